What follows belongs to an exercise in optimizing a design on an open flow for small area and a short achievable clock period; a production flow would make more cautious choices. Where RTL was checked, it was by simulation tests only, not by an equivalence proof against the original. Runs are listed by start time; runs that overlapped did not see each other's results, and the first one shown may already differ from the original design. Not every run is shown, and edits may drop behaviour that the tests do not exercise. No functional check of the RTL was part of runs 2 to 5, 8, 13 and 17. Power figures rest on the tool's default switching activity, not on a simulated workload.

$ cat run.sh
#!/bin/bash
# synth_recipe.tcl (not shown) runs the flow's synth.tcl, then flattens the netlist and writes it again
# the make line also repeats each setting of config.mk as NAME=value (left out here)
make -C /OpenROAD-flow-scripts/flow DESIGN_CONFIG=/design/flow/config.mk WORK_HOME=/design/flow/orfs CLKGATE_MAP_FILE= SYNTH_SCRIPT=/design/flow/synth_recipe.tcl finish
$ cat config.mk
export PLATFORM = sky130hd
export DESIGN_NAME = CPU
export DESIGN_NICKNAME = CPU
export VERILOG_FILES = /design/flow/design.v
export SDC_FILE = /design/flow/constraint.sdc
export NUM_CORES = 4
export LEC_CHECK = 0
export CAP_MARGIN = 20
export CORE_MARGIN = 2
export CORE_UTILIZATION = 40
export SLEW_MARGIN = 20
$ cat constraint.sdc
create_clock -name core_clock -period 27.0 [get_ports {clk}]
set_input_delay 5.4000 -clock core_clock [delete_from_list [all_inputs] [get_ports {clk}]]
set_output_delay 5.4000 -clock core_clock [all_outputs]
set_load 0.01 [all_outputs]
$ cat design.v
module Fetch(
    input clk,
    input reset,
    input [15:0] imem_data,
    output reg [15:0] instruction
);
    always @(posedge clk or posedge reset) begin
        if (reset) begin
            instruction <= 16'b0;
        end else begin
            instruction <= imem_data;
        end
    end
endmodule
module Decode(
    input [15:0] instruction,
    output reg [3:0] opcode,
    output reg [3:0] src_addr1,
    output reg [3:0] src_addr2,
    output reg [3:0] dest_addr,
    output reg [11:0] operand
);
    always @(*) begin
        opcode = instruction[15:12];
        src_addr1 = instruction[11:8];
        src_addr2 = instruction[7:4];
        dest_addr = instruction[3:0];
        operand = instruction[11:0];
    end
endmodule
module ALU(
    input [15:0] A,
    input [15:0] B,
    input [3:0] opcode,
    output reg [15:0] result,
    output reg N,
    output reg Z
);
    always @(*) begin
        N = 1'b0;
        Z = 1'b0;
        case(opcode)
            4'b0001: result = A + B;           
            4'b0010: result = A - B;           
            4'b0100: result = A * B;           
            4'b0101: result = (B == 16'b0) ? 16'hFFFF : A / B;   
            4'b0110: begin                     
                result = A - B;
                N = result[15];
                Z = (result == 0) ? 1 : 0;
            end
            default: result = 16'b0;
        endcase
    end
endmodule
module Execute(
    input [3:0] opcode,
    input [11:0] operand,
    input [15:0] read_data1,
    input [15:0] read_data2,
    output reg [15:0] result,
    output reg N,
    output reg Z
);
    wire [15:0] alu_result;
    wire alu_N, alu_Z;
    ALU alu(
        .A(read_data1),
        .B(read_data2),
        .opcode(opcode),
        .result(alu_result),
        .N(alu_N),
        .Z(alu_Z)
    );
    always @(*) begin
        N = 1'b0;
        Z = 1'b0;
        case(opcode)
            4'b0000: result = {4'b0, operand};  
            4'b0111: result = {4'b0, operand};  
            default: begin
                result = alu_result;
                N = alu_N;
                Z = alu_Z;
            end
        endcase
    end
endmodule
module RegisterFile(
    input clk,
    input reset,
    input write_enable,
    input [3:0] read_addr1,
    input [3:0] read_addr2,
    input [3:0] write_addr,
    input [15:0] write_data,
    output reg [15:0] read_data1,
    output reg [15:0] read_data2
);
    reg [15:0] registers [0:12];   
    integer i;
    always @(posedge clk or posedge reset) begin
        if (reset) begin
            for (i = 0; i < 13; i = i + 1) begin
                registers[i] <= 16'b0;
            end
        end else if (write_enable && write_addr < 4'd13) begin
            registers[write_addr] <= write_data;
        end
    end
    always @(*) begin
        read_data1 = (read_addr1 < 4'd13) ? registers[read_addr1] : 16'b0;
        read_data2 = (read_addr2 < 4'd13) ? registers[read_addr2] : 16'b0;
    end
endmodule
module CPU(
    input clk,
    input reset,
    output [15:0] imem_addr,
    input [15:0] imem_data,
    output rf_we,
    output [3:0] rf_waddr,
    output [15:0] rf_wdata,
    output flag_n,
    output flag_z
);
    reg [15:0] pc;
    wire [15:0] instruction;
    wire [3:0] opcode;
    wire [3:0] read_addr1, read_addr2, write_addr;
    wire [11:0] operand;
    wire [15:0] read_data1, read_data2;
    wire [15:0] result;
    wire N, Z;
    reg write_enable;
    reg [15:0] instruction_reg;
    reg [3:0] opcode_reg;
    reg [3:0] read_addr1_reg, read_addr2_reg, write_addr_reg;
    reg [11:0] operand_reg;
    reg [15:0] read_data1_reg, read_data2_reg;
    reg [15:0] result_reg;
    reg [3:0] write_addr_wb;
    reg N_reg, Z_reg;
    assign imem_addr = pc;
    assign rf_we = write_enable;
    assign rf_waddr = write_addr_wb;
    assign rf_wdata = result_reg;
    assign flag_n = N_reg;
    assign flag_z = Z_reg;
    Fetch fetch(.clk(clk), .reset(reset), .imem_data(imem_data), .instruction(instruction));
    Decode decode(.instruction(instruction_reg), .opcode(opcode), .src_addr1(read_addr1), .src_addr2(read_addr2), .dest_addr(write_addr), .operand(operand));
    Execute execute(.opcode(opcode_reg), .operand(operand_reg), .read_data1(read_data1_reg), .read_data2(read_data2_reg), .result(result), .N(N), .Z(Z));
    RegisterFile rf(.clk(clk), .reset(reset), .write_enable(write_enable), .read_addr1(read_addr1), .read_addr2(read_addr2), .write_addr(write_addr_wb), .write_data(result_reg), .read_data1(read_data1), .read_data2(read_data2));
    always @(posedge clk or posedge reset) begin
        if (reset) begin
            instruction_reg <= 16'b0;
        end else begin
            instruction_reg <= instruction;
        end
    end
    always @(posedge clk or posedge reset) begin
        if (reset) begin
            opcode_reg <= 4'b0;
            read_addr1_reg <= 4'b0;
            read_addr2_reg <= 4'b0;
            write_addr_reg <= 4'b0;
            operand_reg <= 12'b0;
            read_data1_reg <= 16'b0;
            read_data2_reg <= 16'b0;
        end else begin
            opcode_reg <= opcode;
            read_addr1_reg <= read_addr1;
            read_addr2_reg <= read_addr2;
            write_addr_reg <= write_addr;
            operand_reg <= operand;
            read_data1_reg <= read_data1;
            read_data2_reg <= read_data2;
        end
    end
    always @(posedge clk or posedge reset) begin
        if (reset) begin
            result_reg <= 16'b0;
            write_addr_wb <= 4'b0;
            N_reg <= 0;
            Z_reg <= 0;
        end else begin
            result_reg <= result;
            write_addr_wb <= write_addr_reg;
            if (opcode_reg == 4'b0110) begin   
                N_reg <= N;
                Z_reg <= Z;
            end
        end
    end
    always @(posedge clk or posedge reset) begin
        if (reset) begin
            pc <= 16'b0;
            write_enable <= 0;
        end else begin
            case(opcode_reg)
                4'b0000: begin   
                    write_enable <= 1;
                    pc <= pc + 1;
                end
                4'b0011: begin   
                    write_enable <= 1;
                    pc <= pc + 1;
                end
                4'b0111: begin   
                    pc <= result;
                    write_enable <= 0;
                end
                default: begin   
                    write_enable <= 1;
                    pc <= pc + 1;
                end
            endcase
        end
    end
endmodule
==> qor.yml, run 1 <==
syn_to_final_growth_pct: 13.83
arrival_ns: 26.20
maxSlewHeadroom_pct: 14.34
path_class: "register to register"
dr.pass1.iters: 9
multi_input_area_mm2: 0.01738
cts_tree: "done"
grt_remaining_overflow: 0
ff2ff_setup_slack_ns: 1.26
place_hpwl_um: 64520
synth_seq_area_share_pct: 31.27
grt_pass1_wl_um: 141500
synth_cell_types: 87
grt.busiest_layer: "met2"
cts_hold_buf: 0
num_rows: 93
clock_latency_ns: 0.58
antenna_found_initial: 3
post-route-min-period_ns: 25.74
cp-end-kind: "register"
fin_util_pct: 46.12
syn_avg_cell_area_um2: 9.603
required_ns: 27.46
crit_top_cell: "ha_1"
rr_startpoint: "read_data2_reg[11]$_DFF_PP0_"
met3_usage_pct: 4.747
globalRouteMet2Util_pct: 44.58
fillers: 6124
run_status: "no timing/DRC/antenna violations"
min-delay-start: "fetch.instruction[5]$_DFF_PP0_"
maxSlewViolCount: 0
cts_root_buffer: "clkbuf_16"
num_vias: 23010
finalCritPeriodShare_pct: 95.32
layout-drive-gt1-share_pct: 19.70
regToRegEndpoint: "result_reg[0]$_DFF_PP0_"
worst_pin_slew_ns: 1.284
grtUsageTotal_pct: 27.22
drt-total-wl_um: 92780
die_y_um: 259.8
grt.met1_usage_pct: 34.52
die_width_um: 259.8
hold_class: "register to register"
startpoint: "read_data2_reg[11]$_DFF_PP0_"
dp_slack_ns: -0.5606
async_reset_ff_share_pct: 100.0
max_stage_delay_ns: 0.54
ios: 57
maxCapViolCount: 0
hold_viol: 0
rr_worst_depth: 118
grt_pass1_vias: 23370
fmax_ghz: 0.03885
portBuffers: 56
finalSetupViolations: 0
setup_tns_ns: 0
worst_slack_ns: 1.263
finalNonFillerCells: 3669
synth_ff_type: "dfrtp_1"
drtIter0Drc: 2558
grt_start_max_net_pins: 117
skew_ns: 0.01125
largest-register: "rf.registers"
avgViaCountPerCell: 6.271
crit_slowest_cell: "or4_1"
clk_pin_slew_ns: 0.07
syn_inst: 2725
dieArea_mm2: 0.06748
register_area_mm2: 0.008185
synth-edff-count: 0
htreeDepth: 1
placed_cells: 3594
whs_endpoint: "instruction_reg[5]$_DFF_PP0_"
ant_nets: 0
ys_warn_count: 7
synthesis.nets: 3044
holdPathStages: 0
cts.sinks: 327
largest_reg_flops: 208
core_mm2: 0.06458
finalWeightedCongestion: 0.9417
syn_area_mm2: 0.02617
nNetsFinal: 3107
numCtsBuffers: 31
cts_buffer_depth: 3
synth.ff_latch_count: 327
cp_max_fo: 16
start_kind: "register"
initial_core_util_pct: 40.52
drc: 0
routedWlPerCell_um: 25.29
-- worst max-delay path by stage --
stage | end | depth (start not counted)
floorplan | result_reg[0]$_DFF_PP0_ | 117
global placement | result_reg[0]$_DFF_PP0_ | 116
detailed placement | result_reg[0]$_DFF_PP0_ | 117
CTS | result_reg[0]$_DFF_PP0_ | 120
global route | result_reg[0]$_DFF_PP0_ | 114
finish | result_reg[0]$_DFF_PP0_ | 118
-- cells in the final DEF (no fill, tap or decap), drive strengths merged, types with 12 or more instances in the layout --
master,count
and2,41
o211ai,19
ha,219
xnor2,82
xor2,50
a31oi,17
inv,172
or3,20
dfrtp,327
nand2b,25
o21a,40
o31ai,12
a22o,35
nand3,67
nor2,188
a221oi,77
a211oi,15
clkdlybuf4s50,56
a21oi,128
nand2,207
a222oi,31
a22oi,70
nor3,73
a21o,35
and3,13
nor2b,23
o21ai,86
fa,82
clkbuf,43
a21boi,12
buf,110
or2,14
nand4,15
mux2i,12
mux2,242
-- per-layer routing --
layer,vias to the layer above,wire [um],share of wire [%]
met5,-,0,0
met4,0,5317,5.7
met3,353,7813,8.4
met2,1186,42610,46
met1,11390,37040,40
li1,10080,-,-
-- synth_stat cells, types with 7 or more instances --
cell,count,area share [%]
nand2b_1,25,0.60
nand2_1,207,3.0
or2_2,13,0.31
o21a_1,40,1.1
nor2_1,188,2.7
a211oi_1,14,0.40
a22oi_1,70,2.0
a221oi_1,74,2.5
a21oi_1,126,2.4
nor4_1,9,0.22
o211ai_1,19,0.55
or3_1,19,0.45
inv_1,171,2.5
mux2i_1,12,0.46
nand4_1,15,0.36
nand3_1,66,1.3
xnor2_1,82,2.7
nor3_1,69,1.3
and3_1,13,0.31
nor3b_1,11,0.32
nand3b_1,8,0.23
clkbuf_1,130,1.9
o21ai_0,83,1.6
a21o_1,35,1.0
o22ai_1,10,0.24
o211a_1,7,0.27
a22o_1,35,1.2
a31oi_1,15,0.36
xor2_1,50,1.7
a21boi_0,11,0.32
ha_1,219,10
o221ai_1,11,0.37
mux2_2,242,10
o21bai_1,9,0.26
a222oi_1,31,1.2
fa_1,82,6.3
and2_1,40,0.96
dfrtp_1,327,31
o31ai_1,11,0.32
nor2b_1,23,0.55
-- what timing repair did --
item / in CTS / in global routing
pin swaps: 1 / 15
buffers inserted: 0 / 13
gates cloned: 0 / 1
resized for setup: 14 / 87
setup endpoints to repair: 1 / 2
-- per-stage QoR --
stage | area (um2) | hold WS [ns]
finish | 29790 | 0.3457
global route | 29780 | 0.3524
CTS | 29320 | 0.3468
detailed placement | 28180 | 0.3347
global placement | 28170 | 0.3332
floorplan | 26170 | 0.3312
-- layout make-up --
class	instances	share of cell area, %
multi-input combinational	2090	58.35
sequential	327	27.48
timing repair buffer	166	4.721
tap	855	3.592
clock buffer	43	3.024
inverter	172	2.193
clock inverter	14	0.6217
antenna	2	0.01680
-- logic make-up (layout without fill, tap and decap cells) --
| group | Yosys count | in the layout | synth area share, % |
|---|---|---|---|
| other cells | 0 | 2 | 0 |
| xor+xnor | 132 | 132 | 4.418 |
| mux | 254 | 254 | 10.87 |
| fa+ha+maj | 301 | 301 | 16.74 |
| compound gates | 669 | 669 | 18.66 |
| flops | 327 | 327 | 31.27 |
| buf+inv | 308 | 395 | 4.480 |
| simple gates | 734 | 734 | 13.56 |
-- critical path, delay by kind of cell, from the launching register on --
family | cells | cell delay, ns
AO/OA/AOI/OAI | 54 | 10.43
AND/OR/NAND/NOR | 33 | 6.59
adder cells (fa/ha/maj) | 15 | 4.83
buffers and inverters | 12 | 1.91
multiplexers | 4 | 1.39
flip-flops | 1 | 0.45
Power of run 1 is left out: the tool's default activity adds up to more than one toggle a clock period on the data nets, which glitch-free logic cannot reach.
==> run 2, diff against run 1 <==
==> design.v (replaced) <==
module Fetch(
    input clk,
    input reset,
    input [15:0] imem_data,
    output reg [15:0] instruction
);
    always @(posedge clk or posedge reset) begin
        if (reset) instruction <= 16'b0;
        else       instruction <= imem_data;
    end
endmodule
module Stage #(parameter QW = 4) (
    input clk,
    input reset,
    input [15:0] x_in,
    input [3:0] d_in,
    input is_div_in, is_jmp_in, is_cmp_in,
    input [15:0] ra_in,                         
    input [QW-1:0] q_in,                        
    output reg [15:0] x,
    output reg [3:0] d,
    output reg is_div, is_jmp, is_cmp,
    output reg [15:0] ra,
    output reg [QW-1:0] q
);
    always @(posedge clk or posedge reset) begin
        if (reset) begin
            x <= 16'b0;
            d <= 4'b0;
            is_div <= 1'b0;
            is_jmp <= 1'b0;
            is_cmp <= 1'b0;
        end else begin
            x <= x_in;
            d <= d_in;
            is_div <= is_div_in;
            is_jmp <= is_jmp_in;
            is_cmp <= is_cmp_in;
        end
    end
    always @(posedge clk) begin
        ra <= ra_in;
        q <= q_in;
    end
endmodule
module ALU(
    input [15:0] A,
    input [15:0] B,
    input [3:0] opcode,
    input [11:0] imm,
    output reg [15:0] X
);
    wire sub = opcode[1];                       
    wire [15:0] sum = A + (B ^ {16{sub}}) + {15'b0, sub};
    wire [15:0] prod = A * B;
    always @(*) begin
        case (opcode)
            4'd0, 4'd7: X = {4'b0, imm};
            4'd1, 4'd2, 4'd6: X = sum;
            4'd4: X = prod;
            4'd5: X = B;
            default: X = 16'b0;
        endcase
    end
endmodule
module DivRows #(parameter HI = 15, parameter LO = 8) (
    input [(HI == 15) ? 0 : 14 - HI:0] rin,     
    input [HI:LO] a,
    input [15:0] b,
    output [HI:LO] q,
    output [15-LO:0] rout
);
    genvar k;
    generate
        for (k = HI; k >= LO; k = k - 1) begin : row
            localparam W = 16 - k;
            wire [W-1:0] t;
            wire [W:0] d;
            wire bz;
            wire [W-1:0] r;
            if (W == 1) begin : first
                assign t = a[k];
            end else if (k == HI) begin : first
                assign t = {rin[W-2:0], a[k]};
            end else begin : next
                assign t = {row[k+1].r[W-2:0], a[k]};
            end
            if (W == 16) begin : nohi
                assign bz = 1'b1;
            end else begin : hi
                assign bz = ~|b[15:W];
            end
            assign d = {1'b0, t} - {1'b0, b[W-1:0]};
            assign q[k] = bz & ~d[W];
            assign r = q[k] ? d[W-1:0] : t;
        end
    endgenerate
    assign rout = row[LO].r;
endmodule
module Execute #(parameter L2 = 4) (
    input is_div,
    input [15:0] x,
    input [15:0] ra,
    input [15:L2] qhi,
    output [15:0] result
);
    wire [L2-1:0] qlo;
    DivRows #(.HI(L2-1), .LO(0)) rows(.rin(ra[15:L2]), .a(ra[L2-1:0]), .b(x), .q(qlo), .rout());
    assign result = is_div ? {qhi, qlo} : x;
endmodule
module RegisterFile(
    input clk,
    input reset,
    input write_enable,
    input [3:0] read_addr1,
    input [3:0] read_addr2,
    input [3:0] write_addr,
    input [15:0] write_data,
    output [15:0] read_data1,
    output [15:0] read_data2
);
    reg [15:0] registers [0:12];
    reg [12:0] valid;
    wire [12:0] wsel;
    genvar i;
    generate
        for (i = 0; i < 13; i = i + 1) begin : g_reg
            assign wsel[i] = write_enable && (write_addr == i);
            always @(posedge clk)
                if (wsel[i]) registers[i] <= write_data;
        end
    endgenerate
    always @(posedge clk or posedge reset) begin
        if (reset) valid <= 13'b0;
        else       valid <= valid | wsel;
    end
    RegRead rd1(.sel(read_addr1), .valid(valid),
                .r0(registers[0]), .r1(registers[1]), .r2(registers[2]), .r3(registers[3]),
                .r4(registers[4]), .r5(registers[5]), .r6(registers[6]), .r7(registers[7]),
                .r8(registers[8]), .r9(registers[9]), .r10(registers[10]), .r11(registers[11]),
                .r12(registers[12]), .data(read_data1));
    RegRead rd2(.sel(read_addr2), .valid(valid),
                .r0(registers[0]), .r1(registers[1]), .r2(registers[2]), .r3(registers[3]),
                .r4(registers[4]), .r5(registers[5]), .r6(registers[6]), .r7(registers[7]),
                .r8(registers[8]), .r9(registers[9]), .r10(registers[10]), .r11(registers[11]),
                .r12(registers[12]), .data(read_data2));
endmodule
module RegRead(
    input [3:0] sel,
    input [12:0] valid,
    input [15:0] r0, r1, r2, r3, r4, r5, r6, r7, r8, r9, r10, r11, r12,
    output [15:0] data
);
    wire [12:0] s;
    genvar i;
    generate
        for (i = 0; i < 13; i = i + 1) begin : g_sel
            assign s[i] = valid[i] && (sel == i);
        end
    endgenerate
    assign data = ({16{s[0]}}  & r0)  | ({16{s[1]}}  & r1)  | ({16{s[2]}}  & r2)  |
                  ({16{s[3]}}  & r3)  | ({16{s[4]}}  & r4)  | ({16{s[5]}}  & r5)  |
                  ({16{s[6]}}  & r6)  | ({16{s[7]}}  & r7)  | ({16{s[8]}}  & r8)  |
                  ({16{s[9]}}  & r9)  | ({16{s[10]}} & r10) | ({16{s[11]}} & r11) |
                  ({16{s[12]}} & r12);
endmodule
module CPU(
    input clk,
    input reset,
    output [15:0] imem_addr,
    input [15:0] imem_data,
    output rf_we,
    output [3:0] rf_waddr,
    output [15:0] rf_wdata,
    output flag_n,
    output flag_z
);
    localparam L1 = 9;                  
    localparam L2 = 4;                  
    reg [15:0] pc;
    wire [15:0] ir;
    wire [15:0] A, B, X;
    wire [15:L1] q1;
    wire [15-L1:0] rem1;
    wire [L1-1:L2] q2;
    wire [15-L2:0] rem2;
    wire [15:0] x_d, x_e, ra_d, ra_e, result;
    wire [3:0] d_d, d_e;
    wire is_div_d, is_jmp_d, is_cmp_d, is_div_e, is_jmp_e, is_cmp_e;
    wire [15:L1] q_d;
    wire [15:L2] q_e;
    reg [15:0] result_reg;
    reg [3:0] write_addr_wb;
    reg write_enable;
    reg N_reg, Z_reg;
    assign imem_addr = pc;
    assign rf_we = write_enable;
    assign rf_waddr = write_addr_wb;
    assign rf_wdata = result_reg;
    assign flag_n = N_reg;
    assign flag_z = Z_reg;
    Fetch fetch(.clk(clk), .reset(reset), .imem_data(imem_data), .instruction(ir));
    RegisterFile rf(.clk(clk), .reset(reset), .write_enable(~is_jmp_e),
                    .read_addr1(ir[11:8]), .read_addr2(ir[7:4]),
                    .write_addr(d_e), .write_data(result),
                    .read_data1(A), .read_data2(B));
    ALU alu(.A(A), .B(B), .opcode(ir[15:12]), .imm(ir[11:0]), .X(X));
    DivRows #(.HI(15), .LO(L1)) div1(.rin(1'b0), .a(A[15:L1]), .b(B), .q(q1), .rout(rem1));
    Stage #(.QW(16-L1)) sd(.clk(clk), .reset(reset), .x_in(X), .d_in(ir[3:0]),
        .is_div_in(ir[15:12] == 4'd5), .is_jmp_in(ir[15:12] == 4'd7), .is_cmp_in(ir[15:12] == 4'd6),
        .ra_in({rem1, A[L1-1:0]}), .q_in(q1),
        .x(x_d), .d(d_d), .is_div(is_div_d), .is_jmp(is_jmp_d), .is_cmp(is_cmp_d),
        .ra(ra_d), .q(q_d));
    DivRows #(.HI(L1-1), .LO(L2)) div2(.rin(ra_d[15:L1]), .a(ra_d[L1-1:L2]), .b(x_d), .q(q2), .rout(rem2));
    Stage #(.QW(16-L2)) se(.clk(clk), .reset(reset), .x_in(x_d), .d_in(d_d),
        .is_div_in(is_div_d), .is_jmp_in(is_jmp_d), .is_cmp_in(is_cmp_d),
        .ra_in({rem2, ra_d[L2-1:0]}), .q_in({q_d, q2}),
        .x(x_e), .d(d_e), .is_div(is_div_e), .is_jmp(is_jmp_e), .is_cmp(is_cmp_e),
        .ra(ra_e), .q(q_e));
    Execute #(.L2(L2)) execute(.is_div(is_div_e), .x(x_e), .ra(ra_e), .qhi(q_e), .result(result));
    always @(posedge clk or posedge reset) begin
        if (reset) begin
            result_reg <= 16'b0;
            write_addr_wb <= 4'b0;
            write_enable <= 1'b0;
            N_reg <= 1'b0;
            Z_reg <= 1'b0;
            pc <= 16'b0;
        end else begin
            result_reg <= result;
            write_addr_wb <= d_e;
            write_enable <= ~is_jmp_e;
            if (is_cmp_e) begin
                N_reg <= x_e[15];
                Z_reg <= x_e == 16'b0;
            end
            pc <= is_jmp_e ? x_e : pc + 16'd1;
        end
    end
endmodule
==> qor.yml, run 2 <==
routedWlPerCell_um: 24.69
num_rows: 94
synth_ff_type: "edfxtp_1"
dieArea_mm2: 0.06800
final_common_cell: "nand3_1"
hold_class: "register to register"
grt.busiest_layer: "met2"
synth.area.top_cells: "edfxtp_1 24%, dfrtp_1 11%, ha_1 9.7%"
grt_remaining_overflow: 0
ios: 57
layout-drive-gt1-share_pct: 12.65
largest-register: "rf.registers"
ant_nets: 0
grtUsageTotal_pct: 26.42
cts_root_buffer: "clkbuf_16"
arrival_ns: 14.16
synth.ff_latch_count: 373
synth.most_common_cell: "nand3_1"
finalWeightedCongestion: 0.9157
die_width_um: 260.8
dr.pass1.iters: 8
met3_usage_pct: 4.720
drtIter0Drc: 2680
setup_tns_ns: 0
maxSlewHeadroom_pct: 35.81
post-route-min-period_ns: 13.71
crit_slowest_cell: "fa_1"
portBuffers: 56
path_class: "register to register"
crit_top_cell: "o21ai_0"
drc: 0
syn_inst: 2682
worst_pin_slew_ns: 0.9576
finalSetupViolations: 0
fillers: 6055
place_hpwl_um: 61990
finalCritPeriodShare_pct: 50.78
cts_buffer_depth: 3
synth-edff-count: 208
initial_core_util_pct: 40.26
htreeDepth: 2
synth_top_area_cell: "edfxtp_1"
synth_commonest_cells: "266 x nand3_1, 251 x inv_1, 208 x edfxtp_1, 205 x ha_1, 198 x nor2_1"
syn_to_final_growth_pct: 13.05
rsz0062_at_grt: "no"
cp_max_fo: 16
synthesis.nets: 3000
synth_top_area_share_pct: 23.68
globalRouteMet2Util_pct: 42.21
grt_pass1_vias: 21780
cts_setup_buffers: 0
core_mm2: 0.06551
cp-end-kind: "register"
ys_warn_count: 8
cts.sinks: 373
skew_ns: 0.03007
avgViaCountPerCell: 6.002
cts_tree: "done"
async_reset_ff_share_pct: 30.56
synth_cell_types: 93
fmax_ghz: 0.07294
diodes: 0
required_ns: 27.45
drt-total-wl_um: 90230
syn_area_mm2: 0.02637
final_cell_mix: "266 x nand3_1, 250 x inv_1, 208 x edfxtp_1"
synth_seq_area_share_pct: 38.37
die_y_um: 260.8
cts_hold_buf: 0
hold_viol: 0
multi_input_area_mm2: 0.01492
maxCapViolCount: 0
num_vias: 21940
grt.met1_usage_pct: 34.15
register_area_mm2: 0.01012
nNetsFinal: 3077
clk_pin_slew_ns: 0.06
maxSlewViolCount: 0
clock_latency_ns: 0.59
grt_pass1_wl_um: 134200
antenna_found_initial: 1
largest_reg_flops: 208
cts_resized: 0
numCtsBuffers: 43
start_kind: "register"
run_status: "no timing/DRC/antenna violations"
grt_start_max_net_pins: 83
syn_avg_cell_area_um2: 9.833
max_stage_delay_ns: 0.51
## run 2: cell count changes in the layout (fill, tap and decap cells not counted), moves of 48 or more
cell	previous run	this run
dfxtp_1	0	51
dfrtp_1	325	114
edfxtp_1	0	208
o21ai_0	73	121
nand4_1	15	69
mux2_2	242	65
nand2_1	205	140
a221oi_1	74	6
a22oi_1	70	20
inv_1	170	250
nand3_1	65	266
## run 2: kinds of logic (layout without fill, tap and decap cells)
group                      Yosys count  after routing  synth area share (%)
DFF                                373            373                 38.37
buffers and inverters              377            486                 5.760
adders and majority gates          300            300                 16.94
and+or+nand+nor                    960            960                 19.30
xor gates and xnor gates           138            138                 4.635
AOI/OAI and AO/OA                  451            451                 11.48
muxes                               83             83                 3.520
## run 2: path summary, 6_finish.rpt
check / endpoint / start / cells after the start / slack (ns)
worst max register to register: se.ra[8]$_DFF_P_ / sd.x[1]$_DFF_PP0_ / 57 / 13.29
worst min-delay path: se.q[7]$_DFF_P_ / sd.q[2]$_DFF_P_ / 0 / 0.33
worst max-delay path: se.ra[8]$_DFF_P_ / sd.x[1]$_DFF_PP0_ / 57 / 13.29
min in group asynchronous: pc[12]$_DFF_PP0_ / reset / 2 / 5.18
max in group asynchronous: result_reg[15]$_DFF_PP0_ / reset / 3 / 20.67
worst min register to register: se.q[7]$_DFF_P_ / sd.q[2]$_DFF_P_ / 0 / 0.33
## run 2: stage by stage
stage          instances  setup slack (ns)  hold slack, ns  area [um2]  utilization [%]
2_1_floorplan       2682             15.56          0.3096       26370                -
3_5_place_dp        3577             13.43          0.3121       28360            43.30
6_report            3655             13.29          0.3268       29810            45.51
3_3_place_gp        3577             13.76          0.3102       28350            43.28
5_1_grt             3655             11.83          0.3357       29810            45.51
4_1_cts             3654             13.32          0.3273       29790            45.48
## run 2: metal layers
| layer | vias up | wire, um |
|---|---|---|
| met4 | 0 | 5011 |
| li1 | 9729 | - |
| met5 | - | 0 |
| met2 | 1307 | 41070 |
| met3 | 285 | 8276 |
| met1 | 10620 | 35870 |
## run 2: critical path: cells and delay by family (launching register included)
family                   cells  cell delay [ns]
buffers and inverters        5             1.26
adder cells (fa/ha/maj)      5             1.88
AND/OR/NAND/NOR              7             1.42
AO/OA/AOI/OAI               38             7.90
multiplexers                 2             0.77
flip-flops                   1             0.39
## run 2: cell type report
type | count | area share (%)
Inverter | 257 | 3.290
Clock inverter | 22 | 0.8981
Multi-Input combinational cell | 1932 | 50.04
Clock buffer | 55 | 3.899
Timing Repair Buffer | 152 | 4.310
Tap cell | 864 | 3.626
Sequential cell | 373 | 33.94
Power of run 2 is not shown: the default activity estimate is doubtful for this run.
==> run 3, diff against run 2 <==
--- a/design.v
+++ b/design.v
@@ -17,11 +17,13 @@
     input is_div_in, is_jmp_in, is_cmp_in,
     input [15:0] ra_in,                         
     input [QW-1:0] q_in,                        
+    input [15:0] b3_in,                         
     output reg [15:0] x,
     output reg [3:0] d,
     output reg is_div, is_jmp, is_cmp,
     output reg [15:0] ra,
-    output reg [QW-1:0] q
+    output reg [QW-1:0] q,
+    output reg [15:0] b3
 );
     always @(posedge clk or posedge reset) begin
         if (reset) begin
@@ -41,6 +43,7 @@
     always @(posedge clk) begin
         ra <= ra_in;
         q <= q_in;
+        b3 <= b3_in;
     end
 endmodule
 module ALU(
@@ -63,50 +66,69 @@
         endcase
     end
 endmodule
-module DivRows #(parameter HI = 15, parameter LO = 8) (
-    input [(HI == 15) ? 0 : 14 - HI:0] rin,     
-    input [HI:LO] a,
+module DivStep2 #(parameter L = 15) (
+    input [(L >= 15) ? 0 : 14 - L:0] rin,       
+    input a,
     input [15:0] b,
-    output [HI:LO] q,
-    output [15-LO:0] rout
-);
-    genvar k;
-    generate
-        for (k = HI; k >= LO; k = k - 1) begin : row
-            localparam W = 16 - k;
-            wire [W-1:0] t;
-            wire [W:0] d;
-            wire bz;
-            wire [W-1:0] r;
-            if (W == 1) begin : first
-                assign t = a[k];
-            end else if (k == HI) begin : first
-                assign t = {rin[W-2:0], a[k]};
-            end else begin : next
-                assign t = {row[k+1].r[W-2:0], a[k]};
-            end
-            if (W == 16) begin : nohi
-                assign bz = 1'b1;
-            end else begin : hi
-                assign bz = ~|b[15:W];
-            end
-            assign d = {1'b0, t} - {1'b0, b[W-1:0]};
-            assign q[k] = bz & ~d[W];
-            assign r = q[k] ? d[W-1:0] : t;
-        end
-    endgenerate
-    assign rout = row[LO].r;
-endmodule
-module Execute #(parameter L2 = 4) (
+    output q,
+    output [15-L:0] rout
+);
+    localparam W = 16 - L;
+    wire [W-1:0] t;
+    generate if (L >= 15) begin : f
+        assign t = a;
+    end else begin : n
+        assign t = {rin, a};
+    end endgenerate
+    wire [W:0] d1 = {1'b0, t} - {1'b0, b[W-1:0]};
+    wire fit1 = (b <= 16'hFFFF >> L);           
+    assign q = fit1 & ~d1[W];
+    assign rout = q ? d1[W-1:0] : t;
+endmodule
+module DivStep4 #(parameter L = 14) (
+    input [(L >= 14) ? 0 : 13 - L:0] rin,       
+    input [1:0] a,
+    input [15:0] b,
+    input [15:0] b3,
+    output [1:0] q,
+    output [15-L:0] rout
+);
+    localparam W = 16 - L;
+    localparam [16:0] TOP = (17'h1 << W) - 17'h1;    
+    wire [W-1:0] t;
+    generate if (L >= 14) begin : f
+        assign t = a;
+    end else begin : n
+        assign t = {rin, a};
+    end endgenerate
+    wire [15:0] b2 = {b[14:0], 1'b0};
+    wire [W:0] d1 = {1'b0, t} - {1'b0, b[W-1:0]};
+    wire [W:0] d2 = {1'b0, t} - {1'b0, b2[W-1:0]};
+    wire [W:0] d3 = {1'b0, t} - {1'b0, b3[W-1:0]};
+    wire fit1 = ({1'b0, b} <= TOP);
+    wire fit2 = ({1'b0, b} <= TOP / 2);
+    wire fit3 = ({1'b0, b} <= TOP / 3);
+    wire c1 = fit1 & ~d1[W];
+    wire c2 = fit2 & ~d2[W];
+    wire c3 = fit3 & ~d3[W];
+    assign q = {c2, c1 & ~c2 | c3};
+    assign rout = c3 ? d3[W-1:0] : c2 ? d2[W-1:0] : c1 ? d1[W-1:0] : t;
+endmodule
+module Execute(
     input is_div,
     input [15:0] x,
     input [15:0] ra,
-    input [15:L2] qhi,
+    input [15:0] b3,
+    input [15:4] qhi,
     output [15:0] result
 );
-    wire [L2-1:0] qlo;
-    DivRows #(.HI(L2-1), .LO(0)) rows(.rin(ra[15:L2]), .a(ra[L2-1:0]), .b(x), .q(qlo), .rout());
-    assign result = is_div ? {qhi, qlo} : x;
+    wire [13:0] s3_0_r;
+    wire [1:0] s3_0_q;
+    DivStep4 #(.L(2)) s3_0(.rin(ra[15:4]), .a(ra[3:2]), .b(x), .b3(b3), .q(s3_0_q), .rout(s3_0_r));
+    wire [15:0] s3_1_r;
+    wire [1:0] s3_1_q;
+    DivStep4 #(.L(0)) s3_1(.rin(s3_0_r), .a(ra[1:0]), .b(x), .b3(b3), .q(s3_1_q), .rout(s3_1_r));
+    assign result = is_div ? {qhi, s3_0_q, s3_1_q} : x;
 endmodule
 module RegisterFile(
     input clk,
@@ -175,20 +197,16 @@
     output flag_n,
     output flag_z
 );
-    localparam L1 = 9;                  
-    localparam L2 = 4;                  
     reg [15:0] pc;
     wire [15:0] ir;
     wire [15:0] A, B, X;
-    wire [15:L1] q1;
-    wire [15-L1:0] rem1;
-    wire [L1-1:L2] q2;
-    wire [15-L2:0] rem2;
+    wire [15:0] b3 = B + {B[14:0], 1'b0};      
     wire [15:0] x_d, x_e, ra_d, ra_e, result;
     wire [3:0] d_d, d_e;
     wire is_div_d, is_jmp_d, is_cmp_d, is_div_e, is_jmp_e, is_cmp_e;
-    wire [15:L1] q_d;
-    wire [15:L2] q_e;
+    wire [5:0] q_d;
+    wire [11:0] q_e;
+    wire [15:0] b3_d, b3_e;
     reg [15:0] result_reg;
     reg [3:0] write_addr_wb;
     reg write_enable;
@@ -205,19 +223,35 @@
                     .write_addr(d_e), .write_data(result),
                     .read_data1(A), .read_data2(B));
     ALU alu(.A(A), .B(B), .opcode(ir[15:12]), .imm(ir[11:0]), .X(X));
-    DivRows #(.HI(15), .LO(L1)) div1(.rin(1'b0), .a(A[15:L1]), .b(B), .q(q1), .rout(rem1));
-    Stage #(.QW(16-L1)) sd(.clk(clk), .reset(reset), .x_in(X), .d_in(ir[3:0]),
+    wire [1:0] s1_0_r;
+    wire [1:0] s1_0_q;
+    DivStep4 #(.L(14)) s1_0(.rin(1'b0), .a(A[15:14]), .b(B), .b3(b3), .q(s1_0_q), .rout(s1_0_r));
+    wire [3:0] s1_1_r;
+    wire [1:0] s1_1_q;
+    DivStep4 #(.L(12)) s1_1(.rin(s1_0_r), .a(A[13:12]), .b(B), .b3(b3), .q(s1_1_q), .rout(s1_1_r));
+    wire [5:0] s1_2_r;
+    wire [1:0] s1_2_q;
+    DivStep4 #(.L(10)) s1_2(.rin(s1_1_r), .a(A[11:10]), .b(B), .b3(b3), .q(s1_2_q), .rout(s1_2_r));
+    Stage #(.QW(6)) sd(.clk(clk), .reset(reset), .x_in(X), .d_in(ir[3:0]),
         .is_div_in(ir[15:12] == 4'd5), .is_jmp_in(ir[15:12] == 4'd7), .is_cmp_in(ir[15:12] == 4'd6),
-        .ra_in({rem1, A[L1-1:0]}), .q_in(q1),
+        .ra_in({s1_2_r, A[9:0]}), .q_in({s1_0_q, s1_1_q, s1_2_q}), .b3_in(b3),
         .x(x_d), .d(d_d), .is_div(is_div_d), .is_jmp(is_jmp_d), .is_cmp(is_cmp_d),
-        .ra(ra_d), .q(q_d));
-    DivRows #(.HI(L1-1), .LO(L2)) div2(.rin(ra_d[15:L1]), .a(ra_d[L1-1:L2]), .b(x_d), .q(q2), .rout(rem2));
-    Stage #(.QW(16-L2)) se(.clk(clk), .reset(reset), .x_in(x_d), .d_in(d_d),
+        .ra(ra_d), .q(q_d), .b3(b3_d));
+    wire [7:0] s2_0_r;
+    wire [1:0] s2_0_q;
+    DivStep4 #(.L(8)) s2_0(.rin(ra_d[15:10]), .a(ra_d[9:8]), .b(x_d), .b3(b3_d), .q(s2_0_q), .rout(s2_0_r));
+    wire [9:0] s2_1_r;
+    wire [1:0] s2_1_q;
+    DivStep4 #(.L(6)) s2_1(.rin(s2_0_r), .a(ra_d[7:6]), .b(x_d), .b3(b3_d), .q(s2_1_q), .rout(s2_1_r));
+    wire [11:0] s2_2_r;
+    wire [1:0] s2_2_q;
+    DivStep4 #(.L(4)) s2_2(.rin(s2_1_r), .a(ra_d[5:4]), .b(x_d), .b3(b3_d), .q(s2_2_q), .rout(s2_2_r));
+    Stage #(.QW(12)) se(.clk(clk), .reset(reset), .x_in(x_d), .d_in(d_d),
         .is_div_in(is_div_d), .is_jmp_in(is_jmp_d), .is_cmp_in(is_cmp_d),
-        .ra_in({rem2, ra_d[L2-1:0]}), .q_in({q_d, q2}),
+        .ra_in({s2_2_r, ra_d[3:0]}), .q_in({q_d, s2_0_q, s2_1_q, s2_2_q}), .b3_in(b3_d),
         .x(x_e), .d(d_e), .is_div(is_div_e), .is_jmp(is_jmp_e), .is_cmp(is_cmp_e),
-        .ra(ra_e), .q(q_e));
-    Execute #(.L2(L2)) execute(.is_div(is_div_e), .x(x_e), .ra(ra_e), .qhi(q_e), .result(result));
+        .ra(ra_e), .q(q_e), .b3(b3_e));
+    Execute execute(.is_div(is_div_e), .x(x_e), .ra(ra_e), .b3(b3_e), .qhi(q_e), .result(result));
     always @(posedge clk or posedge reset) begin
         if (reset) begin
             result_reg <= 16'b0;
==> qor.yml, run 3 <==
numCtsBuffers: 43
finalSetupViolations: 0
cts_hold_buf: 0
num_vias: 24560
htreeDepth: 2
ys_warn_count: 8
diodes: 0
place_hpwl_um: 73310
synth-edff-count: 208
synth_cell_types: 87
cp_max_fo: 16
die_y_um: 275.9
cp-end-kind: "register"
cts_resized: 0
crit_slowest_cell: "nand4bb_1"
clock_latency_ns: 0.58
cts_buffer_depth: 3
grt_pass1_vias: 23790
maxCapViolCount: 0
cts.sinks: 404
worst_slack_ns: 17.73
initial_core_util_pct: 40.46
drtIter0Drc: 2685
largest-register: "rf.registers"
max_stage_delay_ns: 0.81
dieArea_mm2: 0.07611
rsz0062_at_grt: "no"
ios: 57
run_status: "no timing/DRC/antenna violations"
fillers: 6984
finalCritPeriodShare_pct: 34.34
arrival_ns: 9.72
drt-total-wl_um: 99360
final_cell_mix: "308 x inv_1, 301 x ha_1, 275 x nand2_1"
nNetsFinal: 3562
dr.pass1.iters: 8
clk_pin_slew_ns: 0.06
grt.busiest_layer: "met2"
maxSlewHeadroom_pct: 29.01
path_class: "register to register"
dp_slack_ns: 17.95
avgViaCountPerCell: 5.941
rr_startpoint: "fetch.instruction[6]$_DFF_PP0_"
drc: 0
cts_setup_buffers: 0
rr_worst_depth: 29
placed_cell_area_mm2: 0.03143
grtUsageTotal_pct: 25.85
whs_ns: 0.3215
synth_top_area_share_pct: 21.12
async_reset_ff_share_pct: 28.22
cts_tree: "done"
startpoint: "fetch.instruction[6]$_DFF_PP0_"
hold_viol: 0
met3_usage_pct: 5.063
start_kind: "register"
antenna_found_initial: 2
grt_start_max_net_pins: 74
skew_ns: 0.02388
grt_pass1_wl_um: 147400
portBuffers: 56
maxSlewViolCount: 0
synth.ff_latch_count: 404
stdcell_area_mm2: 0.03292
endpoint: "sd.ra[10]$_DFF_P_"
ff2ff_setup_slack_ns: 17.73
fmax_ghz: 0.1078
syn_area_mm2: 0.02957
synth_commonest_cells: "309 x inv_1, 301 x ha_1, 275 x nand2_1, 208 x edfxtp_1, 198 x nor2_1"
finalWeightedCongestion: 0.9685
syn_to_final_growth_pct: 11.34
regToRegEndpoint: "sd.ra[10]$_DFF_P_"
core_mm2: 0.07308
worst_pin_slew_ns: 1.065
synthesis.nets: 3506
syn_inst: 3085
synth_seq_area_share_pct: 36.33
num_rows: 99
final_common_cell: "inv_1"
routedWlPerCell_um: 24.04
hold_class: "register to register"
synth.most_common_cell: "inv_1"
grt_remaining_overflow: 0
globalRouteMet2Util_pct: 41.47
ant_nets: 0
synth.area.top_cells: "edfxtp_1 21%, ha_1 13%, dfrtp_1 9.6%"
required_ns: 27.45
grt.met1_usage_pct: 34.47
largest_reg_flops: 208
synth_ff_type: "edfxtp_1"
syn_avg_cell_area_um2: 9.584
post-route-min-period_ns: 9.273
synth_top_area_cell: "edfxtp_1"
setup_tns_ns: 0
cts_root_buffer: "clkbuf_16"
die_width_um: 275.9
layout-drive-gt1-share_pct: 6.646
## run 3: how the worst min path moves through the flow
| stage | endpoint | cells after the start | startpoint |
|---|---|---|---|
| floorplan | se.b3[12]$_DFF_P_ | 0 | sd.b3[12]$_DFF_P_ |
| global placement | se.b3[12]$_DFF_P_ | 0 | sd.b3[12]$_DFF_P_ |
| detailed placement | se.ra[2]$_DFF_P_ | 0 | sd.ra[2]$_DFF_P_ |
| CTS | se.ra[2]$_DFF_P_ | 0 | sd.ra[2]$_DFF_P_ |
| global route | se.ra[2]$_DFF_P_ | 0 | sd.ra[2]$_DFF_P_ |
| finish | se.ra[0]$_DFF_P_ | 0 | sd.ra[0]$_DFF_P_ |
## run 3: stage by stage
stage	util, %	instances
after CTS	45.03	4134
after detailed placement	43.01	4055
after global placement	43.00	4055
after global routing	45.05	4134
after floorplan	-	3085
final	45.05	4134
## run 3: worst max-delay path, delay by kind of cell (launching register included)
family / cells / cell delay (ns)
AND/OR/NAND/NOR: 8 / 2.88
multiplexers: 5 / 1.43
adder cells (fa/ha/maj): 3 / 0.91
AO/OA/AOI/OAI: 10 / 2.55
buffers and inverters: 3 / 0.64
flip-flops: 1 / 0.73
## run 3: cell type report
type                       count  area [um2]  area share (%)
clock buffer                  53        1227           3.728
clock inverter                26       252.7          0.7677
inverter                     310        1169           3.550
multi-input combinational   2261       17280           52.50
sequential                   404       10740           32.63
tap                          959        1200           3.645
timing repair buffer         121        1049           3.185
## run 3: cells by family after synthesis
family          count (synthesis)  share of synthesized area [%]
simple gates                  927                          15.72
mux                            26                         0.9267
fa+ha+maj                     403                          19.64
xor+xnor                      184                          5.497
buf+inv                       420                          5.489
compound gates                721                          16.40
flops                         404                          36.33
## run 3: routing by layer
metal	wire, um	vias to the layer above	part of all wire, %
li1	-	11190	-
met1	40790	11890	41
met2	45240	1256	46
met3	9461	224	9.5
met4	3862	2	3.9
met5	13	-	0.013
Power of run 3 is not shown: the default activity estimate is doubtful for this run.
==> run 4, diff against run 3 <==
--- a/design.v
+++ b/design.v
@@ -119,23 +119,26 @@
     input [15:0] x,
     input [15:0] ra,
     input [15:0] b3,
-    input [15:4] qhi,
+    input [15:5] qhi,
     output [15:0] result
 );
-    wire [13:0] s3_0_r;
-    wire [1:0] s3_0_q;
-    DivStep4 #(.L(2)) s3_0(.rin(ra[15:4]), .a(ra[3:2]), .b(x), .b3(b3), .q(s3_0_q), .rout(s3_0_r));
-    wire [15:0] s3_1_r;
+    wire [11:0] s3_0_r;
+    wire s3_0_q;
+    DivStep2 #(.L(4)) s3_0(.rin(ra[15:5]), .a(ra[4]), .b(x), .q(s3_0_q), .rout(s3_0_r));
+    wire [13:0] s3_1_r;
     wire [1:0] s3_1_q;
-    DivStep4 #(.L(0)) s3_1(.rin(s3_0_r), .a(ra[1:0]), .b(x), .b3(b3), .q(s3_1_q), .rout(s3_1_r));
-    assign result = is_div ? {qhi, s3_0_q, s3_1_q} : x;
+    DivStep4 #(.L(2)) s3_1(.rin(s3_0_r), .a(ra[3:2]), .b(x), .b3(b3), .q(s3_1_q), .rout(s3_1_r));
+    wire [15:0] s3_2_r;
+    wire [1:0] s3_2_q;
+    DivStep4 #(.L(0)) s3_2(.rin(s3_1_r), .a(ra[1:0]), .b(x), .b3(b3), .q(s3_2_q), .rout(s3_2_r));
+    assign result = is_div ? {qhi, s3_0_q, s3_1_q, s3_2_q} : x;
 endmodule
 module RegisterFile(
     input clk,
     input reset,
     input write_enable,
-    input [3:0] read_addr1,
-    input [3:0] read_addr2,
+    input [3:0] next_read_addr1,
+    input [3:0] next_read_addr2,
     input [3:0] write_addr,
     input [15:0] write_data,
     output [15:0] read_data1,
@@ -143,7 +146,9 @@
 );
     reg [15:0] registers [0:12];
     reg [12:0] valid;
+    reg [12:0] sel1, sel2;
     wire [12:0] wsel;
+    wire [12:0] valid_next = valid | wsel;
     genvar i;
     generate
         for (i = 0; i < 13; i = i + 1) begin : g_reg
@@ -153,33 +158,39 @@
         end
     endgenerate
     always @(posedge clk or posedge reset) begin
-        if (reset) valid <= 13'b0;
-        else       valid <= valid | wsel;
-    end
-    RegRead rd1(.sel(read_addr1), .valid(valid),
+        if (reset) begin
+            valid <= 13'b0;
+            sel1 <= 13'b0;
+            sel2 <= 13'b0;
+        end else begin
+            valid <= valid_next;
+            sel1 <= Decode13(next_read_addr1) & valid_next;
+            sel2 <= Decode13(next_read_addr2) & valid_next;
+        end
+    end
+    function [12:0] Decode13(input [3:0] a);
+        integer k;
+        begin
+            for (k = 0; k < 13; k = k + 1)
+                Decode13[k] = (a == k);
+        end
+    endfunction
+    RegRead rd1(.s(sel1),
                 .r0(registers[0]), .r1(registers[1]), .r2(registers[2]), .r3(registers[3]),
                 .r4(registers[4]), .r5(registers[5]), .r6(registers[6]), .r7(registers[7]),
                 .r8(registers[8]), .r9(registers[9]), .r10(registers[10]), .r11(registers[11]),
                 .r12(registers[12]), .data(read_data1));
-    RegRead rd2(.sel(read_addr2), .valid(valid),
+    RegRead rd2(.s(sel2),
                 .r0(registers[0]), .r1(registers[1]), .r2(registers[2]), .r3(registers[3]),
                 .r4(registers[4]), .r5(registers[5]), .r6(registers[6]), .r7(registers[7]),
                 .r8(registers[8]), .r9(registers[9]), .r10(registers[10]), .r11(registers[11]),
                 .r12(registers[12]), .data(read_data2));
 endmodule
 module RegRead(
-    input [3:0] sel,
-    input [12:0] valid,
+    input [12:0] s,
     input [15:0] r0, r1, r2, r3, r4, r5, r6, r7, r8, r9, r10, r11, r12,
     output [15:0] data
 );
-    wire [12:0] s;
-    genvar i;
-    generate
-        for (i = 0; i < 13; i = i + 1) begin : g_sel
-            assign s[i] = valid[i] && (sel == i);
-        end
-    endgenerate
     assign data = ({16{s[0]}}  & r0)  | ({16{s[1]}}  & r1)  | ({16{s[2]}}  & r2)  |
                   ({16{s[3]}}  & r3)  | ({16{s[4]}}  & r4)  | ({16{s[5]}}  & r5)  |
                   ({16{s[6]}}  & r6)  | ({16{s[7]}}  & r7)  | ({16{s[8]}}  & r8)  |
@@ -205,7 +216,7 @@
     wire [3:0] d_d, d_e;
     wire is_div_d, is_jmp_d, is_cmp_d, is_div_e, is_jmp_e, is_cmp_e;
     wire [5:0] q_d;
-    wire [11:0] q_e;
+    wire [10:0] q_e;
     wire [15:0] b3_d, b3_e;
     reg [15:0] result_reg;
     reg [3:0] write_addr_wb;
@@ -219,7 +230,7 @@
     assign flag_z = Z_reg;
     Fetch fetch(.clk(clk), .reset(reset), .imem_data(imem_data), .instruction(ir));
     RegisterFile rf(.clk(clk), .reset(reset), .write_enable(~is_jmp_e),
-                    .read_addr1(ir[11:8]), .read_addr2(ir[7:4]),
+                    .next_read_addr1(imem_data[11:8]), .next_read_addr2(imem_data[7:4]),
                     .write_addr(d_e), .write_data(result),
                     .read_data1(A), .read_data2(B));
     ALU alu(.A(A), .B(B), .opcode(ir[15:12]), .imm(ir[11:0]), .X(X));
@@ -243,12 +254,12 @@
     wire [9:0] s2_1_r;
     wire [1:0] s2_1_q;
     DivStep4 #(.L(6)) s2_1(.rin(s2_0_r), .a(ra_d[7:6]), .b(x_d), .b3(b3_d), .q(s2_1_q), .rout(s2_1_r));
-    wire [11:0] s2_2_r;
-    wire [1:0] s2_2_q;
-    DivStep4 #(.L(4)) s2_2(.rin(s2_1_r), .a(ra_d[5:4]), .b(x_d), .b3(b3_d), .q(s2_2_q), .rout(s2_2_r));
-    Stage #(.QW(12)) se(.clk(clk), .reset(reset), .x_in(x_d), .d_in(d_d),
+    wire [10:0] s2_2_r;
+    wire s2_2_q;
+    DivStep2 #(.L(5)) s2_2(.rin(s2_1_r), .a(ra_d[5]), .b(x_d), .q(s2_2_q), .rout(s2_2_r));
+    Stage #(.QW(11)) se(.clk(clk), .reset(reset), .x_in(x_d), .d_in(d_d),
         .is_div_in(is_div_d), .is_jmp_in(is_jmp_d), .is_cmp_in(is_cmp_d),
-        .ra_in({s2_2_r, ra_d[3:0]}), .q_in({q_d, s2_0_q, s2_1_q, s2_2_q}), .b3_in(b3_d),
+        .ra_in({s2_2_r, ra_d[4:0]}), .q_in({q_d, s2_0_q, s2_1_q, s2_2_q}), .b3_in(b3_d),
         .x(x_e), .d(d_e), .is_div(is_div_e), .is_jmp(is_jmp_e), .is_cmp(is_cmp_e),
         .ra(ra_e), .q(q_e), .b3(b3_e));
     Execute execute(.is_div(is_div_e), .x(x_e), .ra(ra_e), .b3(b3_e), .qhi(q_e), .result(result));
==> qor.yml, run 4 <==
syn_inst: 2882
fmax_ghz: 0.1107
finalCritPeriodShare_pct: 33.47
cp_max_fo: 24
drt-total-wl_um: 97890
synth_compound_gate_area_share_pct: 17.94
run_status: "no timing/DRC/antenna violations"
synth.ff_latch_count: 429
max_stage_delay_ns: 0.90
finalSetupViolations: 0
ios: 57
diodes: 0
portBuffers: 56
multi_input_area_mm2: 0.01628
path_class: "register to register"
min-delay-start: "sd.b3[11]$_DFF_P_"
numCtsBuffers: 45
maxSlewViolCount: 0
cts_hold_buf: 0
worst_pin_slew_ns: 1.175
syn_area_mm2: 0.02902
post-route-min-period_ns: 9.037
core_mm2: 0.07161
nNetsFinal: 3360
num_rows: 98
htreeDepth: 2
syn_to_final_growth_pct: 11.77
synth_adder_area_share_pct: 19.43
place_hpwl_um: 71090
hold_viol: 0
startpoint: "se.x[1]$_DFF_PP0_"
grt_pass1_wl_um: 147000
maxCapViolCount: 0
cts_root_buffer: "clkbuf_16"
dieArea_mm2: 0.07473
cts_resized: 0
rsz0062_at_grt: "no"
grt_pass1_vias: 23890
synthesis.nets: 3290
yosys.area_share.simple_pct: 11.82
finalWeightedCongestion: 0.9621
required_ns: 27.23
skew_ns: 0.02704
arrival_ns: 9.27
synth_seq_area_share_pct: 39.18
async_reset_ff_share_pct: 32.63
crit_slowest_cell: "o311ai_2"
cp-end-kind: "register"
start_kind: "register"
antenna_found_initial: 5
synth_commonest_cells: "289 x ha_1, 289 x inv_1, 208 x edfxtp_1, 187 x nand2_1, 187 x nor2_1"
ant_nets: 0
maxSlewHeadroom_pct: 21.66
die_width_um: 273.4
regToRegEndpoint: "rf.registers[4][0]$_DFFE_PP_"
dp_slack_ns: 18.13
synth-edff-count: 208
clk_pin_slew_ns: 0.06
initial_core_util_pct: 40.53
rr_worst_depth: 30
cts.sinks: 429
synth.area.top_cells: "edfxtp_1 22%, ha_1 12%, dfrtp_1 12%"
fillers: 6700
ff2ff_setup_slack_ns: 17.96
drc: 0
hold_class: "register to register"
synth_top_area_cell: "edfxtp_1"
grt_start_max_net_pins: 72
muxShareOfSynthArea_pct: 1.022
grt_remaining_overflow: 0
dr.pass1.iters: 9
num_vias: 23570
register_area_mm2: 0.01137
final_cell_mix: "289 x ha_1, 288 x inv_1, 208 x edfxtp_1"
synth_xor_area_share_pct: 5.600
final_common_cell: "ha_1"
synth_ff_type: "edfxtp_1"
cts_tree: "done"
largest-register: "rf.registers"
synth_top_area_share_pct: 21.52
synth_cell_types: 92
rr_startpoint: "se.x[1]$_DFF_PP0_"
setup_tns_ns: 0
die_y_um: 273.4
drtIter0Drc: 3064
cts_buffer_depth: 3
clock_latency_ns: 0.59
syn_avg_cell_area_um2: 10.07
ys_warn_count: 8
cts_setup_buffers: 0
routedWlPerCell_um: 24.86
endpoint: "rf.registers[4][0]$_DFFE_PP_"
largest_reg_flops: 208
layout-drive-gt1-share_pct: 6.660
grtUsageTotal_pct: 26.07
synth_top_family_by_area: "adder cells"
avgViaCountPerCell: 5.986
worst_slack_ns: 17.96
run 4: cell count changes in the layout (fill, tap and decap cells not counted), sizes merged, moves of 20 or more:
| cell | delta |
|---|---|
| a2111oi | -32 |
| a222oi | +20 |
| a22oi | +111 |
| and3 | -100 |
| dfrtp | +26 |
| nand2 | -88 |
| nand3 | +30 |
| o22ai | -64 |
run 4: worst max-delay path, delay by kind of cell, from the launching register on:
family / cells / cell delay, ns
and+or+nand+nor: 7 / 1.31
muxes: 2 / 0.65
AOI/OAI and AO/OA: 16 / 4.25
DFF: 1 / 0.60
adders and majority gates: 3 / 1.30
buffers and inverters: 2 / 0.56
run 4: layout make-up:
class | count | area share, %
clock inverters | 23 | 0.5940
well taps | 950 | 3.664
multi-input cells | 2069 | 50.20
repair buffers | 110 | 2.989
flip-flops and latches | 429 | 35.05
clock buffers | 60 | 4.031
inverters | 297 | 3.468
run 4: worst min path at each step:
stage / endpoint / cells past startpoint / slack (ns)
2_1_floorplan: se.b3[10]$_DFF_P_ / 0 / 0.31
3_3_place_gp: se.q[6]$_DFF_P_ / 0 / 0.31
3_5_place_dp: se.b3[11]$_DFF_P_ / 0 / 0.31
4_1_cts: se.b3[11]$_DFF_P_ / 0 / 0.33
5_1_grt: se.b3[11]$_DFF_P_ / 0 / 0.33
6_report: se.b3[11]$_DFF_P_ / 0 / 0.33
run 4: metal layers:
layer | routed length [um] | track usage (%) | vias up
met1 | 41060 | 35.59 | 11450
met2 | 42890 | 40.31 | 1278
met3 | 9224 | 4.912 | 285
met4 | 4705 | 11.42 | 2
met5 | 8 | 0 | -
li1 | - | - | 10560
run 4: logic make-up (layout without fill, tap and decap cells):
logic type,count (synthesis),count (layout)
AO/OA/AOI/OAI,750,750
AND/OR/NAND/NOR,717,717
flip-flops,429,429
adder cells (fa/ha/maj),390,390
buffers and inverters,384,490
XOR/XNOR,184,184
multiplexers,28,28
run 4: per-stage QoR:
stage | std cells | instance area, um2 | utilization (%) | hold WS (ns)
floorplan | 2882 | 29020 | - | 0.3096
global placement | 3854 | 30900 | 43.15 | 0.3142
detailed placement | 3855 | 30930 | 43.19 | 0.3136
CTS | 3938 | 32430 | 45.28 | 0.3298
global route | 3938 | 32440 | 45.30 | 0.3346
finish | 3938 | 32440 | 45.30 | 0.3287
Power of run 4 is not shown: the default activity estimate is doubtful for this run.
==> run 5, diff against run 4 <==
--- a/config.mk
+++ b/config.mk
@@ -7,5 +7,6 @@
 export LEC_CHECK = 0
 export CAP_MARGIN = 20
 export CORE_MARGIN = 2
-export CORE_UTILIZATION = 40
+export CORE_UTILIZATION = 60
+export CTS_BUF_LIST = sky130_fd_sc_hd__clkbuf_4 sky130_fd_sc_hd__clkbuf_8
 export SLEW_MARGIN = 20
==> qor.yml, run 5 <==
die_width_um: 223.9
setup_tns_ns: 0
synth_top_area_share_pct: 21.52
synth-edff-count: 208
synth_ff_type: "edfxtp_1"
syn_to_final_growth_pct: 10.69
core_mm2: 0.04775
crit_top_cell: "o21ai_0"
route.met2.wl_um: 40510
async_reset_ff_share_pct: 32.63
syn_inst: 2882
required_ns: 27.48
die_y_um: 223.9
largest_reg_flops: 208
cts.sinks: 429
drc: 0
arrival_ns: 9.19
fillers: 3734
worst-path-buf-inv: 2
ys_warn_count: 8
max_stage_delay_ns: 0.81
synthesis.nets: 3290
m1WireLength_um: 38650
clk_pin_slew_ns: 0.06
cp-end-kind: "register"
critical_path.top_delay_family: "compound AO/OA/AOI/OAI gates"
maxSlewHeadroom_pct: 17.96
synth.ff_latch_count: 429
final_common_cell: "ha_1"
synth_top_area_cell: "edfxtp_1"
path_class: "register to register"
placed_cells: 3529
final_cell_mix: "289 x ha_1, 288 x inv_1, 208 x edfxtp_1"
startpoint: "sd.x[1]$_DFF_PP0_"
avgViaCountPerCell: 6.650
place_hpwl_um: 70200
clock_latency_ns: 0.70
finalWeightedCongestion: 0.9915
cts_resized: 0
htreeDepth: 3
rr_startpoint: "sd.x[1]$_DFF_PP0_"
cp_max_fo: 14
crit_slowest_cell: "a41oi_1"
maxSlewViolCount: 0
drt-total-wl_um: 97120
cts_hold_buf: 0
initial_core_util_pct: 60.78
drtIter0Drc: 3274
synth.area.top_cells: "edfxtp_1 22%, ha_1 12%, dfrtp_1 12%"
ant_nets: 0
finalNonFillerCells: 3664
grt_remaining_overflow: 0
syn_avg_cell_area_um2: 10.07
cts_setup_buffers: 0
num_vias: 24370
numCtsBuffers: 72
skew_ns: 0.05860
hold_class: "register to register"
ios: 57
cts_tree: "done"
wl_met3_um: 12270
fmax_ghz: 0.1149
dr.pass1.iters: 7
layout-drive-gt1-share_pct: 8.634
antenna_found_initial: 5
grt_start_max_net_pins: 85
synth_commonest_cells: "289 x ha_1, 289 x inv_1, 208 x edfxtp_1, 187 x nand2_1, 187 x nor2_1"
rsz0062_at_grt: "no"
start_kind: "register"
grtUsageTotal_pct: 38.82
dieArea_mm2: 0.05014
largest-register: "rf.registers"
syn_area_mm2: 0.02902
portBuffers: 56
top_layer: "met5"
worst_pin_slew_ns: 1.226
hold_viol: 0
num_rows: 80
maxCapViolCount: 0
grt_pass1_vias: 24200
nNetsFinal: 3396
min-delay-start: "sd.b3[14]$_DFF_P_"
cts_root_buffer: "clkbuf_8"
finalSetupViolations: 0
finalCritPeriodShare_pct: 32.24
synth_cell_types: 92
whs_ns: 0.3100
synth_seq_area_share_pct: 39.18
cts_buffer_depth: 3
routedWlPerCell_um: 26.51
run_status: "no timing/DRC/antenna violations"
grt_pass1_wl_um: 144600
post-route-min-period_ns: 8.705
## run 5: worst register-to-register path, delay by kind of cell, from the launching register on
kind / cells / cell delay (ns)
buf+inv: 2 / 0.77
compound gates: 21 / 5.03
simple gates: 2 / 0.22
flops: 1 / 0.46
mux: 2 / 0.89
fa+ha+maj: 3 / 1.18
## run 5: cell families after synthesis
| kind of cell | Yosys count | synth area share (%) |
|---|---|---|
| compound gates | 750 | 17.94 |
| buf+inv | 384 | 5.010 |
| simple gates | 717 | 11.82 |
| mux | 28 | 1.022 |
| flops | 429 | 39.18 |
| fa+ha+maj | 390 | 19.43 |
| xor+xnor | 184 | 5.600 |
## run 5: worst paths after layout
check                                       to  slack, ns  cells past startpoint
hold reg to reg              se.b3[14]$_DFF_P_       0.31                      0
setup / recovery             se.ra[15]$_DFF_P_      18.29                     30
min in group asynchronous      pc[9]$_DFF_PP0_       5.26                      2
hold / removal               se.b3[14]$_DFF_P_       0.31                      0
setup reg to reg             se.ra[15]$_DFF_P_      18.29                     30
max in group asynchronous  se.is_jmp$_DFF_PP0_      20.38                      3
## run 5: stage by stage
stage          instance area (um2)  utilization, %  worst slack (ns)
3_3_place_gp                 30560           64.00             18.26
6_report                     32120           67.28             18.29
2_1_floorplan                29020               -             17.85
4_1_cts                      32100           67.24             18.39
5_1_grt                      32120           67.27             17.48
3_5_place_dp                 30560           64.01             18.43
## run 5: area by class of cell
cell class / instances / area, um2 / share of cell area (%)
Sequential cell: 429 / 11370 / 35.40
Multi-Input combinational cell: 2069 / 16280 / 50.67
Tap cell: 615 / 769.5 / 2.395
Clock inverter: 25 / 242.7 / 0.7556
Timing Repair Buffer: 119 / 1033 / 3.217
Clock buffer: 107 / 1297 / 4.039
Inverter: 297 / 1125 / 3.501
Antenna cell: 3 / 7.507 / 0.02337
## run 5: metal layers
layer	vias up	global-route usage (%)
li1	10630	-
met4	2	19.63
met2	1670	56.63
met5	-	0
met3	391	10.78
met1	11670	53.18
Power of run 5 is not shown: the default activity estimate is doubtful for this run.
==> run 6, diff against run 5 <==
--- a/design.v
+++ b/design.v
@@ -55,7 +55,8 @@
 );
     wire sub = opcode[1];                       
     wire [15:0] sum = A + (B ^ {16{sub}}) + {15'b0, sub};
-    wire [15:0] prod = A * B;
+    wire [15:0] prod;
+    MulLo16 mul(.a(A), .b(B), .p(prod));
     always @(*) begin
         case (opcode)
             4'd0, 4'd7: X = {4'b0, imm};
@@ -114,6 +115,357 @@
     assign q = {c2, c1 & ~c2 | c3};
     assign rout = c3 ? d3[W-1:0] : c2 ? d2[W-1:0] : c1 ? d1[W-1:0] : t;
 endmodule
+module MulLo16(input [15:0] a, input [15:0] b, output [15:0] p);
+    wire pp0_0 = a[0] & b[0];
+    wire pp0_1 = a[1] & b[0];
+    wire pp1_0 = a[0] & b[1];
+    wire pp0_2 = a[2] & b[0];
+    wire pp1_1 = a[1] & b[1];
+    wire pp2_0 = a[0] & b[2];
+    wire pp0_3 = a[3] & b[0];
+    wire pp1_2 = a[2] & b[1];
+    wire pp2_1 = a[1] & b[2];
+    wire pp3_0 = a[0] & b[3];
+    wire pp0_4 = a[4] & b[0];
+    wire pp1_3 = a[3] & b[1];
+    wire pp2_2 = a[2] & b[2];
+    wire pp3_1 = a[1] & b[3];
+    wire pp4_0 = a[0] & b[4];
+    wire pp0_5 = a[5] & b[0];
+    wire pp1_4 = a[4] & b[1];
+    wire pp2_3 = a[3] & b[2];
+    wire pp3_2 = a[2] & b[3];
+    wire pp4_1 = a[1] & b[4];
+    wire pp5_0 = a[0] & b[5];
+    wire pp0_6 = a[6] & b[0];
+    wire pp1_5 = a[5] & b[1];
+    wire pp2_4 = a[4] & b[2];
+    wire pp3_3 = a[3] & b[3];
+    wire pp4_2 = a[2] & b[4];
+    wire pp5_1 = a[1] & b[5];
+    wire pp6_0 = a[0] & b[6];
+    wire pp0_7 = a[7] & b[0];
+    wire pp1_6 = a[6] & b[1];
+    wire pp2_5 = a[5] & b[2];
+    wire pp3_4 = a[4] & b[3];
+    wire pp4_3 = a[3] & b[4];
+    wire pp5_2 = a[2] & b[5];
+    wire pp6_1 = a[1] & b[6];
+    wire pp7_0 = a[0] & b[7];
+    wire pp0_8 = a[8] & b[0];
+    wire pp1_7 = a[7] & b[1];
+    wire pp2_6 = a[6] & b[2];
+    wire pp3_5 = a[5] & b[3];
+    wire pp4_4 = a[4] & b[4];
+    wire pp5_3 = a[3] & b[5];
+    wire pp6_2 = a[2] & b[6];
+    wire pp7_1 = a[1] & b[7];
+    wire pp8_0 = a[0] & b[8];
+    wire pp0_9 = a[9] & b[0];
+    wire pp1_8 = a[8] & b[1];
+    wire pp2_7 = a[7] & b[2];
+    wire pp3_6 = a[6] & b[3];
+    wire pp4_5 = a[5] & b[4];
+    wire pp5_4 = a[4] & b[5];
+    wire pp6_3 = a[3] & b[6];
+    wire pp7_2 = a[2] & b[7];
+    wire pp8_1 = a[1] & b[8];
+    wire pp9_0 = a[0] & b[9];
+    wire pp0_10 = a[10] & b[0];
+    wire pp1_9 = a[9] & b[1];
+    wire pp2_8 = a[8] & b[2];
+    wire pp3_7 = a[7] & b[3];
+    wire pp4_6 = a[6] & b[4];
+    wire pp5_5 = a[5] & b[5];
+    wire pp6_4 = a[4] & b[6];
+    wire pp7_3 = a[3] & b[7];
+    wire pp8_2 = a[2] & b[8];
+    wire pp9_1 = a[1] & b[9];
+    wire pp10_0 = a[0] & b[10];
+    wire pp0_11 = a[11] & b[0];
+    wire pp1_10 = a[10] & b[1];
+    wire pp2_9 = a[9] & b[2];
+    wire pp3_8 = a[8] & b[3];
+    wire pp4_7 = a[7] & b[4];
+    wire pp5_6 = a[6] & b[5];
+    wire pp6_5 = a[5] & b[6];
+    wire pp7_4 = a[4] & b[7];
+    wire pp8_3 = a[3] & b[8];
+    wire pp9_2 = a[2] & b[9];
+    wire pp10_1 = a[1] & b[10];
+    wire pp11_0 = a[0] & b[11];
+    wire pp0_12 = a[12] & b[0];
+    wire pp1_11 = a[11] & b[1];
+    wire pp2_10 = a[10] & b[2];
+    wire pp3_9 = a[9] & b[3];
+    wire pp4_8 = a[8] & b[4];
+    wire pp5_7 = a[7] & b[5];
+    wire pp6_6 = a[6] & b[6];
+    wire pp7_5 = a[5] & b[7];
+    wire pp8_4 = a[4] & b[8];
+    wire pp9_3 = a[3] & b[9];
+    wire pp10_2 = a[2] & b[10];
+    wire pp11_1 = a[1] & b[11];
+    wire pp12_0 = a[0] & b[12];
+    wire pp0_13 = a[13] & b[0];
+    wire pp1_12 = a[12] & b[1];
+    wire pp2_11 = a[11] & b[2];
+    wire pp3_10 = a[10] & b[3];
+    wire pp4_9 = a[9] & b[4];
+    wire pp5_8 = a[8] & b[5];
+    wire pp6_7 = a[7] & b[6];
+    wire pp7_6 = a[6] & b[7];
+    wire pp8_5 = a[5] & b[8];
+    wire pp9_4 = a[4] & b[9];
+    wire pp10_3 = a[3] & b[10];
+    wire pp11_2 = a[2] & b[11];
+    wire pp12_1 = a[1] & b[12];
+    wire pp13_0 = a[0] & b[13];
+    wire pp0_14 = a[14] & b[0];
+    wire pp1_13 = a[13] & b[1];
+    wire pp2_12 = a[12] & b[2];
+    wire pp3_11 = a[11] & b[3];
+    wire pp4_10 = a[10] & b[4];
+    wire pp5_9 = a[9] & b[5];
+    wire pp6_8 = a[8] & b[6];
+    wire pp7_7 = a[7] & b[7];
+    wire pp8_6 = a[6] & b[8];
+    wire pp9_5 = a[5] & b[9];
+    wire pp10_4 = a[4] & b[10];
+    wire pp11_3 = a[3] & b[11];
+    wire pp12_2 = a[2] & b[12];
+    wire pp13_1 = a[1] & b[13];
+    wire pp14_0 = a[0] & b[14];
+    wire pp0_15 = a[15] & b[0];
+    wire pp1_14 = a[14] & b[1];
+    wire pp2_13 = a[13] & b[2];
+    wire pp3_12 = a[12] & b[3];
+    wire pp4_11 = a[11] & b[4];
+    wire pp5_10 = a[10] & b[5];
+    wire pp6_9 = a[9] & b[6];
+    wire pp7_8 = a[8] & b[7];
+    wire pp8_7 = a[7] & b[8];
+    wire pp9_6 = a[6] & b[9];
+    wire pp10_5 = a[5] & b[10];
+    wire pp11_4 = a[4] & b[11];
+    wire pp12_3 = a[3] & b[12];
+    wire pp13_2 = a[2] & b[13];
+    wire pp14_1 = a[1] & b[14];
+    wire pp15_0 = a[0] & b[15];
+    wire n1, n2;
+    assign {n2, n1} = pp0_13 + pp1_12;
+    wire n3, n4;
+    assign {n4, n3} = pp0_14 + pp1_13 + pp2_12;
+    wire n5, n6;
+    assign {n6, n5} = pp3_11 + pp4_10;
+    wire n7, n8;
+    assign {n8, n7} = pp0_15 + pp1_14 + pp2_13;
+    wire n9, n10;
+    assign {n10, n9} = pp3_12 + pp4_11 + pp5_10;
+    wire n11, n12;
+    assign {n12, n11} = pp6_9 + pp7_8;
+    wire n13, n14;
+    assign {n14, n13} = pp0_9 + pp1_8;
+    wire n15, n16;
+    assign {n16, n15} = pp0_10 + pp1_9 + pp2_8;
+    wire n17, n18;
+    assign {n18, n17} = pp3_7 + pp4_6;
+    wire n19, n20;
+    assign {n20, n19} = pp0_11 + pp1_10 + pp2_9;
+    wire n21, n22;
+    assign {n22, n21} = pp3_8 + pp4_7 + pp5_6;
+    wire n23, n24;
+    assign {n24, n23} = pp6_5 + pp7_4;
+    wire n25, n26;
+    assign {n26, n25} = pp0_12 + pp1_11 + pp2_10;
+    wire n27, n28;
+    assign {n28, n27} = pp3_9 + pp4_8 + pp5_7;
+    wire n29, n30;
+    assign {n30, n29} = pp6_6 + pp7_5 + pp8_4;
+    wire n31, n32;
+    assign {n32, n31} = pp9_3 + pp10_2;
+    wire n33, n34;
+    assign {n34, n33} = pp2_11 + pp3_10 + pp4_9;
+    wire n35, n36;
+    assign {n36, n35} = pp5_8 + pp6_7 + pp7_6;
+    wire n37, n38;
+    assign {n38, n37} = pp8_5 + pp9_4 + pp10_3;
+    wire n39, n40;
+    assign {n40, n39} = pp11_2 + pp12_1 + pp13_0;
+    wire n41, n42;
+    assign {n42, n41} = pp5_9 + pp6_8 + pp7_7;
+    wire n43, n44;
+    assign {n44, n43} = pp8_6 + pp9_5 + pp10_4;
+    wire n45, n46;
+    assign {n46, n45} = pp11_3 + pp12_2 + pp13_1;
+    wire n47, n48;
+    assign {n48, n47} = pp14_0 + n2 + n3;
+    wire n49, n50;
+    assign {n50, n49} = pp8_7 + pp9_6 + pp10_5;
+    wire n51, n52;
+    assign {n52, n51} = pp11_4 + pp12_3 + pp13_2;
+    wire n53, n54;
+    assign {n54, n53} = pp14_1 + pp15_0 + n4;
+    wire n55, n56;
+    assign {n56, n55} = n6 + n7 + n9;
+    wire n57, n58;
+    assign {n58, n57} = pp0_6 + pp1_5;
+    wire n59, n60;
+    assign {n60, n59} = pp0_7 + pp1_6 + pp2_5;
+    wire n61, n62;
+    assign {n62, n61} = pp3_4 + pp4_3;
+    wire n63, n64;
+    assign {n64, n63} = pp0_8 + pp1_7 + pp2_6;
+    wire n65, n66;
+    assign {n66, n65} = pp3_5 + pp4_4 + pp5_3;
+    wire n67, n68;
+    assign {n68, n67} = pp6_2 + pp7_1;
+    wire n69, n70;
+    assign {n70, n69} = pp2_7 + pp3_6 + pp4_5;
+    wire n71, n72;
+    assign {n72, n71} = pp5_4 + pp6_3 + pp7_2;
+    wire n73, n74;
+    assign {n74, n73} = pp8_1 + pp9_0 + n13;
+    wire n75, n76;
+    assign {n76, n75} = pp5_5 + pp6_4 + pp7_3;
+    wire n77, n78;
+    assign {n78, n77} = pp8_2 + pp9_1 + pp10_0;
+    wire n79, n80;
+    assign {n80, n79} = n14 + n15 + n17;
+    wire n81, n82;
+    assign {n82, n81} = pp8_3 + pp9_2 + pp10_1;
+    wire n83, n84;
+    assign {n84, n83} = pp11_0 + n16 + n18;
+    wire n85, n86;
+    assign {n86, n85} = n19 + n21 + n23;
+    wire n87, n88;
+    assign {n88, n87} = pp11_1 + pp12_0 + n20;
+    wire n89, n90;
+    assign {n90, n89} = n22 + n24 + n25;
+    wire n91, n92;
+    assign {n92, n91} = n27 + n29 + n31;
+    wire n93, n94;
+    assign {n94, n93} = n1 + n26 + n28;
+    wire n95, n96;
+    assign {n96, n95} = n30 + n32 + n33;
+    wire n97, n98;
+    assign {n98, n97} = n35 + n37 + n39;
+    wire n99, n100;
+    assign {n100, n99} = n5 + n34 + n36;
+    wire n101, n102;
+    assign {n102, n101} = n38 + n40 + n41;
+    wire n103, n104;
+    assign {n104, n103} = n43 + n45 + n47;
+    wire n105, n106;
+    assign {n106, n105} = n11 + n42 + n44;
+    wire n107, n108;
+    assign {n108, n107} = n46 + n48 + n49;
+    wire n109, n110;
+    assign {n110, n109} = n51 + n53 + n55;
+    wire n111, n112;
+    assign {n112, n111} = pp0_4 + pp1_3;
+    wire n113, n114;
+    assign {n114, n113} = pp0_5 + pp1_4 + pp2_3;
+    wire n115, n116;
+    assign {n116, n115} = pp3_2 + pp4_1;
+    wire n117, n118;
+    assign {n118, n117} = pp2_4 + pp3_3 + pp4_2;
+    wire n119, n120;
+    assign {n120, n119} = pp5_1 + pp6_0 + n57;
+    wire n121, n122;
+    assign {n122, n121} = pp5_2 + pp6_1 + pp7_0;
+    wire n123, n124;
+    assign {n124, n123} = n58 + n59 + n61;
+    wire n125, n126;
+    assign {n126, n125} = pp8_0 + n60 + n62;
+    wire n127, n128;
+    assign {n128, n127} = n63 + n65 + n67;
+    wire n129, n130;
+    assign {n130, n129} = n64 + n66 + n68;
+    wire n131, n132;
+    assign {n132, n131} = n69 + n71 + n73;
+    wire n133, n134;
+    assign {n134, n133} = n70 + n72 + n74;
+    wire n135, n136;
+    assign {n136, n135} = n75 + n77 + n79;
+    wire n137, n138;
+    assign {n138, n137} = n76 + n78 + n80;
+    wire n139, n140;
+    assign {n140, n139} = n81 + n83 + n85;
+    wire n141, n142;
+    assign {n142, n141} = n82 + n84 + n86;
+    wire n143, n144;
+    assign {n144, n143} = n87 + n89 + n91;
+    wire n145, n146;
+    assign {n146, n145} = n88 + n90 + n92;
+    wire n147, n148;
+    assign {n148, n147} = n93 + n95 + n97;
+    wire n149, n150;
+    assign {n150, n149} = n94 + n96 + n98;
+    wire n151, n152;
+    assign {n152, n151} = n99 + n101 + n103;
+    wire n153, n154;
+    assign {n154, n153} = n100 + n102 + n104;
+    wire n155, n156;
+    assign {n156, n155} = n105 + n107 + n109;
+    wire n157, n158;
+    assign {n158, n157} = pp0_3 + pp1_2;
+    wire n159, n160;
+    assign {n160, n159} = pp2_2 + pp3_1 + pp4_0;
+    wire n161, n162;
+    assign {n162, n161} = pp5_0 + n112 + n113;
+    wire n163, n164;
+    assign {n164, n163} = n114 + n116 + n117;
+    wire n165, n166;
+    assign {n166, n165} = n118 + n120 + n121;
+    wire n167, n168;
+    assign {n168, n167} = n122 + n124 + n125;
+    wire n169, n170;
+    assign {n170, n169} = n126 + n128 + n129;
+    wire n171, n172;
+    assign {n172, n171} = n130 + n132 + n133;
+    wire n173, n174;
+    assign {n174, n173} = n134 + n136 + n137;
+    wire n175, n176;
+    assign {n176, n175} = n138 + n140 + n141;
+    wire n177, n178;
+    assign {n178, n177} = n142 + n144 + n145;
+    wire n179, n180;
+    assign {n180, n179} = n146 + n148 + n149;
+    wire n181, n182;
+    assign {n182, n181} = n150 + n152 + n153;
+    wire n183, n184;
+    assign {n184, n183} = pp0_2 + pp1_1;
+    wire n185, n186;
+    assign {n186, n185} = pp2_1 + pp3_0 + n157;
+    wire n187, n188;
+    assign {n188, n187} = n111 + n158 + n159;
+    wire n189, n190;
+    assign {n190, n189} = n115 + n160 + n161;
+    wire n191, n192;
+    assign {n192, n191} = n119 + n162 + n163;
+    wire n193, n194;
+    assign {n194, n193} = n123 + n164 + n165;
+    wire n195, n196;
+    assign {n196, n195} = n127 + n166 + n167;
+    wire n197, n198;
+    assign {n198, n197} = n131 + n168 + n169;
+    wire n199, n200;
+    assign {n200, n199} = n135 + n170 + n171;
+    wire n201, n202;
+    assign {n202, n201} = n139 + n172 + n173;
+    wire n203, n204;
+    assign {n204, n203} = n143 + n174 + n175;
+    wire n205, n206;
+    assign {n206, n205} = n147 + n176 + n177;
+    wire n207, n208;
+    assign {n208, n207} = n151 + n178 + n179;
+    wire n209, n210;
+    assign {n210, n209} = n155 + n180 + n181;
+    wire [15:0] s0 = {n208, n206, n204, n202, n200, n198, n196, n194, n192, n190, n188, n186, n184, pp2_0, pp0_1, pp0_0};
+    wire [15:0] s1 = {n209, n207, n205, n203, n201, n199, n197, n195, n193, n191, n189, n187, n185, n183, pp1_0, 1'b0};
+    assign p = s0 + s1;
+endmodule
 module Execute(
     input is_div,
     input [15:0] x,
@@ -136,19 +488,24 @@
 module RegisterFile(
     input clk,
     input reset,
-    input write_enable,
-    input [3:0] next_read_addr1,
-    input [3:0] next_read_addr2,
+    input write_enable,                 
     input [3:0] write_addr,
     input [15:0] write_data,
+    input exec_we,                      
+    input [3:0] exec_addr,
+    input [3:0] next_read_addr1,
+    input [3:0] next_read_addr2,
     output [15:0] read_data1,
     output [15:0] read_data2
 );
     reg [15:0] registers [0:12];
     reg [12:0] valid;
     reg [12:0] sel1, sel2;
+    reg fwd1, fwd2;
     wire [12:0] wsel;
     wire [12:0] valid_next = valid | wsel;
+    wire fwd1_next = exec_we && (exec_addr == next_read_addr1) && (next_read_addr1 < 4'd13);
+    wire fwd2_next = exec_we && (exec_addr == next_read_addr2) && (next_read_addr2 < 4'd13);
     genvar i;
     generate
         for (i = 0; i < 13; i = i + 1) begin : g_reg
@@ -162,10 +519,14 @@
             valid <= 13'b0;
             sel1 <= 13'b0;
             sel2 <= 13'b0;
+            fwd1 <= 1'b0;
+            fwd2 <= 1'b0;
         end else begin
             valid <= valid_next;
-            sel1 <= Decode13(next_read_addr1) & valid_next;
-            sel2 <= Decode13(next_read_addr2) & valid_next;
+            sel1 <= Decode13(next_read_addr1) & valid_next & {13{~fwd1_next}};
+            sel2 <= Decode13(next_read_addr2) & valid_next & {13{~fwd2_next}};
+            fwd1 <= fwd1_next;
+            fwd2 <= fwd2_next;
         end
     end
     function [12:0] Decode13(input [3:0] a);
@@ -175,12 +536,12 @@
                 Decode13[k] = (a == k);
         end
     endfunction
-    RegRead rd1(.s(sel1),
+    RegRead rd1(.s(sel1), .f(fwd1), .fdata(write_data),
                 .r0(registers[0]), .r1(registers[1]), .r2(registers[2]), .r3(registers[3]),
                 .r4(registers[4]), .r5(registers[5]), .r6(registers[6]), .r7(registers[7]),
                 .r8(registers[8]), .r9(registers[9]), .r10(registers[10]), .r11(registers[11]),
                 .r12(registers[12]), .data(read_data1));
-    RegRead rd2(.s(sel2),
+    RegRead rd2(.s(sel2), .f(fwd2), .fdata(write_data),
                 .r0(registers[0]), .r1(registers[1]), .r2(registers[2]), .r3(registers[3]),
                 .r4(registers[4]), .r5(registers[5]), .r6(registers[6]), .r7(registers[7]),
                 .r8(registers[8]), .r9(registers[9]), .r10(registers[10]), .r11(registers[11]),
@@ -188,6 +549,8 @@
 endmodule
 module RegRead(
     input [12:0] s,
+    input f,
+    input [15:0] fdata,
     input [15:0] r0, r1, r2, r3, r4, r5, r6, r7, r8, r9, r10, r11, r12,
     output [15:0] data
 );
@@ -195,7 +558,7 @@
                   ({16{s[3]}}  & r3)  | ({16{s[4]}}  & r4)  | ({16{s[5]}}  & r5)  |
                   ({16{s[6]}}  & r6)  | ({16{s[7]}}  & r7)  | ({16{s[8]}}  & r8)  |
                   ({16{s[9]}}  & r9)  | ({16{s[10]}} & r10) | ({16{s[11]}} & r11) |
-                  ({16{s[12]}} & r12);
+                  ({16{s[12]}} & r12) | ({16{f}} & fdata);
 endmodule
 module CPU(
     input clk,
@@ -229,9 +592,10 @@
     assign flag_n = N_reg;
     assign flag_z = Z_reg;
     Fetch fetch(.clk(clk), .reset(reset), .imem_data(imem_data), .instruction(ir));
-    RegisterFile rf(.clk(clk), .reset(reset), .write_enable(~is_jmp_e),
+    RegisterFile rf(.clk(clk), .reset(reset), .write_enable(write_enable),
+                    .write_addr(write_addr_wb), .write_data(result_reg),
+                    .exec_we(~is_jmp_e), .exec_addr(d_e),
                     .next_read_addr1(imem_data[11:8]), .next_read_addr2(imem_data[7:4]),
-                    .write_addr(d_e), .write_data(result),
                     .read_data1(A), .read_data2(B));
     ALU alu(.A(A), .B(B), .opcode(ir[15:12]), .imm(ir[11:0]), .X(X));
     wire [1:0] s1_0_r;
--- a/config.mk
+++ b/config.mk
@@ -7,6 +7,5 @@
 export LEC_CHECK = 0
 export CAP_MARGIN = 20
 export CORE_MARGIN = 2
-export CORE_UTILIZATION = 60
-export CTS_BUF_LIST = sky130_fd_sc_hd__clkbuf_4 sky130_fd_sc_hd__clkbuf_8
+export CORE_UTILIZATION = 40
 export SLEW_MARGIN = 20
==> qor.yml, run 6 <==
setup_tns_ns: 0
cts.sinks: 431
synth.most_common_cell: "ha_1"
synth_seq_area_share_pct: 39.20
cts_buffer_depth: 3
routedWlPerCell_um: 25.24
drtIter0Drc: 3078
async_reset_ff_share_pct: 32.95
synth.ff_latch_count: 431
num_vias: 23850
syn_to_final_growth_pct: 11.49
largest-register: "rf.registers"
core_mm2: 0.07185
layout-drive-gt1-share_pct: 7.100
ant_nets: 0
maxCapViolCount: 0
cp_max_fo: 10
grt.met1_usage_pct: 35.32
cts_tree: "done"
cts_root_buffer: "clkbuf_16"
synth_top_area_cell: "edfxtp_1"
synth_cell_types: 82
syn_inst: 2912
grt_start_max_net_pins: 73
grt_pass1_wl_um: 149500
synthesis.nets: 3297
fmax_ghz: 0.1104
maxSlewHeadroom_pct: 19.67
avgViaCountPerCell: 6.035
cts_resized: 0
clock_latency_ns: 0.62
die_width_um: 273.9
cts_setup_buffers: 0
clk_pin_slew_ns: 0.06
numCtsBuffers: 44
finalWeightedCongestion: 0.9431
ys_warn_count: 8
whs_ns: 0.3267
initial_core_util_pct: 40.54
die_y_um: 273.9
synth.area.top_cells: "edfxtp_1 21%, dfrtp_1 12%, ha_1 11%"
largest_reg_flops: 208
run_status: "no timing/DRC/antenna violations"
required_ns: 27.47
globalRouteMet2Util_pct: 42.02
cp-end-kind: "register"
finalCritPeriodShare_pct: 33.56
place_hpwl_um: 70490
hold_class: "register to register"
antenna_found_initial: 2
num_rows: 98
fillers: 6766
met3_usage_pct: 5.797
finalSetupViolations: 0
arrival_ns: 9.53
grt_pass1_vias: 23980
final_cell_mix: "267 x ha_1, 255 x inv_1, 220 x nand2_1"
crit_slowest_cell: "o31ai_1"
ios: 57
grt.busiest_layer: "met2"
skew_ns: 0.03926
grtUsageTotal_pct: 26.48
synth_commonest_cells: "267 x ha_1, 256 x inv_1, 220 x nand2_1, 208 x edfxtp_1, 206 x nor2_1"
synth_ff_type: "edfxtp_1"
max_stage_delay_ns: 0.79
drt-total-wl_um: 99720
synth-edff-count: 208
hold_viol: 0
final_common_cell: "ha_1"
portBuffers: 56
crit_top_cell: "o21ai_0"
grt_remaining_overflow: 0
maxSlewViolCount: 0
htreeDepth: 2
dieArea_mm2: 0.07501
drc: 0
rsz0062_at_grt: "no"
synth_top_area_share_pct: 21.44
nNetsFinal: 3349
syn_area_mm2: 0.02913
start_kind: "register"
path_class: "register to register"
worst_pin_slew_ns: 1.196
syn_avg_cell_area_um2: 10.00
dr.pass1.iters: 8
post-route-min-period_ns: 9.061
cts_hold_buf: 0
-- run 6: cell types whose count changed in the layout (fill, tap and decap cells not counted), sizes merged, moves of 11 or more --
cell and change:
nand3 -28, a22oi +56, nand2 +32, nor2 +17, o21ai -18, mux2 +17
inv -35, a222oi -32, ha -22, clkbuf -44, a21oi -14, a221oi +11
-- run 6: cell families after synthesis --
logic type / synth area share [%]
DFF: 39.20
muxes: 1.778
adders and majority gates: 18.34
buffers and inverters: 4.720
AOI/OAI and AO/OA: 18.21
xor gates and xnor gates: 5.699
and+or+nand+nor: 12.05
-- run 6: worst max-delay path, delay by kind of cell, from the launching register on --
kind | cells | cell delay [ns]
AOI/OAI and AO/OA | 19 | 5.48
adders and majority gates | 3 | 1.06
buffers and inverters | 3 | 0.62
DFF | 1 | 0.49
muxes | 1 | 0.36
and+or+nand+nor | 4 | 0.92
-- run 6: layer usage --
layer | vias up | share of wire, %
met4 | 0 | 3.9
met2 | 1372 | 46
met1 | 11590 | 40
met5 | - | 0
met3 | 273 | 10
li1 | 10610 | -
-- run 6: path summary, 6_finish.rpt --
check / from / to / slack (ns) / cells after the start
max: sd.x[1]$_DFF_PP0_ / se.ra[7]$_DFF_P_ / 17.94 / 30
min: sd.q[0]$_DFF_P_ / se.q[5]$_DFF_P_ / 0.33 / 0
max reg2reg: sd.x[1]$_DFF_PP0_ / se.ra[7]$_DFF_P_ / 17.94 / 30
min reg2reg: sd.q[0]$_DFF_P_ / se.q[5]$_DFF_P_ / 0.33 / 0
max in group asynchronous: reset / fetch.instruction[4]$_DFF_PP0_ / 20.30 / 3
min in group asynchronous: reset / pc[1]$_DFF_PP0_ / 5.30 / 2
-- run 6: cell type report --
cell class / instances / area (um2) / area share, %
antenna: 1 / 2.502 / 0.007704
clock buffer: 63 / 1305 / 4.018
clock inverter: 19 / 211.5 / 0.6510
inverter: 262 / 988.4 / 3.043
multi-input combinational: 2115 / 16400 / 50.49
sequential: 431 / 11420 / 35.16
tap: 950 / 1189 / 3.659
timing repair buffer: 110 / 965.9 / 2.974
-- run 6: stage by stage --
stage | instances | instance area [um2] | setup WS, ns | utilization [%]
2_1_floorplan | 2912 | 29130 | 17.79 | -
3_3_place_gp | 3868 | 30960 | 18.28 | 43.09
3_5_place_dp | 3868 | 30960 | 17.99 | 43.09
4_1_cts | 3950 | 32480 | 17.92 | 45.20
5_1_grt | 3950 | 32480 | 17.16 | 45.20
6_report | 3951 | 32480 | 17.94 | 45.20
Power of run 6 is not shown: the default activity estimate is doubtful for this run.
==> run 7, diff against run 6 <==
==> flow/run.sh (new file) <==
#!/bin/bash
# Layout flow: the standard flow (standard synthesis included, unchanged),
# with the timing repair asked for more setup slack than the constraint needs,
# so that it sizes and buffers the critical paths towards a shorter period.
# The clock period and constraints are the standard flow's own (constraint.sdc).
set -euo pipefail
MARGIN=$(cat flow/setup_margin.txt)
bash standard.sh SETUP_SLACK_MARGIN=$MARGIN finish > standard_flow.log 2>&1
==> flow/setup_margin.txt (new file) <==
19.5
==> standard.sh (new file) <==
#!/bin/bash
# synth_recipe.tcl (not shown) runs the flow's synth.tcl, then flattens the netlist and writes it again
# the make line also repeats each setting of config.mk as NAME=value (left out here)
make -C /OpenROAD-flow-scripts/flow DESIGN_CONFIG=/design/flow/config.mk WORK_HOME=/design/flow/orfs CLKGATE_MAP_FILE= SYNTH_SCRIPT=/design/flow/synth_recipe.tcl "${@:-finish}"
--- a/config.mk
+++ b/config.mk
@@ -7,5 +7,5 @@
 export LEC_CHECK = 0
 export CAP_MARGIN = 20
 export CORE_MARGIN = 2
-export CORE_UTILIZATION = 40
+export CORE_UTILIZATION = 55
 export SLEW_MARGIN = 20
removed: run.sh
==> qor.yml, run 7 <==
finalCritPeriodShare_pct: 27.64
grt_pass1_vias: 23570
numCtsBuffers: 46
arrival_ns: 2.06
clk_pin_slew_ns: 0.06
portBuffers: 56
die_y_um: 234.2
core_mm2: 0.05245
synth-edff-count: 208
synth_ff_type: "edfxtp_1"
max_stage_delay_ns: 0.80
path_class: "register to primary output"
synth_seq_area_share_pct: 39.20
clock_latency_ns: 0.59
worst_pin_slew_ns: 0.9401
hold_class: "register to register"
final_common_cell: "ha_1"
start_kind: "register"
num_vias: 24190
synth.area.top_cells: "edfxtp_1 21%, dfrtp_1 12%, ha_1 11%"
avgViaCountPerCell: 6.483
syn_area_mm2: 0.02913
nNetsFinal: 3387
worst_slack_ns: 19.54
place_hpwl_um: 69410
synth.ff_latch_count: 431
cts_tree: "done"
crit_path_cell_trace: "clkdlybuf4s50_1"
required_ns: 21.60
grt_start_max_net_pins: 75
grt_remaining_overflow: 0
post-route-min-period_ns: 7.464
final_cell_mix: "266 x ha_1, 248 x inv_1, 219 x nand2_1"
critical_path.top_delay_family: "flip-flops"
synth_top_area_cell: "edfxtp_1"
maxCapViolCount: 0
cp-end-kind: "primary output"
ios: 57
die_width_um: 234.2
syn_to_final_growth_pct: 12.64
drtIter0Drc: 2657
dr.pass1.iters: 9
cts_hold_buf: 0
crit_slowest_cell: "dfrtp_1"
cts.sinks: 431
worst-path-buf-inv: 1
num_rows: 84
dieArea_mm2: 0.05483
synth_top_area_share_pct: 21.44
synth_cell_types: 82
largest_reg_flops: 208
run_status: "no timing/DRC/antenna violations"
finalWeightedCongestion: 0.9643
fmax_ghz: 0.1340
cts_root_buffer: "clkbuf_16"
rsz0062_at_grt: "yes"
antenna_found_initial: 3
drt-total-wl_um: 98740
ant_nets: 0
cts_buffer_depth: 3
maxSlewViolCount: 0
async_reset_ff_share_pct: 32.95
synth_commonest_cells: "267 x ha_1, 256 x inv_1, 220 x nand2_1, 208 x edfxtp_1, 206 x nor2_1"
synth.most_common_cell: "ha_1"
routedWlPerCell_um: 26.46
htreeDepth: 2
layout-drive-gt1-share_pct: 10.60
syn_avg_cell_area_um2: 10.00
grt_pass1_wl_um: 146000
drc: 0
ys_warn_count: 8
fillers: 4290
initial_core_util_pct: 55.55
setup_tns_ns: 0
skew_ns: 0.02237
synthesis.nets: 3297
dp_slack_ns: 17.96
grtUsageTotal_pct: 36.20
syn_inst: 2912
hold_viol: 0
largest-register: "rf.registers"
cp_max_fo: 16
maxSlewHeadroom_pct: 37.33
finalSetupViolations: 0
-- run 7: repair_timing --
item                       in CTS  in global routing
gates resized for setup        47                 56
buffers inserted               14                 23
cloned                          0                  1
pin swaps                       5                  8
setup endpoints to repair      22                 93
-- run 7: cells by family after synthesis --
group	share of synthesized area [%]
adders and majority gates	18.34
AOI/OAI and AO/OA	18.21
DFF	39.20
buffers and inverters	4.720
muxes	1.778
xor gates and xnor gates	5.699
and+or+nand+nor	12.05
-- run 7: routing by layer --
metal | wire, um | vias up | part of all wire (%) | track usage (%)
li1 | - | 10710 | - | -
met1 | 38930 | 11780 | 39 | 47.20
met2 | 45080 | 1372 | 46 | 58.15
met3 | 8914 | 336 | 9.0 | 6.274
met4 | 5811 | 0 | 5.9 | 18.51
met5 | 0 | - | 0 | 0
-- run 7: area by class of cell --
class                   instances  area, um2  share of cell area, %
inverters                     262       1021                  3.111
flip-flops and latches        431      11470                  34.96
multi-input cells            2115      16640                  50.70
diodes                          5      12.51                0.03813
well taps                     688      860.8                  2.623
repair buffers                146       1247                  3.801
clock buffers                  64       1334                  4.065
clock inverters                21      227.7                 0.6939
-- run 7: final timing paths --
check                                           to  slack (ns)                    start  cells after the start
setup / recovery                       rf_wdata[0]       19.54  result_reg[0]$_DFF_PP0_                      1
hold / removal                     se.q[5]$_DFF_P_        0.33          sd.q[0]$_DFF_P_                      0
setup reg to reg           result_reg[0]$_DFF_PP0_       19.81        se.x[1]$_DFF_PP0_                     29
hold reg to reg                    se.q[5]$_DFF_P_        0.33          sd.q[0]$_DFF_P_                      0
max in group asynchronous     rf.sel2[9]$_DFF_PP0_       20.07                    reset                      4
min in group asynchronous          pc[9]$_DFF_PP0_        5.18                    reset                      2
-- run 7: worst reg2reg max path: cells and delay by family (launching register included) --
family	cells	cell delay, ns
and+or+nand+nor	2	0.18
muxes	3	1.01
adders and majority gates	3	1.12
buffers and inverters	2	0.47
AOI/OAI and AO/OA	19	3.89
DFF	1	0.49
-- run 7: through the flow --
stage               instances  hold WS [ns]  util [%]  instance area, um2
CTS                      3703        0.3269     61.82               32420
finish                   3732        0.3264     62.57               32820
detailed placement       3604        0.3136     58.39               30620
global route             3727        0.3273     62.55               32800
global placement         3604        0.3112     58.39               30620
floorplan                2912        0.3096         -               29150
Power of run 7 is not shown: the default activity estimate is doubtful for this run.
==> run 8, diff against run 7 <==
--- a/design.v
+++ b/design.v
@@ -62,7 +62,7 @@
             4'd0, 4'd7: X = {4'b0, imm};
             4'd1, 4'd2, 4'd6: X = sum;
             4'd4: X = prod;
-            4'd5: X = B;
+            4'd5: X = ~B;
             default: X = 16'b0;
         endcase
     end
@@ -70,50 +70,54 @@
 module DivStep2 #(parameter L = 15) (
     input [(L >= 15) ? 0 : 14 - L:0] rin,       
     input a,
-    input [15:0] b,
+    input [15:0] nb,
     output q,
     output [15-L:0] rout
 );
     localparam W = 16 - L;
+    localparam [15:0] TOP = 16'hFFFF >> L;      
     wire [W-1:0] t;
     generate if (L >= 15) begin : f
         assign t = a;
     end else begin : n
         assign t = {rin, a};
     end endgenerate
-    wire [W:0] d1 = {1'b0, t} - {1'b0, b[W-1:0]};
-    wire fit1 = (b <= 16'hFFFF >> L);           
-    assign q = fit1 & ~d1[W];
-    assign rout = q ? d1[W-1:0] : t;
+    wire [W:0] s1 = {1'b0, t} + {1'b0, nb[W-1:0]} + 1'b1;
+    wire fit1 = (nb >= ~TOP);                   
+    assign q = fit1 & s1[W];
+    assign rout = q ? s1[W-1:0] : t;
 endmodule
 module DivStep4 #(parameter L = 14) (
     input [(L >= 14) ? 0 : 13 - L:0] rin,       
     input [1:0] a,
-    input [15:0] b,
-    input [15:0] b3,
+    input [15:0] nb,
+    input [15:0] nb3,
     output [1:0] q,
     output [15-L:0] rout
 );
     localparam W = 16 - L;
     localparam [16:0] TOP = (17'h1 << W) - 17'h1;    
+    localparam [15:0] TOP1 = TOP;
+    localparam [15:0] TOP2 = TOP / 2;
+    localparam [15:0] TOP3 = TOP / 3;
     wire [W-1:0] t;
     generate if (L >= 14) begin : f
         assign t = a;
     end else begin : n
         assign t = {rin, a};
     end endgenerate
-    wire [15:0] b2 = {b[14:0], 1'b0};
-    wire [W:0] d1 = {1'b0, t} - {1'b0, b[W-1:0]};
-    wire [W:0] d2 = {1'b0, t} - {1'b0, b2[W-1:0]};
-    wire [W:0] d3 = {1'b0, t} - {1'b0, b3[W-1:0]};
-    wire fit1 = ({1'b0, b} <= TOP);
-    wire fit2 = ({1'b0, b} <= TOP / 2);
-    wire fit3 = ({1'b0, b} <= TOP / 3);
-    wire c1 = fit1 & ~d1[W];
-    wire c2 = fit2 & ~d2[W];
-    wire c3 = fit3 & ~d3[W];
+    wire [15:0] nb2 = {nb[14:0], 1'b1};         
+    wire [W:0] s1 = {1'b0, t} + {1'b0, nb[W-1:0]} + 1'b1;
+    wire [W:0] s2 = {1'b0, t} + {1'b0, nb2[W-1:0]} + 1'b1;
+    wire [W:0] s3 = {1'b0, t} + {1'b0, nb3[W-1:0]} + 1'b1;
+    wire fit1 = (nb >= ~TOP1);
+    wire fit2 = (nb >= ~TOP2);
+    wire fit3 = (nb >= ~TOP3);
+    wire c1 = fit1 & s1[W];
+    wire c2 = fit2 & s2[W];
+    wire c3 = fit3 & s3[W];
     assign q = {c2, c1 & ~c2 | c3};
-    assign rout = c3 ? d3[W-1:0] : c2 ? d2[W-1:0] : c1 ? d1[W-1:0] : t;
+    assign rout = c3 ? s3[W-1:0] : c2 ? s2[W-1:0] : c1 ? s1[W-1:0] : t;
 endmodule
 module MulLo16(input [15:0] a, input [15:0] b, output [15:0] p);
     wire pp0_0 = a[0] & b[0];
@@ -468,21 +472,21 @@
 endmodule
 module Execute(
     input is_div,
-    input [15:0] x,
+    input [15:0] x,                     
     input [15:0] ra,
-    input [15:0] b3,
+    input [15:0] b3,                    
     input [15:5] qhi,
     output [15:0] result
 );
     wire [11:0] s3_0_r;
     wire s3_0_q;
-    DivStep2 #(.L(4)) s3_0(.rin(ra[15:5]), .a(ra[4]), .b(x), .q(s3_0_q), .rout(s3_0_r));
+    DivStep2 #(.L(4)) s3_0(.rin(ra[15:5]), .a(ra[4]), .nb(x), .q(s3_0_q), .rout(s3_0_r));
     wire [13:0] s3_1_r;
     wire [1:0] s3_1_q;
-    DivStep4 #(.L(2)) s3_1(.rin(s3_0_r), .a(ra[3:2]), .b(x), .b3(b3), .q(s3_1_q), .rout(s3_1_r));
+    DivStep4 #(.L(2)) s3_1(.rin(s3_0_r), .a(ra[3:2]), .nb(x), .nb3(b3), .q(s3_1_q), .rout(s3_1_r));
     wire [15:0] s3_2_r;
     wire [1:0] s3_2_q;
-    DivStep4 #(.L(0)) s3_2(.rin(s3_1_r), .a(ra[1:0]), .b(x), .b3(b3), .q(s3_2_q), .rout(s3_2_r));
+    DivStep4 #(.L(0)) s3_2(.rin(s3_1_r), .a(ra[1:0]), .nb(x), .nb3(b3), .q(s3_2_q), .rout(s3_2_r));
     assign result = is_div ? {qhi, s3_0_q, s3_1_q, s3_2_q} : x;
 endmodule
 module RegisterFile(
@@ -574,14 +578,16 @@
     reg [15:0] pc;
     wire [15:0] ir;
     wire [15:0] A, B, X;
-    wire [15:0] b3 = B + {B[14:0], 1'b0};      
+    wire [15:0] nB = ~B;
+    wire [15:0] nb3 = ~(B + {B[14:0], 1'b0});  
     wire [15:0] x_d, x_e, ra_d, ra_e, result;
     wire [3:0] d_d, d_e;
     wire is_div_d, is_jmp_d, is_cmp_d, is_div_e, is_jmp_e, is_cmp_e;
     wire [5:0] q_d;
     wire [10:0] q_e;
     wire [15:0] b3_d, b3_e;
-    reg [15:0] result_reg;
+    reg [15:0] result_reg;              
+    reg [15:0] result_wb;               
     reg [3:0] write_addr_wb;
     reg write_enable;
     reg N_reg, Z_reg;
@@ -593,34 +599,34 @@
     assign flag_z = Z_reg;
     Fetch fetch(.clk(clk), .reset(reset), .imem_data(imem_data), .instruction(ir));
     RegisterFile rf(.clk(clk), .reset(reset), .write_enable(write_enable),
-                    .write_addr(write_addr_wb), .write_data(result_reg),
+                    .write_addr(write_addr_wb), .write_data(result_wb),
                     .exec_we(~is_jmp_e), .exec_addr(d_e),
                     .next_read_addr1(imem_data[11:8]), .next_read_addr2(imem_data[7:4]),
                     .read_data1(A), .read_data2(B));
     ALU alu(.A(A), .B(B), .opcode(ir[15:12]), .imm(ir[11:0]), .X(X));
     wire [1:0] s1_0_r;
     wire [1:0] s1_0_q;
-    DivStep4 #(.L(14)) s1_0(.rin(1'b0), .a(A[15:14]), .b(B), .b3(b3), .q(s1_0_q), .rout(s1_0_r));
+    DivStep4 #(.L(14)) s1_0(.rin(1'b0), .a(A[15:14]), .nb(nB), .nb3(nb3), .q(s1_0_q), .rout(s1_0_r));
     wire [3:0] s1_1_r;
     wire [1:0] s1_1_q;
-    DivStep4 #(.L(12)) s1_1(.rin(s1_0_r), .a(A[13:12]), .b(B), .b3(b3), .q(s1_1_q), .rout(s1_1_r));
+    DivStep4 #(.L(12)) s1_1(.rin(s1_0_r), .a(A[13:12]), .nb(nB), .nb3(nb3), .q(s1_1_q), .rout(s1_1_r));
     wire [5:0] s1_2_r;
     wire [1:0] s1_2_q;
-    DivStep4 #(.L(10)) s1_2(.rin(s1_1_r), .a(A[11:10]), .b(B), .b3(b3), .q(s1_2_q), .rout(s1_2_r));
+    DivStep4 #(.L(10)) s1_2(.rin(s1_1_r), .a(A[11:10]), .nb(nB), .nb3(nb3), .q(s1_2_q), .rout(s1_2_r));
     Stage #(.QW(6)) sd(.clk(clk), .reset(reset), .x_in(X), .d_in(ir[3:0]),
         .is_div_in(ir[15:12] == 4'd5), .is_jmp_in(ir[15:12] == 4'd7), .is_cmp_in(ir[15:12] == 4'd6),
-        .ra_in({s1_2_r, A[9:0]}), .q_in({s1_0_q, s1_1_q, s1_2_q}), .b3_in(b3),
+        .ra_in({s1_2_r, A[9:0]}), .q_in({s1_0_q, s1_1_q, s1_2_q}), .b3_in(nb3),
         .x(x_d), .d(d_d), .is_div(is_div_d), .is_jmp(is_jmp_d), .is_cmp(is_cmp_d),
         .ra(ra_d), .q(q_d), .b3(b3_d));
     wire [7:0] s2_0_r;
     wire [1:0] s2_0_q;
-    DivStep4 #(.L(8)) s2_0(.rin(ra_d[15:10]), .a(ra_d[9:8]), .b(x_d), .b3(b3_d), .q(s2_0_q), .rout(s2_0_r));
+    DivStep4 #(.L(8)) s2_0(.rin(ra_d[15:10]), .a(ra_d[9:8]), .nb(x_d), .nb3(b3_d), .q(s2_0_q), .rout(s2_0_r));
     wire [9:0] s2_1_r;
     wire [1:0] s2_1_q;
-    DivStep4 #(.L(6)) s2_1(.rin(s2_0_r), .a(ra_d[7:6]), .b(x_d), .b3(b3_d), .q(s2_1_q), .rout(s2_1_r));
+    DivStep4 #(.L(6)) s2_1(.rin(s2_0_r), .a(ra_d[7:6]), .nb(x_d), .nb3(b3_d), .q(s2_1_q), .rout(s2_1_r));
     wire [10:0] s2_2_r;
     wire s2_2_q;
-    DivStep2 #(.L(5)) s2_2(.rin(s2_1_r), .a(ra_d[5]), .b(x_d), .q(s2_2_q), .rout(s2_2_r));
+    DivStep2 #(.L(5)) s2_2(.rin(s2_1_r), .a(ra_d[5]), .nb(x_d), .q(s2_2_q), .rout(s2_2_r));
     Stage #(.QW(11)) se(.clk(clk), .reset(reset), .x_in(x_d), .d_in(d_d),
         .is_div_in(is_div_d), .is_jmp_in(is_jmp_d), .is_cmp_in(is_cmp_d),
         .ra_in({s2_2_r, ra_d[4:0]}), .q_in({q_d, s2_0_q, s2_1_q, s2_2_q}), .b3_in(b3_d),
@@ -646,4 +652,6 @@
             pc <= is_jmp_e ? x_e : pc + 16'd1;
         end
     end
+    always @(posedge clk)
+        result_wb <= result;
 endmodule
==> flow/setup_margin.txt (replaced) <==
19.8
==> qor.yml, run 8 <==
run_status: "no timing/DRC/antenna violations"
largest-register: "rf.registers"
grt_remaining_overflow: 0
min-delay-start: "sd.ra[0]$_DFF_P_"
clock_latency_ns: 0.62
htreeDepth: 2
synth_ff_type: "edfxtp_1"
synth_seq_area_share_pct: 39.70
arrival_ns: 1.74
die_y_um: 235.9
async_reset_ff_share_pct: 31.77
cts.sinks: 447
finalPower_mw: 2.878
clk_pin_slew_ns: 0.06
grt_start_max_net_pins: 80
whs_endpoint: "se.ra[0]$_DFF_P_"
hold_class: "register to register"
maxCapViolCount: 0
cts_tree: "done"
fmax_ghz: 0.1401
syn_to_final_growth_pct: 13.62
synthesis.nets: 3244
drt-total-wl_um: 101100
worst-path-buf-inv: 1
irDropWorstVdd_uv: 48.27
crit_slowest_cell: "clkdlybuf4s50_1"
synth_commonest_cells: "273 x ha_1, 219 x inv_1, 213 x nand2_1, 208 x edfxtp_1, 198 x a22oi_1"
cts_hold_buf: 0
stdcell_area_mm2: 0.03361
power.density_mw_per_mm2: 85.62
finalNonFillerCells: 3712
maxSlewHeadroom_pct: 25.21
numCtsBuffers: 50
holdPathStages: 0
skew_ns: 0.02833
regToRegEndpoint: "sd.ra[12]$_DFF_P_"
worst_pin_slew_ns: 1.122
rr_startpoint: "rf.fwd2$_DFF_PP0_"
dr.pass1.iters: 6
portBuffers: 56
hold_viol: 0
core_mm2: 0.05287
p_leak_nw: 13.96
ff2ff_setup_slack_ns: 20.14
drc: 0
ys_warn_count: 8
syn_inst: 2853
setup_tns_ns: 0
startpoint: "write_addr_wb[1]$_DFF_PP0_"
grt_pass1_vias: 23930
grt_pass1_wl_um: 150000
ant_nets: 0
drtIter0Drc: 2845
final_common_cell: "ha_1"
syn_area_mm2: 0.02958
placed_cells: 3550
rr_worst_depth: 29
start_kind: "register"
num_vias: 24050
path_class: "register to primary output"
die_width_um: 235.9
cp_max_fo: 8
place_hpwl_um: 69270
finalWeightedCongestion: 0.9795
cts_buffer_depth: 3
final_cell_mix: "272 x ha_1, 213 x nand2_1, 212 x inv_1"
antenna_found_initial: 2
layout-drive-gt1-share_pct: 13.43
post-route-min-period_ns: 7.135
synth.area.top_cells: "edfxtp_1 21%, dfrtp_1 12%, ha_1 12%"
synth.most_common_cell: "ha_1"
largest_reg_flops: 208
cp-end-kind: "primary output"
finalCritPeriodShare_pct: 26.43
max_stage_delay_ns: 0.60
dieArea_mm2: 0.05565
maxSlewViolCount: 0
grtUsageTotal_pct: 36.02
num_rows: 84
syn_avg_cell_area_um2: 10.37
fillers: 4317
ios: 57
fin_util_pct: 63.57
synth-edff-count: 208
critical_path.top_delay_family: "buffers and inverters"
synth_top_area_share_pct: 21.12
required_ns: 21.60
dp_slack_ns: 18.52
whs_ns: 0.3264
synth_top_area_cell: "edfxtp_1"
worst_slack_ns: 19.86
cts_root_buffer: "clkbuf_16"
crit_path_cell_trace: "clkdlybuf4s50_1"
initial_core_util_pct: 55.95
synth.ff_latch_count: 447
synth_cell_types: 99
finalSetupViolations: 0
rsz0062_at_grt: "no"
nNetsFinal: 3372
placed_cell_area_mm2: 0.03083
avgViaCountPerCell: 6.480
routedWlPerCell_um: 27.23
==> run 8: cell count changes after synthesis, sizes merged, moves of 11 or more <==
cell | previous run | this run
a21o | 68 | 38
a21oi | 131 | 120
a22oi | 190 | 206
buf | 6 | 71
clkbuf | 98 | 31
dfxtp | 81 | 97
inv | 261 | 224
nand3 | 56 | 69
o21ai | 125 | 149
o21bai | 19 | 8
==> run 8: worst max-delay path by stage <==
stage,endpoint,slack (ns),cells after the start
after floorplan,N_reg$_DFFE_PP0P_,19.82,1
after global placement,sd.ra[10]$_DFF_P_,18.60,26
after detailed placement,sd.ra[10]$_DFF_P_,18.52,27
after CTS,rf.sel2[0]$_DFF_PP0_,19.75,4
after global routing,result_reg[1]$_DFF_PP0_,19.78,36
final,rf_waddr[1],19.86,1
==> run 8: layer usage <==
layer	vias up	global-route usage, %	wire length [um]
met1	11770	51.36	42350
li1	10570	-	-
met2	1399	53.20	43030
met3	318	7.338	10840
met4	0	15.73	4842
met5	-	0	0
==> run 8: final cells by class <==
type / count / area, um2 / area share [%]
Antenna cell: 1 / 2.502 / 0.007446
Timing Repair Buffer: 177 / 1592 / 4.736
Clock inverter: 18 / 200.2 / 0.5957
Sequential cell: 447 / 11770 / 35.03
Inverter: 226 / 882.1 / 2.625
Tap cell: 688 / 860.8 / 2.561
Clock buffer: 76 / 1501 / 4.468
Multi-Input combinational cell: 2079 / 16790 / 49.97
==> run 8: timing repair <==
action | CTS | global route
endpoints found under the setup margin | 26 | 25
pin swaps | 14 | 21
setup buffers | 28 | 37
resized for setup | 62 | 76
gates cloned | 0 | 1
==> run 8: kinds of logic after synthesis <==
group / after synthesis / synth area share [%]
compound gates: 737 / 17.34
buf+inv: 328 / 5.030
fa+ha+maj: 373 / 18.32
flops: 447 / 39.70
mux: 50 / 1.840
xor+xnor: 184 / 5.550
simple gates: 734 / 12.23
==> run 8: where the power goes <==
| group | internal, mW | switching, mW | leakage [nW] | total [mW] |
|---|---|---|---|---|
| Combinational | 0.525 | 0.710 | 8.63 | 1.24 |
| Clock | 0.407 | 0.286 | 0.839 | 0.692 |
| Sequential | 0.815 | 0.135 | 4.49 | 0.950 |
| Total | 1.75 | 1.13 | 14.0 | 2.88 |
==> run 9, diff against run 8 <==
--- a/design.v
+++ b/design.v
@@ -519,19 +519,14 @@
         end
     endgenerate
     always @(posedge clk or posedge reset) begin
-        if (reset) begin
-            valid <= 13'b0;
-            sel1 <= 13'b0;
-            sel2 <= 13'b0;
-            fwd1 <= 1'b0;
-            fwd2 <= 1'b0;
-        end else begin
-            valid <= valid_next;
-            sel1 <= Decode13(next_read_addr1) & valid_next & {13{~fwd1_next}};
-            sel2 <= Decode13(next_read_addr2) & valid_next & {13{~fwd2_next}};
-            fwd1 <= fwd1_next;
-            fwd2 <= fwd2_next;
-        end
+        if (reset) valid <= 13'b0;
+        else       valid <= valid_next;
+    end
+    always @(posedge clk) begin
+        sel1 <= Decode13(next_read_addr1) & valid_next & {13{~fwd1_next}};
+        sel2 <= Decode13(next_read_addr2) & valid_next & {13{~fwd2_next}};
+        fwd1 <= fwd1_next;
+        fwd2 <= fwd2_next;
     end
     function [12:0] Decode13(input [3:0] a);
         integer k;
==> flow/run.sh (replaced) <==
#!/bin/bash
# Layout flow: the standard flow (standard synthesis included, unchanged),
# with two changes to how the layout is made:
#  - the timing repair is asked for more setup slack than the constraint
#    needs (flow/setup_margin.txt, ns), so that it sizes and buffers the
#    critical paths towards a shorter period;
#  - clock tree synthesis gets the arguments in flow/cts_args.txt.
# The clock period and constraints are the standard flow's own (constraint.sdc).
set -euo pipefail
MARGIN=$(cat flow/setup_margin.txt)
CTS=$(cat flow/cts_args.txt)
bash standard.sh SETUP_SLACK_MARGIN="$MARGIN" CTS_ARGS="$CTS" finish > standard_flow.log 2>&1
==> flow/cts_args.txt (new file) <==
-sink_clustering_enable -repair_clock_nets -dont_use_dummy_load -sink_clustering_size 24 -sink_clustering_max_diameter 90
--- a/config.mk
+++ b/config.mk
@@ -7,5 +7,5 @@
 export LEC_CHECK = 0
 export CAP_MARGIN = 20
 export CORE_MARGIN = 2
-export CORE_UTILIZATION = 55
+export CORE_UTILIZATION = 70
 export SLEW_MARGIN = 20
==> qor.yml, run 9 <==
syn_avg_cell_area_um2: 10.34
whs_endpoint: "se.b3[11]$_DFF_P_"
stdcell_area_mm2: 0.03170
hold_class: "register to register"
crit_path_cell_trace: "clkdlybuf4s50_1"
setup_tns_ns: 0
synth.area.top_cells: "edfxtp_1 21%, ha_1 12%, dfrtp_1 9.8%"
finalWeightedCongestion: 0.9998
grt_remaining_overflow: 0
avgViaCountPerCell: 7.128
finalCritPeriodShare_pct: 26.36
ant_nets: 0
drtIter0Drc: 3531
syn_to_final_growth_pct: 8.730
synth.most_common_cell: "ha_1"
arrival_ns: 1.72
skew_ns: 0.07371
fin_util_pct: 77.46
grt_pass1_vias: 24260
rr_startpoint: "rf.fwd1$_DFF_P_"
drc: 0
whs_ns: 0.3330
maxCapViolCount: 0
antenna_found_initial: 3
clk_pin_slew_ns: 0.09
ff2ff_setup_slack_ns: 19.93
cts_hold_buf: 0
dieArea_mm2: 0.04330
htreeDepth: 1
cts_buffer_depth: 3
cp_max_fo: 8
synth_top_family_by_area: "adder cells"
hold_viol: 0
dr.pass1.iters: 8
required_ns: 21.60
initial_core_util_pct: 71.24
synth_xor_area_share_pct: 5.665
final_common_cell: "ha_1"
clock_latency_ns: 0.60
num_vias: 24460
cts_tree: "done"
run_status: "no timing/DRC/antenna violations"
cts.sinks: 447
min-delay-start: "sd.b3[11]$_DFF_P_"
holdPathStages: 0
syn_area_mm2: 0.02915
post-route-min-period_ns: 7.116
maxSlewHeadroom_pct: 17.64
synthesis.nets: 3211
grtUsageTotal_pct: 43.52
muxShareOfSynthArea_pct: 2.627
final_cell_mix: "268 x ha_1, 208 x edfxtp_1, 207 x nand2_1"
grt_start_max_net_pins: 79
syn_inst: 2820
largest_reg_flops: 208
crit_slowest_cell: "clkdlybuf4s50_1"
finalSetupViolations: 0
synth_top_area_cell: "edfxtp_1"
synth_seq_area_share_pct: 39.79
async_reset_ff_share_pct: 25.50
p_leak_nw: 12.94
grt_pass1_wl_um: 142800
ys_warn_count: 8
portBuffers: 56
regToRegEndpoint: "sd.x[15]$_DFF_PP0_"
numCtsBuffers: 24
routedWlPerCell_um: 27.85
path_class: "register to primary output"
fmax_ghz: 0.1405
core_mm2: 0.04092
place_hpwl_um: 66520
cts_root_buffer: "clkbuf_16"
rr_worst_depth: 19
largest-register: "rf.registers"
irDropWorstVdd_uv: 80.93
worst-path-buf-inv: 1
placed_cell_area_mm2: 0.03025
yosys.area_share.simple_pct: 11.70
die_y_um: 208.1
synth-edff-count: 208
synth.ff_latch_count: 447
nNetsFinal: 3293
power.density_mw_per_mm2: 82.01
die_width_um: 208.1
ios: 57
cp-end-kind: "primary output"
synth_top_area_share_pct: 21.42
start_kind: "register"
synth_adder_area_share_pct: 18.58
layout-drive-gt1-share_pct: 10.90
critical_path.top_delay_family: "buffers and inverters"
finalPower_mw: 2.599
worst_pin_slew_ns: 1.234
diodes: 0
synth_ff_type: "edfxtp_1"
synth_commonest_cells: "273 x ha_1, 213 x inv_1, 209 x nand2_1, 208 x edfxtp_1, 203 x a22oi_1"
num_rows: 74
rsz0062_at_grt: "yes"
fillers: 2702
maxSlewViolCount: 0
synth_cell_types: 81
max_stage_delay_ns: 0.60
synth_compound_gate_area_share_pct: 16.96
drt-total-wl_um: 95580
-- run 9: cell count changes after synthesis, sizes merged, moves of 12 or more --
cell	previous run	this run
dfrtp	142	114
dfxtp	97	125
o21ai	149	133
a21boi	21	7
nand3	69	56
mux2	32	44
-- run 9: report_power, final --
group / total (mW) / internal, mW / switching, mW / leakage [nW]
Combinational: 1.28 / 0.541 / 0.741 / 8.28
Clock: 0.365 / 0.158 / 0.206 / 0.296
Sequential: 0.953 / 0.814 / 0.139 / 4.36
Total: 2.60 / 1.51 / 1.09 / 12.9
-- run 9: final cells by class --
| type | instances | area (um2) | area share (%) |
|---|---|---|---|
| multi-input combinational | 2057 | 16620 | 52.42 |
| sequential | 447 | 11610 | 36.64 |
| timing repair buffer | 155 | 1361 | 4.295 |
| inverter | 217 | 840.8 | 2.653 |
| tap | 532 | 665.6 | 2.100 |
| clock buffer | 24 | 600.6 | 1.895 |
-- run 9: cell families (layout without fill, tap and decap cells) --
family	after synthesis	in the layout
mux	71	71
flops	447	447
buf+inv	316	396
fa+ha+maj	373	373
compound gates	716	716
simple gates	710	710
xor+xnor	187	187
-- run 9: metal layers --
| metal | track usage [%] | part of all wire [%] |
|---|---|---|
| met3 | 11.05 | 14 |
| met4 | 27.78 | 8.2 |
| met2 | 67.43 | 44 |
| met5 | 0 | 0.014 |
| met1 | 54.70 | 34 |
-- run 9: how the worst max path moves through the flow --
stage,end,from,cells after the start,slack [ns]
5_1_grt,result_reg[1]$_DFF_PP0_,se.x[0]$_DFF_PP0_,36,19.70
3_3_place_gp,sd.ra[10]$_DFF_P_,rf.sel2[10]$_DFF_P_,27,18.29
3_5_place_dp,sd.ra[10]$_DFF_P_,rf.sel2[10]$_DFF_P_,27,18.24
4_1_cts,result_reg[0]$_DFF_PP0_,se.x[0]$_DFF_PP0_,36,19.81
6_report,rf_waddr[1],write_addr_wb[1]$_DFF_PP0_,1,19.88
2_1_floorplan,result_reg[0]$_DFF_PP0_,se.x[0]$_DFF_PP0_,37,20.08
-- run 9: repair_timing --
item                       in CTS  in global routing
gates resized for setup        61                 78
pin swaps                      11                 23
cloned                          1                  0
setup endpoints to repair      26                 24
hold endpoints to repair        0                  0
setup buffers                  19                 30
-- run 9: per-stage QoR --
stage | setup slack [ns] | std cells
finish | 19.88 | 3432
global route | 19.70 | 3432
CTS | 19.81 | 3402
detailed placement | 18.24 | 3358
global placement | 18.29 | 3358
floorplan | 20.08 | 2820
==> run 10, diff against run 9 <==
--- a/config.mk
+++ b/config.mk
@@ -7,5 +7,5 @@
 export LEC_CHECK = 0
 export CAP_MARGIN = 20
 export CORE_MARGIN = 2
-export CORE_UTILIZATION = 70
+export CORE_UTILIZATION = 55
 export SLEW_MARGIN = 20
==> qor.yml, run 10 <==
run_status: "no timing/DRC/antenna violations"
setup_tns_ns: 0
ys_warn_count: 8
hold_viol: 0
irDropWorstVdd_uv: 63.60
skew_ns: 0.1191
layout-drive-gt1-share_pct: 12.24
initial_core_util_pct: 55.59
num_rows: 84
fin_util_pct: 61.56
syn_area_mm2: 0.02915
worst_slack_ns: 19.91
finalCritPeriodShare_pct: 26.28
max_stage_delay_ns: 0.60
swShare_pct: 41.18
crit_path_cell_trace: "clkdlybuf4s50_1"
grt_remaining_overflow: 0
worst-path-buf-inv: 1
cts_root_buffer: "clkbuf_16"
post-route-min-period_ns: 7.095
avgViaCountPerCell: 6.534
drt-total-wl_um: 99830
grt_pass1_wl_um: 145100
p_int_mw: 1.527
maxCapViolCount: 0
drc: 0
portBuffers: 56
start_kind: "register"
num_vias: 23720
synth_top_area_cell: "edfxtp_1"
finalSetupViolations: 0
synth.ff_latch_count: 447
p_leak_nw: 13.23
core_mm2: 0.05245
path_class: "register to primary output"
power_switching_mw: 1.069
p_seq_share_pct: 36.6
final_common_cell: "ha_1"
nNetsFinal: 3333
place_hpwl_um: 70350
die_y_um: 234.2
synth_top_area_share_pct: 21.42
synth_cell_types: 81
die_width_um: 234.2
required_ns: 21.60
cts_buffer_depth: 3
syn_avg_cell_area_um2: 10.34
maxSlewViolCount: 0
dr.pass1.iters: 8
syn_to_final_growth_pct: 10.75
dp_slack_ns: 18.68
worst_pin_slew_ns: 1.142
fmax_ghz: 0.1409
hold_class: "register to register"
ant_nets: 0
cts.sinks: 447
numCtsBuffers: 26
maxSlewHeadroom_pct: 23.74
antenna_found_initial: 7
arrival_ns: 1.69
finalWeightedCongestion: 0.9612
ios: 57
final_cell_mix: "270 x ha_1, 208 x edfxtp_1, 206 x nand2_1"
power.density_mw_per_mm2: 80.42
largest-register: "rf.registers"
grt_start_max_net_pins: 69
htreeDepth: 1
pwr-share-clk_pct: 14.6
cp_max_fo: 8
crit_slowest_cell: "clkdlybuf4s50_1"
clock_latency_ns: 0.62
grtUsageTotal_pct: 36.08
cts_hold_buf: 0
cp-end-kind: "primary output"
dieArea_mm2: 0.05486
syn_inst: 2820
async_reset_ff_share_pct: 25.50
comb_power_share_pct: 48.8
synth_commonest_cells: "273 x ha_1, 213 x inv_1, 209 x nand2_1, 208 x edfxtp_1, 203 x a22oi_1"
synth.area.top_cells: "edfxtp_1 21%, ha_1 12%, dfrtp_1 9.8%"
grt_pass1_vias: 23070
clk_pin_slew_ns: 0.09
cts_tree: "done"
critical_path.top_delay_family: "buffers and inverters"
rsz0062_at_grt: "yes"
largest_reg_flops: 208
synth.most_common_cell: "ha_1"
drtIter0Drc: 2573
synth_seq_area_share_pct: 39.79
synth_ff_type: "edfxtp_1"
routedWlPerCell_um: 27.50
synthesis.nets: 3211
synth-edff-count: 208
==> run 10: cell counts after synthesis <==
Identical to the previous run, type by type.
==> run 10: cell type report <==
class | count | area [um2]
Sequential cell | 447 | 11610
Timing Repair Buffer | 192 | 1629
Antenna cell | 2 | 5.005
Inverter | 217 | 842.1
Clock buffer | 26 | 650.6
Multi-Input combinational cell | 2058 | 16680
Fill cell | 4396 | 20160
Tap cell | 688 | 860.8
==> run 10: logic make-up after synthesis <==
group | share of synthesized area [%]
AOI/OAI and AO/OA | 16.96
and+or+nand+nor | 11.70
DFF | 39.79
adders and majority gates | 18.58
buffers and inverters | 4.670
xor gates and xnor gates | 5.665
muxes | 2.627
==> run 10: power groups by stage <==
stage               Sequential (mW)  Combinational [mW]  Clock [mW]
global route                  0.957                1.39       0.410
global placement              0.962                1.15           0
floorplan                     0.894               0.852           0
detailed placement            0.962                1.18           0
CTS                           0.947                1.20       0.385
finish                        0.951                1.27       0.380
==> run 10: worst paths after layout <==
path	startpoint	endpoint	slack, ns	cells after the start
worst max-delay path	write_addr_wb[0]$_DFF_PP0_	rf_waddr[0]	19.91	1
worst min register to register	sd.q[1]$_DFF_P_	se.q[6]$_DFF_P_	0.32	0
worst max register to register	se.x[0]$_DFF_PP0_	result_reg[1]$_DFF_PP0_	20.08	33
max in group asynchronous	reset	sd.is_div$_DFF_PP0_	20.17	4
min in group asynchronous	reset	pc[8]$_DFF_PP0_	5.33	3
worst min-delay path	sd.q[1]$_DFF_P_	se.q[6]$_DFF_P_	0.32	0
==> run 10: timing repair <==
item,4_1_cts,5_1_grt
endpoints found under the setup margin,24,24
buffers inserted,14,48
pin swaps,10,35
gates cloned,1,3
resized for setup,51,96
==> run 10: worst register-to-register path, delay by kind of cell, from the launching register on <==
family	cells	cell delay, ns
compound gates	16	3.08
buf+inv	7	1.02
simple gates	3	0.45
fa+ha+maj	4	0.99
mux	3	0.82
flops	1	0.46
==> run 10: per-layer routing <==
metal	track usage [%]	share of wire (%)
met1	47.13	39
met4	17.19	5.7
met3	5.776	9.2
met2	58.77	46
met5	0	0.029
==> run 10: through the flow <==
step | hold WS [ns] | cells | instance area, um2 | total power, mW
2_1_floorplan | 0.3096 | 2820 | 29160 | 1.746
4_1_cts | 0.3108 | 3577 | 31540 | 2.533
5_1_grt | 0.3067 | 3628 | 32280 | 2.753
6_report | 0.3208 | 3630 | 32290 | 2.596
3_3_place_gp | 0.3121 | 3536 | 30620 | 2.114
3_5_place_dp | 0.3121 | 3536 | 30620 | 2.139
==> run 11, diff against run 10 <==
==> flow/cts_args.txt (replaced) <==
-sink_clustering_enable -repair_clock_nets -dont_use_dummy_load -sink_clustering_size 30 -sink_clustering_max_diameter 100
--- a/config.mk
+++ b/config.mk
@@ -5,7 +5,7 @@
 export SDC_FILE = /design/flow/constraint.sdc
 export NUM_CORES = 4
 export LEC_CHECK = 0
-export CAP_MARGIN = 20
+export CAP_MARGIN = 10
 export CORE_MARGIN = 2
 export CORE_UTILIZATION = 55
-export SLEW_MARGIN = 20
+export SLEW_MARGIN = 10
==> qor.yml, run 11 <==
run_status: "no timing/DRC/antenna violations"
skew_ns: 0.07624
maxSlewHeadroom_pct: 22.71
synth_seq_area_share_pct: 39.79
synth_ff_type: "edfxtp_1"
core_mm2: 0.05245
cts.sinks: 447
final_cell_mix: "267 x ha_1, 208 x edfxtp_1, 206 x nand2_1"
ys_warn_count: 8
drtIter0Drc: 2609
initial_core_util_pct: 55.59
cts_tree: "done"
finalSetupViolations: 0
numCtsBuffers: 21
dr.pass1.iters: 17
synth.most_common_cell: "ha_1"
finalWeightedCongestion: 0.9612
worst_pin_slew_ns: 1.158
fmax_ghz: 0.1402
synth-edff-count: 208
syn_to_final_growth_pct: 10.12
route.met2.wl_um: 46450
layout-drive-gt1-share_pct: 11.93
cp_max_fo: 8
async_reset_ff_share_pct: 25.50
htreeDepth: 1
grt_pass1_vias: 22980
synth.ff_latch_count: 447
dieArea_mm2: 0.05486
cts_hold_buf: 0
m1WireLength_um: 38970
grt_start_max_net_pins: 69
finalPower_mw: 2.560
antenna_found_initial: 7
top_layer: "met5"
power.density_mw_per_mm2: 79.74
num_rows: 84
synth_top_area_cell: "edfxtp_1"
start_kind: "register"
place_hpwl_um: 70350
final_common_cell: "ha_1"
cts_buffer_depth: 3
post-route-min-period_ns: 7.134
largest_reg_flops: 208
ant_nets: 0
cts_root_buffer: "clkbuf_16"
grtUsageTotal_pct: 36.02
num_vias: 23550
die_width_um: 234.2
irDropWorstVdd_uv: 52.54
critical_path.top_delay_family: "buffers and inverters"
max_stage_delay_ns: 0.61
p_leak_nw: 13.10
portBuffers: 56
wl_met3_um: 8668
avgViaCountPerCell: 6.511
crit_path_cell_trace: "clkdlybuf4s50_1"
clk_pin_slew_ns: 0.11
hold_viol: 0
synth_cell_types: 81
setup_tns_ns: 0
maxCapViolCount: 0
whs_ns: 0.3292
path_class: "register to primary output"
clock_latency_ns: 0.59
maxSlewViolCount: 0
hold_class: "register to register"
grt_pass1_wl_um: 144900
syn_area_mm2: 0.02915
synthesis.nets: 3211
ios: 57
drc: 0
cp-end-kind: "primary output"
finalCritPeriodShare_pct: 26.42
grt_remaining_overflow: 0
worst-path-buf-inv: 1
routedWlPerCell_um: 27.48
largest-register: "rf.registers"
die_y_um: 234.2
drt-total-wl_um: 99380
synth.area.top_cells: "edfxtp_1 21%, ha_1 12%, dfrtp_1 9.8%"
crit_slowest_cell: "clkdlybuf4s50_1"
syn_inst: 2820
nNetsFinal: 3318
synth_commonest_cells: "273 x ha_1, 213 x inv_1, 209 x nand2_1, 208 x edfxtp_1, 203 x a22oi_1"
syn_avg_cell_area_um2: 10.34
required_ns: 21.60
rsz0062_at_grt: "yes"
arrival_ns: 1.73
synth_top_area_share_pct: 21.42
==> run 11: path summary, 6_finish.rpt <==
path / start / end / slack [ns] / cells past startpoint
max: write_addr_wb[1]$_DFF_PP0_ / rf_waddr[1] / 19.87 / 1
min: sd.q[2]$_DFF_P_ / se.q[7]$_DFF_P_ / 0.33 / 0
max reg2reg: se.x[6]$_DFF_PP0_ / result_reg[0]$_DFF_PP0_ / 20.11 / 30
max in group asynchronous: reset / sd.is_div$_DFF_PP0_ / 20.16 / 4
min reg2reg: sd.q[2]$_DFF_P_ / se.q[7]$_DFF_P_ / 0.33 / 0
min in group asynchronous: reset / result_reg[6]$_DFF_PP0_ / 5.39 / 3
==> run 11: cell families after synthesis <==
logic type,synth area share [%]
adders and majority gates,18.58
muxes,2.627
xor gates and xnor gates,5.665
and+or+nand+nor,11.70
DFF,39.79
buffers and inverters,4.670
AOI/OAI and AO/OA,16.96
==> run 11: area by class of cell <==
class,count,area (um2)
sequential,447,11610
inverter,217,838.3
antenna,4,10.01
clock buffer,21,525.5
multi-input combinational,2058,16720
tap,688,860.8
fill,4402,20340
timing repair buffer,182,1538
==> run 11: where the power goes <==
part	switching (mW)	total [mW]	internal, mW
Sequential	0.137	0.951	0.814
Combinational	0.725	1.27	0.543
Clock	0.201	0.341	0.140
Total	1.06	2.56	1.50
==> run 11: repair_timing <==
action / in CTS / in global routing
endpoints found under the setup margin: 24 / 24
gates resized for setup: 54 / 97
cloned: 1 / 2
pin swaps: 10 / 32
hold endpoints to repair: 0 / 0
setup buffers: 17 / 36
==> run 11: metal layers <==
layer	track usage (%)	vias to the layer above
met5	0	-
met4	16.02	6
met3	5.946	306
met2	59.11	1301
met1	47.00	11540
li1	-	10400
==> run 11: through the flow <==
step                setup slack (ns)  std cells  cell area (um2)  utilization, %
detailed placement             18.68       3536            30620           58.39
floorplan                      20.08       2820            29160               -
CTS                            19.80       3575            31430           59.93
global placement               18.79       3536            30620           58.39
global route                   19.74       3613            32090           61.19
finish                         19.87       3617            32100           61.21
==> run 12, diff against run 11 <==
--- a/design.v
+++ b/design.v
@@ -51,12 +51,17 @@
     input [15:0] B,
     input [3:0] opcode,
     input [11:0] imm,
-    output reg [15:0] X
+    output reg [15:0] X,
+    output [15:0] nb3
 );
     wire sub = opcode[1];                       
-    wire [15:0] sum = A + (B ^ {16{sub}}) + {15'b0, sub};
+    wire div = opcode == 4'd5;
+    wire [15:0] opa = div ? B : A;
+    wire [15:0] opb = div ? {B[14:0], 1'b0} : (B ^ {16{sub}});
+    wire [15:0] sum = opa + opb + {15'b0, sub};
     wire [15:0] prod;
     MulLo16 mul(.a(A), .b(B), .p(prod));
+    assign nb3 = ~sum;
     always @(*) begin
         case (opcode)
             4'd0, 4'd7: X = {4'b0, imm};
@@ -574,7 +579,8 @@
     wire [15:0] ir;
     wire [15:0] A, B, X;
     wire [15:0] nB = ~B;
-    wire [15:0] nb3 = ~(B + {B[14:0], 1'b0});  
+    wire [15:0] nb3;                    
+    wire [5:0] nb3_lo = ~(B[5:0] + {B[4:0], 1'b0});    
     wire [15:0] x_d, x_e, ra_d, ra_e, result;
     wire [3:0] d_d, d_e;
     wire is_div_d, is_jmp_d, is_cmp_d, is_div_e, is_jmp_e, is_cmp_e;
@@ -598,16 +604,16 @@
                     .exec_we(~is_jmp_e), .exec_addr(d_e),
                     .next_read_addr1(imem_data[11:8]), .next_read_addr2(imem_data[7:4]),
                     .read_data1(A), .read_data2(B));
-    ALU alu(.A(A), .B(B), .opcode(ir[15:12]), .imm(ir[11:0]), .X(X));
+    ALU alu(.A(A), .B(B), .opcode(ir[15:12]), .imm(ir[11:0]), .X(X), .nb3(nb3));
     wire [1:0] s1_0_r;
     wire [1:0] s1_0_q;
-    DivStep4 #(.L(14)) s1_0(.rin(1'b0), .a(A[15:14]), .nb(nB), .nb3(nb3), .q(s1_0_q), .rout(s1_0_r));
+    DivStep4 #(.L(14)) s1_0(.rin(1'b0), .a(A[15:14]), .nb(nB), .nb3({10'b0, nb3_lo}), .q(s1_0_q), .rout(s1_0_r));
     wire [3:0] s1_1_r;
     wire [1:0] s1_1_q;
-    DivStep4 #(.L(12)) s1_1(.rin(s1_0_r), .a(A[13:12]), .nb(nB), .nb3(nb3), .q(s1_1_q), .rout(s1_1_r));
+    DivStep4 #(.L(12)) s1_1(.rin(s1_0_r), .a(A[13:12]), .nb(nB), .nb3({10'b0, nb3_lo}), .q(s1_1_q), .rout(s1_1_r));
     wire [5:0] s1_2_r;
     wire [1:0] s1_2_q;
-    DivStep4 #(.L(10)) s1_2(.rin(s1_1_r), .a(A[11:10]), .nb(nB), .nb3(nb3), .q(s1_2_q), .rout(s1_2_r));
+    DivStep4 #(.L(10)) s1_2(.rin(s1_1_r), .a(A[11:10]), .nb(nB), .nb3({10'b0, nb3_lo}), .q(s1_2_q), .rout(s1_2_r));
     Stage #(.QW(6)) sd(.clk(clk), .reset(reset), .x_in(X), .d_in(ir[3:0]),
         .is_div_in(ir[15:12] == 4'd5), .is_jmp_in(ir[15:12] == 4'd7), .is_cmp_in(ir[15:12] == 4'd6),
         .ra_in({s1_2_r, A[9:0]}), .q_in({s1_0_q, s1_1_q, s1_2_q}), .b3_in(nb3),
==> flow/cts_args.txt (replaced) <==
-sink_clustering_enable -repair_clock_nets -dont_use_dummy_load -sink_clustering_size 24 -sink_clustering_max_diameter 90
--- a/config.mk
+++ b/config.mk
@@ -5,7 +5,7 @@
 export SDC_FILE = /design/flow/constraint.sdc
 export NUM_CORES = 4
 export LEC_CHECK = 0
-export CAP_MARGIN = 10
+export CAP_MARGIN = 20
 export CORE_MARGIN = 2
 export CORE_UTILIZATION = 55
-export SLEW_MARGIN = 10
+export SLEW_MARGIN = 20
==> qor.yml, run 12 <==
p_seq_share_pct: 37.6
htreeDepth: 1
run_status: "no timing/DRC/antenna violations"
fmax_ghz: 0.1412
grt_remaining_overflow: 0
largest-register: "rf.registers"
cp-end-kind: "primary output"
placed_cell_area_mm2: 0.03041
p_leak_nw: 12.79
cts_hold_buf: 0
nNetsFinal: 3290
numCtsBuffers: 25
crit_slowest_cell: "clkdlybuf4s50_1"
initial_core_util_pct: 55.29
num_rows: 84
async_reset_ff_share_pct: 25.50
portBuffers: 56
worst-path-buf-inv: 1
fillers: 4405
start_kind: "register"
ys_warn_count: 8
pwr-share-clk_pct: 14.9
finalNonFillerCells: 3605
die_width_um: 233.4
multi_input_area_mm2: 0.01647
rsz0062_at_grt: "yes"
whs_ns: 0.3136
finalWeightedCongestion: 0.9388
cts_root_buffer: "clkbuf_16"
synth_ff_type: "edfxtp_1"
max_stage_delay_ns: 0.60
place_hpwl_um: 68480
synth_top_area_share_pct: 21.58
avgViaCountPerCell: 6.516
drt-total-wl_um: 97970
ios: 57
maxCapViolCount: 0
layout-drive-gt1-share_pct: 9.427
grt_pass1_vias: 22800
register_area_mm2: 0.01162
startpoint: "pc[2]$_DFF_PP0_"
syn_avg_cell_area_um2: 10.11
irDropWorstVdd_uv: 76.83
finalCritPeriodShare_pct: 26.24
required_ns: 21.60
diodes: 0
ant_nets: 0
p_int_mw: 1.475
worst_pin_slew_ns: 1.011
min-delay-start: "sd.q[2]$_DFF_P_"
cts.sinks: 447
synth.area.top_cells: "edfxtp_1 22%, ha_1 11%, dfrtp_1 9.9%"
critical_path.top_delay_family: "buffers and inverters"
hold_class: "register to register"
power_switching_mw: 1.037
core_mm2: 0.05234
clock_latency_ns: 0.59
synth.ff_latch_count: 447
power.density_mw_per_mm2: 79.65
arrival_ns: 1.68
dieArea_mm2: 0.05447
cp_max_fo: 9
die_y_um: 233.4
finalSetupViolations: 0
cts_buffer_depth: 3
synth_commonest_cells: "260 x nand2_1, 252 x ha_1, 211 x a22oi_1, 208 x edfxtp_1, 173 x inv_1"
antenna_found_initial: 3
synth.most_common_cell: "nand2_1"
setup_tns_ns: 0
drc: 0
rr_startpoint: "sd.x[0]$_DFF_PP0_"
skew_ns: 0.05869
routedWlPerCell_um: 27.18
final_common_cell: "nand2_1"
path_class: "register to primary output"
cts_tree: "done"
grtUsageTotal_pct: 35.69
num_vias: 23490
grt_pass1_wl_um: 143600
synthesis.nets: 3234
dr.pass1.iters: 7
drtIter0Drc: 2845
comb_power_share_pct: 47.5
maxSlewViolCount: 0
syn_to_final_growth_pct: 8.980
synth_seq_area_share_pct: 40.09
synth_top_area_cell: "edfxtp_1"
ff2ff_setup_slack_ns: 20.19
syn_area_mm2: 0.02894
swShare_pct: 41.28
synth_cell_types: 89
post-route-min-period_ns: 7.085
largest_reg_flops: 208
clk_pin_slew_ns: 0.09
placed_cells: 3556
synth-edff-count: 208
stdcell_area_mm2: 0.03154
maxSlewHeadroom_pct: 32.60
hold_viol: 0
crit_path_cell_trace: "clkdlybuf4s50_1"
final_cell_mix: "259 x nand2_1, 252 x ha_1, 211 x a22oi_1"
grt_start_max_net_pins: 77
syn_inst: 2863
[run 12: power groups by stage]
stage               Clock, mW  Sequential, mW  Combinational, mW
floorplan                   0           0.894              0.817
global placement            0           0.957               1.12
detailed placement          0           0.957               1.14
CTS                     0.380           0.943               1.16
global route            0.401           0.953               1.31
finish                  0.374           0.945               1.19
[run 12: cells by family (layout without fill, tap and decap cells)]
logic type / after synthesis / count (layout) / synth area share, %
fa+ha+maj: 353 / 353 / 17.88
simple gates: 772 / 772 / 12.79
flops: 447 / 447 / 40.09
buf+inv: 299 / 352 / 4.263
compound gates: 775 / 776 / 17.99
xor+xnor: 162 / 162 / 4.950
mux: 55 / 55 / 2.036
[run 12: worst paths after layout]
check / depth (start not counted) / end
max: 1 / imem_addr[2]
min in group asynchronous: 2 / rf.valid[7]$_DFF_PP0_
max in group asynchronous: 3 / se.x[0]$_DFF_PP0_
max reg2reg: 30 / se.ra[15]$_DFF_P_
min reg2reg: 0 / se.q[7]$_DFF_P_
min: 0 / se.q[7]$_DFF_P_
[run 12: repair_timing]
action | in CTS | in global routing
resized for setup | 41 | 61
setup endpoints to repair | 24 | 31
cloned | 0 | 1
pin swaps | 2 | 10
buffers inserted | 7 | 16
[run 12: layout make-up]
type	instances	area share [%]
Multi-Input combinational cell	2118	52.23
Clock buffer	25	1.984
Sequential cell	447	36.83
Inverter	182	2.269
Timing Repair Buffer	145	3.955
Tap cell	688	2.729
[run 12: stage by stage]
stage                     power, mW  utilization [%]  worst slack, ns
after global placement        2.076            58.04            19.02
after CTS                     2.480            59.59            19.80
after global routing          2.662            60.26            19.74
after floorplan               1.711                -            19.98
after detailed placement      2.097            58.09            18.77
final                         2.512            60.26            19.92
[run 12: layer usage]
metal	routed length [um]	track usage (%)
met3	9534	5.615
met1	39450	48.99
met2	43900	55.90
met5	15	0
met4	5072	16.12
==> run 13, diff against run 12 <==
--- a/design.v
+++ b/design.v
@@ -515,6 +515,7 @@
     wire [12:0] valid_next = valid | wsel;
     wire fwd1_next = exec_we && (exec_addr == next_read_addr1) && (next_read_addr1 < 4'd13);
     wire fwd2_next = exec_we && (exec_addr == next_read_addr2) && (next_read_addr2 < 4'd13);
+    wire [12:0] readable = valid_next & ~(Decode13(exec_addr) & {13{exec_we}});
     genvar i;
     generate
         for (i = 0; i < 13; i = i + 1) begin : g_reg
@@ -528,8 +529,8 @@
         else       valid <= valid_next;
     end
     always @(posedge clk) begin
-        sel1 <= Decode13(next_read_addr1) & valid_next & {13{~fwd1_next}};
-        sel2 <= Decode13(next_read_addr2) & valid_next & {13{~fwd2_next}};
+        sel1 <= Decode13(next_read_addr1) & readable;
+        sel2 <= Decode13(next_read_addr2) & readable;
         fwd1 <= fwd1_next;
         fwd2 <= fwd2_next;
     end
==> qor.yml, run 13 <==
run_status: "no timing/DRC/antenna violations"
power_switching_mw: 1.012
synth.most_common_cell: "ha_1"
skew_ns: 0.1123
routedWlPerCell_um: 27.08
rr_worst_depth: 31
path_class: "register to primary output"
ff2ff_setup_slack_ns: 19.96
drtIter0Drc: 2561
power.density_mw_per_mm2: 78.00
rr_startpoint: "se.x[0]$_DFF_PP0_"
cts_root_buffer: "clkbuf_16"
synth.ff_latch_count: 447
start_kind: "register"
grt_remaining_overflow: 0
numCtsBuffers: 24
finalCritPeriodShare_pct: 26.41
num_rows: 83
ios: 57
irDropWorstVdd_uv: 63.56
swShare_pct: 40.86
min-delay-start: "sd.b3[14]$_DFF_P_"
maxCapViolCount: 0
pwr-share-clk_pct: 14.8
regToRegEndpoint: "result_reg[0]$_DFF_PP0_"
antenna_found_initial: 5
core_mm2: 0.05161
grt.busiest_layer: "met2"
synthesis.nets: 3215
ant_nets: 0
p_leak_nw: 12.79
grt_pass1_wl_um: 143300
cts.sinks: 447
finalSetupViolations: 0
fillers: 4306
clk_pin_slew_ns: 0.09
hold_class: "register to register"
fmax_ghz: 0.1403
crit_slowest_cell: "clkdlybuf4s50_1"
synth_cell_types: 79
grtUsageTotal_pct: 35.49
cts_buffer_depth: 3
maxSlewHeadroom_pct: 18.00
worst_pin_slew_ns: 1.221
layout-drive-gt1-share_pct: 10.94
syn_inst: 2844
required_ns: 21.60
holdPathStages: 0
met3_usage_pct: 5.933
hold_viol: 0
critical_path.top_delay_family: "buffers and inverters"
max_stage_delay_ns: 0.61
syn_to_final_growth_pct: 9.969
cts_tree: "done"
cp-end-kind: "primary output"
largest_reg_flops: 208
finalPower_mw: 2.477
htreeDepth: 1
cp_max_fo: 9
num_vias: 23640
grt_pass1_vias: 23100
synth-edff-count: 208
ys_warn_count: 8
comb_power_share_pct: 47.2
finalWeightedCongestion: 0.9744
syn_avg_cell_area_um2: 10.16
crit_path_cell_trace: "clkdlybuf4s50_1"
die_y_um: 233.2
synth_commonest_cells: "252 x ha_1, 242 x nand2_1, 208 x edfxtp_1, 204 x a22oi_1, 167 x nor2_1"
final_cell_mix: "248 x ha_1, 241 x nand2_1, 208 x edfxtp_1"
synth_top_area_share_pct: 21.63
synth_top_area_cell: "edfxtp_1"
dp_slack_ns: 18.96
grt.met1_usage_pct: 46.89
globalRouteMet2Util_pct: 56.98
dr.pass1.iters: 6
setup_tns_ns: 0
synth.area.top_cells: "edfxtp_1 22%, ha_1 11%, dfrtp_1 9.9%"
largest-register: "rf.registers"
p_seq_share_pct: 38.0
clock_latency_ns: 0.61
whs_endpoint: "se.b3[14]$_DFF_P_"
initial_core_util_pct: 55.96
dieArea_mm2: 0.05436
portBuffers: 56
syn_area_mm2: 0.02888
arrival_ns: 1.73
synth_seq_area_share_pct: 40.17
post-route-min-period_ns: 7.130
rsz0062_at_grt: "no"
drt-total-wl_um: 97610
worst_slack_ns: 19.87
die_width_um: 233.2
maxSlewViolCount: 0
drc: 0
p_int_mw: 1.465
placed_cell_area_mm2: 0.03039
avgViaCountPerCell: 6.556
grt_start_max_net_pins: 62
synth_ff_type: "edfxtp_1"
async_reset_ff_share_pct: 25.50
final_common_cell: "ha_1"
cts_hold_buf: 0
nNetsFinal: 3298
place_hpwl_um: 67750
worst-path-buf-inv: 1
diodes: 0
stdcell_area_mm2: 0.03176
run 13: worst max-delay path by stage:
stage,from,to,slack [ns],cells after the start
final,pc[2]$_DFF_PP0_,imem_addr[2],19.87,1
after floorplan,sd.x[0]$_DFF_PP0_,se.ra[5]$_DFF_P_,19.87,34
after global placement,sd.x[1]$_DFF_PP0_,se.ra[14]$_DFF_P_,19.17,33
after global routing,se.x[0]$_DFF_PP0_,result_reg[0]$_DFF_PP0_,19.74,31
after CTS,rf.sel2[6]$_DFF_P_,sd.ra[15]$_DFF_P_,19.81,29
after detailed placement,sd.x[1]$_DFF_PP0_,se.ra[12]$_DFF_P_,18.96,33
run 13: what timing repair did:
item / CTS / global route
buffers inserted: 6 / 43
gates cloned: 2 / 3
pin swaps: 6 / 23
setup endpoints to repair: 22 / 26
gates resized for setup: 29 / 68
run 13: layout make-up:
type	count	area [um2]	share of cell area [%]
Clock buffer	24	600.6	1.891
Inverter	165	639.4	2.013
Multi-Input combinational cell	2108	16540	52.08
Sequential cell	447	11610	36.57
Tap cell	680	850.8	2.679
Timing Repair Buffer	181	1515	4.771
run 13: logic make-up (layout without fill, tap and decap cells):
| logic type | count (synthesis) | count (layout) | share of synthesized area, % |
|---|---|---|---|
| multiplexers | 67 | 67 | 2.469 |
| adder cells (fa/ha/maj) | 353 | 353 | 17.92 |
| flip-flops | 447 | 447 | 40.17 |
| AO/OA/AOI/OAI | 767 | 770 | 17.94 |
| AND/OR/NAND/NOR | 755 | 755 | 12.50 |
| buffers and inverters | 292 | 370 | 4.016 |
| XOR/XNOR | 163 | 163 | 4.991 |
run 13: metal layers:
layer | share of wire [%] | routed length (um) | vias up
met4 | 5.1 | 4977 | 4
met1 | 40 | 39210 | 11590
met2 | 46 | 44680 | 1232
met5 | 0.033 | 32 | -
li1 | - | - | 10510
met3 | 8.9 | 8709 | 302
run 13: power by group through the flow:
stage | combinational, mW | clock, mW | sequential, mW
after floorplan | 0.792 | 0 | 0.890
after CTS | 1.12 | 0.370 | 0.938
final | 1.17 | 0.366 | 0.941
after global routing | 1.28 | 0.394 | 0.947
after detailed placement | 1.10 | 0 | 0.952
after global placement | 1.08 | 0 | 0.952
run 13: stage by stage:
| stage | cells | hold slack, ns | util [%] |
|---|---|---|---|
| floorplan | 2844 | 0.3096 | - |
| global placement | 3527 | 0.3133 | 58.87 |
| detailed placement | 3527 | 0.3121 | 58.88 |
| CTS | 3559 | 0.2988 | 60.32 |
| global route | 3605 | 0.2987 | 61.54 |
| finish | 3605 | 0.2961 | 61.54 |
==> run 14, diff against run 13 <==
--- a/design.v
+++ b/design.v
@@ -515,7 +515,6 @@
     wire [12:0] valid_next = valid | wsel;
     wire fwd1_next = exec_we && (exec_addr == next_read_addr1) && (next_read_addr1 < 4'd13);
     wire fwd2_next = exec_we && (exec_addr == next_read_addr2) && (next_read_addr2 < 4'd13);
-    wire [12:0] readable = valid_next & ~(Decode13(exec_addr) & {13{exec_we}});
     genvar i;
     generate
         for (i = 0; i < 13; i = i + 1) begin : g_reg
@@ -529,8 +528,8 @@
         else       valid <= valid_next;
     end
     always @(posedge clk) begin
-        sel1 <= Decode13(next_read_addr1) & readable;
-        sel2 <= Decode13(next_read_addr2) & readable;
+        sel1 <= Decode13(next_read_addr1) & valid_next & {13{~fwd1_next}};
+        sel2 <= Decode13(next_read_addr2) & valid_next & {13{~fwd2_next}};
         fwd1 <= fwd1_next;
         fwd2 <= fwd2_next;
     end
--- a/config.mk
+++ b/config.mk
@@ -7,5 +7,5 @@
 export LEC_CHECK = 0
 export CAP_MARGIN = 20
 export CORE_MARGIN = 2
-export CORE_UTILIZATION = 55
+export CORE_UTILIZATION = 65
 export SLEW_MARGIN = 20
==> qor.yml, run 14 <==
cts_hold_buf: 0
p_int_mw: 1.479
synth_ff_type: "edfxtp_1"
whs_ns: 0.3136
syn_avg_cell_area_um2: 10.11
synth.most_common_cell: "nand2_1"
syn_area_mm2: 0.02894
grt_pass1_vias: 23590
synthesis.nets: 3234
setup_tns_ns: 0
cts_tree: "done"
maxCapViolCount: 0
synth_seq_area_share_pct: 40.09
swShare_pct: 41.53
layout-drive-gt1-share_pct: 9.514
synth_commonest_cells: "260 x nand2_1, 252 x ha_1, 211 x a22oi_1, 208 x edfxtp_1, 173 x inv_1"
final_common_cell: "nand2_1"
antenna_found_initial: 8
num_rows: 77
place_hpwl_um: 65050
ant_nets: 0
synth_top_area_share_pct: 21.58
run_status: "no timing/DRC/antenna violations"
irDropWorstVdd_uv: 57.07
grt_remaining_overflow: 0
ios: 57
drt-total-wl_um: 94610
dieArea_mm2: 0.04623
skew_ns: 0.09626
drc: 0
p_seq_share_pct: 37.3
rsz0062_at_grt: "yes"
dr.pass1.iters: 7
max_stage_delay_ns: 0.62
post-route-min-period_ns: 7.186
rr_worst_depth: 19
pwr-share-clk_pct: 14.9
crit_slowest_cell: "clkdlybuf4s50_1"
finalNonFillerCells: 3515
htreeDepth: 1
worst_pin_slew_ns: 1.148
largest_reg_flops: 208
largest-register: "rf.registers"
comb_power_share_pct: 47.8
synth.area.top_cells: "edfxtp_1 22%, ha_1 11%, dfrtp_1 9.9%"
power_switching_mw: 1.051
finalPower_mw: 2.530
arrival_ns: 1.79
crit_path_cell_trace: "clkdlybuf4s50_1"
power.density_mw_per_mm2: 80.44
grtUsageTotal_pct: 39.96
grt_pass1_wl_um: 139500
nNetsFinal: 3295
worst-path-buf-inv: 1
crit_cells: 1
required_ns: 21.60
cts_buffer_depth: 3
placed_cells: 3464
maxSlewHeadroom_pct: 22.85
async_reset_ff_share_pct: 25.50
ys_warn_count: 8
final_cell_mix: "259 x nand2_1, 251 x ha_1, 211 x a22oi_1"
critical_path.top_delay_family: "buffers and inverters"
syn_inst: 2863
path_class: "register to primary output"
holdPathStages: 0
die_width_um: 215.0
clock_latency_ns: 0.61
die_y_um: 215.0
cp-end-kind: "primary output"
portBuffers: 56
finalSetupViolations: 0
num_vias: 24220
cts.sinks: 447
clk_pin_slew_ns: 0.09
synth.ff_latch_count: 447
cts_root_buffer: "clkbuf_16"
hold_class: "register to register"
routedWlPerCell_um: 26.92
finalWeightedCongestion: 0.9735
initial_core_util_pct: 65.59
numCtsBuffers: 25
hold_viol: 0
maxSlewViolCount: 0
cp_max_fo: 5
synth-edff-count: 208
finalCritPeriodShare_pct: 26.62
avgViaCountPerCell: 6.890
synth_cell_types: 89
fmax_ghz: 0.1392
p_leak_nw: 12.80
drtIter0Drc: 2862
grt_start_max_net_pins: 76
core_mm2: 0.04412
start_kind: "register"
syn_to_final_growth_pct: 8.677
synth_top_area_cell: "edfxtp_1"
fillers: 3334
run 14: changes by cell type after synthesis, sizes merged, moves of 7 or more:
cell	change
a211oi	+7
a21oi	+13
buf	+16
clkbuf	-26
inv	+16
nand2	+18
nand3	+7
o211ai	-8
o21a	-10
or2	-15
xor2	-7
run 14: final cells by class:
| class | count | area, um2 | area share (%) |
|---|---|---|---|
| Multi-Input combinational cell | 2119 | 16490 | 52.43 |
| Sequential cell | 447 | 11610 | 36.91 |
| Timing Repair Buffer | 149 | 1266 | 4.026 |
| Tap cell | 592 | 740.7 | 2.355 |
| Inverter | 182 | 716.9 | 2.280 |
| Clock buffer | 25 | 625.6 | 1.989 |
| Antenna cell | 1 | 2.502 | 0.007956 |
run 14: power by group through the flow:
| stage | Sequential [mW] | Combinational [mW] | Clock, mW |
|---|---|---|---|
| 2_1_floorplan | 0.894 | 0.817 | 0 |
| 3_3_place_gp | 0.949 | 1.10 | 0 |
| 3_5_place_dp | 0.951 | 1.13 | 0 |
| 4_1_cts | 0.938 | 1.14 | 0.376 |
| 5_1_grt | 0.948 | 1.32 | 0.398 |
| 6_report | 0.943 | 1.21 | 0.377 |
run 14: per-layer routing:
layer	global-route usage, %	routed length [um]	vias to the layer above
met5	0	92	-
met4	22.39	5755	14
met3	8.351	10610	395
met2	62.33	42520	1672
met1	52.33	35630	11660
li1	-	-	10480
run 14: logic make-up (layout without fill, tap and decap cells):
family / Yosys count / count (layout) / synth area share (%)
compound gates: 775 / 776 / 17.99
xor+xnor: 162 / 162 / 4.950
fa+ha+maj: 353 / 353 / 17.88
buf+inv: 299 / 356 / 4.263
flops: 447 / 447 / 40.09
mux: 55 / 55 / 2.036
other cells: 0 / 1 / 0
simple gates: 772 / 773 / 12.79
run 14: repair_timing:
action                     CTS  global route
setup endpoints to repair   23            26
gates cloned                 0             2
gates resized for setup     35            66
buffers inserted             4            19
pin swaps                    2             7
run 14: worst paths after layout:
path,end,slack [ns],startpoint
setup reg to reg,sd.x[15]$_DFF_PP0_,19.91,rf.sel1[0]$_DFF_P_
max in group asynchronous,sd.x[1]$_DFF_PP0_,20.35,reset
hold / removal,se.ra[2]$_DFF_P_,0.31,sd.ra[2]$_DFF_P_
min in group asynchronous,result_reg[4]$_DFF_PP0_,5.30,reset
hold reg to reg,se.ra[2]$_DFF_P_,0.31,sd.ra[2]$_DFF_P_
setup / recovery,rf_waddr[3],19.81,write_addr_wb[3]$_DFF_PP0_
run 14: stage by stage:
step / setup WS [ns] / area, um2 / utilization, %
6_report: 19.81 / 31450 / 71.28
5_1_grt: 19.74 / 31450 / 71.27
4_1_cts: 19.81 / 31020 / 70.31
3_5_place_dp: 18.73 / 30280 / 68.63
3_3_place_gp: 18.99 / 30280 / 68.63
2_1_floorplan: 19.98 / 28940 / -
==> run 15, diff against run 14 <==
==> flow/setup_margin.txt (replaced) <==
20.2
--- a/config.mk
+++ b/config.mk
@@ -7,5 +7,5 @@
 export LEC_CHECK = 0
 export CAP_MARGIN = 20
 export CORE_MARGIN = 2
-export CORE_UTILIZATION = 65
+export CORE_UTILIZATION = 55
 export SLEW_MARGIN = 20
==> qor.yml, run 15 <==
skew_ns: 0.09912
syn_avg_cell_area_um2: 10.11
ant_nets: 0
routedWlPerCell_um: 27.44
async_reset_ff_share_pct: 25.50
stdcell_area_mm2: 0.03212
largest-register: "rf.registers"
synth_adder_area_share_pct: 17.88
maxSlewViolCount: 0
hold_class: "register to register"
dieArea_mm2: 0.05447
synth_cell_types: 89
htreeDepth: 1
muxShareOfSynthArea_pct: 2.036
max_stage_delay_ns: 0.53
fillers: 4364
clock_latency_ns: 0.63
numCtsBuffers: 26
synth_xor_area_share_pct: 4.950
grt_start_max_net_pins: 79
synth.area.top_cells: "edfxtp_1 22%, ha_1 11%, dfrtp_1 9.9%"
holdPathStages: 0
start_kind: "primary input"
placed_cell_area_mm2: 0.03040
drtIter0Drc: 2680
rsz0062_at_grt: "yes"
arrival_ns: 7.23
rr_startpoint: "rf.sel2[6]$_DFF_P_"
setup_tns_ns: 0
initial_core_util_pct: 55.29
crit_slowest_cell: "clkdlybuf4s15_1"
die_width_um: 233.4
grt_remaining_overflow: 0
grtUsageTotal_pct: 35.99
crit_top_cell: "o21ai_0"
fmax_ghz: 0.1479
synth_commonest_cells: "260 x nand2_1, 252 x ha_1, 211 x a22oi_1, 208 x edfxtp_1, 173 x inv_1"
avgViaCountPerCell: 6.553
final_cell_mix: "258 x nand2_1, 249 x ha_1, 209 x a22oi_1"
layout-drive-gt1-share_pct: 12.36
cts_hold_buf: 0
portBuffers: 56
place_hpwl_um: 68000
regToRegEndpoint: "sd.ra[14]$_DFF_P_"
core_mm2: 0.05234
clk_pin_slew_ns: 0.10
synth.most_common_cell: "nand2_1"
cts_root_buffer: "clkbuf_16"
hold_viol: 0
worst-path-buf-inv: 1
syn_area_mm2: 0.02894
drt-total-wl_um: 99980
dp_slack_ns: 18.56
run_status: "no timing/DRC/antenna violations"
min-delay-start: "sd.q[2]$_DFF_P_"
antenna_found_initial: 4
maxCapViolCount: 0
synth_compound_gate_area_share_pct: 17.99
drc: 0
syn_to_final_growth_pct: 10.97
yosys.area_share.simple_pct: 12.79
irDropWorstVdd_uv: 71.32
required_ns: 27.47
synth_ff_type: "edfxtp_1"
largest_reg_flops: 208
maxSlewHeadroom_pct: 21.82
dr.pass1.iters: 9
finalCritPeriodShare_pct: 25.05
finalSetupViolations: 0
critical_path.top_delay_family: "simple AND/OR/NAND/NOR gates"
final_common_cell: "nand2_1"
worst_slack_ns: 20.24
cts_tree: "done"
post-route-min-period_ns: 6.763
synth_top_area_cell: "edfxtp_1"
synth_seq_area_share_pct: 40.09
num_rows: 84
cts.sinks: 447
ys_warn_count: 8
synth_top_family_by_area: "compound AO/OA/AOI/OAI gates"
synth_top_area_share_pct: 21.58
grt_pass1_wl_um: 144200
finalWeightedCongestion: 0.9522
synthesis.nets: 3234
finalPower_mw: 2.564
synth.ff_latch_count: 447
synth-edff-count: 208
nNetsFinal: 3326
p_leak_nw: 13.18
power.density_mw_per_mm2: 79.83
whs_endpoint: "se.q[7]$_DFF_P_"
die_y_um: 233.4
grt_pass1_vias: 22960
path_class: "primary input to register"
cts_buffer_depth: 3
syn_inst: 2863
ff2ff_setup_slack_ns: 20.40
ios: 57
rr_worst_depth: 31
worst_pin_slew_ns: 1.166
cp-end-kind: "register"
cp_max_fo: 10
crit_path_cell_trace: "clkdlybuf4s15_1 -> o21ai_0 -> nand3_1 -> o21ai_0 -> and4_1 -> nand2b_1 -> or2_2 -> nor4_1"
num_vias: 23870
-- run 15: cell counts after synthesis --
No cell type changed its count.
-- run 15: metal layers --
metal,global-route usage [%],vias to the layer above,share of wire (%),routed length (um)
met3,6.812,318,9.8,9785
met2,56.72,1307,45,45160
met4,17.86,6,5.7,5672
met1,47.66,11690,39,39330
met5,0,-,0.032,32
li1,-,10550,-,-
-- run 15: per-stage QoR --
stage	hold slack, ns	util (%)	cells
global route	0.3177	61.35	3641
detailed placement	0.3121	58.09	3558
finish	0.3093	61.36	3643
floorplan	0.3096	-	2863
CTS	0.3238	60.16	3609
global placement	0.3128	58.09	3558
-- run 15: cells by family (layout without fill, tap and decap cells) --
family,Yosys count,in the layout
AOI/OAI and AO/OA,775,779
xor gates and xnor gates,162,162
adders and majority gates,353,353
buffers and inverters,299,385
DFF,447,447
muxes,55,55
other,0,2
and+or+nand+nor,772,772
-- run 15: final cells by class --
type                    instances  area (um2)  share of cell area [%]
multi-input cells            2121       16800                   52.31
flip-flops and latches        447       11620                   36.19
repair buffers                177        1455                   4.531
well taps                     688       860.8                   2.680
inverters                     182       720.7                   2.244
clock buffers                  26       650.6                   2.026
diodes                          2       5.005                 0.01558
-- run 15: worst max path at each step --
stage / from / end / slack (ns) / depth (start not counted)
after floorplan: sd.x[1]$_DFF_PP0_ / se.ra[8]$_DFF_P_ / 20.20 / 36
after global placement: se.x[1]$_DFF_PP0_ / result_reg[0]$_DFF_PP0_ / 18.82 / 30
after detailed placement: se.x[1]$_DFF_PP0_ / result_reg[0]$_DFF_PP0_ / 18.56 / 30
after CTS: result_reg[9]$_DFF_PP0_ / rf_wdata[9] / 20.20 / 1
after global routing: sd.x[0]$_DFF_PP0_ / se.ra[15]$_DFF_P_ / 20.12 / 36
final: imem_data[9] / rf.sel1[4]$_DFF_P_ / 20.24 / 8
-- run 15: worst register-to-register path, delay by kind of cell, from the launching register on --
kind | cells | cell delay (ns)
AO/OA/AOI/OAI | 11 | 1.95
buffers and inverters | 7 | 1.15
flip-flops | 1 | 0.32
adder cells (fa/ha/maj) | 4 | 1.06
AND/OR/NAND/NOR | 7 | 1.34
multiplexers | 2 | 0.57
-- run 15: report_power, final --
part	internal [mW]	switching, mW
registers	0.815	0.126
logic	0.506	0.727
clock network	0.170	0.220
total	1.49	1.07
-- run 15: repair_timing --
action	4_1_cts	5_1_grt
setup endpoints to repair	151	83
gates cloned	1	3
pin swaps	11	27
buffers inserted	24	29
resized for setup	134	96
==> run 16, diff against run 15 <==
==> flow/setup_margin.txt (replaced) <==
20.0
==> qor.yml, run 16 <==
run_status: "no timing/DRC/antenna violations"
syn_avg_cell_area_um2: 10.11
drtIter0Drc: 2739
drt-total-wl_um: 98420
finalPower_mw: 2.543
placed_cell_area_mm2: 0.03040
routedWlPerCell_um: 27.04
largest_reg_flops: 208
final_common_cell: "nand2_1"
hold_viol: 0
synth_cell_types: 89
die_width_um: 233.4
cts.sinks: 447
dp_slack_ns: 18.72
cts_tree: "done"
cp_max_fo: 2
synth_top_area_share_pct: 21.58
numCtsBuffers: 25
synth_ff_type: "edfxtp_1"
num_vias: 23760
num_rows: 84
synth_seq_area_share_pct: 40.09
cts_buffer_depth: 3
ant_nets: 0
post-route-min-period_ns: 6.980
power.density_mw_per_mm2: 79.74
layout-drive-gt1-share_pct: 11.19
finalCritPeriodShare_pct: 25.85
maxSlewHeadroom_pct: 33.04
grt_remaining_overflow: 0
setup_tns_ns: 0
final_cell_mix: "259 x nand2_1, 249 x ha_1, 210 x a22oi_1"
dr.pass1.iters: 6
avgViaCountPerCell: 6.527
hold_class: "register to register"
synthesis.nets: 3234
ios: 57
irDropWorstVdd_uv: 63.25
async_reset_ff_share_pct: 25.50
largest-register: "rf.registers"
nNetsFinal: 3322
fmax_ghz: 0.1433
maxCapViolCount: 0
crit_path_cell_trace: "clkdlybuf4s50_1"
clk_pin_slew_ns: 0.09
syn_to_final_growth_pct: 10.19
p_leak_nw: 12.95
drc: 0
dieArea_mm2: 0.05447
critical_path.top_delay_family: "buffers and inverters"
place_hpwl_um: 68470
syn_inst: 2863
worst_slack_ns: 20.02
worst_pin_slew_ns: 0.9968
synth.ff_latch_count: 447
synth-edff-count: 208
antenna_found_initial: 5
max_stage_delay_ns: 0.56
stdcell_area_mm2: 0.03189
grt_pass1_wl_um: 142500
maxSlewViolCount: 0
grt_pass1_vias: 22870
core_mm2: 0.05234
arrival_ns: 1.58
clock_latency_ns: 0.59
htreeDepth: 1
finalWeightedCongestion: 0.9357
cts_hold_buf: 0
ys_warn_count: 8
syn_area_mm2: 0.02894
grt_start_max_net_pins: 78
skew_ns: 0.07470
crit_slowest_cell: "clkdlybuf4s50_1"
cts_root_buffer: "clkbuf_16"
initial_core_util_pct: 55.29
path_class: "register to primary output"
synth.area.top_cells: "edfxtp_1 22%, ha_1 11%, dfrtp_1 9.9%"
rsz0062_at_grt: "no"
synth_top_area_cell: "edfxtp_1"
die_y_um: 233.4
grtUsageTotal_pct: 35.59
cp-end-kind: "primary output"
synth.most_common_cell: "nand2_1"
synth_commonest_cells: "260 x nand2_1, 252 x ha_1, 211 x a22oi_1, 208 x edfxtp_1, 173 x inv_1"
start_kind: "register"
finalSetupViolations: 0
portBuffers: 56
required_ns: 21.60
worst-path-buf-inv: 1
-- run 16: stage by stage --
step | utilization, % | std cells | hold WS [ns]
3_5_place_dp | 58.09 | 3558 | 0.3121
3_3_place_gp | 58.09 | 3558 | 0.3146
2_1_floorplan | - | 2863 | 0.3096
5_1_grt | 60.91 | 3637 | 0.3441
4_1_cts | 59.80 | 3597 | 0.3338
6_report | 60.92 | 3640 | 0.3347
-- run 16: cell families after synthesis --
kind of cell    count (synthesis)  synth area share [%]
compound gates                775                 17.99
xor+xnor                      162                 4.950
fa+ha+maj                     353                 17.88
buf+inv                       299                 4.263
flops                         447                 40.09
mux                            55                 2.036
simple gates                  772                 12.79
-- run 16: power by group --
| part | leakage [nW] | internal, mW | total, mW | switching (mW) |
|---|---|---|---|---|
| clock | 0.308 | 0.164 | 0.376 | 0.212 |
| sequential | 4.35 | 0.815 | 0.940 | 0.125 |
| combinational | 8.29 | 0.510 | 1.23 | 0.716 |
| total | 13.0 | 1.49 | 2.54 | 1.05 |
-- run 16: per-layer routing --
metal / vias to the layer above / routed length (um) / track usage (%)
met5: - / 11 / 0
li1: 10550 / - / -
met3: 301 / 9932 / 6.482
met4: 2 / 5179 / 16.20
met2: 1377 / 44940 / 57.11
met1: 11530 / 38360 / 47.04
-- run 16: final cells by class --
| cell class | count | area, um2 |
|---|---|---|
| clock buffers | 25 | 625.6 |
| repair buffers | 175 | 1461 |
| inverters | 182 | 716.9 |
| diodes | 3 | 7.507 |
| fillers | 4401 | 20450 |
| well taps | 688 | 860.8 |
| multi-input cells | 2120 | 16590 |
| flip-flops and latches | 447 | 11620 |
-- run 16: worst paths after layout --
kind                                            start               endpoint  slack, ns  cells after the start
max reg2reg                       rf.sel2[10]$_DFF_P_      sd.ra[12]$_DFF_P_      20.24                     28
min                                  sd.ra[2]$_DFF_P_       se.ra[2]$_DFF_P_       0.33                      0
min reg2reg                          sd.ra[2]$_DFF_P_       se.ra[2]$_DFF_P_       0.33                      0
min in group asynchronous                       reset  rf.valid[3]$_DFF_PP0_       5.35                      2
max in group asynchronous                       reset        pc[0]$_DFF_PP0_      20.35                      3
max                        write_addr_wb[1]$_DFF_PP0_            rf_waddr[1]      20.02                      1
-- run 16: repair_timing --
action / CTS / global route
resized for setup: 59 / 76
pin swaps: 5 / 19
cloned: 1 / 2
endpoints found under the setup margin: 34 / 104
buffers inserted: 13 / 38
==> run 17, diff against run 16 <==
--- a/design.v
+++ b/design.v
@@ -515,6 +515,7 @@
     wire [12:0] valid_next = valid | wsel;
     wire fwd1_next = exec_we && (exec_addr == next_read_addr1) && (next_read_addr1 < 4'd13);
     wire fwd2_next = exec_we && (exec_addr == next_read_addr2) && (next_read_addr2 < 4'd13);
+    wire [12:0] readable = valid_next & ~(Decode13(exec_addr) & {13{exec_we}});
     genvar i;
     generate
         for (i = 0; i < 13; i = i + 1) begin : g_reg
@@ -528,8 +529,8 @@
         else       valid <= valid_next;
     end
     always @(posedge clk) begin
-        sel1 <= Decode13(next_read_addr1) & valid_next & {13{~fwd1_next}};
-        sel2 <= Decode13(next_read_addr2) & valid_next & {13{~fwd2_next}};
+        sel1 <= Decode13(next_read_addr1) & readable;
+        sel2 <= Decode13(next_read_addr2) & readable;
         fwd1 <= fwd1_next;
         fwd2 <= fwd2_next;
     end
==> flow/setup_margin.txt (replaced) <==
20.45
==> qor.yml, run 17 <==
ant_nets: 0
synth_seq_area_share_pct: 40.17
synth_compound_gate_area_share_pct: 17.94
route.met2.wl_um: 46190
power_switching_mw: 1.063
holdPathStages: 0
finalCritPeriodShare_pct: 24.59
async_reset_ff_share_pct: 25.50
p_seq_share_pct: 36.1
fmax_ghz: 0.1506
setup_tns_ns: 0
final_cell_mix: "237 x nand2_1, 230 x ha_1, 208 x edfxtp_1"
cts.sinks: 447
rsz0062_at_grt: "yes"
dr.pass1.iters: 7
m1WireLength_um: 39570
syn_avg_cell_area_um2: 10.16
grtUsageTotal_pct: 36.58
synth.area.top_cells: "edfxtp_1 22%, ha_1 11%, dfrtp_1 9.9%"
synthesis.nets: 3215
synth_commonest_cells: "252 x ha_1, 242 x nand2_1, 208 x edfxtp_1, 204 x a22oi_1, 167 x nor2_1"
largest_reg_flops: 208
critical_path.top_delay_family: "flip-flops"
power.density_mw_per_mm2: 77.87
clk_pin_slew_ns: 0.10
synth.most_common_cell: "ha_1"
crit_slowest_cell: "dfrtp_2"
cts_tree: "done"
cp_max_fo: 2
ys_warn_count: 8
maxSlewHeadroom_pct: 30.47
worst_pin_slew_ns: 1.043
layout-drive-gt1-share_pct: 18.78
core_mm2: 0.05161
synth_top_area_share_pct: 21.63
synth_top_family_by_area: "compound AO/OA/AOI/OAI gates"
cts_root_buffer: "clkbuf_16"
skew_ns: 0.1282
grt_start_max_net_pins: 61
syn_area_mm2: 0.02888
nNetsFinal: 3398
drt-total-wl_um: 101300
ff2ff_setup_slack_ns: 20.43
pwr-share-clk_pct: 14.6
worst-path-buf-inv: 1
run_status: "no timing/DRC/antenna violations"
top_layer: "met5"
yosys.area_share.simple_pct: 12.50
largest-register: "rf.registers"
clock_latency_ns: 0.63
regToRegEndpoint: "result_reg[0]$_DFF_PP0_"
syn_inst: 2844
cp-end-kind: "primary output"
hold_class: "register to register"
stdcell_area_mm2: 0.03334
final_common_cell: "nand2_1"
placed_cell_area_mm2: 0.03043
numCtsBuffers: 25
die_y_um: 233.2
grt_remaining_overflow: 0
dieArea_mm2: 0.05436
arrival_ns: 1.24
drc: 0
hold_viol: 0
p_int_mw: 1.533
finalSetupViolations: 0
comb_power_share_pct: 49.3
num_rows: 83
grt_pass1_vias: 23870
initial_core_util_pct: 55.96
synth_ff_type: "edfxtp_1"
wl_met3_um: 9634
grt_pass1_wl_um: 147800
startpoint: "pc[0]$_DFF_PP0_"
finalWeightedCongestion: 0.9577
cts_buffer_depth: 3
synth_adder_area_share_pct: 17.92
max_stage_delay_ns: 0.47
num_vias: 24460
start_kind: "register"
htreeDepth: 1
portBuffers: 56
whs_endpoint: "se.b3[11]$_DFF_P_"
synth_cell_types: 79
synth.ff_latch_count: 447
rr_startpoint: "se.x[0]$_DFF_PP0_"
post-route-min-period_ns: 6.640
antenna_found_initial: 4
die_width_um: 233.2
rr_worst_depth: 30
maxSlewViolCount: 0
syn_to_final_growth_pct: 15.42
irDropWorstVdd_uv: 73.52
place_hpwl_um: 68570
avgViaCountPerCell: 6.596
swShare_pct: 40.95
synth_xor_area_share_pct: 4.991
muxShareOfSynthArea_pct: 2.469
min-delay-start: "sd.b3[11]$_DFF_P_"
ios: 57
synth_top_area_cell: "edfxtp_1"
required_ns: 21.60
synth-edff-count: 208
maxCapViolCount: 0
routedWlPerCell_um: 27.31
path_class: "register to primary output"
drtIter0Drc: 2661
crit_path_cell_trace: "buf_6"
cts_hold_buf: 0
p_leak_nw: 13.48
[run 17: cell types whose count changed in the layout (fill, tap and decap cells not counted), sizes merged, moves of 8 or more]
cell,change
a21oi,-13
buf,+142
clkdlybuf4s50,-36
inv,-17
nand2,-18
o211ai,+8
o21a,+10
or2,+15
[run 17: metal layers]
layer  up-vias  GRT usage, %
li1      10710             -
met4         4         17.85
met1     11970         47.99
met5         -             0
met2      1438         58.67
met3       345         6.409
[run 17: worst max path at each step]
| stage | to | cells after the start |
|---|---|---|
| 2_1_floorplan | N_reg$_DFFE_PP0P_ | 1 |
| 3_5_place_dp | result_reg[0]$_DFF_PP0_ | 26 |
| 4_1_cts | imem_addr[0] | 1 |
| 6_report | imem_addr[0] | 1 |
| 5_1_grt | result_reg[0]$_DFF_PP0_ | 32 |
| 3_3_place_gp | result_reg[0]$_DFF_PP0_ | 26 |
[run 17: timing repair]
action / CTS / global route
endpoints found under the setup margin: 125 / 115
gates resized for setup: 279 / 165
pin swaps: 39 / 75
hold endpoints to repair: 0 / 0
setup buffers: 80 / 72
cloned: 6 / 1
[run 17: power groups by stage]
| stage | Combinational, mW | Clock (mW) | Sequential (mW) |
|---|---|---|---|
| 2_1_floorplan | 0.799 | 0 | 0.891 |
| 3_3_place_gp | 1.07 | 0 | 0.955 |
| 3_5_place_dp | 1.10 | 0 | 0.955 |
| 4_1_cts | 1.16 | 0.385 | 0.932 |
| 5_1_grt | 1.39 | 0.410 | 0.942 |
| 6_report | 1.28 | 0.380 | 0.938 |
[run 17: cell families after synthesis]
group | Yosys count
buffers and inverters | 292
AO/OA/AOI/OAI | 767
flip-flops | 447
XOR/XNOR | 163
multiplexers | 67
AND/OR/NAND/NOR | 755
adder cells (fa/ha/maj) | 353
[run 17: area by class of cell]
class	count	area, um2
fill	4181	18280
multi-input combinational	2108	17300
inverter	165	671.9
timing repair buffer	280	2221
clock buffer	25	625.6
sequential	447	11660
tap	680	850.8
antenna	3	7.507
[run 17: metrics by stage]
stage	util [%]	std cells	power (mW)	hold slack, ns	worst slack (ns)
floorplan	-	2844	1.689	0.3096	20.21
global placement	58.95	3521	2.026	0.3160	18.73
detailed placement	58.96	3521	2.054	0.3121	18.67
CTS	61.91	3632	2.482	0.2828	20.34
global route	64.57	3705	2.745	0.2749	20.24
finish	64.59	3708	2.596	0.2805	20.36
==> run 18, diff against run 17 <==
--- a/design.v
+++ b/design.v
@@ -515,7 +515,6 @@
     wire [12:0] valid_next = valid | wsel;
     wire fwd1_next = exec_we && (exec_addr == next_read_addr1) && (next_read_addr1 < 4'd13);
     wire fwd2_next = exec_we && (exec_addr == next_read_addr2) && (next_read_addr2 < 4'd13);
-    wire [12:0] readable = valid_next & ~(Decode13(exec_addr) & {13{exec_we}});
     genvar i;
     generate
         for (i = 0; i < 13; i = i + 1) begin : g_reg
@@ -529,8 +528,8 @@
         else       valid <= valid_next;
     end
     always @(posedge clk) begin
-        sel1 <= Decode13(next_read_addr1) & readable;
-        sel2 <= Decode13(next_read_addr2) & readable;
+        sel1 <= Decode13(next_read_addr1) & valid_next & {13{~fwd1_next}};
+        sel2 <= Decode13(next_read_addr2) & valid_next & {13{~fwd2_next}};
         fwd1 <= fwd1_next;
         fwd2 <= fwd2_next;
     end
==> qor.yml, run 18 <==
syn_area_mm2: 0.02894
antenna_found_initial: 10
worst_pin_slew_ns: 1.131
drc: 0
finalSetupViolations: 0
num_vias: 24150
startpoint: "pc[0]$_DFF_PP0_"
routedWlPerCell_um: 27.48
path_class: "register to primary output"
maxSlewHeadroom_pct: 24.15
rsz0062_at_grt: "yes"
regToRegEndpoint: "sd.ra[12]$_DFF_P_"
cts_buffer_depth: 3
endpoint: "imem_addr[0]"
synth_cell_types: 89
hold_class: "register to register"
cts_root_buffer: "clkbuf_16"
run_status: "no timing/DRC/antenna violations"
start_kind: "register"
synth.most_common_cell: "nand2_1"
critical_path.top_delay_family: "flip-flops"
initial_core_util_pct: 55.29
required_ns: 21.60
arrival_ns: 1.17
synth_ff_type: "edfxtp_1"
grt_start_max_net_pins: 65
finalPower_mw: 2.605
dr.pass1.iters: 6
cts.sinks: 447
synth-edff-count: 208
maxSlewViolCount: 0
num_rows: 84
clock_latency_ns: 0.60
cts_hold_buf: 0
post-route-min-period_ns: 6.571
layout-drive-gt1-share_pct: 16.73
synth.area.top_cells: "edfxtp_1 22%, ha_1 11%, dfrtp_1 9.9%"
numCtsBuffers: 25
finalNonFillerCells: 3702
cts_tree: "done"
min-delay-start: "sd.q[5]$_DFF_P_"
fmax_ghz: 0.1522
final_common_cell: "nand2_1"
ff2ff_setup_slack_ns: 20.53
die_width_um: 233.4
largest_reg_flops: 208
max_stage_delay_ns: 0.48
synth_commonest_cells: "260 x nand2_1, 252 x ha_1, 211 x a22oi_1, 208 x edfxtp_1, 173 x inv_1"
cp-end-kind: "primary output"
place_hpwl_um: 68720
avgViaCountPerCell: 6.522
nNetsFinal: 3386
dieArea_mm2: 0.05447
portBuffers: 56
grt_pass1_wl_um: 147400
final_cell_mix: "258 x nand2_1, 245 x ha_1, 208 x edfxtp_1"
crit_slowest_cell: "dfrtp_2"
hold_viol: 0
crit_path_cell_trace: "buf_6"
rr_startpoint: "rf.sel2[3]$_DFF_P_"
cp_max_fo: 4
power.density_mw_per_mm2: 79.40
clk_pin_slew_ns: 0.09
synth_top_area_share_pct: 21.58
grtUsageTotal_pct: 36.56
async_reset_ff_share_pct: 25.50
htreeDepth: 1
p_leak_nw: 13.44
synth.ff_latch_count: 447
grt_pass1_vias: 23340
placed_cells: 3563
maxCapViolCount: 0
syn_to_final_growth_pct: 13.39
drt-total-wl_um: 101700
die_y_um: 233.4
synth_seq_area_share_pct: 40.09
grt_remaining_overflow: 0
core_mm2: 0.05234
largest-register: "rf.registers"
irDropWorstVdd_uv: 55.47
ys_warn_count: 8
rr_worst_depth: 30
drtIter0Drc: 2864
syn_inst: 2863
finalCritPeriodShare_pct: 24.34
skew_ns: 0.08012
synthesis.nets: 3234
syn_avg_cell_area_um2: 10.11
crit_cells: 1
finalWeightedCongestion: 0.9369
ios: 57
synth_top_area_cell: "edfxtp_1"
worst-path-buf-inv: 1
ant_nets: 0
setup_tns_ns: 0
## run 18: changes by cell type after synthesis, moves of 7 or more
cell	change
inv_1	+14
clkbuf_1	-26
nand3_1	+7
buf_2	+15
o211ai_1	-8
mux2i_1	-7
a22oi_1	+7
or2_2	-15
nand2_1	+18
o21a_1	-10
xor2_1	-7
a21oi_1	+14
a211oi_1	+7
## run 18: per-layer routing
layer	wire [um]	vias to the layer above	global-route usage, %
li1	-	10670	-
met1	40710	11770	49.42
met2	46190	1398	58.23
met3	9738	303	6.628
met4	5041	6	14.85
met5	41	-	0
## run 18: where the power goes
| group | internal, mW | switching [mW] |
|---|---|---|
| sequential | 0.816 | 0.124 |
| clock | 0.164 | 0.213 |
| combinational | 0.535 | 0.754 |
| total | 1.51 | 1.09 |
## run 18: cell type report
cell class | instances | area, um2
antenna | 1 | 2.502
clock buffer | 25 | 625.6
fill | 4320 | 19530
inverter | 182 | 739.5
multi-input combinational | 2123 | 17100
sequential | 447 | 11630
tap | 688 | 860.8
timing repair buffer | 236 | 1857
## run 18: worst min-delay path by stage
stage,end,slack (ns),depth (start not counted)
after floorplan,se.b3[10]$_DFF_P_,0.31,0
after global placement,se.b3[10]$_DFF_P_,0.31,0
after detailed placement,se.b3[12]$_DFF_P_,0.31,0
after CTS,se.q[10]$_DFF_P_,0.33,0
after global routing,se.q[10]$_DFF_P_,0.34,0
final,se.q[10]$_DFF_P_,0.33,0
## run 18: kinds of logic after synthesis
kind of cell	Yosys count	share of synthesized area, %
and+or+nand+nor	772	12.79
buffers and inverters	299	4.263
muxes	55	2.036
adders and majority gates	353	17.88
DFF	447	40.09
xor gates and xnor gates	162	4.950
AOI/OAI and AO/OA	775	17.99
## run 18: timing repair
item | CTS | global route
gates cloned | 3 | 4
pin swaps | 28 | 49
setup buffers | 56 | 50
resized for setup | 302 | 142
endpoints found under the setup margin | 140 | 43
## run 18: stage by stage
step,setup slack [ns],utilization [%],cell area (um2),hold WS [ns]
6_report,20.43,62.70,32820,0.3309
5_1_grt,20.30,62.69,32810,0.3357
4_1_cts,20.41,60.76,31800,0.3324
3_5_place_dp,18.39,58.18,30450,0.3121
3_3_place_gp,18.42,58.18,30450,0.3125
2_1_floorplan,20.21,-,28990,0.3096
==> run 19, diff against run 18 <==
==> flow/setup_margin.txt (replaced) <==
20.7
==> qor.yml, run 19 <==
largest_reg_flops: 208
path_class: "register to primary output"
ys_warn_count: 8
max_stage_delay_ns: 0.46
synth_top_area_share_pct: 21.58
p_leak_nw: 13.93
dieArea_mm2: 0.05447
synthesis.nets: 3234
holdPathStages: 0
required_ns: 21.60
synth.area.top_cells: "edfxtp_1 22%, ha_1 11%, dfrtp_1 9.9%"
hold_class: "register to register"
synth_seq_area_share_pct: 40.09
finalWeightedCongestion: 0.9167
grt_remaining_overflow: 0
syn_avg_cell_area_um2: 10.11
maxSlewViolCount: 0
avgViaCountPerCell: 6.574
p_int_mw: 1.584
cts.sinks: 447
grtUsageTotal_pct: 36.98
ff2ff_setup_slack_ns: 20.68
swShare_pct: 42.06
p_seq_share_pct: 34.5
largest-register: "rf.registers"
synth.most_common_cell: "nand2_1"
critical_path.top_delay_family: "flip-flops"
arrival_ns: 1.23
grt_start_max_net_pins: 74
crit_cells: 1
htreeDepth: 1
nNetsFinal: 3453
ant_nets: 0
maxSlewHeadroom_pct: 20.35
drc: 0
finalSetupViolations: 0
power.density_mw_per_mm2: 79.81
post-route-min-period_ns: 6.627
portBuffers: 56
grt_pass1_wl_um: 148200
routedWlPerCell_um: 27.81
start_kind: "register"
synth-edff-count: 208
drt-total-wl_um: 104900
synth_ff_type: "edfxtp_1"
syn_to_final_growth_pct: 18.38
cts_root_buffer: "clkbuf_16"
whs_ns: 0.3175
num_rows: 84
finalCritPeriodShare_pct: 24.54
die_y_um: 233.4
die_width_um: 233.4
ios: 57
core_mm2: 0.05234
skew_ns: 0.09039
maxCapViolCount: 0
cp_max_fo: 4
comb_power_share_pct: 51.3
fmax_ghz: 0.1509
place_hpwl_um: 69230
num_vias: 24790
layout-drive-gt1-share_pct: 22.18
cp-end-kind: "primary output"
initial_core_util_pct: 55.29
power_switching_mw: 1.150
crit_path_cell_trace: "buf_6"
pwr-share-clk_pct: 14.3
synth_cell_types: 89
synth.ff_latch_count: 447
rr_worst_depth: 32
dr.pass1.iters: 7
final_common_cell: "nand2_1"
final_cell_mix: "255 x nand2_1, 228 x ha_1, 211 x buf_4"
worst_pin_slew_ns: 1.195
crit_slowest_cell: "dfrtp_2"
async_reset_ff_share_pct: 25.50
synth_commonest_cells: "260 x nand2_1, 252 x ha_1, 211 x a22oi_1, 208 x edfxtp_1, 173 x inv_1"
setup_tns_ns: 0
hold_viol: 0
irDropWorstVdd_uv: 54.90
cts_buffer_depth: 3
numCtsBuffers: 26
antenna_found_initial: 5
worst-path-buf-inv: 1
clk_pin_slew_ns: 0.10
run_status: "no timing/DRC/antenna violations"
clock_latency_ns: 0.62
syn_inst: 2863
synth_top_area_cell: "edfxtp_1"
grt_pass1_vias: 23760
drtIter0Drc: 2903
syn_area_mm2: 0.02894
cts_tree: "done"
rsz0062_at_grt: "yes"
fillers: 4113
run 19: cell counts after synthesis:
No cell type changed its count.
run 19: cell families (layout without fill, tap and decap cells):
| logic type | count (synthesis) | after routing | share of synthesized area, % |
|---|---|---|---|
| XOR/XNOR | 162 | 162 | 4.950 |
| flip-flops | 447 | 447 | 40.09 |
| buffers and inverters | 299 | 509 | 4.263 |
| AO/OA/AOI/OAI | 775 | 782 | 17.99 |
| AND/OR/NAND/NOR | 772 | 772 | 12.79 |
| other | 0 | 3 | 0 |
| adder cells (fa/ha/maj) | 353 | 353 | 17.88 |
| multiplexers | 55 | 55 | 2.036 |
run 19: area by class of cell:
| cell class | instances | area (um2) | share of cell area, % |
|---|---|---|---|
| Antenna cell | 3 | 7.507 | 0.02191 |
| Clock buffer | 26 | 650.6 | 1.899 |
| Inverter | 182 | 747.0 | 2.180 |
| Multi-Input combinational cell | 2124 | 17920 | 52.30 |
| Sequential cell | 447 | 11640 | 33.98 |
| Tap cell | 688 | 860.8 | 2.513 |
| Timing Repair Buffer | 299 | 2421 | 7.067 |
| Timing Repair inverter | 2 | 12.51 | 0.03652 |
run 19: per-layer routing:
layer / up-vias / global-route usage, % / wire, um
met5: - / 0 / 33
met4: 6 / 16.67 / 5763
met3: 370 / 6.750 / 11380
met2: 1541 / 58.86 / 47250
met1: 12050 / 49.30 / 40430
li1: 10820 / - / -
run 19: worst paths after layout:
path | startpoint | to
max in group asynchronous | reset | se.is_cmp$_DFF_PP0_
hold / removal | sd.q[1]$_DFF_P_ | se.q[6]$_DFF_P_
min in group asynchronous | reset | rf.valid[11]$_DFF_PP0_
setup reg to reg | sd.x[0]$_DFF_PP0_ | se.ra[6]$_DFF_P_
setup / recovery | write_addr_wb[0]$_DFF_PP0_ | rf_waddr[0]
hold reg to reg | sd.q[1]$_DFF_P_ | se.q[6]$_DFF_P_
run 19: stage by stage:
stage          std cells  setup WS [ns]  util, %  cell area (um2)  power, mW
4_1_cts             3690          20.37    62.06            32480      2.559
2_1_floorplan       2863          20.21        -            29040      1.714
5_1_grt             3768          20.36    65.44            34250      2.874
3_5_place_dp        3560          18.57    58.18            30450      2.096
3_3_place_gp        3560          18.66    58.18            30450      2.073
6_report            3771          20.37    65.45            34260      2.734
run 19: timing repair:
action / in CTS / in global routing
hold buffers: 0 / 0
setup endpoints to repair: 168 / 79
gates cloned: 7 / 4
setup buffers: 97 / 74
pin swaps: 56 / 123
gates resized for setup: 396 / 255
run 19: power by group through the flow:
stage | registers, mW | clock network (mW) | logic (mW)
6_report | 0.942 | 0.390 | 1.40
5_1_grt | 0.947 | 0.415 | 1.51
4_1_cts | 0.933 | 0.392 | 1.23
3_5_place_dp | 0.954 | 0 | 1.14
3_3_place_gp | 0.953 | 0 | 1.12
2_1_floorplan | 0.894 | 0 | 0.819

what the ideal ports hide:
The flow's constraints put no driver on any port. The routed layouts listed below were extracted and timed again, unchanged, in two steps.
Step 1 sets driving cells, clkbuf_16 on the clock port and buf_2 on the other inputs (assumed; they add their load-dependent delay and slew).
Step 2 adds t to the input delays and takes it off the output delays; t is the mean of the earliest and latest rising clock arrival at the registers after step 1. Input paths then give back, and output paths get back, about the clock's delay inside the block.
Three values: ideal ports, drivers, drivers and shift; two values: the first two.
run | t (ns) | setup WS [ns] | pins driven straight from the clock port
run 1 | 0.623 | 1.263 / 1.263 / 1.263 | 1
run 2 | 0.635 | 13.290 / 13.290 / 13.290 | 1
run 3 | 0.627 | 17.727 / 17.727 / 17.727 | 1
run 4 | 0.637 | 17.963 / 17.963 / 17.963 | 1
run 5 | 0.726 | 18.295 / 18.295 / 18.295 | 1
run 6 | 0.661 | 17.939 / 17.939 / 17.939 | 1
run 7 | 0.645 | 19.536 / 19.473 / 19.360 | 1
run 8 | 0.665 | 19.865 / 19.798 / 19.472 | 1
run 9 | 0.625 | 19.884 / 19.822 / 19.431 | 1
run 10 | 0.624 | 19.905 / 19.841 / 19.439 | 1
run 11 | 0.610 | 19.866 / 19.806 / 19.419 | 1
run 12 | 0.619 | 19.915 / 19.853 / 19.258 | 1
run 13 | 0.617 | 19.870 / 19.811 / 19.592 | 1
run 14 | 0.627 | 19.814 / 19.753 / 19.347 | 1
run 15 | 0.645 | 20.237 / 20.194 / 19.549 | 1
run 16 | 0.622 | 20.020 / 19.957 / 19.453 | 1
run 17 | 0.627 | 20.360 / 20.300 / 20.119 | 1
run 18 | 0.625 | 20.429 / 20.365 / 19.925 | 1
run 19 | 0.649 | 20.374 / 20.305 / 20.053 | 1
After both steps setup and hold are still met in every run listed. For run 15, which loses most, drivers alone change the setup slack by -0.043 ns; drivers and shift together by -0.688 ns. The worst setup slack also covers recovery checks on asynchronous resets.
